From an optimization exercise on the open Yosys and OpenROAD flow, aimed at small area; shortcuts taken in it are not production practice.
At most, simulation tests tie the RTL to the original design; equivalence was not proved.
Runs are listed by start time; runs that overlapped did not see each other's results, and the first one shown may already differ from the original design.
Some runs may be left out. An edit can pass the tests and still lose a function that they never use.
Only the layout flow was run in runs 3, 12 and 13; the RTL was not checked for function there.
The clock cells of runs 9 to 18 come from the design's own scripts or RTL, not from TritonCTS.
The flow treats the clock pin as an ideal source. Dropping or thinning the clock tree relies on that and would not hold on a real chip.
Power is estimated from default activity; no workload was simulated.

**design/flow/run.sh**
```bash
#!/bin/bash
# synth_recipe.tcl (not shown) runs the flow's synth.tcl, then flattens the netlist and writes it again
# the make line also repeats each setting of config.mk as NAME=value (left out here)
make -C /OpenROAD-flow-scripts/flow DESIGN_CONFIG=/design/flow/config.mk WORK_HOME=/design/flow/orfs CLKGATE_MAP_FILE= SYNTH_SCRIPT=/design/flow/synth_recipe.tcl finish
```
**design/flow/config.mk**
```make
export PLATFORM = sky130hd
export DESIGN_NAME = pong
export DESIGN_NICKNAME = pong
export VERILOG_FILES = /design/flow/design.v
export SDC_FILE = /design/flow/constraint.sdc
export NUM_CORES = 4
export LEC_CHECK = 0
export CAP_MARGIN = 20
export CORE_MARGIN = 2
export CORE_UTILIZATION = 40
export SLEW_MARGIN = 20
```
**design/flow/constraint.sdc**
```tcl
create_clock -name core_clock -period 12.0 [get_ports {pclk}]
set_input_delay 2.4000 -clock core_clock [delete_from_list [all_inputs] [get_ports {pclk}]]
set_output_delay 2.4000 -clock core_clock [all_outputs]
set_load 0.01 [all_outputs]
```
**design/flow/design.v**
```verilog
`timescale 1ns / 1ps
module pong(btns, auto, background, pclk, rst, hsync, vsync, red, green, blue);
    input wire pclk;  
    input wire rst;   
    input wire auto, background;
    input wire[3:0] btns;
    output wire hsync, vsync;
    output reg[4:0] red, blue;
    output reg[5:0] green;
    parameter WINDOW_HEIGHT = 480;
    parameter WINDOW_WIDTH = 640;
    parameter H_PIXELS = 800;
    parameter V_LINES = 521;
    parameter H_PULSE = 96;
    parameter V_PULSE = 2;
    parameter HBP = 144;
    parameter HFP = 784;
    parameter VBP = 31;
    parameter VFP = 511;
    parameter PADDLE_WIDTH = 10;
    parameter PADDLE_HEIGHT = 60;
    parameter PADDLE_LEFT = 40;
    parameter PADDLE_RIGHT = 640-PADDLE_LEFT-PADDLE_WIDTH;
    parameter PADDLE_START = 200;
    reg[8:0] paddle1_pos;
    reg[8:0] paddle2_pos;
    parameter BALL_WIDTH = 6;
    parameter BALL_START_X = 316;
    parameter BALL_START_Y = 210;
    parameter VEL_START_X = 1;
    parameter VEL_START_Y = 3;
    reg[9:0] ball_y;
    reg[10:0] ball_x;
    reg[1:0] vel_x;
    reg[1:0] vel_y;
    reg[12:0] counter;
    reg[9:0] hcount;
    reg[9:0] vcount;    
    wire vga_en;
    wire[10:0] pixel_x;
    wire[9:0] pixel_y;
    reg reset;
    always @(posedge pclk)  begin
        if (rst) begin
            paddle1_pos = PADDLE_START;
            paddle2_pos = PADDLE_START;
            ball_x = BALL_START_X;
            ball_y = BALL_START_Y;
            vel_x = VEL_START_X;
            vel_y = VEL_START_Y;
            reset = 0;
            counter <= 0;
        end else begin
        if (reset) begin
            paddle1_pos = PADDLE_START;
            paddle2_pos = PADDLE_START;
            ball_x = BALL_START_X;
            ball_y = BALL_START_Y;
            vel_x = VEL_START_X;
            vel_y = VEL_START_Y;
            reset = 0;
        end
        if (ball_x < PADDLE_LEFT + PADDLE_WIDTH && vel_x < 2) begin  
            if (ball_x > PADDLE_LEFT && ball_y > paddle1_pos && ball_y < paddle1_pos + PADDLE_HEIGHT) begin
                vel_x = 3 - vel_x;
            end else reset = 1;
        end else if (ball_x > PADDLE_RIGHT && vel_x > 1) begin
            if (ball_x < PADDLE_RIGHT + PADDLE_WIDTH && ball_y > paddle2_pos && ball_y < paddle2_pos + PADDLE_HEIGHT) begin
                vel_x = 3 - vel_x;
            end else reset = 1;
        end else if ((ball_y < 2 && vel_y < 2) || (ball_y > WINDOW_HEIGHT-BALL_WIDTH && vel_y > 1)) begin
            vel_y = 3 - vel_y;   
        end
        if (counter == 0) begin
            if (btns[0] && paddle1_pos+PADDLE_HEIGHT<WINDOW_HEIGHT-1) paddle1_pos = paddle1_pos + 1;
            else if (btns[1] && paddle1_pos>0) paddle1_pos = paddle1_pos - 1;
            if (!auto) begin
                if (btns[2] && paddle2_pos+PADDLE_HEIGHT<WINDOW_HEIGHT-1) paddle2_pos = paddle2_pos + 1;
                else if (btns[3] && paddle2_pos>0) paddle2_pos = paddle2_pos - 1;
            end else paddle2_pos = (ball_y > WINDOW_HEIGHT - PADDLE_HEIGHT/2) ? 
                                        WINDOW_HEIGHT-PADDLE_HEIGHT : 
                                        ((ball_y < PADDLE_HEIGHT/2 + 2) ? 2 : ball_y - PADDLE_HEIGHT/2);
            if (vel_x >= 2) ball_x = ball_x + (vel_x-1);
            else if (vel_x < 2) ball_x = ball_x - (2-vel_x);
            if (vel_y >= 2) ball_y = ball_y + (vel_y-1);
            else if (vel_y < 2) ball_y = ball_y - (2-vel_y);
        end 
        counter <= counter + 1;
        end
    end
    assign vga_en = (counter % 5 == 0) ? 1'b1 : 1'b0;
    always @(posedge pclk) begin
        if (rst) begin
            hcount <= 0;
            vcount <= 0;
        end else if (vga_en) begin
        if (hcount < H_PIXELS-1) hcount <= hcount + 1;
        else begin
            hcount <= 0;
            vcount <= (vcount < V_LINES-1) ? vcount+1 : 0;
        end
        end
    end
    assign hsync = hcount >= H_PULSE;
    assign vsync = vcount >= V_PULSE;
    assign pixel_x = hcount - HBP;
    assign pixel_y = vcount - VBP;
    always @* begin
        if (vcount >= VBP && vcount < VFP && hcount >= HBP && hcount < HFP) begin            
            if (pixel_x > PADDLE_LEFT && pixel_x < PADDLE_LEFT+PADDLE_WIDTH &&
                pixel_y > paddle1_pos && pixel_y < paddle1_pos+PADDLE_HEIGHT) begin
                red = 31;
                blue = 0;
                green = 0;
            end
            else if (pixel_x > PADDLE_RIGHT && pixel_x < PADDLE_RIGHT+PADDLE_WIDTH && 
                     pixel_y > paddle2_pos && pixel_y < paddle2_pos+PADDLE_HEIGHT) begin
                red = 31;
                blue = 0;
                green = 0;
            end
            else if (pixel_x > ball_x && pixel_x < ball_x + BALL_WIDTH &&
                     pixel_y > ball_y && pixel_y < ball_y + BALL_WIDTH) begin
                red = 0;
                blue = 0;
                green = 63;
            end
            else begin
               red = 0;
               blue = 31;
               green = 0;
            end
        end else begin
            red = 0;
            blue = 0;
            green = 0;
        end
    end
endmodule
```
==> results of run 1 <==
sequential cells by signal, indices dropped and copies added (netlist names):
name	cells
ball_x	11
ball_y	10
counter	13
hcount	10
paddle1_pos	9
paddle2_pos	9
reset	1
vcount	10
vel_x	2
vel_y	2
layer usage:
metal / vias up / share of wire / track usage
li1: 6395 / - / -
met1: 5897 / 0.46 / 0.272
met2: 256 / 0.49 / 0.386
met3: 56 / 0.030 / 0.0153
met4: 0 / 0.022 / 0.0605
met5: - / 0 / 0
cells in the final DEF (no fill, tap or decap), types with 8 or more instances in the layout:
cell type / count
ha_1: 179
nor2_1: 168
nand2_1: 123
a21oi_1: 123
inv_1: 111
o21ai_0: 106
xnor2_1: 88
dfxtp_1: 77
nand3_1: 62
nor3_1: 57
nor2b_1: 39
nand2b_1: 39
nand4_1: 34
xor2_1: 32
and3_1: 26
a31oi_1: 26
a211oi_1: 26
o21bai_1: 23
clkdlybuf4s50_1: 23
a21o_1: 21
or3_1: 20
nor4_1: 20
o21a_1: 19
o31ai_1: 17
buf_4: 16
o211ai_1: 15
and2_1: 15
mux2i_1: 15
or2_2: 11
o21ai_1: 11
nand3b_1: 10
a211o_1: 10
clkbuf_16: 9
or4_1: 8
worst paths after layout:
| check | slack (ns) | cells past startpoint | endpoint |
|---|---|---|---|
| max | 1.60 | 31 | hcount[2] |
| min reg2reg | 0.55 | 2 | vcount[8] |
| max reg2reg | 1.60 | 31 | hcount[2] |
| min | 0.55 | 2 | vcount[8] |
power by group:
| group | internal [mW] | leakage (nW) | switching, mW |
|---|---|---|---|
| Combinational | 0.605 | 4.95 | 0.795 |
| Clock | 0.173 | 0.148 | 0.120 |
| Sequential | 0.298 | 0.629 | 0.0536 |
per-stage QoR:
step | utilization | cells
2_1_floorplan | - | 1777
3_3_place_gp | 0.421 | 2130
3_5_place_dp | 0.421 | 2130
4_1_cts | 0.430 | 2146
5_1_grt | 0.430 | 2146
6_report | 0.430 | 2146
cell type report:
| type | count | area share |
|---|---|---|
| Clock buffer | 11 | 0.0186 |
| Clock inverter | 5 | 0.00432 |
| Timing Repair Buffer | 40 | 0.0261 |
| Sequential cell | 77 | 0.113 |
| Inverter | 113 | 0.0311 |
| Multi-Input combinational cell | 1498 | 0.770 |
| Tap cell | 402 | 0.0369 |
logic make-up (layout without fill, tap and decap cells):
logic type	Yosys count	count (layout)	share of synthesized area
muxes	26	26	0.0229
DFF	77	77	0.120
adders and majority gates	184	184	0.181
xor gates and xnor gates	121	121	0.0828
AOI/OAI and AO/OA	491	491	0.253
buffers and inverters	202	169	0.0680
and+or+nand+nor	676	676	0.273
worst register-to-register path, delay by kind of cell (launching register included):
family	cells	cell delay, ns
simple gates	14	4.53
compound gates	11	3.42
flops	1	0.88
fa+ha+maj	2	0.53
mux	2	0.50
buf+inv	2	0.43
==> flow_metrics.env, run 1 <==
export IMPL_outcome="finished clean"
export IMPL_clk_latency_ns=0.35
export IMPL_core_um2=31600
export IMPL_slew_headroom=0.412
export IMPL_routed_wirelength_mm=36.0
export IMPL_portBuffers=24
export IMPL_syn_cell_area_um2=12900
export IMPL_wl_per_cell_um=16.8
export IMPL_syn_inst=1777
export IMPL_grt_pass1_vias=12200
export IMPL_seqCellArea_um2=1540
export IMPL_nFillCells=3158
export IMPL_clk_pin_slew_ns=0.06
export IMPL_grt_total_usage=0.214
export IMPL_fin_nets=1930
export IMPL_tns_ns=0
export IMPL_rsz0062_at_grt="no"
export IMPL_viasPerCell=5.87
export IMPL_synth_edf_count=0
export IMPL_synth_cell_types=111
export IMPL_synth_top_cell_by_area="ha_1"
export IMPL_start_util=0.407
export IMPL_timing_final_ws_setup_ns=1.60
export IMPL_drtIter0Drc=828
export IMPL_synth_area_per_cell_um2=7.25
export IMPL_gp_congestion=0.891
export IMPL_critPathBufInv=2
export IMPL_cp_max_fo=29
export IMPL_cts_hold_buf=0
export IMPL_cts_tree="yes"
export IMPL_power_mw=2.04
export IMPL_design_die_area_um2=33700
export IMPL_synth_flop_cell="dfxtp_1"
export IMPL_drtAntennaViolNets=0
export IMPL_route_detailed_drc=0
export IMPL_fin_crit_sh=0.867
export IMPL_synth_seq_cells=77
export IMPL_antenna_found_initial=0
export IMPL_synthTopCellsByCount="179 x ha_1, 168 x nor2_1, 123 x a21oi_1, 123 x nand2_1, 111 x inv_1"
export IMPL_worstPathRequired_ns=12.25
export IMPL_post_cts_buffers=0
export IMPL_slowest_stage="dfxtp_1"
export IMPL_yosysWarnings=1
export IMPL_num_rows=65
export IMPL_final_max_slew_viol_count=0
export IMPL_ys_seq_area_frac=0.120
export IMPL_fin_skew_ns=0.00847
export IMPL_worst_pin_slew_ns=0.875
export IMPL_clock_root_buffer="clkbuf_16"
export IMPL_grt_ovfl_total=0
export IMPL_diodes=0
export IMPL_die_w_um=184
export IMPL_dpl_cell_area_um2=13300
export IMPL_multi_input_area_um2=10500
export IMPL_min_period_ns=10.40
export IMPL_endpoint_kind="register"
export IMPL_drive_above_1_share=0.0516
export IMPL_cts_num_sinks=77
export IMPL_grt_pass1_wl_mm=60.0
export IMPL_post_synth_top_area_fraction=0.174
export IMPL_max_cap_viol_count=0
export IMPL_yosysMostFrequentCell="ha_1"
export IMPL_setup_viol=0
export IMPL_numCtsBuffers=9
export IMPL_htree_levels=3
export IMPL_ir_drop_mv=0.153
export IMPL_timing_fmax_mhz=96.1
export IMPL_dr_pass1_iters=5
export IMPL_start_kind="register"
export IMPL_cts_resized=0
export IMPL_startpoint="counter[10]"
export IMPL_worstHoldStart="vcount[8]"
export IMPL_hold_slack_ns=0.553
export IMPL_synth_area_leaders="ha_1 17%, dfxtp_1 12%, xnor2_1 6.0%"
export IMPL_hpwl_mm=28.0
export IMPL_cts_buffer_depth=2
export IMPL_cp_top_family="simple AND/OR/NAND/NOR gates"
export IMPL_die_y_um=184
export IMPL_pre_cts_ws_ns=1.74
export IMPL_slowest_delay_ns=0.88
export IMPL_min_path_type="reg2reg"
export IMPL_design_area_um2=13600
export IMPL_path_class="reg2reg"
export IMPL_io_pins=26
export IMPL_finalHoldViolCount=0
export IMPL_worstReg2RegStart="counter[10]"
export IMPL_cp_arrival_ns=10.65
export IMPL_grt_max_degree=50
export IMPL_syn2layout_area_growth_pct=5.65
export IMPL_vias=12600
export IMPL_power_density_nw_per_um2=150
export IMPL_leakage_nw=5.73
export IMPL_synth_async_reset_ratio=0
==> inputs of run 2 (changes only) <==
==> design/flow/design.v (replaced) <==
`timescale 1ns / 1ps
module pong(btns, auto, background, pclk, rst, hsync, vsync, red, green, blue);
    input wire pclk;
    input wire rst;
    input wire auto, background;
    input wire[3:0] btns;
    output wire hsync, vsync;
    output wire[4:0] red, blue;
    output wire[5:0] green;
    reg [10:0] q;
    reg [2:0]  m;
    reg [9:0]  hcount, vcount;
    reg [8:0]  paddle1_pos, paddle2_pos;
    reg [9:0]  ball_x;           
    reg [7:0]  ball_yh;          
    reg        vel_x, vel_y;     
    wire m0   = ~|m;
    wire qz   = ~|q;
    wire step = qz & m0;                               
    wire wrap = q[10] & q[9] & q[6] & q[5] & q[2] & q[1] & m[0];  
    always @(posedge pclk) begin
        if (rst | wrap) begin
            q <= 0;
            m <= 0;
        end else begin
            m <= m[2] ? 3'd0 : m + 3'd1;
            q <= q + {10'd0, m[2]};
        end
    end
    wire hend = hcount[9] & hcount[8] & (&hcount[4:0]);    
    wire vend = vcount[9] & vcount[3];                     
    always @(posedge pclk) begin
        if (rst) begin
            hcount <= 0;
            vcount <= 0;
        end else if (m0) begin
            if (hend) begin
                hcount <= 0;
                vcount <= vend ? 10'd0 : vcount + 10'd1;
            end else
                hcount <= hcount + 10'd1;
        end
    end
    wire zone1 = ~vel_x & ~ball_x[9] & ~ball_x[8] & ~ball_x[7] & ~ball_x[6] &
                 ~ball_x[3] & ~ball_x[2] & ~ball_x[1] & ball_x[0];        
    wire zone2 = vel_x & ball_x[9] & ball_x[6] & (&ball_x[3:0]);          
    wire [8:0] pg = vel_x ? paddle2_pos : paddle1_pos;
    wire [9:0] dyp = {1'b0, ball_yh, 1'b0} - {1'b0, pg};
    wire hit  = (dyp >= 10'd1) && (dyp <= 10'd59);
    wire zone = zone1 | zone2;
    wire restore = zone & ~hit & qz & m[1] & ~m[0];    
    wire wall = (~vel_y & ~|ball_yh) | (vel_y & (&ball_yh[7:5]) & (&ball_yh[3:1]));
    wire p1_top = paddle1_pos[8] & paddle1_pos[7] & paddle1_pos[5] & paddle1_pos[1] & paddle1_pos[0];
    wire p1_bot = ~|paddle1_pos;
    wire p2_top = paddle2_pos[8] & paddle2_pos[7] & paddle2_pos[5] &
                  (paddle2_pos[2] | (paddle2_pos[1] & paddle2_pos[0]));
    wire p2_bot = ~|paddle2_pos;
    wire [7:0] yoff = ball_yh - 8'd15;
    wire [8:0] p2_auto = (ball_yh > 8'd225) ? 9'd420 :
                         (ball_yh < 8'd16)  ? 9'd2 : {yoff, 1'b0};
    always @(posedge pclk) begin
        if (rst | restore) begin
            paddle1_pos <= 9'd200;
            paddle2_pos <= 9'd200;
            ball_x      <= 10'd316;
            ball_yh     <= 8'd105;
            vel_x       <= 1'b0;
            vel_y       <= 1'b1;
        end else begin
            if (zone & hit) vel_x <= ~vel_x;
            if (wall) vel_y <= ~vel_y;
            if (step) begin
                if (btns[0] & ~p1_top) paddle1_pos <= paddle1_pos + 9'd1;
                else if (btns[1] & ~p1_bot) paddle1_pos <= paddle1_pos - 9'd1;
                if (auto) paddle2_pos <= p2_auto;
                else if (btns[2] & ~p2_top) paddle2_pos <= paddle2_pos + 9'd1;
                else if (btns[3] & ~p2_bot) paddle2_pos <= paddle2_pos - 9'd1;
                ball_x  <= vel_x ? ball_x + 10'd1 : ball_x - 10'd1;
                ball_yh <= vel_y ? ball_yh + 8'd1 : ball_yh - 8'd1;
            end
        end
    end
    assign hsync = hcount >= 10'd96;
    assign vsync = vcount >= 10'd2;
    wire vis  = (vcount >= 10'd31) && (vcount < 10'd511) && (hcount >= 10'd144) && (hcount < 10'd784);
    wire pcol = ((hcount >= 10'd185) && (hcount <= 10'd193)) || ((hcount >= 10'd735) && (hcount <= 10'd743));
    wire [8:0] pd = hcount[9] ? paddle2_pos : paddle1_pos;
    wire [9:0] dvp = vcount - {1'b0, pd};
    wire pad = pcol && (dvp >= 10'd32) && (dvp <= 10'd90);
    wire [9:0] dbx = hcount - ball_x;
    wire [9:0] dby = vcount - {1'b0, ball_yh, 1'b0};
    wire ball = (dbx >= 10'd145) && (dbx <= 10'd149) && (dby >= 10'd32) && (dby <= 10'd36);
    assign red   = {5{pad}};
    assign green = {6{vis & ball & ~pad}};
    assign blue  = {5{vis & ~ball & ~pad}};
endmodule
==> run 2 against run 1 <==
  * Still clean on timing, DRC and antenna
  * Die area decreased by 48%
  * Clock skew down 0.0019 ns
  * Design area fell by 47%
  * Critical endpoint is now green[4]
==> flow_metrics.env, run 2 <==
export IMPL_synth_edf_count=0
export IMPL_syn2layout_area_growth_pct=9.87
export IMPL_wl_per_cell_um=14.9
export IMPL_startpoint="hcount[9]"
export IMPL_place_inst=1023
export IMPL_viasPerCell=5.50
export IMPL_route_detailed_drc=0
export IMPL_clock_root_buffer="clkbuf_16"
export IMPL_endpoint_kind="primary output"
export IMPL_min_period_ns=6.72
export IMPL_post_cts_buffers=0
export IMPL_largest_reg_flops=11
export IMPL_p_clk_frac=0.263
export IMPL_syn_cell_area_um2=6590
export IMPL_outcome="finished clean"
export IMPL_leakage_nw=2.98
export IMPL_worstPathRequired_ns=9.60
export IMPL_slowest_delay_ns=0.64
export IMPL_cts_buffer_depth=2
export IMPL_power_density_nw_per_um2=143
export IMPL_grt_pass1_wl_mm=26.1
export IMPL_slew_headroom=0.287
export IMPL_synth_cell_types=67
export IMPL_routed_wirelength_mm=15.5
export IMPL_top_register="q"
export IMPL_rrSetupSlack_ns=8.51
export IMPL_cp_max_fo=10
export IMPL_cts_resized=0
export IMPL_fin_nets=911
export IMPL_tns_ns=0
export IMPL_dpl_cell_area_um2=6950
export IMPL_vias=5712
export IMPL_cp_arrival_ns=4.32
export IMPL_internal_power_mw=0.629
export IMPL_synth_seq_cells=72
export IMPL_path_class="reg2out"
export IMPL_start_kind="register"
export IMPL_start_util=0.412
export IMPL_final_max_slew_viol_count=0
export IMPL_hpwl_mm=11.6
export IMPL_diodes=0
export IMPL_drtIter0Drc=301
export IMPL_drtAntennaViolNets=0
export IMPL_final_cells=1039
export IMPL_worstReg2RegStart="vel_x"
export IMPL_ys_seq_area_frac=0.219
export IMPL_setup_viol=0
export IMPL_timing_final_ws_setup_ns=5.28
export IMPL_mostFrequentLayoutCell="nor2_1"
export IMPL_worstHoldStart="ball_x[6]"
export IMPL_cts_num_sinks=72
export IMPL_cp_top_family="compound AO/OA/AOI/OAI gates"
export IMPL_synth_async_reset_ratio=0
export IMPL_critical_path_cell_count=13
export IMPL_drive_above_1_share=0.0595
export IMPL_switching_power_mw=0.410
export IMPL_max_cap_viol_count=0
export IMPL_clk_latency_ns=0.35
export IMPL_die_w_um=132
export IMPL_antenna_found_initial=0
export IMPL_fin_skew_ns=0.00659
export IMPL_combPwrFrac=0.426
export IMPL_rsz0062_at_grt="no"
export IMPL_design_die_area_um2=17500
export IMPL_dr_pass1_iters=5
export IMPL_p_seq_frac=0.310
export IMPL_design_area_um2=7240
export IMPL_min_to="ball_x[6]"
export IMPL_r2r_end="paddle2_pos[7]"
export IMPL_slowest_stage="clkdlybuf4s50_1"
export IMPL_fin_crit_sh=0.560
export IMPL_cts_tree="yes"
export IMPL_synth_area_per_cell_um2=8.12
export IMPL_critPathBufInv=3
export IMPL_timing_fmax_mhz=149
export IMPL_clk_pin_slew_ns=0.06
export IMPL_grt_total_usage=0.181
export IMPL_crit_top_cell="o21ai_0"
export IMPL_gp_congestion=0.892
export IMPL_mostFrequentLayoutCells="100 x nor2_1, 78 x ha_1, 72 x dfxtp_1, 60 x nand2_1, 43 x a21oi_1"
export IMPL_htree_levels=3
export IMPL_power_mw=1.04
export IMPL_synth_flop_cell="dfxtp_1"
export IMPL_yosysWarnings=1
export IMPL_synthTopCellsByCount="100 x nor2_1, 78 x ha_1, 72 x dfxtp_1"
export IMPL_min_path_cells=2
export IMPL_yosysMostFrequentCell="nor2_1"
export IMPL_grt_ovfl_total=0
export IMPL_post_synth_top_area_fraction=0.219
export IMPL_synth_top_cell_by_area="dfxtp_1"
export IMPL_min_path_type="reg2reg"
export IMPL_grt_max_degree=22
export IMPL_ir_drop_mv=0.0629
export IMPL_synth_area_leaders="dfxtp_1 22%, ha_1 15%, nor2_1 5.7%"
export IMPL_numCtsBuffers=9
export IMPL_syn_inst=812
export IMPL_core_um2=16000
export IMPL_r2r_cells=9
export IMPL_grt_pass1_vias=5242
export IMPL_finalHoldViolCount=0
export IMPL_io_pins=26
export IMPL_worstPathCellList="buf_4, mux2_2, ha_1, inv_1, fa_1, a21o_1, a221oi_1, xnor2_1, o21ai_0, o21ai_0, o31ai_1, nor3_1, clkdlybuf4s50_1"
export IMPL_die_y_um=132
export IMPL_swShare=0.394
export IMPL_num_rows=46
export IMPL_worst_pin_slew_ns=1.06
export IMPL_pre_cts_ws_ns=5.60
export IMPL_cts_hold_buf=0
export IMPL_portBuffers=24
## run 2: cells by family (layout without fill, tap and decap cells)
group	Yosys count	in the layout	synth area share
AO/OA/AOI/OAI	189	189	0.207
adder cells (fa/ha/maj)	85	85	0.169
XOR/XNOR	69	69	0.0939
buffers and inverters	77	88	0.0546
flip-flops	72	72	0.219
multiplexers	30	30	0.0469
AND/OR/NAND/NOR	290	290	0.210
## run 2: final cells by class
cell class / count / area, um2
fill: 1641 / 8760
multi-input combinational: 663 / 4790
sequential: 72 / 1440
timing repair buffer: 30 / 285
tap: 216 / 270
clock buffer: 9 / 225
inverter: 42 / 158
clock inverter: 7 / 72.6
## run 2: through the flow
step | utilization | hold slack (ns)
after global routing | 0.453 | 0.560
after global placement | 0.434 | 0.500
after floorplan | - | 0.462
after CTS | 0.453 | 0.515
after detailed placement | 0.434 | 0.504
final | 0.453 | 0.514
## run 2: worst register-to-register path: stages, from the launching register on
cell and delay, ns:
dfxtp_1 0.77, mux2i_1 0.27, ha_1 0.30, a211o_1 0.31, a311oi_1 0.31, o21bai_1 0.13
mux2i_1 0.21, o211ai_2 0.20, a31oi_4 0.61, o21ai_0 0.22
## run 2: how the worst max path moves through the flow
stage                    end  slack (ns)
floorplan           green[1]        5.98
global placement    green[3]        5.66
detailed placement  green[4]        5.60
CTS                 green[4]        5.21
global route        green[3]        4.86
finish              green[4]        5.28
## run 2: per-layer routing
layer,GRT usage,up-vias,share of wire
met4,0.0532,0,0.014
met3,0.0311,17,0.037
met5,0,-,0
met2,0.276,94,0.43
met1,0.261,2656,0.52
li1,-,2945,-
## run 2: power by group through the flow
stage	Clock (mW)	Combinational, mW	Sequential (mW)
2_1_floorplan	0	0.365	0.305
3_3_place_gp	0	0.435	0.326
3_5_place_dp	0	0.440	0.327
4_1_cts	0.279	0.443	0.321
5_1_grt	0.289	0.505	0.327
6_report	0.274	0.443	0.322
==> inputs of run 3 (changes only) <==
==> design/flow/design.v (replaced) <==
`timescale 1ns / 1ps
module pong(btns, auto, background, pclk, rst, hsync, vsync, red, green, blue);
    input wire pclk;
    input wire rst;
    input wire auto, background;
    input wire[3:0] btns;
    output wire hsync, vsync;
    output wire[4:0] red, blue;
    output wire[5:0] green;
    reg [10:0] q;
    reg [2:0]  m;
    reg [9:0]  hcount, vcount;
    reg [8:0]  paddle1_pos, paddle2_pos;
    reg [9:0]  ball_x;           
    reg [7:0]  ball_yh;          
    reg        vel_x, vel_y;     
    reg        miss;             
    genvar i;
    wire m0   = ~|m;
    wire step = ~|q & m0;                                           
    wire wrap = q[10] & q[9] & q[6] & q[5] & q[2] & q[1] & m[0];    
    wire [11:0] qc;
    wire [10:0] qn;
    assign qc[0] = m[2];
    generate for (i = 0; i < 11; i = i + 1) begin : g_q
        assign qn[i] = q[i] ^ qc[i];
        assign qc[i+1] = q[i] & qc[i];
    end endgenerate
    always @(posedge pclk) begin
        if (rst | wrap) begin
            q <= 0;
            m <= 0;
        end else begin
            m <= {m[1] & m[0], m[1] ^ m[0], ~m[0] & ~m[2]};
            q <= qn;
        end
    end
    wire hend = hcount[9] & hcount[8] & (&hcount[4:0]);    
    wire vend = vcount[9] & vcount[3];                     
    wire [10:0] hc, vc;
    wire [9:0] hn, vn;
    assign hc[0] = m0;
    assign vc[0] = m0 & hend;
    generate for (i = 0; i < 10; i = i + 1) begin : g_hv
        assign hn[i] = hcount[i] ^ hc[i];
        assign hc[i+1] = hcount[i] & hc[i];
        assign vn[i] = vcount[i] ^ vc[i];
        assign vc[i+1] = vcount[i] & vc[i];
    end endgenerate
    always @(posedge pclk) begin
        if (rst | (m0 & hend))
            hcount <= 0;
        else
            hcount <= hn;
        if (rst | (m0 & hend & vend))
            vcount <= 0;
        else
            vcount <= vn;
    end
    wire zone1 = ~vel_x & ~ball_x[9] & ~ball_x[8] & ~ball_x[7] & ~ball_x[6] &
                 ~ball_x[3] & ~ball_x[2] & ~ball_x[1] & ball_x[0];        
    wire zone2 = vel_x & ball_x[9] & ball_x[6] & (&ball_x[3:0]);          
    wire [8:0] pg = vel_x ? paddle2_pos : paddle1_pos;
    wire [8:0] ca, cb;       
    wire [7:0] ph = pg[8:1];
    assign ca[0] = 1'b0;
    generate for (i = 0; i < 8; i = i + 1) begin : g_lo
        assign ca[i+1] = (~ph[i] & ball_yh[i]) | (~(ph[i] ^ ball_yh[i]) & ca[i]);
    end endgenerate
    wire gt_lo = ca[8];
    wire [7:0] d;
    wire [8:0] bw;
    assign bw[0] = 1'b0;
    generate for (i = 0; i < 8; i = i + 1) begin : g_d
        assign d[i] = ball_yh[i] ^ ph[i] ^ bw[i];
        assign bw[i+1] = (~ball_yh[i] & ph[i]) | (~(ball_yh[i] ^ ph[i]) & bw[i]);
    end endgenerate
    wire hit = gt_lo & (d[7:5] == 3'b000) & ((d[4:0] < 5'd30) | ((d[4:0] == 5'd30) & pg[0]));
    wire zone = zone1 | zone2;
    wire wall = (~vel_y & ~|ball_yh) | (vel_y & (&ball_yh[7:5]) & (&ball_yh[3:1]));
    wire init = rst | miss;
    wire p1_top = paddle1_pos[8] & paddle1_pos[7] & paddle1_pos[5] & paddle1_pos[1] & paddle1_pos[0];
    wire p1_bot = ~|paddle1_pos;
    wire p2_top = paddle2_pos[8] & paddle2_pos[7] & paddle2_pos[5] &
                  (paddle2_pos[2] | (paddle2_pos[1] & paddle2_pos[0]));
    wire p2_bot = ~|paddle2_pos;
    wire p1_up = btns[0] & ~p1_top;
    wire p1_dn = btns[1] & ~p1_bot;
    wire p2_up = btns[2] & ~p2_top;
    wire p2_dn = btns[3] & ~p2_bot;
    wire [9:0] p1t, p2t;
    wire [8:0] p1n, p2n;
    assign p1t[0] = step & (p1_up | p1_dn);
    assign p2t[0] = step & (p2_up | p2_dn);
    generate for (i = 0; i < 9; i = i + 1) begin : g_p
        assign p1n[i] = paddle1_pos[i] ^ p1t[i];
        assign p1t[i+1] = p1t[i] & ~(paddle1_pos[i] ^ p1_up);
        assign p2n[i] = paddle2_pos[i] ^ p2t[i];
        assign p2t[i+1] = p2t[i] & ~(paddle2_pos[i] ^ p2_up);
    end endgenerate
    wire [10:0] bxt;
    wire [9:0] bxn;
    assign bxt[0] = step;
    generate for (i = 0; i < 10; i = i + 1) begin : g_bx
        assign bxn[i] = ball_x[i] ^ bxt[i];
        assign bxt[i+1] = bxt[i] & ~(ball_x[i] ^ vel_x);
    end endgenerate
    wire [8:0] byt;
    wire [7:0] byn;
    assign byt[0] = step;
    generate for (i = 0; i < 8; i = i + 1) begin : g_by
        assign byn[i] = ball_yh[i] ^ byt[i];
        assign byt[i+1] = byt[i] & ~(ball_yh[i] ^ vel_y);
    end endgenerate
    wire [7:0] yoff;
    wire [8:0] yb;
    assign yb[0] = 1'b0;
    generate for (i = 0; i < 8; i = i + 1) begin : g_yo
        localparam K = (8'd15 >> i) & 1;
        assign yoff[i] = ball_yh[i] ^ K[0] ^ yb[i];
        assign yb[i+1] = (~ball_yh[i] & (K[0] | yb[i])) | (K[0] & yb[i]);
    end endgenerate
    wire y_hi = (&ball_yh[7:5]) & (|ball_yh[4:1]);    
    wire y_lo = ~|ball_yh[7:4];                                                                                      
    wire [7:0] p2_auto = y_hi ? 8'd210 : y_lo ? 8'd1 : yoff;
    always @(posedge pclk) begin
        miss <= zone & ~hit;
        if (init) begin
            paddle1_pos <= 9'd200;
            paddle2_pos <= 9'd200;
            ball_x      <= 10'd316;
            ball_yh     <= 8'd105;
            vel_x       <= 1'b0;
            vel_y       <= 1'b1;
        end else begin
            if (zone & hit) vel_x <= ~vel_x;
            if (wall) vel_y <= ~vel_y;
            paddle1_pos <= p1n;
            paddle2_pos <= (step & auto) ? {p2_auto, 1'b0} : p2n;
            ball_x  <= bxn;
            ball_yh <= byn;
        end
    end
    assign hsync = hcount[9] | hcount[8] | hcount[7] | (hcount[6] & hcount[5]);    
    assign vsync = |vcount[9:1];                                                      
    wire v_in = (|vcount[9:5] | (&vcount[4:0])) & ~(&vcount[8:0]) & ~vcount[9];     
    wire h_in = (hcount >= 10'd144) && (hcount < 10'd784);
    wire vis  = v_in & h_in;
    wire pcol = ((hcount >= 10'd185) && (hcount <= 10'd193)) || ((hcount >= 10'd735) && (hcount <= 10'd743));
    wire [8:0] pd = hcount[9] ? paddle2_pos : paddle1_pos;
    wire [9:0] e;
    wire [10:0] eb;
    wire [9:0] pd32 = {1'b0, pd} + 10'd32;
    assign eb[0] = 1'b0;
    generate for (i = 0; i < 10; i = i + 1) begin : g_e
        assign e[i] = vcount[i] ^ pd32[i] ^ eb[i];
        assign eb[i+1] = (~vcount[i] & pd32[i]) | (~(vcount[i] ^ pd32[i]) & eb[i]);
    end endgenerate
    wire pad = pcol & ~eb[10] & ~|e[9:6] & ~(&e[5:3] & (e[2] | (e[1] & e[0])));
    wire [9:0] f;
    wire [10:0] fb;
    wire [9:0] bx145 = ball_x + 10'd145;
    assign fb[0] = 1'b0;
    generate for (i = 0; i < 10; i = i + 1) begin : g_f
        assign f[i] = hcount[i] ^ bx145[i] ^ fb[i];
        assign fb[i+1] = (~hcount[i] & bx145[i]) | (~(hcount[i] ^ bx145[i]) & fb[i]);
    end endgenerate
    wire bxon = ~fb[10] & ~|f[9:3] & ~(f[2] & (f[1] | f[0]));
    wire [8:0] g;
    wire [9:0] gb;
    wire [8:0] by16 = {1'b0, ball_yh} + 9'd16;
    assign gb[0] = 1'b0;
    generate for (i = 0; i < 9; i = i + 1) begin : g_g
        assign g[i] = vcount[i+1] ^ by16[i] ^ gb[i];
        assign gb[i+1] = (~vcount[i+1] & by16[i]) | (~(vcount[i+1] ^ by16[i]) & gb[i]);
    end endgenerate
    wire byon = ~gb[9] & ~|g[8:2] & (~g[1] | (~g[0] & ~vcount[0]));
    wire ball = bxon & byon;
    assign red   = {5{pad}};
    assign green = {6{vis & ball & ~pad}};
    assign blue  = {5{vis & ~ball & ~pad}};
endmodule
==> design/flow/flow/run.sh (new file) <==
#!/bin/bash
# Own layout flow: ORFS with an area-oriented synthesis (see synth.tcl), small
# port buffers and a clock tree of small buffers without dummy loads.
set -euo pipefail
cd "$(dirname "$0")/.."
W=$(pwd)
export MY_ABC_SCRIPT=$W/flow/abc.scr
make -C "$FLOW_HOME" DESIGN_CONFIG=$W/config.mk WORK_HOME=$W/orfs CLKGATE_MAP_FILE= \
  SYNTH_SCRIPT=$W/flow/synth.tcl ADDER_MAP_FILE= \
  "CTS_ARGS=-sink_clustering_enable -repair_clock_nets -dont_use_dummy_load -buf_list {sky130_fd_sc_hd__clkbuf_4 sky130_fd_sc_hd__clkbuf_8} -root_buf sky130_fd_sc_hd__clkbuf_8" \
  "BUFFER_PORTS_ARGS=-buffer_cell sky130_fd_sc_hd__buf_1" \
  finish > $W/make.log 2>&1
R=$W/orfs/results/sky130hd/pong/base
: # left out here: write the final layout as DEF
==> design/flow/flow/abc.scr (new file) <==
strash
&get -n
&deepsyn -T 30
&put
dch -f
amap
==> design/flow/flow/synth.tcl (new file) <==
# The standard flow's synthesis (synth_recipe.tcl) with two changes: no full/half-adder
# extraction (ADDER_MAP_FILE is cleared by run.sh) and an area-oriented ABC
# script in place of ORFS's. Registers are untouched by both.
proc synth {args} { yosys synth -nofsm -noshare {*}$args }
proc abc {args} {
  set i [lsearch -exact $args "-script"]
  if {$i >= 0 && [info exists ::env(MY_ABC_SCRIPT)]} { lset args [expr {$i+1}] $::env(MY_ABC_SCRIPT) }
  yosys abc {*}$args
}
source $::env(SCRIPTS_DIR)/synth.tcl
# left out here: clear keep_hierarchy, flatten, clean up, hide names made inside functions, write 1_2_yosys.v
==> design/flow/standard.sh (new file) <==
#!/bin/bash
# synth_recipe.tcl (not shown) runs the flow's synth.tcl, then flattens the netlist and writes it again
# the make line also repeats each setting of config.mk as NAME=value (left out here)
make -C /OpenROAD-flow-scripts/flow DESIGN_CONFIG=/design/flow/config.mk WORK_HOME=/design/flow/orfs CLKGATE_MAP_FILE= SYNTH_SCRIPT=/design/flow/synth_recipe.tcl "${@:-finish}"
removed: design/flow/run.sh
==> run 3 against run 2 <==
  * Register-to-register slack lost 0.21 ns
  * Highest routed layer unchanged
  * Power shrank 51%
  * Largest power group is now registers
  * Critical endpoint is now green[3]
  * Synthesized cell count shrank 21%
==> flow_metrics.env, run 3 <==
export IMPL_start_util=0.407
export IMPL_cts_hold_buf=0
export IMPL_worstPathRequired_ns=9.60
export IMPL_numCtsBuffers=9
export IMPL_cp_max_fo=15
export IMPL_yosysMostFrequentCell="nor2_1"
export IMPL_ir_drop_mv=0.0564
export IMPL_grt_pass1_wl_mm=20.0
export IMPL_crit_top_cell="nor2_1"
export IMPL_max_cap_viol_count=0
export IMPL_die_y_um=109
export IMPL_mostFrequentLayoutCells="136 x nor2_1, 88 x clkinv_1, 73 x dfxtp_1, 55 x o21ai_0, 44 x nand2_1"
export IMPL_ys_seq_area_frac=0.334
export IMPL_post_synth_top_area_fraction=0.334
export IMPL_rsz0062_at_grt="no"
export IMPL_synthTopCellsByCount="136 x nor2_1, 88 x clkinv_1, 73 x dfxtp_1"
export IMPL_min_path_type="reg2reg"
export IMPL_htree_levels=3
export IMPL_power_mw=0.509
export IMPL_largest_reg_flops=11
export IMPL_drtIter0Drc=312
export IMPL_path_class="reg2out"
export IMPL_num_rows=38
export IMPL_synth_flop_cell="dfxtp_1"
export IMPL_endpoint_kind="primary output"
export IMPL_cp_top_family="simple AND/OR/NAND/NOR gates"
export IMPL_core_um2=10700
export IMPL_power_density_nw_per_um2=109
export IMPL_design_die_area_um2=11800
export IMPL_portBuffers=24
export IMPL_grt_max_degree=30
export IMPL_clk_pin_slew_ns=0.08
export IMPL_drive_above_1_share=0.0151
export IMPL_gp_congestion=0.916
export IMPL_cts_resized=0
export IMPL_finalHoldViolCount=0
export IMPL_grt_total_usage=0.217
export IMPL_setup_viol=0
export IMPL_fin_crit_sh=0.543
export IMPL_synth_area_per_cell_um2=6.79
export IMPL_synth_cell_types=41
export IMPL_worst_pin_slew_ns=0.909
export IMPL_syn2layout_area_growth_pct=6.66
export IMPL_clock_root_buffer="clkbuf_8"
export IMPL_clk_latency_ns=0.36
export IMPL_swShare=0.313
export IMPL_vias=4593
export IMPL_viasPerCell=5.71
export IMPL_routed_wirelength_mm=12.0
export IMPL_cts_num_sinks=73
export IMPL_mostFrequentLayoutCell="nor2_1"
export IMPL_fin_nets=674
export IMPL_grt_ovfl_total=0
export IMPL_cp_arrival_ns=4.11
export IMPL_route_detailed_drc=0
export IMPL_final_max_slew_viol_count=0
export IMPL_timing_fmax_mhz=154
export IMPL_antenna_found_initial=0
export IMPL_outcome="finished clean"
export IMPL_synth_area_leaders="dfxtp_1 33%, nor2_1 12%, clkinv_1 7.5%"
export IMPL_drtAntennaViolNets=0
export IMPL_leakage_nw=1.50
export IMPL_die_w_um=109
export IMPL_internal_power_mw=0.350
export IMPL_top_register="q"
export IMPL_slowest_stage="dfxtp_1"
export IMPL_dr_pass1_iters=5
export IMPL_critPathBufInv=2
export IMPL_post_cts_buffers=0
export IMPL_grt_pass1_vias=4253
export IMPL_worstPathCellList="clkinv_1, o22ai_1, nor2_1, or2_0, a2111oi_0, nor2_1, nor2_1, nor3_1, or4_1, nor2b_1, buf_1"
export IMPL_synth_seq_cells=73
export IMPL_cts_buffer_depth=2
export IMPL_p_seq_frac=0.534
export IMPL_slew_headroom=0.390
export IMPL_min_period_ns=6.51
export IMPL_tns_ns=0
export IMPL_diodes=0
export IMPL_io_pins=26
export IMPL_syn_cell_area_um2=4380
export IMPL_syn_inst=644
export IMPL_slowest_delay_ns=0.71
export IMPL_yosysWarnings=1
export IMPL_p_clk_frac=0.301
export IMPL_combPwrFrac=0.166
export IMPL_synth_top_cell_by_area="dfxtp_1"
export IMPL_switching_power_mw=0.159
export IMPL_fin_skew_ns=0.0161
export IMPL_wl_per_cell_um=15.0
export IMPL_start_kind="register"
export IMPL_synth_edf_count=0
export IMPL_cts_tree="yes"
export IMPL_synth_async_reset_ratio=0
export IMPL_hpwl_mm=9.14
[run 3: changes by cell type in the layout (fill, tap and decap cells not counted), sizes merged, moves of 16 or more]
cell | before | now
clkinv | 4 | 88
ha | 78 | 0
inv | 42 | 0
xnor2 | 41 | 0
nor2 | 100 | 136
xor2 | 27 | 0
mux2i | 26 | 0
clkdlybuf4s50 | 24 | 0
o21ai | 31 | 55
o22ai | 3 | 26
buf | 6 | 25
a211oi | 6 | 24
a21o | 17 | 0
nand2 | 60 | 44
[run 3: power by group through the flow]
stage | combinational (mW) | sequential [mW] | clock, mW
after floorplan | 0.0637 | 0.271 | 0
after global placement | 0.0814 | 0.276 | 0
after detailed placement | 0.0830 | 0.277 | 0
after CTS | 0.0836 | 0.271 | 0.157
after global routing | 0.0963 | 0.273 | 0.168
final | 0.0843 | 0.272 | 0.153
[run 3: logic make-up (layout without fill, tap and decap cells)]
family / count (synthesis) / in the layout / share of synthesized area
compound gates: 209 / 209 / 0.310
buf+inv: 102 / 122 / 0.0995
simple gates: 260 / 260 / 0.256
flops: 73 / 73 / 0.334
[run 3: final cells by class]
cell class,instances,area (um2)
clock buffer,9,124
fill,1169,6080
inverter,88,330
multi-input combinational,469,2480
sequential,73,1460
tap,140,175
timing repair buffer,25,97.6
[run 3: path summary, 6_finish.rpt]
path	startpoint	endpoint	slack [ns]	depth (start not counted)
hold / removal	m[1]	m[2]	0.47	2
hold reg to reg	m[1]	m[2]	0.47	2
setup reg to reg	q[1]	paddle2_pos[7]	8.30	13
setup / recovery	hcount[9]	green[3]	5.49	11
[run 3: through the flow]
stage	utilization	instances	worst slack (ns)	instance area, um2	hold WS [ns]
final	0.434	804	5.49	4670	0.469
after global routing	0.434	804	5.04	4670	0.500
after CTS	0.434	804	5.51	4670	0.471
after detailed placement	0.423	795	5.89	4540	0.460
after global placement	0.423	795	5.85	4540	0.446
after floorplan	-	644	6.64	4380	0.432
[run 3: layer usage]
| metal | GRT usage | part of all wire | up-vias |
|---|---|---|---|
| met1 | 0.284 | 0.47 | 2094 |
| li1 | - | - | 2358 |
| met5 | 0 | 0 | - |
| met4 | 0.124 | 0.041 | 0 |
| met3 | 0.0307 | 0.050 | 29 |
| met2 | 0.340 | 0.44 | 112 |
[run 3: worst min-delay path: stages, from the launching register on]
cell     delay [ns]
dfxtp_1        0.32
nand2_1        0.07
nor2_1         0.04
==> inputs of run 4 (changes only) <==
==> design/flow/design.v (replaced) <==
`timescale 1ns / 1ps
module pong(btns, auto, background, pclk, rst, hsync, vsync, red, green, blue);
    input wire pclk;
    input wire rst;
    input wire auto, background;
    input wire[3:0] btns;
    output wire hsync, vsync;
    output wire[4:0] red, blue;
    output wire[5:0] green;
    reg [10:0] q;
    reg [2:0]  m;
    reg [9:0]  hcount, vcount;
    reg [8:0]  pad1, pad2;       
    reg [9:0]  ball_x;           
    reg [7:0]  ball_yh;          
    reg        vel_x, vel_y;     
    genvar i;
    wire m0   = ~|m;
    wire qz   = ~|q;
    wire step = qz & m0;                                            
    wire cnt2 = qz & m[1] & ~m[0];                                  
    wire wrap = q[10] & q[9] & q[6] & q[5] & q[2] & q[1] & m[0];    
    wire [11:0] qc;
    wire [10:0] qn;
    assign qc[0] = m[2];
    generate for (i = 0; i < 11; i = i + 1) begin : g_q
        assign qn[i] = q[i] ^ qc[i];
        assign qc[i+1] = q[i] & qc[i];
    end endgenerate
    always @(posedge pclk) begin
        if (rst | wrap) begin
            q <= 0;
            m <= 0;
        end else begin
            m <= {m[1] & m[0], m[1] ^ m[0], ~m[0] & ~m[2]};
            q <= qn;
        end
    end
    wire hend = hcount[9] & hcount[8] & (&hcount[4:0]);    
    wire vend = vcount[9] & vcount[3];                     
    wire [10:0] hc, vc;
    wire [9:0] hn, vn;
    assign hc[0] = m0;
    assign vc[0] = m0 & hend;
    generate for (i = 0; i < 10; i = i + 1) begin : g_hv
        assign hn[i] = hcount[i] ^ hc[i];
        assign hc[i+1] = hcount[i] & hc[i];
        assign vn[i] = vcount[i] ^ vc[i];
        assign vc[i+1] = vcount[i] & vc[i];
    end endgenerate
    always @(posedge pclk) begin
        if (rst | (m0 & hend))
            hcount <= 0;
        else
            hcount <= hn;
        if (rst | (m0 & hend & vend))
            vcount <= 0;
        else
            vcount <= vn;
    end
    wire zone1 = ~vel_x & ~ball_x[9] & ~ball_x[8] & ~ball_x[7] & ~ball_x[6] &
                 ~ball_x[3] & ~ball_x[2] & ~ball_x[1] & ball_x[0];        
    wire zone2 = vel_x & ball_x[9] & ball_x[6] & (&ball_x[3:0]);          
    wire zone  = zone1 | zone2;
    wire [8:0] pg = vel_x ? pad2 : pad1;
    wire [7:0] e;
    wire [8:0] eb;
    assign eb[0] = 1'b0;
    generate for (i = 0; i < 8; i = i + 1) begin : g_e
        assign e[i] = ball_yh[i] ^ pg[i+1] ^ eb[i];
        assign eb[i+1] = (~ball_yh[i] & pg[i+1]) | (~(ball_yh[i] ^ pg[i+1]) & eb[i]);
    end endgenerate
    wire hit = ((&e[7:4]) & (|e[3:1])) |                                
               (~|e[7:4] & (~(&e[3:0]) | pg[0]));                       
    wire restore = zone & ~hit & cnt2;
    wire wall = (~vel_y & ~|ball_yh) | (vel_y & (&ball_yh[7:5]) & (&ball_yh[3:1]));
    wire init = rst | restore;
    wire p1_top = pad1[8] & pad1[7] & pad1[6] & pad1[0];                
    wire p1_bot = ~pad1[8] & ~pad1[7] & ~pad1[6] & ~pad1[5] & ~pad1[0];  
    wire p2_top = pad2[8] & pad2[7] & pad2[6] & (pad2[1] | pad2[0]);    
    wire p2_bot = ~pad2[8] & ~pad2[7] & ~pad2[6] & ~pad2[5] & ~pad2[0];  
    wire p1_up = btns[0] & ~p1_top;
    wire p1_dn = btns[1] & ~p1_bot;
    wire p2_up = btns[2] & ~p2_top;
    wire p2_dn = btns[3] & ~p2_bot;
    wire [9:0] p1t, p2t;
    wire [8:0] p1n, p2n;
    assign p1t[0] = step & (p1_up | p1_dn);
    assign p2t[0] = step & (p2_up | p2_dn);
    generate for (i = 0; i < 9; i = i + 1) begin : g_p
        assign p1n[i] = pad1[i] ^ p1t[i];
        assign p1t[i+1] = p1t[i] & ~(pad1[i] ^ p1_up);
        assign p2n[i] = pad2[i] ^ p2t[i];
        assign p2t[i+1] = p2t[i] & ~(pad2[i] ^ p2_up);
    end endgenerate
    wire [10:0] bxt;
    wire [9:0] bxn;
    assign bxt[0] = step;
    generate for (i = 0; i < 10; i = i + 1) begin : g_bx
        assign bxn[i] = ball_x[i] ^ bxt[i];
        assign bxt[i+1] = bxt[i] & ~(ball_x[i] ^ vel_x);
    end endgenerate
    wire [8:0] byt;
    wire [7:0] byn;
    assign byt[0] = step;
    generate for (i = 0; i < 8; i = i + 1) begin : g_by
        assign byn[i] = ball_yh[i] ^ byt[i];
        assign byt[i+1] = byt[i] & ~(ball_yh[i] ^ vel_y);
    end endgenerate
    wire y_lo = ~|ball_yh[7:4];                          
    wire y_hi = (&ball_yh[7:5]) & (|ball_yh[4:1]);       
    wire [7:0] p2_auto = y_lo ? 8'd16 : y_hi ? 8'd225 : ball_yh;
    always @(posedge pclk) begin
        if (init) begin
            pad1    <= 9'd230;
            pad2    <= 9'd230;
            ball_x  <= 10'd316;
            ball_yh <= 8'd105;
            vel_x   <= 1'b0;
            vel_y   <= 1'b1;
        end else begin
            if (zone & hit) vel_x <= ~vel_x;
            if (wall) vel_y <= ~vel_y;
            pad1    <= p1n;
            pad2    <= (step & auto) ? {p2_auto, 1'b0} : p2n;
            ball_x  <= bxn;
            ball_yh <= byn;
        end
    end
    assign hsync = hcount[9] | hcount[8] | hcount[7] | (hcount[6] & hcount[5]);    
    assign vsync = |vcount[9:1];                                                      
    wire v_in = (|vcount[9:5] | (&vcount[4:0])) & ~(&vcount[8:0]) & ~vcount[9];     
    wire h_in = (hcount >= 10'd144) && (hcount < 10'd784);
    wire vis  = v_in & h_in;
    wire pcol = ((hcount >= 10'd185) && (hcount <= 10'd193)) || ((hcount >= 10'd735) && (hcount <= 10'd743));
    wire [8:0] pd = hcount[9] ? pad2 : pad1;
    wire [9:0] d, pdx;
    wire [10:0] db;
    assign pdx = {1'b0, pd};
    assign db[0] = 1'b0;
    generate for (i = 0; i < 10; i = i + 1) begin : g_d
        assign d[i] = vcount[i] ^ pdx[i] ^ db[i];
        assign db[i+1] = (~vcount[i] & pdx[i]) | (~(vcount[i] ^ pdx[i]) & db[i]);
    end endgenerate
    wire pad = pcol & ~|d[9:6] & (|d[5:1]) & ~(&d[5:2] & (d[1] | d[0]));
    wire [9:0] f;
    wire [10:0] fb;
    assign fb[0] = 1'b0;
    generate for (i = 0; i < 10; i = i + 1) begin : g_f
        assign f[i] = hcount[i] ^ ball_x[i] ^ fb[i];
        assign fb[i+1] = (~hcount[i] & ball_x[i]) | (~(hcount[i] ^ ball_x[i]) & fb[i]);
    end endgenerate
    wire bxon = (f[9:3] == 7'b0010010) & (|f[2:0]) & ~(f[2] & f[1]);
    wire [8:0] g, yx;
    wire [9:0] gb;
    assign yx = {1'b0, ball_yh};
    assign gb[0] = 1'b0;
    generate for (i = 0; i < 9; i = i + 1) begin : g_g
        assign g[i] = vcount[i+1] ^ yx[i] ^ gb[i];
        assign gb[i+1] = (~vcount[i+1] & yx[i]) | (~(vcount[i+1] ^ yx[i]) & gb[i]);
    end endgenerate
    wire byon = (g[8:2] == 7'b0000100) & (~g[1] | (~g[0] & ~vcount[0]));
    wire ball = bxon & byon;
    assign red   = {5{pad}};
    assign green = {6{vis & ball & ~pad}};
    assign blue  = {5{vis & ~ball & ~pad}};
endmodule
==> run 4 against run 3 <==
  * Power is 5.8% higher
  * Sequential share of layout area is 0.43 points lower
  * Design area stayed put
  * Non-clock buffer count is 2 higher
  * Count of clock-buffer cells in the layout stayed put
  * Clock power hardly changed
  * Critical endpoint is now blue[4]
  * Largest cell class unchanged
==> flow_metrics.env, run 4 <==
export IMPL_worstPathRequired_ns=9.60
export IMPL_rsz0062_at_grt="no"
export IMPL_portBuffers=24
export IMPL_route_detailed_drc=0
export IMPL_antenna_found_initial=0
export IMPL_place_inst=800
export IMPL_leakage_nw=1.55
export IMPL_switching_power_mw=0.177
export IMPL_synth_top_cell_by_area="dfxtp_1"
export IMPL_min_period_ns=6.75
export IMPL_path_class="reg2out"
export IMPL_synth_area_leaders="dfxtp_1 33%, nor2_1 12%, clkinv_1 8.1%"
export IMPL_design_die_area_um2=11800
export IMPL_syn2layout_area_growth_pct=7.03
export IMPL_synth_top_family_by_area="compound AO/OA/AOI/OAI gates"
export IMPL_dr_pass1_iters=6
export IMPL_yosys_area_share_adder=0
export IMPL_cts_resized=0
export IMPL_fin_crit_sh=0.563
export IMPL_synth_async_reset_ratio=0
export IMPL_timing_fmax_mhz=148
export IMPL_swShare=0.329
export IMPL_core_um2=10700
export IMPL_power_density_nw_per_um2=115
export IMPL_synthTopCellsByCount="142 x nor2_1, 94 x clkinv_1, 72 x dfxtp_1"
export IMPL_synth_flop_cell="dfxtp_1"
export IMPL_fin_skew_ns=0.0180
export IMPL_grt_max_degree=17
export IMPL_combPwrFrac=0.215
export IMPL_grt_total_usage=0.209
export IMPL_top_register="q"
export IMPL_cts_buffer_depth=2
export IMPL_yosys_area_share_simple=0.258
export IMPL_finalHoldViolCount=0
export IMPL_worst_pin_slew_ns=0.887
export IMPL_synthXorXnorAreaFrac=0.00201
export IMPL_dpl_cell_area_um2=4540
export IMPL_viasPerCell=5.63
export IMPL_design_area_um2=4670
export IMPL_clk_latency_ns=0.36
export IMPL_outcome="finished clean"
export IMPL_clk_pin_slew_ns=0.08
export IMPL_endpoint_kind="primary output"
export IMPL_clock_root_buffer="clkbuf_8"
export IMPL_mostFrequentLayoutCell="nor2_1"
export IMPL_start_kind="register"
export IMPL_drtAntennaViolNets=0
export IMPL_power_mw=0.539
export IMPL_drtIter0Drc=224
export IMPL_tns_ns=0
export IMPL_synth_edf_count=0
export IMPL_ys_seq_area_frac=0.331
export IMPL_p_clk_frac=0.279
export IMPL_fin_nets=679
export IMPL_max_cap_viol_count=0
export IMPL_grt_pass1_wl_mm=19.3
export IMPL_die_y_um=108
export IMPL_cts_num_sinks=72
export IMPL_cp_arrival_ns=4.35
export IMPL_hpwl_mm=9.01
export IMPL_cts_hold_buf=0
export IMPL_final_max_slew_viol_count=0
export IMPL_die_w_um=108
export IMPL_grt_pass1_vias=4066
export IMPL_synth_mux_area_frac=0
export IMPL_num_rows=38
export IMPL_yosysWarnings=1
export IMPL_r2r_cells=27
export IMPL_htree_levels=3
export IMPL_synth_seq_cells=72
export IMPL_start_util=0.406
export IMPL_setup_viol=0
export IMPL_slew_headroom=0.401
export IMPL_syn_inst=647
export IMPL_synth_compound_area_frac=0.305
export IMPL_gp_congestion=0.847
export IMPL_cp_max_fo=14
export IMPL_synth_area_per_cell_um2=6.74
export IMPL_min_path_type="reg2reg"
export IMPL_mostFrequentLayoutCells="142 x nor2_1, 94 x clkinv_1, 72 x dfxtp_1, 46 x nand2_1, 45 x o21ai_0"
export IMPL_min_path_cells=1
export IMPL_routed_wirelength_mm=11.6
export IMPL_diodes=0
export IMPL_vias=4552
export IMPL_yosysMostFrequentCell="nor2_1"
export IMPL_p_seq_frac=0.506
export IMPL_synth_cell_types=40
export IMPL_post_synth_top_area_fraction=0.331
export IMPL_wl_per_cell_um=14.4
export IMPL_post_cts_buffers=0
export IMPL_grt_ovfl_total=0
export IMPL_ir_drop_mv=0.0843
export IMPL_final_cells=809
export IMPL_internal_power_mw=0.361
export IMPL_io_pins=26
export IMPL_cts_tree="yes"
export IMPL_syn_cell_area_um2=4360
export IMPL_numCtsBuffers=9
export IMPL_drive_above_1_share=0.0179
export IMPL_largest_reg_flops=11
-- run 4: power by group through the flow --
stage / Clock, mW / Combinational, mW / Sequential [mW]
2_1_floorplan: 0 / 0.0873 / 0.272
3_5_place_dp: 0 / 0.113 / 0.278
3_3_place_gp: 0 / 0.112 / 0.278
6_report: 0.150 / 0.116 / 0.273
4_1_cts: 0.155 / 0.114 / 0.272
5_1_grt: 0.166 / 0.133 / 0.275
-- run 4: metal layers --
layer | share of wire | vias to the layer above | wire, um | track usage
li1 | - | 2366 | - | -
met1 | 0.48 | 2061 | 5540 | 0.279
met2 | 0.46 | 112 | 5390 | 0.338
met3 | 0.044 | 13 | 514 | 0.0374
met4 | 0.015 | 0 | 174 | 0.0733
met5 | 0 | - | 0 | 0
-- run 4: logic make-up after synthesis --
| logic type | after synthesis |
|---|---|
| xor gates and xnor gates | 1 |
| AOI/OAI and AO/OA | 205 |
| buffers and inverters | 108 |
| and+or+nand+nor | 261 |
| DFF | 72 |
-- run 4: area by class of cell --
| class | count | area, um2 |
|---|---|---|
| repair buffers | 27 | 113 |
| inverters | 94 | 353 |
| well taps | 140 | 175 |
| multi-input cells | 467 | 2460 |
| clock buffers | 9 | 124 |
| flip-flops and latches | 72 | 1440 |
| fillers | 1148 | 6080 |
-- run 4: final timing paths --
kind         startpoint  endpoint  slack, ns
max           hcount[9]   blue[4]       5.25
min                m[2]      m[0]       0.47
max reg2reg       vel_x   pad2[4]       5.80
min reg2reg        m[2]      m[0]       0.47
-- run 4: per-stage QoR --
stage,hold slack (ns),setup slack (ns),utilization
2_1_floorplan,0.418,6.53,-
3_3_place_gp,0.441,5.74,0.423
3_5_place_dp,0.459,5.66,0.423
4_1_cts,0.471,5.25,0.434
5_1_grt,0.501,4.90,0.434
6_report,0.474,5.25,0.434
-- run 4: worst max-delay path: stages, from the launching register on --
cell      delay (ns)
dfxtp_1         0.69
clkinv_1        0.55
o22ai_1         0.48
nand2_1         0.13
a2111o_1        0.41
or4_1           0.49
nor4_1          0.73
or4b_1          0.26
nor2_1          0.09
buf_1           0.16
==> inputs of run 5 (changes only) <==
--- a/design/flow/flow/run.sh
+++ b/design/flow/flow/run.sh
@@ -9,3 +9,3 @@
   SYNTH_SCRIPT=$W/flow/synth.tcl ADDER_MAP_FILE= \
-  "CTS_ARGS=-sink_clustering_enable -repair_clock_nets -dont_use_dummy_load -buf_list {sky130_fd_sc_hd__clkbuf_4 sky130_fd_sc_hd__clkbuf_8} -root_buf sky130_fd_sc_hd__clkbuf_8" \
+  "CTS_ARGS=-sink_clustering_enable -repair_clock_nets -dont_use_dummy_load -sink_clustering_size 30 -sink_clustering_max_diameter 200 -buf_list {sky130_fd_sc_hd__clkbuf_4} -root_buf sky130_fd_sc_hd__clkbuf_4" \
   "BUFFER_PORTS_ARGS=-buffer_cell sky130_fd_sc_hd__buf_1" \
==> run 5 against run 4 <==
  * Critical endpoint unchanged
  * Core utilization fell by 0.52 points
  * Highest routed layer unchanged
  * Final cell count unchanged
  * Critical path type unchanged
  * Combinational power about the same
==> flow_metrics.env, run 5 <==
export IMPL_outcome="finished clean"
export IMPL_worst_pin_slew_ns=0.891
export IMPL_start_util=0.406
export IMPL_vias=4524
export IMPL_design_die_area_um2=11800
export IMPL_cts_buffer_depth=2
export IMPL_endpoint_kind="primary output"
export IMPL_critPathBufInv=2
export IMPL_setup_viol=0
export IMPL_multi_input_area_um2=2460
export IMPL_synth_cell_types=40
export IMPL_hold_slack_ns=0.480
export IMPL_fin_crit_sh=0.570
export IMPL_cp_arrival_ns=4.44
export IMPL_slowest_delay_ns=0.73
export IMPL_tns_ns=0
export IMPL_gp_congestion=0.847
export IMPL_synth_top_cell_by_area="dfxtp_1"
export IMPL_cts_tree="yes"
export IMPL_largest_reg_flops=11
export IMPL_cts_hold_buf=0
export IMPL_post_cts_buffers=0
export IMPL_mostFrequentLayoutCell="nor2_1"
export IMPL_portBuffers=24
export IMPL_fin_skew_ns=0.0292
export IMPL_cts_resized=0
export IMPL_start_kind="register"
export IMPL_grt_ovfl_total=0
export IMPL_grt_total_usage=0.209
export IMPL_antenna_found_initial=0
export IMPL_syn2layout_area_growth_pct=5.74
export IMPL_syn_cell_area_um2=4360
export IMPL_routed_wirelength_mm=11.6
export IMPL_core_um2=10700
export IMPL_power_density_nw_per_um2=109
export IMPL_pre_cts_ws_ns=5.66
export IMPL_clk_pin_slew_ns=0.12
export IMPL_timing_fmax_mhz=146
export IMPL_timing_final_ws_setup_ns=5.16
export IMPL_design_area_um2=4610
export IMPL_grt_pass1_wl_mm=19.3
export IMPL_grt_pass1_vias=4062
export IMPL_num_rows=38
export IMPL_rsz0062_at_grt="no"
export IMPL_path_class="reg2out"
export IMPL_numCtsBuffers=9
export IMPL_mostFrequentLayoutCells="142 x nor2_1, 94 x clkinv_1, 72 x dfxtp_1, 46 x nand2_1, 45 x o21ai_0"
export IMPL_slowest_stage="nor4_1"
export IMPL_synth_area_leaders="dfxtp_1 33%, nor2_1 12%, clkinv_1 8.1%"
export IMPL_drtIter0Drc=216
export IMPL_viasPerCell=5.59
export IMPL_synth_edf_count=0
export IMPL_power_mw=0.502
export IMPL_cp_max_fo=14
export IMPL_worstPathRequired_ns=9.60
export IMPL_max_cap_viol_count=0
export IMPL_min_period_ns=6.84
export IMPL_die_w_um=108
export IMPL_top_register="q"
export IMPL_synth_async_reset_ratio=0
export IMPL_diodes=0
export IMPL_dpl_cell_area_um2=4540
export IMPL_syn_inst=647
export IMPL_yosysMostFrequentCell="nor2_1"
export IMPL_finalHoldViolCount=0
export IMPL_wl_per_cell_um=14.4
export IMPL_min_path_type="reg2reg"
export IMPL_nFillCells=1154
export IMPL_die_y_um=108
export IMPL_clk_latency_ns=0.43
export IMPL_clock_root_buffer="clkbuf_4"
export IMPL_drive_above_1_share=0.0179
export IMPL_ir_drop_mv=0.0790
export IMPL_grt_max_degree=17
export IMPL_final_max_slew_viol_count=0
export IMPL_drtAntennaViolNets=0
export IMPL_cts_num_sinks=72
export IMPL_route_detailed_drc=0
export IMPL_yosysWarnings=1
export IMPL_synthTopCellsByCount="142 x nor2_1, 94 x clkinv_1, 72 x dfxtp_1"
export IMPL_ys_seq_area_frac=0.331
export IMPL_seqCellArea_um2=1440
export IMPL_leakage_nw=1.52
export IMPL_worstPathCellList="clkinv_1, o22ai_1, nand2_1, a2111o_1, or4_1, nor4_1, or4b_1, nor2_1, buf_1"
export IMPL_cp_top_family="simple AND/OR/NAND/NOR gates"
export IMPL_synth_area_per_cell_um2=6.74
export IMPL_slew_headroom=0.398
export IMPL_dr_pass1_iters=5
export IMPL_synth_seq_cells=72
export IMPL_synth_flop_cell="dfxtp_1"
export IMPL_io_pins=26
export IMPL_htree_levels=3
export IMPL_fin_nets=679
export IMPL_post_synth_top_area_fraction=0.331
export IMPL_hpwl_mm=9.01
## run 5: cell counts after synthesis
No cell type changed its count.
## run 5: worst paths after layout
kind	slack (ns)	endpoint	start	depth (start not counted)
setup reg to reg	5.78	pad2[3]	vel_x	27
hold reg to reg	0.48	m[0]	m[2]	1
hold / removal	0.48	m[0]	m[2]	1
setup / recovery	5.16	blue[4]	hcount[9]	9
## run 5: worst register-to-register path: cells and delay by family, from the launching register on
| family | cells | cell delay, ns |
|---|---|---|
| AO/OA/AOI/OAI | 12 | 2.32 |
| AND/OR/NAND/NOR | 10 | 1.47 |
| flip-flops | 1 | 0.74 |
| buffers and inverters | 4 | 1.42 |
| XOR/XNOR | 1 | 0.19 |
## run 5: through the flow
stage,utilization,std cells
floorplan,-,647
global placement,0.423,800
detailed placement,0.423,800
CTS,0.429,809
global route,0.429,809
finish,0.429,809
## run 5: report_power, final
group | total [mW] | internal [mW] | switching, mW
combinational | 0.116 | 0.0412 | 0.0747
sequential | 0.273 | 0.253 | 0.0194
clock | 0.113 | 0.0349 | 0.0783
total | 0.502 | 0.329 | 0.172
## run 5: cells by family (layout without fill, tap and decap cells)
family	after synthesis	count (layout)	share of synthesized area
and+or+nand+nor	261	261	0.258
xor gates and xnor gates	1	1	0.00201
DFF	72	72	0.331
AOI/OAI and AO/OA	205	205	0.305
buffers and inverters	108	130	0.105
## run 5: cell type report
class / count / area share
clock buffer: 9 / 0.0147
tap: 140 / 0.0380
timing repair buffer: 27 / 0.0244
inverter: 94 / 0.0765
multi-input combinational: 467 / 0.534
sequential: 72 / 0.313
## run 5: routing by layer
metal  GRT usage  vias up  share of wire  wire (um)
met2       0.337      109           0.46       5380
li1            -     2362              -          -
met5           0        -              0          0
met3      0.0265       18          0.042        492
met4      0.0842        0          0.018        205
met1       0.281     2035           0.48       5560
==> inputs of run 6 (changes only) <==
--- a/design/flow/flow/run.sh
+++ b/design/flow/flow/run.sh
@@ -9,3 +9,3 @@
   SYNTH_SCRIPT=$W/flow/synth.tcl ADDER_MAP_FILE= \
-  "CTS_ARGS=-sink_clustering_enable -repair_clock_nets -dont_use_dummy_load -sink_clustering_size 30 -sink_clustering_max_diameter 200 -buf_list {sky130_fd_sc_hd__clkbuf_4} -root_buf sky130_fd_sc_hd__clkbuf_4" \
+  "CTS_ARGS=-sink_clustering_enable -repair_clock_nets -dont_use_dummy_load -sink_clustering_size 80 -sink_clustering_max_diameter 500 -buf_list {sky130_fd_sc_hd__clkbuf_16} -root_buf sky130_fd_sc_hd__clkbuf_16" \
   "BUFFER_PORTS_ARGS=-buffer_cell sky130_fd_sc_hd__buf_1" \
==> run 6 against run 5 <==
  * Final cell count is the same
  * Combinational power is essentially flat
  * Clock power grew 96%
  * Largest cell class unchanged
==> flow_metrics.env, run 6 <==
export IMPL_fin_nets=679
export IMPL_fin_skew_ns=0.0123
export IMPL_num_rows=38
export IMPL_min_period_ns=6.73
export IMPL_cts_buffer_depth=2
export IMPL_cp_arrival_ns=4.33
export IMPL_rsz0062_at_grt="no"
export IMPL_mostFrequentLayoutCell="nor2_1"
export IMPL_grt_total_usage=0.209
export IMPL_p_seq_frac=0.447
export IMPL_internal_power_mw=0.426
export IMPL_yosysMostFrequentCell="nor2_1"
export IMPL_synth_async_reset_ratio=0
export IMPL_post_cts_buffers=0
export IMPL_critPathBufInv=2
export IMPL_switching_power_mw=0.185
export IMPL_cts_hold_buf=0
export IMPL_start_util=0.406
export IMPL_leakage_nw=1.59
export IMPL_grt_pass1_wl_mm=19.3
export IMPL_cp_top_family="simple AND/OR/NAND/NOR gates"
export IMPL_syn_cell_area_um2=4360
export IMPL_timing_final_ws_setup_ns=5.27
export IMPL_slowest_delay_ns=0.73
export IMPL_wl_per_cell_um=14.4
export IMPL_viasPerCell=5.61
export IMPL_grt_pass1_vias=4076
export IMPL_numCtsBuffers=9
export IMPL_gp_congestion=0.847
export IMPL_clock_root_buffer="clkbuf_16"
export IMPL_cts_tree="yes"
export IMPL_io_pins=26
export IMPL_synth_area_leaders="dfxtp_1 33%, nor2_1 12%, clkinv_1 8.1%"
export IMPL_top_register="q"
export IMPL_ys_seq_area_frac=0.331
export IMPL_worst_pin_slew_ns=0.882
export IMPL_diodes=0
export IMPL_slowest_stage="nor4_1"
export IMPL_min_path_type="reg2reg"
export IMPL_combPwrFrac=0.191
export IMPL_clk_latency_ns=0.34
export IMPL_route_detailed_drc=0
export IMPL_tns_ns=0
export IMPL_synth_top_cell_by_area="dfxtp_1"
export IMPL_clk_pin_slew_ns=0.06
export IMPL_die_w_um=108
export IMPL_grt_max_degree=17
export IMPL_worstPathRequired_ns=9.60
export IMPL_startpoint="hcount[9]"
export IMPL_drtAntennaViolNets=0
export IMPL_pre_cts_ws_ns=5.66
export IMPL_power_density_nw_per_um2=128
export IMPL_postLayoutCoreUtil=0.444
export IMPL_syn2layout_area_growth_pct=9.35
export IMPL_drtIter0Drc=231
export IMPL_synth_edf_count=0
export IMPL_worstPathCellList="clkinv_1, o22ai_1, nand2_1, a2111o_1, or4_1, nor4_1, or4b_1, nor2_1, buf_1"
export IMPL_synth_seq_cells=72
export IMPL_cts_num_sinks=72
export IMPL_worstHoldStart="m[2]"
export IMPL_cp_max_fo=14
export IMPL_core_um2=10700
export IMPL_finalHoldViolCount=0
export IMPL_swShare=0.303
export IMPL_die_y_um=108
export IMPL_htree_levels=3
export IMPL_design_die_area_um2=11800
export IMPL_grt_ovfl_total=0
export IMPL_cts_resized=0
export IMPL_antenna_found_initial=0
export IMPL_dr_pass1_iters=5
export IMPL_mostFrequentLayoutCells="142 x nor2_1, 94 x clkinv_1, 72 x dfxtp_1, 46 x nand2_1, 45 x o21ai_0"
export IMPL_rrSetupSlack_ns=5.78
export IMPL_portBuffers=24
export IMPL_fin_crit_sh=0.561
export IMPL_setup_viol=0
export IMPL_max_cap_viol_count=0
export IMPL_final_max_slew_viol_count=0
export IMPL_drive_above_1_share=0.0179
export IMPL_p_clk_frac=0.362
export IMPL_hpwl_mm=9.01
export IMPL_ir_drop_mv=0.0691
export IMPL_post_synth_top_area_fraction=0.331
export IMPL_routed_wirelength_mm=11.6
export IMPL_endpoint_kind="primary output"
export IMPL_vias=4538
export IMPL_path_class="reg2out"
export IMPL_syn_inst=647
export IMPL_nFillCells=1136
export IMPL_yosysWarnings=1
export IMPL_synth_area_per_cell_um2=6.74
export IMPL_synthTopCellsByCount="142 x nor2_1, 94 x clkinv_1, 72 x dfxtp_1"
export IMPL_timing_fmax_mhz=149
export IMPL_synth_cell_types=40
export IMPL_worstReg2RegStart="vel_x"
export IMPL_outcome="finished clean"
export IMPL_slew_headroom=0.404
export IMPL_synth_flop_cell="dfxtp_1"
export IMPL_start_kind="register"
export IMPL_largest_reg_flops=11
run 6: path summary, 6_finish.rpt:
| path | to | cells after the start |
|---|---|---|
| worst min-delay path | m[0] | 1 |
| worst min register to register | m[0] | 1 |
| worst max-delay path | blue[4] | 9 |
| worst max register to register | pad2[4] | 27 |
run 6: power by group through the flow:
stage               sequential, mW  combinational [mW]  clock (mW)
detailed placement           0.278               0.113           0
CTS                          0.273               0.115       0.227
floorplan                    0.272              0.0873           0
global placement             0.278               0.112           0
global route                 0.275               0.134       0.239
finish                       0.273               0.117       0.221
run 6: cell type report:
type / count / area, um2 / area share
inverter: 94 / 353 / 0.0740
multi-input combinational: 467 / 2460 / 0.516
sequential: 72 / 1440 / 0.302
tap: 140 / 175 / 0.0367
timing repair buffer: 27 / 113 / 0.0236
clock buffer: 9 / 225 / 0.0472
run 6: worst reg2reg max path: stages (launching register included):
cell      delay (ns)
dfxtp_1         0.72
clkinv_1        0.59
o22ai_1         0.36
nor2_1          0.08
a21oi_1         0.28
o211ai_1        0.18
nand2_1         0.13
nor2_1          0.06
nand2_1         0.07
o21a_1          0.15
nand2_1         0.07
o21ai_0         0.11
nand2_1         0.10
o21ai_0         0.10
o21ai_0         0.16
o21ai_0         0.25
nor2_1          0.07
a21oi_1         0.14
xor2_1          0.20
o21ai_0         0.19
a31oi_1         0.23
clkinv_1        0.48
nor2_1          0.31
clkinv_1        0.11
nor2_1          0.21
clkinv_1        0.24
or3_1           0.39
o22ai_1         0.16
run 6: cells by family (layout without fill, tap and decap cells):
| family | after synthesis | count (layout) | synth area share |
|---|---|---|---|
| buf+inv | 108 | 130 | 0.105 |
| simple gates | 261 | 261 | 0.258 |
| xor+xnor | 1 | 1 | 0.00201 |
| compound gates | 205 | 205 | 0.305 |
| flops | 72 | 72 | 0.331 |
run 6: stage by stage:
step                instances  cell area (um2)  hold WS (ns)  power, mW
finish                    809             4770         0.470      0.611
global route              809             4770         0.498      0.648
CTS                       809             4770         0.468      0.615
detailed placement        800             4540         0.459      0.391
global placement          800             4540         0.441      0.389
floorplan                 647             4360         0.418      0.360
run 6: routing by layer:
layer / part of all wire / GRT usage / wire length [um]
met5: 0 / 0 / 0
met4: 0.020 / 0.0797 / 235
met3: 0.036 / 0.0368 / 421
met2: 0.46 / 0.340 / 5360
met1: 0.48 / 0.276 / 5620
==> inputs of run 7 (changes only) <==
--- a/design/flow/flow/run.sh
+++ b/design/flow/flow/run.sh
@@ -9,3 +9,3 @@
   SYNTH_SCRIPT=$W/flow/synth.tcl ADDER_MAP_FILE= \
-  "CTS_ARGS=-sink_clustering_enable -repair_clock_nets -dont_use_dummy_load -sink_clustering_size 80 -sink_clustering_max_diameter 500 -buf_list {sky130_fd_sc_hd__clkbuf_16} -root_buf sky130_fd_sc_hd__clkbuf_16" \
+  "CTS_ARGS=-sink_clustering_enable -repair_clock_nets -dont_use_dummy_load -buf_list {sky130_fd_sc_hd__clkbuf_2} -root_buf sky130_fd_sc_hd__clkbuf_8" \
   "BUFFER_PORTS_ARGS=-buffer_cell sky130_fd_sc_hd__buf_1" \
--- a/design/flow/config.mk
+++ b/design/flow/config.mk
@@ -9,3 +9,4 @@
 export CORE_MARGIN = 2
-export CORE_UTILIZATION = 40
+export CORE_UTILIZATION = 65
+export PLACE_DENSITY = 0.8
 export SLEW_MARGIN = 20
==> run 7 against run 6 <==
  * Fmax is 1.4% lower
  * Combinational power hardly changed
  * Sequential power hardly changed
  * Register-to-register slack worse by 0.03 ns
  * Clock skew is 0.014 ns higher
==> flow_metrics.env, run 7 <==
export IMPL_synth_area_per_cell_um2=6.74
export IMPL_endpoint_kind="primary output"
export IMPL_cts_buffer_depth=2
export IMPL_synthTopCellsByCount="142 x nor2_1, 94 x clkinv_1, 72 x dfxtp_1"
export IMPL_synth_seq_cells=72
export IMPL_ir_drop_mv=0.0859
export IMPL_numCtsBuffers=9
export IMPL_r2r_end="pad2[3]"
export IMPL_nFillCells=567
export IMPL_fin_crit_sh=0.569
export IMPL_drtIter0Drc=381
export IMPL_cts_hold_buf=0
export IMPL_cp_max_fo=14
export IMPL_slew_headroom=0.400
export IMPL_seqCellArea_um2=1440
export IMPL_drtAntennaViolNets=0
export IMPL_die_w_um=85.9
export IMPL_startpoint="hcount[9]"
export IMPL_start_util=0.679
export IMPL_syn2layout_area_growth_pct=5.22
export IMPL_cts_num_sinks=72
export IMPL_wl_per_cell_um=15.2
export IMPL_synth_edf_count=0
export IMPL_multi_input_area_um2=2460
export IMPL_synth_cell_types=40
export IMPL_fin_skew_ns=0.0258
export IMPL_antenna_found_initial=0
export IMPL_post_cts_buffers=0
export IMPL_worst_pin_slew_ns=0.888
export IMPL_min_period_ns=6.83
export IMPL_r2r_cells=28
export IMPL_clk_latency_ns=0.35
export IMPL_setup_viol=0
export IMPL_viasPerCell=6.32
export IMPL_hpwl_mm=8.78
export IMPL_num_rows=29
export IMPL_synth_area_leaders="dfxtp_1 33%, nor2_1 12%, clkinv_1 8.1%"
export IMPL_syn_cell_area_um2=4360
export IMPL_met3_usage=0.0674
export IMPL_grt_total_usage=0.323
export IMPL_grtUsageMet2=0.516
export IMPL_yosysMostFrequentCell="nor2_1"
export IMPL_grt_busiest_layer="met2"
export IMPL_min_path_type="reg2reg"
export IMPL_drive_above_1_share=0.0179
export IMPL_grt_ovfl_total=0
export IMPL_core_um2=6420
export IMPL_cts_tree="yes"
export IMPL_rsz0062_at_grt="no"
export IMPL_timing_fmax_mhz=146
export IMPL_top_register="q"
export IMPL_power_mw=0.537
export IMPL_final_max_slew_viol_count=0
export IMPL_worstHoldStart="m[2]"
export IMPL_ys_seq_area_frac=0.331
export IMPL_fin_nets=679
export IMPL_design_die_area_um2=7380
export IMPL_io_pins=26
export IMPL_leakage_nw=1.55
export IMPL_outcome="finished clean"
export IMPL_finalHoldViolCount=0
export IMPL_path_class="reg2out"
export IMPL_syn_inst=647
export IMPL_dr_pass1_iters=7
export IMPL_grtUsageMet1=0.444
export IMPL_synth_async_reset_ratio=0
export IMPL_vias=4713
export IMPL_diodes=0
export IMPL_grt_pass1_wl_mm=19.1
export IMPL_start_kind="register"
export IMPL_grt_pass1_vias=4076
export IMPL_tns_ns=0
export IMPL_worstReg2RegStart="vel_x"
export IMPL_power_density_nw_per_um2=117
export IMPL_mostFrequentLayoutCell="nor2_1"
export IMPL_routed_wirelength_mm=11.4
export IMPL_portBuffers=24
export IMPL_clock_root_buffer="clkbuf_8"
export IMPL_min_to="m[0]"
export IMPL_cts_resized=0
export IMPL_yosysWarnings=1
export IMPL_synth_flop_cell="dfxtp_1"
export IMPL_post_synth_top_area_fraction=0.331
export IMPL_max_cap_viol_count=0
export IMPL_synth_top_cell_by_area="dfxtp_1"
export IMPL_die_y_um=85.9
export IMPL_grt_max_degree=17
export IMPL_rrSetupSlack_ns=5.75
export IMPL_route_detailed_drc=0
export IMPL_worstPathRequired_ns=9.60
export IMPL_mostFrequentLayoutCells="142 x nor2_1, 94 x clkinv_1, 72 x dfxtp_1, 46 x nand2_1, 45 x o21ai_0"
export IMPL_htree_levels=3
export IMPL_min_path_cells=1
export IMPL_largest_reg_flops=11
export IMPL_clk_pin_slew_ns=0.07
export IMPL_gp_congestion=0.917
export IMPL_cp_arrival_ns=4.43
-- run 7: cell counts after synthesis --
No cell type changed its count.
-- run 7: area by class of cell --
class | instances | share of cell area
clock buffers | 9 | 0.0270
inverters | 94 | 0.0769
multi-input cells | 467 | 0.536
flip-flops and latches | 72 | 0.314
well taps | 77 | 0.0210
repair buffers | 27 | 0.0245
-- run 7: per-layer routing --
metal  share of wire  vias up
li1                -     2359
met1            0.45     2143
met2            0.46      185
met3           0.073       26
met4           0.020        0
met5               0        -
-- run 7: power by group --
| part | internal (mW) | total, mW | switching, mW | leakage [nW] |
|---|---|---|---|---|
| clock | 0.0669 | 0.148 | 0.0807 | 0.0647 |
| sequential | 0.253 | 0.273 | 0.0193 | 0.585 |
| combinational | 0.0411 | 0.117 | 0.0759 | 0.895 |
-- run 7: cell families (layout without fill, tap and decap cells) --
group,count (synthesis),count (layout),share of synthesized area
flops,72,72,0.331
compound gates,205,205,0.305
xor+xnor,1,1,0.00201
simple gates,261,261,0.258
buf+inv,108,130,0.105
-- run 7: critical path: stages, from the launching register on --
cell      delay (ns)
dfxtp_1         0.73
clkinv_1        0.62
o22ai_1         0.46
clkinv_1        0.14
a22oi_1         0.34
nor2_1          0.09
nor4_1          0.23
o21ai_0         0.15
a21oi_1         0.13
nor4_1          0.11
or4b_1          0.56
nor2b_1         0.29
buf_1           0.20
-- run 7: stage by stage --
step                worst slack, ns  utilization  hold WS [ns]  instance area (um2)  instances
finish                         5.17        0.714         0.452                 4590        746
detailed placement             5.61        0.695         0.442                 4460        737
floorplan                      6.53            -         0.418                 4360        647
global route                   4.76        0.714         0.494                 4590        746
global placement               5.69        0.695         0.437                 4460        737
CTS                            5.25        0.714         0.453                 4590        746
-- run 7: worst max path at each step --
| stage | endpoint | cells after the start | slack, ns |
|---|---|---|---|
| after floorplan | green[1] | 12 | 6.53 |
| final | green[2] | 12 | 5.17 |
| after global placement | blue[0] | 9 | 5.69 |
| after global routing | green[2] | 12 | 4.76 |
| after CTS | blue[1] | 9 | 5.25 |
| after detailed placement | blue[1] | 9 | 5.61 |
==> inputs of run 8 (changes only) <==
==> design/flow/flow/run.sh (replaced) <==
#!/bin/bash
# Own layout flow: ORFS with an area-oriented synthesis (see synth.tcl), small
# port buffers, no timing-driven buffering in placement, and a small
# hand-built two-level clock tree (cts_hook.tcl) in place of TritonCTS.
set -euo pipefail
cd "$(dirname "$0")/.."
W=$(pwd)
export MY_ABC_SCRIPT=$W/flow/abc.scr
make -C "$FLOW_HOME" DESIGN_CONFIG=$W/config.mk WORK_HOME=$W/orfs CLKGATE_MAP_FILE= \
  SYNTH_SCRIPT=$W/flow/synth.tcl ADDER_MAP_FILE= \
  REMOVE_ABC_BUFFERS=1 GPL_TIMING_DRIVEN=0 \
  PRE_CTS_TCL=$W/flow/cts_hook.tcl \
  "BUFFER_PORTS_ARGS=-buffer_cell sky130_fd_sc_hd__buf_1" \
  finish > $W/make.log 2>&1
R=$W/orfs/results/sky130hd/pong/base
: # left out here: write the final layout as DEF
==> design/flow/flow/clock_tree.tcl (new file) <==
# Clock tree built by hand: the flip-flops are split into CLK_K groups by
# position (k-means); each group gets one leaf buffer at its centre, and one
# root buffer drives the leaf buffers. 
proc build_clock_tree {K leaf_cell root_cell} {
  set block [ord::get_db_block]
  set dbu [$block getDefUnits]
  set net [$block findNet pclk]
  set pins {}
  set xs {}
  set ys {}
  foreach it [$net getITerms] {
    set inst [$it getInst]
    set loc [$inst getLocation]
    lappend pins "[$inst getName]/[[$it getMTerm] getName]"
    lappend xs [expr {[lindex $loc 0] / double($dbu)}]
    lappend ys [expr {[lindex $loc 1] / double($dbu)}]
  }
  set n [llength $pins]
  # initial centres: spread along sorted x
  set order [lsort -real -indices $xs]
  set cx {}; set cy {}
  for {set k 0} {$k < $K} {incr k} {
    set i [lindex $order [expr {int(($k + 0.5) * $n / $K)}]]
    lappend cx [lindex $xs $i]; lappend cy [lindex $ys $i]
  }
  for {set iter 0} {$iter < 50} {incr iter} {
    # capacity-limited assignment: nearest centre with room left, pins taken
    # in order of how much they prefer their best centre
    set cap [expr {int(ceil(double($n) / $K))}]
    set cnt {}
    for {set k 0} {$k < $K} {incr k} { lappend cnt 0 }
    set asg {}
    set pref {}
    for {set i 0} {$i < $n} {incr i} {
      lappend asg -1
      set ds {}
      for {set k 0} {$k < $K} {incr k} {
        lappend ds [expr {abs([lindex $xs $i] - [lindex $cx $k]) + abs([lindex $ys $i] - [lindex $cy $k])}]
      }
      set srt [lsort -real $ds]
      lappend pref [list $i [expr {[lindex $srt end] - [lindex $srt 0]}] $ds]
    }
    foreach e [lsort -real -decreasing -index 1 $pref] {
      set i [lindex $e 0]; set ds [lindex $e 2]
      foreach k [lsort -real -indices $ds] {
        if {[lindex $cnt $k] < $cap} { lset asg $i $k; lset cnt $k [expr {[lindex $cnt $k] + 1}]; break }
      }
    }
    for {set k 0} {$k < $K} {incr k} {
      set sx 0; set sy 0; set c 0
      for {set i 0} {$i < $n} {incr i} {
        if {[lindex $asg $i] == $k} { set sx [expr {$sx + [lindex $xs $i]}]; set sy [expr {$sy + [lindex $ys $i]}]; incr c }
      }
      if {$c > 0} { lset cx $k [expr {$sx / $c}]; lset cy $k [expr {$sy / $c}] }
    }
  }
  set rx 0; set ry 0
  for {set k 0} {$k < $K} {incr k} {
    set pl {}
    for {set i 0} {$i < $n} {incr i} {
      if {[lindex $asg $i] == $k} { lappend pl [get_pins [lindex $pins $i]] }
    }
    puts "clock leaf $k: [llength $pl] sinks at [lindex $cx $k] [lindex $cy $k]"
    insert_buffer -buffer_cell $leaf_cell -net pclk -load_pins $pl -location [list [lindex $cx $k] [lindex $cy $k]] -buffer_name clkleaf_$k -net_name clknet_leaf_$k
    set rx [expr {$rx + [lindex $cx $k] / $K}]; set ry [expr {$ry + [lindex $cy $k] / $K}]
  }
  insert_buffer -buffer_cell $root_cell -net pclk -location [list $rx $ry] -buffer_name clkroot -net_name clknet_root
  foreach nn [$block getNets] {
    if {[string match "clknet_*" [$nn getName]] || [$nn getName] == "pclk"} { $nn setSigType CLOCK }
  }
  set_propagated_clock [all_clocks]
}
==> design/flow/flow/cts_eval.tcl (new file) <==
# Run by cts_hook.tcl in a separate OpenROAD: builds one candidate clock tree
# on the placed design and prints the worst flip-flop clock-pin slew.
read_lef $::env(TECH_LEF)
read_lef $::env(SC_LEF)
foreach lib $::env(LIB_FILES) { read_liberty $lib }
read_db $::env(RESULTS_DIR)/3_place.odb
read_sdc $::env(RESULTS_DIR)/3_place.sdc
source $::env(PLATFORM_DIR)/setRC.tcl
source $::env(CLK_TREE_TCL)
build_clock_tree $::env(CLK_K) $::env(CLK_LEAF) $::env(CLK_ROOT)
detailed_placement
estimate_parasitics -placement
set worst 0
foreach p [get_pins -of_objects [get_cells -filter "is_sequential"] -filter "name == CLK"] {
  set s [get_property $p slew_max]
  if {$s > $worst} { set worst $s }
}
puts "CTS_EVAL_SLEW $worst"
==> design/flow/flow/cts_hook.tcl (new file) <==
# PRE_CTS_TCL hook: replaces TritonCTS with a small two-level clock tree
# (clock_tree.tcl). Candidates are tried in order of buffer area, each in a
# separate OpenROAD on the placed design; the first whose worst estimated
# flip-flop clock-pin slew is at most 105 ps is built here.
set dir [file dirname [info script]]
source $dir/clock_tree.tcl
set ::env(CLK_TREE_TCL) $dir/clock_tree.tcl
set cands {
  {4 sky130_fd_sc_hd__clkbuf_8 sky130_fd_sc_hd__clkbuf_8}
  {8 sky130_fd_sc_hd__clkbuf_4 sky130_fd_sc_hd__clkbuf_8}
  {9 sky130_fd_sc_hd__clkbuf_4 sky130_fd_sc_hd__clkbuf_8}
  {5 sky130_fd_sc_hd__clkbuf_8 sky130_fd_sc_hd__clkbuf_8}
  {10 sky130_fd_sc_hd__clkbuf_4 sky130_fd_sc_hd__clkbuf_8}
  {6 sky130_fd_sc_hd__clkbuf_8 sky130_fd_sc_hd__clkbuf_8}
  {12 sky130_fd_sc_hd__clkbuf_4 sky130_fd_sc_hd__clkbuf_8}
  {8 sky130_fd_sc_hd__clkbuf_8 sky130_fd_sc_hd__clkbuf_8}
}
set chosen [lindex $cands end]
foreach c $cands {
  set ::env(CLK_K) [lindex $c 0]
  set ::env(CLK_LEAF) [lindex $c 1]
  set ::env(CLK_ROOT) [lindex $c 2]
  set out [exec openroad -no_init -exit $dir/cts_eval.tcl 2>@1]
  set slew 1
  regexp {CTS_EVAL_SLEW ([0-9.eE+-]+)} $out -> slew
  puts "clock tree candidate $c: worst slew $slew"
  if {$slew <= 0.105e-9 || ($slew < 1e-3 && $slew <= 0.105)} { set chosen $c; break }
}
puts "clock tree chosen: $chosen"
build_clock_tree {*}$chosen
proc clock_tree_synthesis {args} { puts "clock_tree_synthesis skipped: clock tree built by cts_hook.tcl" }
--- a/design/flow/config.mk
+++ b/design/flow/config.mk
@@ -9,4 +9,3 @@
 export CORE_MARGIN = 2
-export CORE_UTILIZATION = 65
-export PLACE_DENSITY = 0.8
+export CORE_UTILIZATION = 40
 export SLEW_MARGIN = 20
==> run 8 against run 7 <==
  * Area after synthesis stayed put
  * Synthesized cell count did not move
  * The flow now stops in clock tree synthesis (4_1_cts)
==> flow_metrics.env, run 8 <==
export IMPL_outcome="stopped before the end"
export IMPL_synth_cell_types=40
export IMPL_io_pins=26
export IMPL_synthTopCellsByCount="142 x nor2_1, 94 x clkinv_1, 72 x dfxtp_1"
export IMPL_place_inst=798
export IMPL_synthXorXnorAreaFrac=0.00201
export IMPL_pre_cts_ws_ns=5.66
export IMPL_synth_mux_area_frac=0
export IMPL_stop_stage="clock tree synthesis (4_1_cts)"
export IMPL_synth_compound_area_frac=0.305
export IMPL_gp_congestion=0.893
export IMPL_num_rows=38
export IMPL_syn_cell_area_um2=4360
export IMPL_yosys_area_share_adder=0
export IMPL_hpwl_mm=9.11
export IMPL_die_w_um=108
export IMPL_synth_area_leaders="dfxtp_1 33%, nor2_1 12%, clkinv_1 8.1%"
export IMPL_stop_error="Error: cts.tcl, 6 OpenROAD e136b9c9734c"
export IMPL_yosysWarnings=1
export IMPL_synth_async_reset_ratio=0
export IMPL_synth_top_cell_by_area="dfxtp_1"
export IMPL_die_y_um=108
export IMPL_post_synth_top_area_fraction=0.331
export IMPL_yosys_area_share_simple=0.258
export IMPL_start_util=0.406
export IMPL_syn_inst=647
export IMPL_ys_seq_area_frac=0.331
export IMPL_synth_flop_cell="dfxtp_1"
export IMPL_synth_area_per_cell_um2=6.74
export IMPL_yosysMostFrequentCell="nor2_1"
export IMPL_synth_seq_cells=72
export IMPL_synth_edf_count=0
export IMPL_synth_top_family_by_area="compound AO/OA/AOI/OAI gates"
export IMPL_portBuffers=24
[run 8: kinds of logic after synthesis]
logic type                Yosys count
AOI/OAI and AO/OA                 205
buffers and inverters             108
xor gates and xnor gates            1
and+or+nand+nor                   261
DFF                                72
[run 8: power groups by stage]
stage               clock network, mW  logic [mW]  registers [mW]
floorplan                           0      0.0873           0.272
global placement                    0       0.111           0.278
detailed placement                  0       0.115           0.278
[run 8: how the worst min path moves through the flow]
stage                       to  depth (start not counted)
after floorplan           m[0]                          1
after global placement    m[0]                          1
after detailed placement  m[0]                          1
[run 8: per-stage QoR]
stage                util  instance area (um2)
floorplan               -                 4260
global placement    0.421                 4520
detailed placement  0.422                 4540
==> inputs of run 9 (changes only) <==
--- a/design/flow/flow/cts_eval.tcl
+++ b/design/flow/flow/cts_eval.tcl
@@ -13,3 +13,3 @@
 set worst 0
-foreach p [get_pins -of_objects [get_cells -filter "is_sequential"] -filter "name == CLK"] {
+foreach p [get_pins -of_objects [get_cells -filter "ref_name =~ sky130_fd_sc_hd__df*"] -filter "name == CLK"] {
   set s [get_property $p slew_max]
--- a/design/flow/flow/cts_hook.tcl
+++ b/design/flow/flow/cts_hook.tcl
@@ -22,3 +22,3 @@
   set ::env(CLK_ROOT) [lindex $c 2]
-  set out [exec openroad -no_init -exit $dir/cts_eval.tcl 2>@1]
+  if {[catch {exec openroad -no_init -exit $dir/cts_eval.tcl 2>@1} out]} { puts "clock tree candidate $c failed: $out" }
   set slew 1
==> run 9 against run 8 <==
  * Now clean on timing, DRC and antenna
  * Synthesized cell count stayed put
  * Area after synthesis stayed put
==> flow_metrics.env, run 9 <==
export IMPL_outcome="finished clean"
export IMPL_design_die_area_um2=11800
export IMPL_routed_wirelength_mm=11.7
export IMPL_synthTopCellsByCount="142 x nor2_1, 94 x clkinv_1, 72 x dfxtp_1"
export IMPL_pre_cts_ws_ns=5.66
export IMPL_gp_congestion=0.893
export IMPL_fin_nets=677
export IMPL_num_rows=38
export IMPL_syn2layout_area_growth_pct=6.92
export IMPL_post_synth_top_area_fraction=0.331
export IMPL_power_mw=0.543
export IMPL_drtAntennaViolNets=0
export IMPL_min_period_ns=6.73
export IMPL_grt_total_usage=0.199
export IMPL_p_seq_frac=0.503
export IMPL_fin_crit_sh=0.561
export IMPL_die_y_um=108
export IMPL_timing_fmax_mhz=149
export IMPL_mostFrequentLayoutCells="142 x nor2_1, 94 x clkinv_1, 72 x dfxtp_1, 46 x nand2_1, 45 x o21ai_0"
export IMPL_synth_area_leaders="dfxtp_1 33%, nor2_1 12%, clkinv_1 8.1%"
export IMPL_finalHoldViolCount=0
export IMPL_wl_per_cell_um=14.5
export IMPL_synth_top_cell_by_area="dfxtp_1"
export IMPL_synth_edf_count=0
export IMPL_synth_cell_types=40
export IMPL_die_w_um=108
export IMPL_setup_viol=0
export IMPL_drive_above_1_share=0.0165
export IMPL_cts_resized=0
export IMPL_endpoint_kind="primary output"
export IMPL_path_class="reg2out"
export IMPL_synth_seq_cells=72
export IMPL_mostFrequentLayoutCell="nor2_1"
export IMPL_cp_arrival_ns=4.33
export IMPL_synth_flop_cell="dfxtp_1"
export IMPL_power_density_nw_per_um2=117
export IMPL_largest_reg_flops=11
export IMPL_slowest_stage="nor4_1"
export IMPL_switching_power_mw=0.182
export IMPL_clk_pin_slew_ns=0.07
export IMPL_min_path_type="reg2reg"
export IMPL_post_cts_buffers=0
export IMPL_p_clk_frac=0.282
export IMPL_hpwl_mm=9.11
export IMPL_slowest_delay_ns=0.70
export IMPL_ys_seq_area_frac=0.331
export IMPL_swShare=0.336
export IMPL_drtIter0Drc=232
export IMPL_worstPathCellList="clkinv_1, o22ai_1, nand2_1, a2111o_1, or4_1, nor4_1, or4b_1, nor2_1, buf_1"
export IMPL_final_max_slew_viol_count=0
export IMPL_syn_cell_area_um2=4360
export IMPL_ir_drop_mv=0.0685
export IMPL_grt_pass1_vias=3936
export IMPL_syn_inst=647
export IMPL_slew_headroom=0.301
export IMPL_tns_ns=0
export IMPL_clk_latency_ns=0.37
export IMPL_start_kind="register"
export IMPL_start_util=0.406
export IMPL_viasPerCell=5.54
export IMPL_combPwrFrac=0.215
export IMPL_internal_power_mw=0.361
export IMPL_grt_pass1_wl_mm=19.2
export IMPL_hold_slack_ns=0.439
export IMPL_diodes=0
export IMPL_yosysMostFrequentCell="nor2_1"
export IMPL_timing_final_ws_setup_ns=5.27
export IMPL_fin_skew_ns=0.0120
export IMPL_core_um2=10700
export IMPL_dr_pass1_iters=7
export IMPL_worstPathRequired_ns=9.60
export IMPL_io_pins=26
export IMPL_leakage_nw=1.54
export IMPL_route_detailed_drc=0
export IMPL_cp_max_fo=14
export IMPL_max_cap_viol_count=0
export IMPL_cts_hold_buf=0
export IMPL_grt_max_degree=17
export IMPL_synth_async_reset_ratio=0
export IMPL_worst_pin_slew_ns=1.04
export IMPL_antenna_found_initial=0
export IMPL_yosysWarnings=1
export IMPL_vias=4472
export IMPL_top_register="q"
export IMPL_portBuffers=24
export IMPL_synth_area_per_cell_um2=6.74
export IMPL_grt_ovfl_total=0
export IMPL_rsz0062_at_grt="no"
## run 9: cell counts after synthesis
Identical to the previous run, type by type.
## run 9: critical path: cells and delay by family, from the launching register on
family          cells  cell delay, ns
flops               1            0.68
compound gates      2            0.88
simple gates        5            1.64
buf+inv             2            0.76
## run 9: power by group through the flow
stage	Combinational (mW)	Clock [mW]	Sequential, mW
detailed placement	0.115	0	0.278
global route	0.132	0.168	0.276
finish	0.117	0.153	0.273
global placement	0.111	0	0.278
floorplan	0.0873	0	0.272
CTS	0.115	0.160	0.273
## run 9: through the flow
stage / cells / instance area [um2] / utilization
global route: 807 / 4660 / 0.434
floorplan: 633 / 4260 / -
global placement: 797 / 4520 / 0.421
CTS: 807 / 4660 / 0.434
finish: 807 / 4660 / 0.434
detailed placement: 798 / 4540 / 0.422
## run 9: cells by family after synthesis
kind of cell / count (synthesis) / share of synthesized area
AND/OR/NAND/NOR: 261 / 0.258
AO/OA/AOI/OAI: 205 / 0.305
XOR/XNOR: 1 / 0.00201
buffers and inverters: 108 / 0.105
flip-flops: 72 / 0.331
## run 9: metal layers
| metal | vias up | share of wire | routed length [um] | track usage |
|---|---|---|---|---|
| li1 | 2361 | - | - | - |
| met1 | 2009 | 0.48 | 5620 | 0.281 |
| met2 | 88 | 0.46 | 5350 | 0.329 |
| met3 | 14 | 0.043 | 498 | 0.0151 |
| met4 | 0 | 0.021 | 246 | 0.0467 |
| met5 | - | 0 | 0 | 0 |
## run 9: cell type report, without the clock buffers
cell class | instances | area [um2]
Multi-Input combinational cell | 467 | 2470
Inverter | 94 | 353
Fill cell | 1131 | 6080
Sequential cell | 72 | 1440
Tap cell | 140 | 175
Timing Repair Buffer | 25 | 101
## run 9: worst paths after layout
check / start / endpoint / slack, ns / depth (start not counted)
max: hcount[9] / blue[4] / 5.27 / 9
min: m[2] / m[0] / 0.44 / 1
max reg2reg: vel_x / pad2[3] / 5.50 / 28
min reg2reg: m[2] / m[0] / 0.44 / 1
==> inputs of run 10 (changes only) <==
--- a/design/flow/design.v
+++ b/design/flow/design.v
@@ -122,3 +122,3 @@
             if (zone & hit) vel_x <= ~vel_x;
-            if (wall) vel_y <= ~vel_y;
+            if (wall & ~zone) vel_y <= ~vel_y;
             pad1    <= p1n;
--- a/design/flow/flow/cts_hook.tcl
+++ b/design/flow/flow/cts_hook.tcl
@@ -26,3 +26,3 @@
   puts "clock tree candidate $c: worst slew $slew"
-  if {$slew <= 0.105e-9 || ($slew < 1e-3 && $slew <= 0.105)} { set chosen $c; break }
+  if {$slew <= 0.105} { set chosen $c; break }
 }
--- a/design/flow/config.mk
+++ b/design/flow/config.mk
@@ -9,3 +9,4 @@
 export CORE_MARGIN = 2
-export CORE_UTILIZATION = 40
+export CORE_UTILIZATION = 70
+export PLACE_DENSITY = 0.8
 export SLEW_MARGIN = 20
==> run 10 against run 9 <==
  * Register-to-register slack worse by 0.05 ns
  * Core utilization is 33 points higher
  * Power is 5.3% lower
  * Critical path depth is 3 higher
==> flow_metrics.env, run 10 <==
export IMPL_outcome="finished clean"
export IMPL_synth_flop_cell="dfxtp_1"
export IMPL_drtIter0Drc=383
export IMPL_hpwl_mm=8.87
export IMPL_tns_ns=0
export IMPL_syn_inst=647
export IMPL_antenna_found_initial=0
export IMPL_fin_nets=677
export IMPL_num_rows=28
export IMPL_vias=4937
export IMPL_drive_above_1_share=0.0165
export IMPL_grt_max_degree=17
export IMPL_routed_wirelength_mm=11.9
export IMPL_startpoint="hcount[9]"
export IMPL_swShare=0.345
export IMPL_start_util=0.732
export IMPL_combPwrFrac=0.233
export IMPL_ys_seq_area_frac=0.329
export IMPL_seqCellArea_um2=1440
export IMPL_wl_per_cell_um=16.0
export IMPL_synthTopCellsByCount="134 x nor2_1, 95 x clkinv_1, 72 x dfxtp_1"
export IMPL_grt_ovfl_total=0
export IMPL_die_w_um=83.1
export IMPL_mostFrequentLayoutCell="nor2_1"
export IMPL_synth_seq_cells=72
export IMPL_internal_power_mw=0.337
export IMPL_r2r_cells=26
export IMPL_worstReg2RegStart="vel_x"
export IMPL_portBuffers=24
export IMPL_min_to="m[2]"
export IMPL_core_um2=5990
export IMPL_p_clk_frac=0.234
export IMPL_nFillCells=496
export IMPL_fin_crit_sh=0.596
export IMPL_post_cts_buffers=0
export IMPL_rrSetupSlack_ns=5.45
export IMPL_max_cap_viol_count=0
export IMPL_timing_fmax_mhz=140
export IMPL_path_class="reg2out"
export IMPL_drtAntennaViolNets=0
export IMPL_slew_headroom=0.271
export IMPL_syn_cell_area_um2=4380
export IMPL_top_register="q"
export IMPL_mostFrequentLayoutCells="134 x nor2_1, 95 x clkinv_1, 72 x dfxtp_1, 51 x o21ai_0, 44 x nor3_1"
export IMPL_clk_latency_ns=0.38
export IMPL_clk_pin_slew_ns=0.08
export IMPL_worst_pin_slew_ns=1.08
export IMPL_synth_cell_types=39
export IMPL_gp_congestion=0.928
export IMPL_endpoint_kind="primary output"
export IMPL_multi_input_area_um2=2480
export IMPL_start_kind="register"
export IMPL_pre_cts_ws_ns=5.41
export IMPL_syn2layout_area_growth_pct=3.74
export IMPL_leakage_nw=1.49
export IMPL_grt_pass1_vias=4518
export IMPL_worstPathRequired_ns=9.60
export IMPL_fin_skew_ns=0.0269
export IMPL_yosysWarnings=1
export IMPL_ir_drop_mv=0.0981
export IMPL_design_die_area_um2=6910
export IMPL_synth_edf_count=0
export IMPL_r2r_end="pad2[4]"
export IMPL_diodes=0
export IMPL_io_pins=26
export IMPL_dr_pass1_iters=5
export IMPL_cts_hold_buf=0
export IMPL_cts_resized=0
export IMPL_switching_power_mw=0.178
export IMPL_timing_final_ws_setup_ns=4.85
export IMPL_synth_async_reset_ratio=0
export IMPL_final_max_slew_viol_count=0
export IMPL_yosysMostFrequentCell="nor2_1"
export IMPL_finalHoldViolCount=0
export IMPL_worstHoldStart="m[1]"
export IMPL_synth_area_leaders="dfxtp_1 33%, nor2_1 11%, clkinv_1 8.1%"
export IMPL_power_density_nw_per_um2=113
export IMPL_post_synth_top_area_fraction=0.329
export IMPL_min_path_cells=2
export IMPL_die_y_um=83.1
export IMPL_setup_viol=0
export IMPL_synth_top_cell_by_area="dfxtp_1"
export IMPL_viasPerCell=6.65
export IMPL_largest_reg_flops=11
export IMPL_min_period_ns=7.15
export IMPL_rsz0062_at_grt="no"
export IMPL_synth_area_per_cell_um2=6.78
export IMPL_p_seq_frac=0.533
export IMPL_cp_arrival_ns=4.75
export IMPL_grt_total_usage=0.330
export IMPL_route_detailed_drc=0
export IMPL_min_path_type="reg2reg"
export IMPL_grt_pass1_wl_mm=19.7
export IMPL_cp_max_fo=16
## run 10: cell count changes after synthesis, sizes merged, moves of 4 or more
cell	change
o21ai	+5
a21oi	-10
nor3	+5
a211oi	+4
nand3	+4
nor2	-8
or4	-4
## run 10: cell type report, without the clock buffers
cell class	instances	share of cell area
Sequential cell	72	0.317
Tap cell	75	0.0206
Inverter	95	0.0784
Multi-Input combinational cell	466	0.546
Timing Repair Buffer	24	0.0198
## run 10: metal layers
metal,share of wire,vias up,GRT usage
li1,-,2381,-
met5,0,-,0
met3,0.085,42,0.0328
met4,0.024,0,0.104
met1,0.42,2235,0.440
met2,0.48,279,0.565
## run 10: power by group through the flow
| stage | Clock (mW) | Sequential (mW) | Combinational (mW) |
|---|---|---|---|
| 3_3_place_gp | 0 | 0.277 | 0.109 |
| 2_1_floorplan | 0 | 0.273 | 0.0894 |
| 6_report | 0.120 | 0.274 | 0.120 |
| 5_1_grt | 0.130 | 0.276 | 0.134 |
| 4_1_cts | 0.121 | 0.273 | 0.116 |
| 3_5_place_dp | 0 | 0.278 | 0.115 |
## run 10: how the worst max path moves through the flow
stage                     to  slack (ns)  cells past startpoint
floorplan           green[0]        5.21                      9
global placement     pad2[4]        5.36                     26
detailed placement  green[1]        5.41                     12
CTS                 green[1]        5.00                     12
global route        green[4]        4.60                     12
finish              green[4]        4.85                     12
## run 10: cells by family (layout without fill, tap and decap cells)
logic type,Yosys count,in the layout,synth area share
flip-flops,72,72,0.329
AND/OR/NAND/NOR,256,256,0.251
AO/OA/AOI/OAI,210,210,0.314
buffers and inverters,109,129,0.105
## run 10: stage by stage
step / std cells / area (um2) / utilization / hold WS [ns] / total power [mW]
5_1_grt: 742 / 4550 / 0.759 / 0.495 / 0.540
6_report: 742 / 4550 / 0.759 / 0.484 / 0.514
2_1_floorplan: 633 / 4280 / - / 0.425 / 0.362
4_1_cts: 742 / 4550 / 0.759 / 0.481 / 0.510
3_5_place_dp: 732 / 4470 / 0.746 / 0.468 / 0.394
3_3_place_gp: 732 / 4460 / 0.745 / 0.461 / 0.386
## run 10: worst max-delay path, stage by stage, from the launching register on
cell      delay (ns)
dfxtp_1         0.77
clkinv_1        0.58
o22ai_1         0.45
nor2_1          0.12
a21oi_1         0.31
clkinv_1        0.17
o32ai_1         0.45
nor2_1          0.10
nor4_1          0.75
clkinv_1        0.16
o311ai_0        0.16
nor2_1          0.19
buf_1           0.16
==> inputs of run 11 (changes only) <==
--- a/design/flow/flow/run.sh
+++ b/design/flow/flow/run.sh
@@ -1,3 +1,4 @@
 #!/bin/bash
-# Own layout flow: ORFS with an area-oriented synthesis (see synth.tcl), small
+# Own layout flow: ORFS with an area-oriented synthesis that keeps the best of
+# several ABC scripts (see synth.tcl), small
 # port buffers, no timing-driven buffering in placement, and a small
@@ -7,3 +8,3 @@
 W=$(pwd)
-export MY_ABC_SCRIPT=$W/flow/abc.scr
+export MY_ABC_SCRIPTS="$(ls $W/flow/abc_*.scr | tr '\n' ' ')"
 make -C "$FLOW_HOME" DESIGN_CONFIG=$W/config.mk WORK_HOME=$W/orfs CLKGATE_MAP_FILE= \
==> design/flow/flow/abc_dch.scr (new file) <==
strash
dch -f
amap
==> design/flow/flow/abc_ds1.scr (new file) <==
strash
&get -n
&deepsyn -T 20 -S 1
&put
dch -f
amap
==> design/flow/flow/abc_ds2.scr (new file) <==
strash
&get -n
&deepsyn -T 20 -S 2
&put
dch -f
amap
==> design/flow/flow/abc_ds3.scr (new file) <==
strash
&get -n
&deepsyn -T 20 -S 3
&put
dch -f
amap
==> design/flow/flow/abc_ds4.scr (new file) <==
strash
&get -n
&deepsyn -T 20 -S 4
&put
dch -f
amap
==> design/flow/flow/abc_ds5.scr (new file) <==
strash
&get -n
&deepsyn -T 20 -S 5
&put
dch -f
amap
==> design/flow/flow/abc_ds6.scr (new file) <==
strash
&get -n
&deepsyn -T 20 -S 6
&put
dch -f
amap
==> design/flow/flow/abc_ds7.scr (new file) <==
strash
&get -n
&deepsyn -T 20 -S 7
&put
dch -f
amap
==> design/flow/flow/abc_ds8.scr (new file) <==
strash
&get -n
&deepsyn -T 20 -S 8
&put
dch -f
amap
--- a/design/flow/flow/cts_hook.tcl
+++ b/design/flow/flow/cts_hook.tcl
@@ -3,3 +3,3 @@
 # separate OpenROAD on the placed design; the first whose worst estimated
-# flip-flop clock-pin slew is at most 105 ps is built here.
+# flip-flop clock-pin slew is at most 100 ps is built here.
 set dir [file dirname [info script]]
@@ -26,3 +26,3 @@
   puts "clock tree candidate $c: worst slew $slew"
-  if {$slew <= 0.105} { set chosen $c; break }
+  if {$slew <= 0.100} { set chosen $c; break }
 }
==> design/flow/flow/synth.tcl (replaced) <==
# The standard flow's synthesis (synth_recipe.tcl) with two changes: no full/half-adder
# extraction (ADDER_MAP_FILE is cleared by run.sh) and, in place of ORFS's
# single ABC run, several area-oriented ABC scripts tried on the same logic,
# keeping the smallest mapped result. Registers are untouched by both.
proc synth {args} { yosys synth -nofsm -noshare {*}$args }
proc abc {args} {
  set i [lsearch -exact $args "-script"]
  if {$i < 0 || ![info exists ::env(MY_ABC_SCRIPTS)]} { yosys abc {*}$args; return }
  set lib [lindex $::env(LIB_FILES) 0]
  yosys design -save pre_abc
  set best ""
  set best_area 1e30
  foreach s $::env(MY_ABC_SCRIPTS) {
    yosys design -load pre_abc
    lset args [expr {$i+1}] $s
    yosys abc {*}$args
    yosys opt_clean
    set out [tee -q -s result.string stat -liberty $lib]
    set area 1e30
    regexp {Chip area for module[^:]*:\s*([0-9.]+)} $out -> area
    puts "ABC script [file tail $s]: area $area"
    if {$area < $best_area} { set best_area $area; set best $s; yosys design -save best_abc }
  }
  puts "ABC script chosen: [file tail $best] ($best_area)"
  yosys design -load best_abc
}
source $::env(SCRIPTS_DIR)/synth.tcl
# left out here: clear keep_hierarchy, flatten, clean up, hide names made inside functions, write 1_2_yosys.v
removed: design/flow/flow/abc.scr
==> run 11 against run 10 <==
  * Still clean on timing, DRC and antenna
  * Clock skew shrank 0.0089 ns
  * Synthesized cell count decreased by 2.2%
  * Sequential power is 4% lower
==> flow_metrics.env, run 11 <==
export IMPL_outcome="finished clean"
export IMPL_yosysWarnings=1
export IMPL_cts_hold_buf=0
export IMPL_leakage_nw=1.48
export IMPL_fin_nets=659
export IMPL_synth_cell_types=41
export IMPL_synth_top_cell_by_area="dfxtp_1"
export IMPL_cp_top_family="compound AO/OA/AOI/OAI gates"
export IMPL_synthXorXnorAreaFrac=0
export IMPL_yosysMostFrequentCell="nor2_1"
export IMPL_fin_crit_sh=0.594
export IMPL_grt_ovfl_total=0
export IMPL_worstPathCellList="clkinv_1, o22ai_1, nor2_1, a21oi_1, nand2_1, o21ai_0, a21oi_1, nand2_1, o21a_1, nand2_1, o21a_1, and4_1, or3_1, a211oi_1, or4_1, nor2_1, buf_1"
export IMPL_start_kind="register"
export IMPL_crit_top_cell="nand2_1"
export IMPL_hpwl_mm=8.52
export IMPL_seqCellArea_um2=1440
export IMPL_ir_drop_mv=0.129
export IMPL_rsz0062_at_grt="no"
export IMPL_slowest_stage="dfxtp_1"
export IMPL_routed_wirelength_mm=11.2
export IMPL_synthTopCellsByCount="121 x nor2_1, 100 x clkinv_1, 72 x dfxtp_1"
export IMPL_antenna_found_initial=0
export IMPL_path_class="reg2out"
export IMPL_min_period_ns=7.13
export IMPL_endpoint_kind="primary output"
export IMPL_cts_resized=0
export IMPL_power_mw=0.473
export IMPL_viasPerCell=6.50
export IMPL_timing_fmax_mhz=140
export IMPL_synth_area_leaders="dfxtp_1 33%, nor2_1 10%, clkinv_1 8.6%"
export IMPL_worst_pin_slew_ns=0.840
export IMPL_grt_total_usage=0.324
export IMPL_yosys_area_share_adder=0
export IMPL_synth_area_per_cell_um2=6.88
export IMPL_dr_pass1_iters=8
export IMPL_synth_top_family_by_area="compound AO/OA/AOI/OAI gates"
export IMPL_clk_latency_ns=0.35
export IMPL_clk_pin_slew_ns=0.09
export IMPL_nFillCells=487
export IMPL_grt_max_degree=20
export IMPL_final_max_slew_viol_count=0
export IMPL_syn_inst=633
export IMPL_synth_compound_area_frac=0.311
export IMPL_ys_seq_area_frac=0.331
export IMPL_design_die_area_um2=6860
export IMPL_largest_reg_flops=11
export IMPL_die_y_um=82.9
export IMPL_route_detailed_drc=0
export IMPL_num_rows=28
export IMPL_mostFrequentLayoutCells="121 x nor2_1, 100 x clkinv_1, 72 x dfxtp_1, 48 x nand2_1, 45 x o21ai_0"
export IMPL_drtIter0Drc=444
export IMPL_critPathBufInv=2
export IMPL_gp_congestion=0.932
export IMPL_slew_headroom=0.433
export IMPL_drtAntennaViolNets=0
export IMPL_cp_arrival_ns=4.73
export IMPL_start_util=0.731
export IMPL_portBuffers=24
export IMPL_worstPathRequired_ns=9.60
export IMPL_grt_pass1_vias=4338
export IMPL_slowest_delay_ns=0.74
export IMPL_mostFrequentLayoutCell="nor2_1"
export IMPL_tns_ns=0
export IMPL_core_um2=5960
export IMPL_wl_per_cell_um=15.4
export IMPL_synth_async_reset_ratio=0
export IMPL_diodes=0
export IMPL_syn2layout_area_growth_pct=3.85
export IMPL_min_path_type="reg2reg"
export IMPL_synth_edf_count=0
export IMPL_fin_skew_ns=0.0180
export IMPL_drive_above_1_share=0.0108
export IMPL_max_cap_viol_count=0
export IMPL_synth_flop_cell="dfxtp_1"
export IMPL_cp_max_fo=14
export IMPL_power_density_nw_per_um2=105
export IMPL_post_synth_top_area_fraction=0.331
export IMPL_synth_seq_cells=72
export IMPL_yosys_area_share_simple=0.248
export IMPL_syn_cell_area_um2=4350
export IMPL_synth_mux_area_frac=0
export IMPL_post_cts_buffers=0
export IMPL_top_register="q"
export IMPL_multi_input_area_um2=2440
export IMPL_grt_pass1_wl_mm=19.3
export IMPL_vias=4707
export IMPL_io_pins=26
export IMPL_finalHoldViolCount=0
export IMPL_setup_viol=0
export IMPL_die_w_um=82.9
## run 11: cell types whose count changed in the layout (fill, tap and decap cells not counted), moves of 6 or more
cell / before / now
nor2_1: 134 / 121
o21ai_0: 51 / 45
o221ai_1: 10 / 21
nor3_1: 44 / 32
clkbuf_4: 9 / 0
o211ai_1: 9 / 2
## run 11: logic make-up (layout without fill, tap and decap cells)
| logic type | count (synthesis) | after routing |
|---|---|---|
| buf+inv | 114 | 130 |
| simple gates | 246 | 246 |
| flops | 72 | 72 |
| compound gates | 201 | 201 |
## run 11: final cells by class, without the clock buffers
cell class | count | area share
multi-input combinational | 447 | 0.539
timing repair buffer | 24 | 0.0199
sequential | 72 | 0.319
inverter | 100 | 0.0830
tap | 75 | 0.0208
## run 11: path summary, 6_finish.rpt
| kind | startpoint | to | slack [ns] | cells past startpoint |
|---|---|---|---|---|
| hold reg to reg | q[1] | q[1] | 0.48 | 2 |
| setup reg to reg | vel_x | pad2[6] | 5.62 | 24 |
| setup / recovery | hcount[9] | blue[2] | 4.87 | 17 |
| hold / removal | q[1] | q[1] | 0.48 | 2 |
## run 11: worst reg2reg max path: stages (launching register included)
cell,delay [ns]
dfxtp_1,0.79
clkinv_1,0.60
o22ai_1,0.40
clkinv_1,0.13
o22ai_1,0.21
clkinv_1,0.12
nand2_1,0.11
o21a_1,0.14
nand2_1,0.06
o21ai_0,0.09
nand2_1,0.09
o21ai_0,0.14
a21oi_1,0.14
nand2_1,0.09
o21ai_0,0.10
nand2_1,0.09
o21ai_0,0.10
a21oi_1,0.28
nand3_1,0.11
nor2b_1,0.17
a31oi_2,0.63
clkinv_1,0.75
a21oi_1,0.38
clkinv_1,0.28
o22a_1,0.27
## run 11: metrics by stage
stage	util	hold WS, ns	cell area (um2)	setup slack [ns]	cells
2_1_floorplan	-	0.425	4250	5.47	619
3_3_place_gp	0.744	0.456	4430	5.20	718
3_5_place_dp	0.745	0.468	4440	5.37	718
4_1_cts	0.759	0.488	4520	4.98	724
5_1_grt	0.759	0.515	4520	4.46	724
6_report	0.759	0.482	4520	4.87	724
## run 11: power breakdown
| group | internal, mW | total [mW] | switching (mW) |
|---|---|---|---|
| sequential | 0.250 | 0.264 | 0.0149 |
| combinational | 0.0303 | 0.0873 | 0.0571 |
| clock | 0.0454 | 0.121 | 0.0760 |
## run 11: routing by layer
layer / part of all wire / track usage / vias to the layer above
li1: - / - / 2318
met1: 0.44 / 0.445 / 2133
met2: 0.44 / 0.529 / 220
met3: 0.081 / 0.0348 / 36
met4: 0.037 / 0.116 / 0
met5: 0 / 0 / -
==> inputs of run 12 (changes only) <==
--- a/design/flow/design.v
+++ b/design/flow/design.v
@@ -9,3 +9,3 @@
     output wire[5:0] green;
-    reg [10:0] q;
+    reg [12:0] lfsr;
     reg [2:0]  m;
@@ -17,22 +17,14 @@
     genvar i;
+    wire nz   = ~|lfsr[11:2];
+    wire z12  = nz & ~lfsr[1] & ~lfsr[0];
+    wire step = z12 & ~lfsr[12];                                    
+    wire wrap = z12 & lfsr[12];                                     
+    wire cnt2 = nz & ~lfsr[12] & lfsr[1] & lfsr[0];                 
     wire m0   = ~|m;
-    wire qz   = ~|q;
-    wire step = qz & m0;                                            
-    wire cnt2 = qz & m[1] & ~m[0];                                  
-    wire wrap = q[10] & q[9] & q[6] & q[5] & q[2] & q[1] & m[0];    
-    wire [11:0] qc;
-    wire [10:0] qn;
-    assign qc[0] = m[2];
-    generate for (i = 0; i < 11; i = i + 1) begin : g_q
-        assign qn[i] = q[i] ^ qc[i];
-        assign qc[i+1] = q[i] & qc[i];
-    end endgenerate
+    wire lfb  = lfsr[12] ^ lfsr[3] ^ lfsr[2] ^ lfsr[0] ^ z12;
     always @(posedge pclk) begin
-        if (rst | wrap) begin
-            q <= 0;
-            m <= 0;
-        end else begin
-            m <= {m[1] & m[0], m[1] ^ m[0], ~m[0] & ~m[2]};
-            q <= qn;
-        end
+        if (rst) lfsr <= 13'd0;
+        else     lfsr <= {lfsr[11:0], lfb};
+        if (rst | wrap) m <= 3'd0;
+        else            m <= {m[1] & m[0], m[1] ^ m[0], ~m[0] & ~m[2]};
     end
@@ -136,11 +128,10 @@
     wire [8:0] pd = hcount[9] ? pad2 : pad1;
-    wire [9:0] d, pdx;
-    wire [10:0] db;
-    assign pdx = {1'b0, pd};
+    wire [8:0] d;
+    wire [9:0] db;
     assign db[0] = 1'b0;
-    generate for (i = 0; i < 10; i = i + 1) begin : g_d
-        assign d[i] = vcount[i] ^ pdx[i] ^ db[i];
-        assign db[i+1] = (~vcount[i] & pdx[i]) | (~(vcount[i] ^ pdx[i]) & db[i]);
+    generate for (i = 0; i < 9; i = i + 1) begin : g_d
+        assign d[i] = vcount[i] ^ pd[i] ^ db[i];
+        assign db[i+1] = (~vcount[i] & pd[i]) | (~(vcount[i] ^ pd[i]) & db[i]);
     end endgenerate
-    wire pad = pcol & ~|d[9:6] & (|d[5:1]) & ~(&d[5:2] & (d[1] | d[0]));
+    wire pad = pcol & ~|d[8:6] & (|d[5:1]) & ~(&d[5:2] & (d[1] | d[0]));
     wire [9:0] f;
@@ -153,11 +144,10 @@
     wire bxon = (f[9:3] == 7'b0010010) & (|f[2:0]) & ~(f[2] & f[1]);
-    wire [8:0] g, yx;
-    wire [9:0] gb;
-    assign yx = {1'b0, ball_yh};
+    wire [7:0] g;
+    wire [8:0] gb;
     assign gb[0] = 1'b0;
-    generate for (i = 0; i < 9; i = i + 1) begin : g_g
-        assign g[i] = vcount[i+1] ^ yx[i] ^ gb[i];
-        assign gb[i+1] = (~vcount[i+1] & yx[i]) | (~(vcount[i+1] ^ yx[i]) & gb[i]);
+    generate for (i = 0; i < 8; i = i + 1) begin : g_g
+        assign g[i] = vcount[i+1] ^ ball_yh[i] ^ gb[i];
+        assign gb[i+1] = (~vcount[i+1] & ball_yh[i]) | (~(vcount[i+1] ^ ball_yh[i]) & gb[i]);
     end endgenerate
-    wire byon = (g[8:2] == 7'b0000100) & (~g[1] | (~g[0] & ~vcount[0]));
+    wire byon = (g[7:2] == 6'b000100) & (~g[1] | (~g[0] & ~vcount[0]));
     wire ball = bxon & byon;
--- a/design/flow/flow/clock_tree.tcl
+++ b/design/flow/flow/clock_tree.tcl
@@ -1,4 +1 @@
-# Clock tree built by hand: the flip-flops are split into CLK_K groups by
-# position (k-means); each group gets one leaf buffer at its centre, and one
-# root buffer drives the leaf buffers. 
 proc build_clock_tree {K leaf_cell root_cell} {
@@ -66,3 +63,5 @@
   }
-  insert_buffer -buffer_cell $root_cell -net pclk -location [list $rx $ry] -buffer_name clkroot -net_name clknet_root
+  if {$root_cell != "none"} {
+    insert_buffer -buffer_cell $root_cell -net pclk -location [list $rx $ry] -buffer_name clkroot -net_name clknet_root
+  }
   foreach nn [$block getNets] {
--- a/design/flow/flow/cts_hook.tcl
+++ b/design/flow/flow/cts_hook.tcl
@@ -3,3 +3,3 @@
 # separate OpenROAD on the placed design; the first whose worst estimated
-# flip-flop clock-pin slew is at most 100 ps is built here.
+# flip-flop clock-pin slew is at most 105 ps is built here.
 set dir [file dirname [info script]]
@@ -8,9 +8,11 @@
 set cands {
-  {4 sky130_fd_sc_hd__clkbuf_8 sky130_fd_sc_hd__clkbuf_8}
-  {8 sky130_fd_sc_hd__clkbuf_4 sky130_fd_sc_hd__clkbuf_8}
-  {9 sky130_fd_sc_hd__clkbuf_4 sky130_fd_sc_hd__clkbuf_8}
-  {5 sky130_fd_sc_hd__clkbuf_8 sky130_fd_sc_hd__clkbuf_8}
-  {10 sky130_fd_sc_hd__clkbuf_4 sky130_fd_sc_hd__clkbuf_8}
-  {6 sky130_fd_sc_hd__clkbuf_8 sky130_fd_sc_hd__clkbuf_8}
-  {12 sky130_fd_sc_hd__clkbuf_4 sky130_fd_sc_hd__clkbuf_8}
+  {4 sky130_fd_sc_hd__buf_8 none}
+  {5 sky130_fd_sc_hd__buf_8 sky130_fd_sc_hd__buf_4}
+  {8 sky130_fd_sc_hd__buf_4 sky130_fd_sc_hd__buf_4}
+  {6 sky130_fd_sc_hd__buf_8 sky130_fd_sc_hd__buf_4}
+  {9 sky130_fd_sc_hd__buf_4 sky130_fd_sc_hd__buf_4}
+  {4 sky130_fd_sc_hd__buf_12 none}
+  {7 sky130_fd_sc_hd__buf_8 sky130_fd_sc_hd__buf_4}
+  {10 sky130_fd_sc_hd__buf_4 sky130_fd_sc_hd__buf_4}
+  {8 sky130_fd_sc_hd__buf_8 sky130_fd_sc_hd__buf_4}
   {8 sky130_fd_sc_hd__clkbuf_8 sky130_fd_sc_hd__clkbuf_8}
@@ -26,3 +28,3 @@
   puts "clock tree candidate $c: worst slew $slew"
-  if {$slew <= 0.100} { set chosen $c; break }
+  if {$slew <= 0.105} { set chosen $c; break }
 }
==> run 12 against run 11 <==
  * Largest cell class unchanged
  * Still clean
  * Die area is 0.60% lower
  * Core utilization is 0.13 points higher
  * First-iteration DRC count is 0.68% lower
  * Critical path type unchanged
==> flow_metrics.env, run 12 <==
export IMPL_outcome="finished clean"
export IMPL_synth_async_reset_ratio=0
export IMPL_r2r_cells=24
export IMPL_design_area_um2=4530
export IMPL_synth_flop_cell="dfxtp_1"
export IMPL_viasPerCell=6.46
export IMPL_route_detailed_drc=0
export IMPL_worstPathCellList="clkinv_1, o22ai_1, nor2_1, a21oi_1, a21o_1, nand2_1, o21ai_0, nand2_1, o21ai_0, nand2_1, o21ai_0, nand2_1, o21ai_0, nor4_1, a2111oi_1, buf_1, a311o_1, nor2b_1, buf_1"
export IMPL_tns_ns=0
export IMPL_slowest_delay_ns=0.75
export IMPL_design_die_area_um2=6820
export IMPL_vias=4547
export IMPL_rrSetupSlack_ns=5.90
export IMPL_critPathBufInv=3
export IMPL_cp_top_family="compound AO/OA/AOI/OAI gates"
export IMPL_mostFrequentLayoutCells="110 x nor2_1, 101 x clkinv_1, 74 x dfxtp_1, 43 x o21ai_0, 41 x o221ai_1"
export IMPL_ir_drop_mv=0.136
export IMPL_grt_total_usage=0.322
export IMPL_dpl_cell_area_um2=4450
export IMPL_gp_congestion=0.937
export IMPL_cts_hold_buf=0
export IMPL_fin_skew_ns=0.0134
export IMPL_synthTopCellsByCount="110 x nor2_1, 101 x clkinv_1, 74 x dfxtp_1"
export IMPL_portBuffers=24
export IMPL_worstHoldStart="lfsr[8]"
export IMPL_synth_area_per_cell_um2=7.08
export IMPL_clk_pin_slew_ns=0.09
export IMPL_synth_edf_count=0
export IMPL_core_um2=5960
export IMPL_nFillCells=484
export IMPL_rsz0062_at_grt="no"
export IMPL_grt_pass1_wl_mm=17.7
export IMPL_syn_cell_area_um2=4330
export IMPL_antenna_found_initial=0
export IMPL_post_synth_top_area_fraction=0.342
export IMPL_path_class="reg2out"
export IMPL_min_path_type="reg2reg"
export IMPL_yosysMostFrequentCell="nor2_1"
export IMPL_post_cts_buffers=0
export IMPL_io_pins=26
export IMPL_syn_inst=611
export IMPL_grt_pass1_vias=3948
export IMPL_grt_max_degree=21
export IMPL_die_w_um=82.6
export IMPL_diodes=0
export IMPL_slowest_stage="dfxtp_1"
export IMPL_top_register="lfsr"
export IMPL_yosysWarnings=1
export IMPL_worstPathRequired_ns=9.60
export IMPL_worstReg2RegStart="vel_x"
export IMPL_synth_area_leaders="dfxtp_1 34%, nor2_1 9.5%, clkinv_1 8.8%"
export IMPL_endpoint_kind="primary output"
export IMPL_cp_max_fo=15
export IMPL_power_density_nw_per_um2=116
export IMPL_hpwl_mm=8.12
export IMPL_r2r_end="ball_yh[2]"
export IMPL_leakage_nw=1.48
export IMPL_max_cap_viol_count=0
export IMPL_final_max_slew_viol_count=0
export IMPL_mostFrequentLayoutCell="nor2_1"
export IMPL_min_to="lfsr[9]"
export IMPL_place_inst=698
export IMPL_wl_per_cell_um=15.6
export IMPL_finalHoldViolCount=0
export IMPL_num_rows=28
export IMPL_synth_seq_cells=74
export IMPL_postLayoutCoreUtil=0.760
export IMPL_timing_fmax_mhz=138
export IMPL_slew_headroom=0.389
export IMPL_fin_nets=639
export IMPL_dr_pass1_iters=5
export IMPL_synth_cell_types=39
export IMPL_clk_latency_ns=0.36
export IMPL_setup_viol=0
export IMPL_routed_wirelength_mm=11.0
export IMPL_min_period_ns=7.25
export IMPL_drive_above_1_share=0.0175
export IMPL_cts_resized=0
export IMPL_final_cells=704
export IMPL_drtAntennaViolNets=0
export IMPL_grt_ovfl_total=0
export IMPL_die_y_um=82.6
export IMPL_largest_reg_flops=13
export IMPL_drtIter0Drc=441
export IMPL_worst_pin_slew_ns=0.909
export IMPL_start_kind="register"
export IMPL_fin_crit_sh=0.604
export IMPL_min_path_cells=2
export IMPL_start_util=0.726
export IMPL_synth_top_cell_by_area="dfxtp_1"
export IMPL_ys_seq_area_frac=0.342
export IMPL_cp_arrival_ns=4.85
export IMPL_syn2layout_area_growth_pct=4.69
==> run 12: changes by cell type in the layout (fill, tap and decap cells not counted), sizes merged, moves of 9 or more <==
cell,change
o22ai,+9
nor3,-13
nor2,-11
o221ai,+20
nand2,-11
==> run 12: cells by family after synthesis <==
group                  after synthesis  share of synthesized area
and+or+nand+nor                    197                      0.194
DFF                                 74                      0.342
buffers and inverters              115                      0.112
AOI/OAI and AO/OA                  225                      0.351
==> run 12: through the flow <==
step / setup WS, ns / power [mW] / hold WS, ns
floorplan: 4.18 / 0.368 / 0.392
global placement: 4.78 / 0.389 / 0.400
detailed placement: 5.25 / 0.396 / 0.413
CTS: 4.82 / 0.522 / 0.428
global route: 4.29 / 0.550 / 0.438
finish: 4.75 / 0.527 / 0.426
==> run 12: report_power, final <==
group	internal (mW)	total [mW]	switching (mW)
registers	0.259	0.279	0.0192
clock network	0.0496	0.132	0.0823
logic	0.0416	0.116	0.0744
==> run 12: area by class of cell, without the clock buffers <==
class	count	area [um2]	share of cell area
timing repair buffer	26	105	0.0232
tap	75	93.8	0.0207
inverter	101	379	0.0837
multi-input combinational	422	2390	0.527
sequential	74	1480	0.327
==> run 12: worst max path at each step <==
stage / startpoint / endpoint / cells after the start
2_1_floorplan: hcount[9] / green[0] / 17
3_3_place_gp: hcount[9] / green[5] / 18
3_5_place_dp: hcount[9] / green[2] / 19
4_1_cts: hcount[9] / green[2] / 19
5_1_grt: hcount[9] / green[3] / 20
6_report: hcount[9] / green[4] / 19
==> run 12: per-layer routing <==
layer / wire [um] / share of wire / up-vias / global-route usage
li1: - / - / 2299 / -
met1: 4690 / 0.43 / 2050 / 0.426
met2: 5200 / 0.47 / 163 / 0.556
met3: 760 / 0.069 / 35 / 0.0283
met4: 356 / 0.032 / 0 / 0.103
met5: 0 / 0 / - / 0
==> run 12: worst min-delay path, stage by stage (launching register included) <==
cell,delay (ns)
dfxtp_1,0.31
clkinv_1,0.05
nor2_1,0.03
==> inputs of run 13 (changes only) <==
--- a/design/flow/config.mk
+++ b/design/flow/config.mk
@@ -7,3 +7,3 @@
 export LEC_CHECK = 0
-export CAP_MARGIN = 20
+export CAP_MARGIN = 0
 export CORE_MARGIN = 2
@@ -11,2 +11,2 @@
 export PLACE_DENSITY = 0.8
-export SLEW_MARGIN = 20
+export SLEW_MARGIN = 0
==> run 13 against run 12 <==
  * Fmax is 1.3% lower
  * Critical path depth is 1 higher
  * Sequential power hardly changed
  * Critical endpoint unchanged
==> flow_metrics.env, run 13 <==
export IMPL_place_inst=698
export IMPL_seqCellArea_um2=1480
export IMPL_start_kind="register"
export IMPL_start_util=0.726
export IMPL_hold_slack_ns=0.421
export IMPL_slew_headroom=0.396
export IMPL_finalHoldViolCount=0
export IMPL_synth_flop_cell="dfxtp_1"
export IMPL_hpwl_mm=8.02
export IMPL_cts_resized=0
export IMPL_final_max_slew_viol_count=0
export IMPL_setup_viol=0
export IMPL_antenna_found_initial=0
export IMPL_max_cap_viol_count=0
export IMPL_grt_pass1_vias=3837
export IMPL_rsz0062_at_grt="no"
export IMPL_vias=4562
export IMPL_min_path_type="reg2reg"
export IMPL_syn2layout_area_growth_pct=4.92
export IMPL_ys_seq_area_frac=0.342
export IMPL_tns_ns=0
export IMPL_power_mw=0.527
export IMPL_cp_max_fo=15
export IMPL_drtIter0Drc=370
export IMPL_io_pins=26
export IMPL_grt_max_degree=21
export IMPL_final_cells=704
export IMPL_yosysMostFrequentCell="nor2_1"
export IMPL_route_detailed_drc=0
export IMPL_combPwrFrac=0.220
export IMPL_mostFrequentLayoutCells="110 x nor2_1, 101 x clkinv_1, 74 x dfxtp_1, 43 x o21ai_0, 41 x o221ai_1"
export IMPL_portBuffers=24
export IMPL_grt_ovfl_total=0
export IMPL_mostFrequentLayoutCell="nor2_1"
export IMPL_drtAntennaViolNets=0
export IMPL_gp_congestion=0.937
export IMPL_die_y_um=82.6
export IMPL_path_class="reg2out"
export IMPL_fin_crit_sh=0.612
export IMPL_synth_area_leaders="dfxtp_1 34%, nor2_1 9.5%, clkinv_1 8.8%"
export IMPL_cp_arrival_ns=4.94
export IMPL_endpoint_kind="primary output"
export IMPL_viasPerCell=6.48
export IMPL_min_period_ns=7.34
export IMPL_fin_nets=639
export IMPL_syn_cell_area_um2=4330
export IMPL_timing_fmax_mhz=136
export IMPL_grt_pass1_wl_mm=17.1
export IMPL_design_die_area_um2=6820
export IMPL_multi_input_area_um2=2390
export IMPL_p_seq_frac=0.528
export IMPL_worst_pin_slew_ns=0.906
export IMPL_num_rows=28
export IMPL_wl_per_cell_um=15.3
export IMPL_diodes=0
export IMPL_post_synth_top_area_fraction=0.342
export IMPL_core_um2=5960
export IMPL_cts_hold_buf=0
export IMPL_die_w_um=82.6
export IMPL_dr_pass1_iters=5
export IMPL_grt_total_usage=0.313
export IMPL_swShare=0.335
export IMPL_synth_seq_cells=74
export IMPL_switching_power_mw=0.176
export IMPL_largest_reg_flops=13
export IMPL_post_cts_buffers=0
export IMPL_fin_skew_ns=0.0207
export IMPL_synth_top_cell_by_area="dfxtp_1"
export IMPL_routed_wirelength_mm=10.8
export IMPL_synth_edf_count=0
export IMPL_clk_latency_ns=0.39
export IMPL_synth_area_per_cell_um2=7.08
export IMPL_power_density_nw_per_um2=116
export IMPL_synthTopCellsByCount="110 x nor2_1, 101 x clkinv_1, 74 x dfxtp_1"
export IMPL_ir_drop_mv=0.116
export IMPL_p_clk_frac=0.252
export IMPL_drive_above_1_share=0.0191
export IMPL_top_register="lfsr"
export IMPL_yosysWarnings=1
export IMPL_nFillCells=465
export IMPL_clk_pin_slew_ns=0.09
export IMPL_worstPathRequired_ns=9.60
export IMPL_synth_cell_types=39
export IMPL_syn_inst=611
export IMPL_internal_power_mw=0.351
export IMPL_outcome="finished clean"
export IMPL_leakage_nw=1.49
export IMPL_synth_async_reset_ratio=0
-- run 13: kinds of logic (layout without fill, tap and decap cells) --
| kind of cell | Yosys count | after routing | synth area share |
|---|---|---|---|
| buffers and inverters | 115 | 133 | 0.112 |
| flip-flops | 74 | 74 | 0.342 |
| AO/OA/AOI/OAI | 225 | 225 | 0.351 |
| AND/OR/NAND/NOR | 197 | 197 | 0.194 |
-- run 13: power groups by stage --
stage                     Sequential [mW]  Clock (mW)  Combinational [mW]
after floorplan                     0.279           0              0.0894
after global placement              0.282           0               0.107
after detailed placement            0.283           0               0.112
after CTS                           0.278       0.132               0.113
after global routing                0.281       0.139               0.130
final                               0.278       0.133               0.116
-- run 13: layout make-up, without the clock buffers --
class                           count  area share
Sequential cell                    74       0.326
Multi-Input combinational cell    422       0.526
Inverter                          101      0.0835
Timing Repair Buffer               26      0.0254
Tap cell                           75      0.0207
-- run 13: per-stage QoR --
| stage | setup slack (ns) | cell area (um2) | util |
|---|---|---|---|
| after floorplan | 4.18 | 4220 | - |
| after global placement | 4.78 | 4400 | 0.739 |
| after detailed placement | 5.19 | 4430 | 0.745 |
| after CTS | 4.75 | 4520 | 0.758 |
| after global routing | 4.19 | 4540 | 0.762 |
| final | 4.66 | 4540 | 0.762 |
-- run 13: critical path: stages, from the launching register on --
cell             delay [ns]
dfxtp_1                0.76
clkinv_1               0.64
o22ai_1                0.43
nor2_1                 0.10
a21oi_1                0.28
a21o_1                 0.19
nand2_1                0.06
o21ai_0                0.09
nand2_1                0.09
o21ai_0                0.10
nand2_1                0.09
o21ai_0                0.10
nand2_1                0.08
o21ai_0                0.11
nand4_1                0.12
o221ai_1               0.18
a2111oi_1              0.08
clkdlybuf4s18_2        0.29
a311o_1                0.30
nor2b_1                0.27
buf_1                  0.19
-- run 13: worst paths after layout --
kind / start / to / slack [ns] / cells after the start
setup / recovery: hcount[9] / green[4] / 4.66 / 20
hold / removal: m[2] / m[0] / 0.42 / 1
hold reg to reg: m[2] / m[0] / 0.42 / 1
setup reg to reg: vel_x / ball_yh[2] / 6.37 / 24
-- run 13: routing by layer --
layer / GRT usage / wire length (um)
met5: 0 / 0
met4: 0.0885 / 320
met3: 0.0283 / 672
met2: 0.552 / 5040
met1: 0.409 / 4760
==> inputs of run 14 (changes only) <==
--- a/design/flow/design.v
+++ b/design/flow/design.v
@@ -22,3 +22,3 @@
     wire cnt2 = nz & ~lfsr[12] & lfsr[1] & lfsr[0];                 
-    wire m0   = ~|m;
+    wire m0   = ~m[1] & ~m[0];                                      
     wire lfb  = lfsr[12] ^ lfsr[3] ^ lfsr[2] ^ lfsr[0] ^ z12;
@@ -28,3 +28,3 @@
         if (rst | wrap) m <= 3'd0;
-        else            m <= {m[1] & m[0], m[1] ^ m[0], ~m[0] & ~m[2]};
+        else            m <= {m[1] & m[0], m[0], ~m[2]};
     end
--- a/design/flow/config.mk
+++ b/design/flow/config.mk
@@ -7,3 +7,3 @@
 export LEC_CHECK = 0
-export CAP_MARGIN = 0
+export CAP_MARGIN = 20
 export CORE_MARGIN = 2
@@ -11,2 +11,2 @@
 export PLACE_DENSITY = 0.8
-export SLEW_MARGIN = 0
+export SLEW_MARGIN = 20
==> run 14 against run 13 <==
  * Register-to-register slack got worse by 0.38 ns
  * Area after synthesis decreased by 0.40%
  * Critical endpoint is now blue[4]
  * Sequential share of layout area increased by 0.47 points
==> flow_metrics.env, run 14 <==
export IMPL_largest_reg_flops=13
export IMPL_hpwl_mm=8.14
export IMPL_drtAntennaViolNets=0
export IMPL_grt_ovfl_total=0
export IMPL_clk_latency_ns=0.37
export IMPL_timing_final_ws_setup_ns=5.18
export IMPL_cp_arrival_ns=4.42
export IMPL_synth_compound_area_frac=0.306
export IMPL_grt_total_usage=0.325
export IMPL_power_density_nw_per_um2=115
export IMPL_cts_hold_buf=0
export IMPL_critPathBufInv=3
export IMPL_viasPerCell=6.38
export IMPL_slowest_delay_ns=0.69
export IMPL_pre_cts_ws_ns=5.62
export IMPL_syn_inst=619
export IMPL_yosys_area_share_simple=0.243
export IMPL_die_y_um=82.5
export IMPL_leakage_nw=1.48
export IMPL_min_path_type="reg2reg"
export IMPL_synth_top_cell_by_area="dfxtp_1"
export IMPL_mostFrequentLayoutCells="129 x nor2_1, 94 x clkinv_1, 74 x dfxtp_1, 42 x o21ai_0, 40 x a21oi_1"
export IMPL_design_die_area_um2=6800
export IMPL_synth_edf_count=0
export IMPL_endpoint_kind="primary output"
export IMPL_worstPathRequired_ns=9.60
export IMPL_vias=4529
export IMPL_syn_cell_area_um2=4310
export IMPL_synthTopCellsByCount="129 x nor2_1, 94 x clkinv_1, 74 x dfxtp_1"
export IMPL_grt_pass1_vias=4073
export IMPL_top_register="lfsr"
export IMPL_start_kind="register"
export IMPL_synth_area_per_cell_um2=6.96
export IMPL_worst_pin_slew_ns=0.949
export IMPL_post_synth_top_area_fraction=0.344
export IMPL_wl_per_cell_um=15.2
export IMPL_synth_async_reset_ratio=0
export IMPL_start_util=0.728
export IMPL_ir_drop_mv=0.122
export IMPL_rsz0062_at_grt="no"
export IMPL_diodes=0
export IMPL_synth_cell_types=40
export IMPL_cp_max_fo=15
export IMPL_drive_above_1_share=0.0110
export IMPL_worstPathCellList="clkinv_1, o22ai_1, clkinv_1, a22oi_1, nand2_1, o21a_1, a21oi_1, nand2_1, o21ai_0, nor4b_1, or4_1, a311oi_1, or4_1, nor2_1, buf_1"
export IMPL_hold_slack_ns=0.404
export IMPL_drtIter0Drc=323
export IMPL_setup_viol=0
export IMPL_fin_nets=645
export IMPL_r2r_cells=20
export IMPL_post_cts_buffers=0
export IMPL_worstReg2RegStart="vel_x"
export IMPL_startpoint="hcount[9]"
export IMPL_clk_pin_slew_ns=0.09
export IMPL_dr_pass1_iters=5
export IMPL_io_pins=26
export IMPL_finalHoldViolCount=0
export IMPL_timing_fmax_mhz=147
export IMPL_slowest_stage="dfxtp_1"
export IMPL_mostFrequentLayoutCell="nor2_1"
export IMPL_path_class="reg2out"
export IMPL_die_w_um=82.5
export IMPL_synth_mux_area_frac=0
export IMPL_yosys_area_share_adder=0
export IMPL_route_detailed_drc=0
export IMPL_r2r_end="pad2[3]"
export IMPL_synth_area_leaders="dfxtp_1 34%, nor2_1 11%, clkinv_1 8.2%"
export IMPL_rrSetupSlack_ns=5.99
export IMPL_design_area_um2=4470
export IMPL_cts_resized=0
export IMPL_syn2layout_area_growth_pct=3.83
export IMPL_min_period_ns=6.82
export IMPL_tns_ns=0
export IMPL_fin_skew_ns=0.0142
export IMPL_grt_max_degree=23
export IMPL_portBuffers=24
export IMPL_worstHoldStart="m[2]"
export IMPL_num_rows=28
export IMPL_ys_seq_area_frac=0.344
export IMPL_synthXorXnorAreaFrac=0
export IMPL_grt_pass1_wl_mm=17.7
export IMPL_slew_headroom=0.368
export IMPL_outcome="finished clean"
export IMPL_synth_seq_cells=74
export IMPL_power_mw=0.514
export IMPL_final_max_slew_viol_count=0
export IMPL_critical_path_cell_count=15
export IMPL_core_um2=5920
export IMPL_cp_top_family="compound AO/OA/AOI/OAI gates"
export IMPL_synth_flop_cell="dfxtp_1"
export IMPL_synth_top_family_by_area="compound AO/OA/AOI/OAI gates"
export IMPL_dpl_cell_area_um2=4390
export IMPL_yosysMostFrequentCell="nor2_1"
export IMPL_crit_end="blue[4]"
export IMPL_fin_crit_sh=0.569
export IMPL_antenna_found_initial=0
export IMPL_yosysWarnings=1
export IMPL_max_cap_viol_count=0
export IMPL_routed_wirelength_mm=10.8
export IMPL_gp_congestion=0.984
==> run 14: cell types whose count changed after synthesis, moves of 4 or more <==
cell / before / now
nor2_1: 110 / 129
o221ai_1: 41 / 23
o22ai_1: 35 / 27
clkinv_1: 101 / 94
or2_0: 2 / 9
a211oi_1: 17 / 12
a221oi_1: 6 / 11
nor2b_1: 3 / 8
o21a_1: 4 / 9
a22oi_1: 8 / 4
nand4_1: 6 / 2
or4_1: 1 / 5
==> run 14: cell type report, without the clock buffers <==
type,count,area [um2]
inverter,94,353
fill,476,1450
timing repair buffer,24,90.1
sequential,74,1480
multi-input combinational,437,2370
tap,75,93.8
==> run 14: per-layer routing <==
layer | track usage | up-vias | share of wire
met5 | 0 | - | 0
li1 | - | 2255 | -
met4 | 0.110 | 0 | 0.031
met2 | 0.583 | 170 | 0.48
met1 | 0.409 | 2077 | 0.43
met3 | 0.0239 | 27 | 0.061
==> run 14: cells by family (layout without fill, tap and decap cells) <==
group                  count (synthesis)  in the layout
and+or+nand+nor                      237            237
DFF                                   74             74
AOI/OAI and AO/OA                    200            200
buffers and inverters                108            124
==> run 14: how the worst min path moves through the flow <==
stage / depth (start not counted) / slack, ns / endpoint
5_1_grt: 1 / 0.41 / m[0]
2_1_floorplan: 1 / 0.37 / m[0]
4_1_cts: 1 / 0.40 / m[0]
3_5_place_dp: 1 / 0.38 / m[0]
6_report: 1 / 0.40 / m[0]
3_3_place_gp: 1 / 0.37 / m[0]
==> run 14: power by group <==
part	internal, mW	switching [mW]
Combinational	0.0375	0.0682
Sequential	0.258	0.0188
Clock	0.0495	0.0816
==> run 14: through the flow <==
stage | utilization | std cells
after floorplan | - | 605
after global placement | 0.741 | 704
after detailed placement | 0.742 | 704
after CTS | 0.755 | 710
after global routing | 0.755 | 710
final | 0.755 | 710
==> inputs of run 15 (changes only) <==
--- a/design/flow/flow/run.sh
+++ b/design/flow/flow/run.sh
@@ -4,3 +4,4 @@
 # port buffers, no timing-driven buffering in placement, and a small
-# hand-built two-level clock tree (cts_hook.tcl) in place of TritonCTS.
+# hand-built two-level clock tree (cts_hook.tcl) in place of TritonCTS, and
+# only small buffers for repair_design (repair_hook.tcl).
 set -euo pipefail
@@ -13,2 +14,3 @@
   PRE_CTS_TCL=$W/flow/cts_hook.tcl \
+  PRE_RESIZE_TCL=$W/flow/repair_hook.tcl PRE_GLOBAL_ROUTE_TCL=$W/flow/repair_hook.tcl \
   "BUFFER_PORTS_ARGS=-buffer_cell sky130_fd_sc_hd__buf_1" \
==> design/flow/flow/repair_hook.tcl (new file) <==
# PRE_RESIZE_TCL / PRE_GLOBAL_ROUTE_TCL hook: keep the large buffers and the
# delay cells out of repair_design's reach, so that nets with many loads are
# repaired with small buffers.
set_dont_use [get_lib_cells {sky130_fd_sc_hd__buf_6 sky130_fd_sc_hd__buf_8 sky130_fd_sc_hd__buf_12 sky130_fd_sc_hd__buf_16 sky130_fd_sc_hd__bufbuf_* sky130_fd_sc_hd__clkbuf_8 sky130_fd_sc_hd__clkbuf_16 sky130_fd_sc_hd__clkdlybuf4s* sky130_fd_sc_hd__dlygate4sd* sky130_fd_sc_hd__dlymetal6s*}]
==> run 15 against run 14 <==
  * Still clean on timing, DRC and antenna
  * Hold slack unchanged
  * Fmax did not move
  * Design area did not move
  * Final cell count unchanged
  * Global-route usage unchanged
  * Clock skew did not move
  * Combinational power barely moved
  * Power unchanged
  * Critical path type unchanged
  * Critical endpoint unchanged
  * Largest power group unchanged
==> flow_metrics.env, run 15 <==
export IMPL_slowest_delay_ns=0.69
export IMPL_final_cells=710
export IMPL_min_path_type="reg2reg"
export IMPL_finalHoldViolCount=0
export IMPL_cts_resized=0
export IMPL_nFillCells=476
export IMPL_r2r_cells=20
export IMPL_synth_flop_cell="dfxtp_1"
export IMPL_route_detailed_drc=0
export IMPL_endpoint_kind="primary output"
export IMPL_mostFrequentLayoutCells="129 x nor2_1, 94 x clkinv_1, 74 x dfxtp_1, 42 x o21ai_0, 40 x a21oi_1"
export IMPL_yosys_area_share_simple=0.243
export IMPL_drtIter0Drc=323
export IMPL_start_util=0.728
export IMPL_hold_slack_ns=0.404
export IMPL_rrSetupSlack_ns=5.99
export IMPL_fin_crit_sh=0.569
export IMPL_max_cap_viol_count=0
export IMPL_die_w_um=82.5
export IMPL_min_to="m[0]"
export IMPL_place_inst=704
export IMPL_worstHoldStart="m[2]"
export IMPL_yosys_area_share_adder=0
export IMPL_portBuffers=24
export IMPL_postLayoutCoreUtil=0.755
export IMPL_syn_inst=619
export IMPL_synth_cell_types=40
export IMPL_vias=4529
export IMPL_setup_viol=0
export IMPL_clk_latency_ns=0.37
export IMPL_synth_area_per_cell_um2=6.96
export IMPL_grt_pass1_vias=4073
export IMPL_synth_compound_area_frac=0.306
export IMPL_start_kind="register"
export IMPL_core_um2=5920
export IMPL_tns_ns=0
export IMPL_num_rows=28
export IMPL_fin_skew_ns=0.0142
export IMPL_yosysWarnings=1
export IMPL_die_y_um=82.5
export IMPL_drive_above_1_share=0.0110
export IMPL_final_max_slew_viol_count=0
export IMPL_worst_pin_slew_ns=0.949
export IMPL_clk_pin_slew_ns=0.09
export IMPL_min_period_ns=6.82
export IMPL_r2r_end="pad2[3]"
export IMPL_cp_arrival_ns=4.42
export IMPL_dr_pass1_iters=5
export IMPL_dpl_cell_area_um2=4390
export IMPL_cp_max_fo=15
export IMPL_rsz0062_at_grt="no"
export IMPL_syn_cell_area_um2=4310
export IMPL_routed_wirelength_mm=10.8
export IMPL_diodes=0
export IMPL_ir_drop_mv=0.122
export IMPL_cts_hold_buf=0
export IMPL_synth_async_reset_ratio=0
export IMPL_ys_seq_area_frac=0.344
export IMPL_worstPathCellList="clkinv_1, o22ai_1, clkinv_1, a22oi_1, nand2_1, o21a_1, a21oi_1, nand2_1, o21ai_0, nor4b_1, or4_1, a311oi_1, or4_1, nor2_1, buf_1"
export IMPL_min_path_cells=1
export IMPL_top_register="lfsr"
export IMPL_synth_mux_area_frac=0
export IMPL_path_class="reg2out"
export IMPL_synth_seq_cells=74
export IMPL_antenna_found_initial=0
export IMPL_power_density_nw_per_um2=115
export IMPL_timing_fmax_mhz=147
export IMPL_worstPathRequired_ns=9.60
export IMPL_slowest_stage="dfxtp_1"
export IMPL_grt_ovfl_total=0
export IMPL_design_die_area_um2=6800
export IMPL_io_pins=26
export IMPL_wl_per_cell_um=15.2
export IMPL_synthXorXnorAreaFrac=0
export IMPL_outcome="finished clean"
export IMPL_synthTopCellsByCount="129 x nor2_1, 94 x clkinv_1, 74 x dfxtp_1"
export IMPL_drtAntennaViolNets=0
export IMPL_largest_reg_flops=13
export IMPL_synth_area_leaders="dfxtp_1 34%, nor2_1 11%, clkinv_1 8.2%"
export IMPL_synth_top_cell_by_area="dfxtp_1"
export IMPL_post_synth_top_area_fraction=0.344
export IMPL_synth_top_family_by_area="compound AO/OA/AOI/OAI gates"
export IMPL_syn2layout_area_growth_pct=3.83
export IMPL_leakage_nw=1.48
export IMPL_grt_pass1_wl_mm=17.7
export IMPL_grt_total_usage=0.325
export IMPL_worstReg2RegStart="vel_x"
export IMPL_post_cts_buffers=0
export IMPL_gp_congestion=0.984
export IMPL_fin_nets=645
export IMPL_grt_max_degree=23
export IMPL_slew_headroom=0.368
export IMPL_startpoint="hcount[9]"
export IMPL_design_area_um2=4470
export IMPL_mostFrequentLayoutCell="nor2_1"
export IMPL_hpwl_mm=8.14
export IMPL_viasPerCell=6.38
export IMPL_yosysMostFrequentCell="nor2_1"
export IMPL_synth_edf_count=0
## run 15: logic make-up after synthesis
group / after synthesis
flops: 74
simple gates: 237
buf+inv: 108
compound gates: 200
## run 15: power breakdown
group	switching [mW]	internal (mW)
clock network	0.0816	0.0495
logic	0.0682	0.0375
registers	0.0188	0.258
## run 15: worst max path at each step
stage | to | slack [ns] | cells past startpoint
finish | blue[4] | 5.18 | 15
global route | blue[1] | 4.53 | 15
global placement | blue[0] | 5.69 | 15
CTS | blue[4] | 5.17 | 15
floorplan | green[0] | 5.48 | 14
detailed placement | blue[4] | 5.62 | 15
## run 15: metal layers
metal  global-route usage  routed length, um  part of all wire
met1                0.409               4580              0.43
met2                0.583               5200              0.48
met3               0.0239                655             0.061
met4                0.110                338             0.031
met5                    0                  0                 0
## run 15: worst max-delay path: cells and delay by family (launching register included)
family | cells | cell delay, ns
flops | 1 | 0.69
simple gates | 6 | 0.95
compound gates | 6 | 1.56
buf+inv | 3 | 0.86
## run 15: layout make-up, without the clock buffers
class                      count  area (um2)  share of cell area
sequential                    74        1480               0.331
tap                           75        93.8              0.0210
timing repair buffer          24        90.1              0.0201
inverter                      94         353              0.0789
multi-input combinational    437        2370               0.530
## run 15: metrics by stage
stage / setup slack (ns) / power, mW
final: 5.18 / 0.514
after global routing: 4.53 / 0.538
after CTS: 5.17 / 0.512
after detailed placement: 5.62 / 0.384
after global placement: 5.69 / 0.379
after floorplan: 5.48 / 0.357
==> inputs of run 16 (changes only) <==
==> design/flow/flow/abc_ds10.scr (new file) <==
strash
&get -n
&deepsyn -T 20 -S 10
&put
dch -f
amap
==> design/flow/flow/abc_ds11.scr (new file) <==
strash
&get -n
&deepsyn -T 20 -S 11
&put
dch -f
amap
==> design/flow/flow/abc_ds12.scr (new file) <==
strash
&get -n
&deepsyn -T 20 -S 12
&put
dch -f
amap
==> design/flow/flow/abc_ds13.scr (new file) <==
strash
&get -n
&deepsyn -T 20 -S 13
&put
dch -f
amap
==> design/flow/flow/abc_ds14.scr (new file) <==
strash
&get -n
&deepsyn -T 20 -S 14
&put
dch -f
amap
==> design/flow/flow/abc_ds15.scr (new file) <==
strash
&get -n
&deepsyn -T 20 -S 15
&put
dch -f
amap
==> design/flow/flow/abc_ds16.scr (new file) <==
strash
&get -n
&deepsyn -T 20 -S 16
&put
dch -f
amap
==> design/flow/flow/abc_ds9.scr (new file) <==
strash
&get -n
&deepsyn -T 20 -S 9
&put
dch -f
amap
--- a/design/flow/flow/cts_hook.tcl
+++ b/design/flow/flow/cts_hook.tcl
@@ -3,3 +3,3 @@
 # separate OpenROAD on the placed design; the first whose worst estimated
-# flip-flop clock-pin slew is at most 105 ps is built here.
+# flip-flop clock-pin slew is at most 110 ps is built here.
 set dir [file dirname [info script]]
@@ -28,3 +28,3 @@
   puts "clock tree candidate $c: worst slew $slew"
-  if {$slew <= 0.105} { set chosen $c; break }
+  if {$slew <= 0.110} { set chosen $c; break }
 }
==> run 16 against run 15 <==
  * Die area grew 0.13%
  * Clock skew is essentially flat
  * Critical path depth grew 1
  * Clock power shrank 21%
  * Final cell count grew 1.7%
  * Area after synthesis grew 0.15%
  * Power grew 30%
  * Largest power group unchanged
  * Critical path type unchanged
  * Highest routed layer unchanged
  * Via count grew 1.3%
  * Combinational power grew 130%
  * Wire length grew 5.3%
  * Critical endpoint is now green[3]
  * Still clean
  * Largest cell class unchanged
  * Sequential cell count is the same
==> flow_metrics.env, run 16 <==
export IMPL_synthXorXnorAreaFrac=0
export IMPL_vias=4587
export IMPL_diodes=0
export IMPL_hold_slack_ns=0.397
export IMPL_ir_drop_mv=0.197
export IMPL_synth_cell_types=40
export IMPL_synth_async_reset_ratio=0
export IMPL_synth_flop_cell="dfxtp_1"
export IMPL_fin_skew_ns=0.0141
export IMPL_met3_usage=0.0272
export IMPL_min_path_type="reg2reg"
export IMPL_final_cells=722
export IMPL_grt_ovfl_total=0
export IMPL_io_pins=26
export IMPL_grt_pass1_wl_mm=17.9
export IMPL_postLayoutCoreUtil=0.749
export IMPL_finalHoldViolCount=0
export IMPL_outcome="finished clean"
export IMPL_synthTopCellsByCount="133 x nor2_1, 104 x clkinv_1, 74 x dfxtp_1"
export IMPL_grt_total_usage=0.330
export IMPL_dr_pass1_iters=6
export IMPL_synth_top_cell_by_area="dfxtp_1"
export IMPL_nFillCells=501
export IMPL_syn2layout_area_growth_pct=3.45
export IMPL_yosysWarnings=1
export IMPL_p_clk_frac=0.155
export IMPL_synth_compound_area_frac=0.295
export IMPL_yosysMostFrequentCell="nor2_1"
export IMPL_slew_headroom=0.356
export IMPL_largest_reg_flops=13
export IMPL_cp_arrival_ns=4.21
export IMPL_grt_max_degree=20
export IMPL_grtUsageMet1=0.444
export IMPL_internal_power_mw=0.398
export IMPL_final_max_slew_viol_count=0
export IMPL_synth_mux_area_frac=0
export IMPL_die_w_um=82.5
export IMPL_dpl_cell_area_um2=4400
export IMPL_post_synth_top_area_fraction=0.343
export IMPL_wl_per_cell_um=15.7
export IMPL_rsz0062_at_grt="no"
export IMPL_power_density_nw_per_um2=150
export IMPL_tns_ns=0
export IMPL_timing_fmax_mhz=151
export IMPL_power_mw=0.668
export IMPL_hpwl_mm=8.62
export IMPL_p_seq_frac=0.474
export IMPL_place_inst=718
export IMPL_synth_top_family_by_area="compound AO/OA/AOI/OAI gates"
export IMPL_synth_seq_cells=74
export IMPL_top_register="lfsr"
export IMPL_mostFrequentLayoutCells="133 x nor2_1, 104 x clkinv_1, 74 x dfxtp_1, 54 x o21ai_0, 38 x nand2_1"
export IMPL_grt_busiest_layer="met2"
export IMPL_gp_congestion=0.944
export IMPL_routed_wirelength_mm=11.4
export IMPL_drive_above_1_share=0.00927
export IMPL_ys_seq_area_frac=0.343
export IMPL_multi_input_area_um2=2350
export IMPL_die_y_um=82.5
export IMPL_max_cap_viol_count=0
export IMPL_drtIter0Drc=411
export IMPL_antenna_found_initial=0
export IMPL_start_util=0.724
export IMPL_synth_area_per_cell_um2=6.82
export IMPL_route_detailed_drc=0
export IMPL_min_period_ns=6.61
export IMPL_synth_area_leaders="dfxtp_1 34%, nor2_1 12%, clkinv_1 9.0%"
export IMPL_clk_pin_slew_ns=0.10
export IMPL_post_cts_buffers=0
export IMPL_synth_edf_count=0
export IMPL_design_area_um2=4460
export IMPL_clk_latency_ns=0.14
export IMPL_seqCellArea_um2=1480
export IMPL_core_um2=5960
export IMPL_syn_cell_area_um2=4310
export IMPL_design_die_area_um2=6810
export IMPL_fin_nets=657
export IMPL_yosys_area_share_simple=0.247
export IMPL_fin_crit_sh=0.551
export IMPL_start_kind="register"
export IMPL_num_rows=28
export IMPL_swShare=0.403
export IMPL_grt_pass1_vias=4031
export IMPL_leakage_nw=1.49
export IMPL_switching_power_mw=0.269
export IMPL_endpoint_kind="primary output"
export IMPL_mostFrequentLayoutCell="nor2_1"
export IMPL_timing_final_ws_setup_ns=5.39
export IMPL_path_class="reg2out"
export IMPL_syn_inst=633
export IMPL_cts_resized=0
export IMPL_cts_hold_buf=0
export IMPL_drtAntennaViolNets=0
export IMPL_pre_cts_ws_ns=5.44
export IMPL_combPwrFrac=0.371
export IMPL_yosys_area_share_adder=0
export IMPL_portBuffers=24
export IMPL_worst_pin_slew_ns=0.953
export IMPL_grtUsageMet2=0.573
export IMPL_cp_max_fo=16
export IMPL_viasPerCell=6.35
export IMPL_worstPathRequired_ns=9.60
export IMPL_setup_viol=0
[run 16: path summary, 6_finish.rpt]
path | from | end | slack (ns) | depth (start not counted)
max | hcount[9] | green[3] | 5.39 | 16
min reg2reg | m[2] | m[0] | 0.40 | 1
min | m[2] | m[0] | 0.40 | 1
max reg2reg | vel_x | pad2[1] | 6.23 | 20
[run 16: area by class of cell, without the clock buffers]
| type | count | area share |
|---|---|---|
| Sequential cell | 74 | 0.332 |
| Timing Repair Buffer | 24 | 0.0202 |
| Tap cell | 75 | 0.0210 |
| Inverter | 104 | 0.0875 |
| Multi-Input combinational cell | 441 | 0.526 |
[run 16: layer usage]
layer / vias up / wire (um)
li1: 2277 / -
met1: 2106 / 5030
met2: 172 / 5290
met3: 32 / 743
met4: 0 / 291
met5: - / 0
[run 16: critical path, cell delays in order (launching register included)]
cell and delay, ns:
dfxtp_1 0.77, clkinv_1 0.58, o22ai_1 0.42, nor2_1 0.09, a21oi_1 0.21, o21ai_0 0.13
a21oi_1 0.21, or2_0 0.17, nand2_1 0.07, o21ai_0 0.13, nor2_1 0.08, nor2_1 0.11
nor2_1 0.06, a2111oi_2 0.59, or3_1 0.22, nor2_1 0.09, buf_1 0.15
[run 16: cells by family after synthesis]
group,after synthesis
compound gates,196
buf+inv,118
flops,74
simple gates,245
[run 16: power groups by stage]
stage	registers [mW]	clock network, mW	logic, mW
3_5_place_dp	0.319	0	0.241
4_1_cts	0.314	0.103	0.242
6_report	0.316	0.104	0.248
2_1_floorplan	0.308	0	0.186
5_1_grt	0.320	0.111	0.277
3_3_place_gp	0.318	0	0.228
==> inputs of run 17 (changes only) <==
==> design/flow/flow/abc_ds1.scr (replaced) <==
strash
&get -n
&deepsyn -J 50 -T 300 -S 1
&put
dch -f
amap
==> design/flow/flow/abc_ds10.scr (replaced) <==
strash
&get -n
&deepsyn -J 50 -T 300 -S 10
&put
dch -f
amap
==> design/flow/flow/abc_ds11.scr (replaced) <==
strash
&get -n
&deepsyn -J 50 -T 300 -S 11
&put
dch -f
amap
==> design/flow/flow/abc_ds12.scr (replaced) <==
strash
&get -n
&deepsyn -J 50 -T 300 -S 12
&put
dch -f
amap
==> design/flow/flow/abc_ds13.scr (replaced) <==
strash
&get -n
&deepsyn -J 50 -T 300 -S 13
&put
dch -f
amap
==> design/flow/flow/abc_ds14.scr (replaced) <==
strash
&get -n
&deepsyn -J 50 -T 300 -S 14
&put
dch -f
amap
==> design/flow/flow/abc_ds15.scr (replaced) <==
strash
&get -n
&deepsyn -J 50 -T 300 -S 15
&put
dch -f
amap
==> design/flow/flow/abc_ds16.scr (replaced) <==
strash
&get -n
&deepsyn -J 50 -T 300 -S 16
&put
dch -f
amap
==> design/flow/flow/abc_ds2.scr (replaced) <==
strash
&get -n
&deepsyn -J 50 -T 300 -S 2
&put
dch -f
amap
==> design/flow/flow/abc_ds3.scr (replaced) <==
strash
&get -n
&deepsyn -J 50 -T 300 -S 3
&put
dch -f
amap
==> design/flow/flow/abc_ds4.scr (replaced) <==
strash
&get -n
&deepsyn -J 50 -T 300 -S 4
&put
dch -f
amap
==> design/flow/flow/abc_ds5.scr (replaced) <==
strash
&get -n
&deepsyn -J 50 -T 300 -S 5
&put
dch -f
amap
==> design/flow/flow/abc_ds6.scr (replaced) <==
strash
&get -n
&deepsyn -J 50 -T 300 -S 6
&put
dch -f
amap
==> design/flow/flow/abc_ds7.scr (replaced) <==
strash
&get -n
&deepsyn -J 50 -T 300 -S 7
&put
dch -f
amap
==> design/flow/flow/abc_ds8.scr (replaced) <==
strash
&get -n
&deepsyn -J 50 -T 300 -S 8
&put
dch -f
amap
==> design/flow/flow/abc_ds9.scr (replaced) <==
strash
&get -n
&deepsyn -J 50 -T 300 -S 9
&put
dch -f
amap
==> run 17 against run 16 <==
  * First-iteration DRC count decreased by 7.5%
  * Wire length decreased by 5.4%
  * Core utilization increased by 0.23 points
  * Critical path depth decreased by 1
  * Register-to-register slack got worse by 0.29 ns
  * Clock skew about the same
  * Clock power about the same
==> flow_metrics.env, run 17 <==
export IMPL_antenna_found_initial=0
export IMPL_synth_async_reset_ratio=0
export IMPL_timing_final_ws_setup_ns=5.36
export IMPL_mostFrequentLayoutCell="nor2_1"
export IMPL_min_period_ns=6.64
export IMPL_clk_pin_slew_ns=0.10
export IMPL_core_um2=5920
export IMPL_fin_crit_sh=0.554
export IMPL_fin_skew_ns=0.0137
export IMPL_nFillCells=480
export IMPL_clk_latency_ns=0.13
export IMPL_grt_max_degree=23
export IMPL_num_rows=28
export IMPL_start_kind="register"
export IMPL_syn_cell_area_um2=4310
export IMPL_power_mw=0.484
export IMPL_leakage_nw=1.47
export IMPL_syn_inst=619
export IMPL_yosys_area_share_simple=0.243
export IMPL_slowest_delay_ns=0.68
export IMPL_grtUsageMet1=0.411
export IMPL_yosysMostFrequentCell="nor2_1"
export IMPL_pre_cts_ws_ns=5.62
export IMPL_drive_above_1_share=0.00790
export IMPL_slowest_stage="dfxtp_1"
export IMPL_synth_compound_area_frac=0.306
export IMPL_synth_seq_cells=74
export IMPL_design_area_um2=4450
export IMPL_syn2layout_area_growth_pct=3.31
export IMPL_post_synth_top_area_fraction=0.344
export IMPL_io_pins=26
export IMPL_synth_area_per_cell_um2=6.96
export IMPL_yosys_area_share_adder=0
export IMPL_met3_usage=0.0130
export IMPL_dpl_cell_area_um2=4390
export IMPL_slew_headroom=0.361
export IMPL_worstPathRequired_ns=9.60
export IMPL_wl_per_cell_um=15.2
export IMPL_ir_drop_mv=0.133
export IMPL_grt_total_usage=0.324
export IMPL_route_detailed_drc=0
export IMPL_largest_reg_flops=13
export IMPL_dr_pass1_iters=5
export IMPL_synthXorXnorAreaFrac=0
export IMPL_gp_congestion=0.984
export IMPL_hpwl_mm=8.14
export IMPL_endpoint_kind="primary output"
export IMPL_routed_wirelength_mm=10.7
export IMPL_final_max_slew_viol_count=0
export IMPL_finalHoldViolCount=0
export IMPL_synth_top_family_by_area="compound AO/OA/AOI/OAI gates"
export IMPL_grt_ovfl_total=0
export IMPL_synth_flop_cell="dfxtp_1"
export IMPL_synth_mux_area_frac=0
export IMPL_min_path_type="reg2reg"
export IMPL_outcome="finished clean"
export IMPL_post_cts_buffers=0
export IMPL_rrSetupSlack_ns=5.94
export IMPL_synth_cell_types=40
export IMPL_die_w_um=82.5
export IMPL_final_cells=708
export IMPL_tns_ns=0
export IMPL_drtIter0Drc=380
export IMPL_yosysWarnings=1
export IMPL_viasPerCell=6.42
export IMPL_place_inst=704
export IMPL_timing_fmax_mhz=151
export IMPL_power_density_nw_per_um2=109
export IMPL_grt_pass1_wl_mm=17.6
export IMPL_path_class="reg2out"
export IMPL_r2r_end="pad2[3]"
export IMPL_synth_area_leaders="dfxtp_1 34%, nor2_1 11%, clkinv_1 8.2%"
export IMPL_die_y_um=82.5
export IMPL_r2r_cells=22
export IMPL_ys_seq_area_frac=0.344
export IMPL_worstReg2RegStart="vel_x"
export IMPL_cp_arrival_ns=4.24
export IMPL_cp_max_fo=15
export IMPL_rsz0062_at_grt="no"
export IMPL_fin_nets=643
export IMPL_grtUsageMet2=0.583
export IMPL_cts_resized=0
export IMPL_synthTopCellsByCount="129 x nor2_1, 94 x clkinv_1, 74 x dfxtp_1"
export IMPL_worst_pin_slew_ns=0.958
export IMPL_grt_pass1_vias=4080
export IMPL_diodes=0
export IMPL_drtAntennaViolNets=0
export IMPL_setup_viol=0
export IMPL_worstPathCellList="clkinv_1, o22ai_1, clkinv_1, a22oi_1, nand2_1, o21a_1, a21oi_1, nand2_1, o21ai_0, nor4b_1, or4_1, a311oi_1, or4_1, nor2_1, buf_1"
export IMPL_max_cap_viol_count=0
export IMPL_cts_hold_buf=0
export IMPL_design_die_area_um2=6800
export IMPL_grt_busiest_layer="met2"
export IMPL_start_util=0.728
export IMPL_top_register="lfsr"
export IMPL_crit_end="blue[4]"
export IMPL_startpoint="hcount[9]"
export IMPL_mostFrequentLayoutCells="129 x nor2_1, 94 x clkinv_1, 74 x dfxtp_1, 42 x o21ai_0, 40 x a21oi_1"
export IMPL_vias=4548
export IMPL_synth_edf_count=0
export IMPL_worstHoldStart="m[2]"
export IMPL_synth_top_cell_by_area="dfxtp_1"
export IMPL_portBuffers=24
run 17: changes by cell type in the layout (fill, tap and decap cells not counted), sizes merged, moves of 4 or more:
cell    before  now
o211ai       9    5
o221ai      17   23
or2          3    9
nor2       133  129
a21oi       30   41
o21ai       55   42
clkinv     104   94
o21a         4    9
a221oi       4   11
nor3        31   22
nand4        6    2
run 17: worst max-delay path, delay by kind of cell (launching register included):
kind | cells | cell delay [ns]
AO/OA/AOI/OAI | 6 | 1.61
buffers and inverters | 3 | 0.85
flip-flops | 1 | 0.68
AND/OR/NAND/NOR | 6 | 0.96
run 17: metrics by stage:
stage | hold WS [ns] | utilization
finish | 0.393 | 0.752
global route | 0.404 | 0.752
CTS | 0.394 | 0.752
detailed placement | 0.376 | 0.742
global placement | 0.375 | 0.741
floorplan | 0.368 | -
run 17: report_power, final:
group          internal (mW)  leakage (nW)  total [mW]  switching [mW]
Clock                 0.0383        0.0297       0.101          0.0627
Combinational         0.0375         0.837       0.106          0.0687
Sequential             0.258         0.602       0.277          0.0189
Total                  0.334          1.47       0.484           0.150
run 17: cells by family after synthesis:
family | Yosys count
AND/OR/NAND/NOR | 237
flip-flops | 74
AO/OA/AOI/OAI | 200
buffers and inverters | 108
run 17: area by class of cell, without the clock buffers:
type / count / area, um2 / area share
multi-input combinational: 437 / 2370 / 0.533
timing repair buffer: 24 / 90.1 / 0.0202
sequential: 74 / 1480 / 0.333
tap: 75 / 93.8 / 0.0211
inverter: 94 / 353 / 0.0793
run 17: worst min-delay path by stage:
stage	cells after the start	slack, ns	end
3_5_place_dp	1	0.38	m[0]
3_3_place_gp	1	0.37	m[0]
2_1_floorplan	1	0.37	m[0]
4_1_cts	1	0.39	m[0]
5_1_grt	1	0.40	m[0]
6_report	1	0.39	m[0]
run 17: routing by layer:
metal / share of wire / vias to the layer above / wire length [um]
li1: - / 2260 / -
met1: 0.43 / 2068 / 4660
met2: 0.47 / 184 / 5090
met3: 0.054 / 36 / 576
met4: 0.039 / 0 / 418
met5: 0 / - / 0
==> inputs of run 18 (changes only) <==
--- a/design/flow/flow/cts_hook.tcl
+++ b/design/flow/flow/cts_hook.tcl
@@ -8,11 +8,11 @@
 set cands {
+  {4 sky130_fd_sc_hd__clkbuf_8 none}
   {4 sky130_fd_sc_hd__buf_8 none}
-  {5 sky130_fd_sc_hd__buf_8 sky130_fd_sc_hd__buf_4}
+  {5 sky130_fd_sc_hd__buf_6 sky130_fd_sc_hd__buf_4}
   {8 sky130_fd_sc_hd__buf_4 sky130_fd_sc_hd__buf_4}
-  {6 sky130_fd_sc_hd__buf_8 sky130_fd_sc_hd__buf_4}
+  {6 sky130_fd_sc_hd__buf_6 sky130_fd_sc_hd__buf_4}
   {9 sky130_fd_sc_hd__buf_4 sky130_fd_sc_hd__buf_4}
+  {5 sky130_fd_sc_hd__clkbuf_8 sky130_fd_sc_hd__buf_4}
   {4 sky130_fd_sc_hd__buf_12 none}
-  {7 sky130_fd_sc_hd__buf_8 sky130_fd_sc_hd__buf_4}
   {10 sky130_fd_sc_hd__buf_4 sky130_fd_sc_hd__buf_4}
-  {8 sky130_fd_sc_hd__buf_8 sky130_fd_sc_hd__buf_4}
   {8 sky130_fd_sc_hd__clkbuf_8 sky130_fd_sc_hd__clkbuf_8}
==> run 18 against run 17 <==
  * Sequential power barely moved
  * Largest power group unchanged
  * Power did not move
  * Die area did not move
  * Still clean
  * Via count did not move
  * Setup slack did not move
==> flow_metrics.env, run 18 <==
export IMPL_yosysMostFrequentCell="nor2_1"
export IMPL_min_to="m[0]"
export IMPL_mostFrequentLayoutCells="129 x nor2_1, 94 x clkinv_1, 74 x dfxtp_1, 42 x o21ai_0, 40 x a21oi_1"
export IMPL_die_y_um=82.5
export IMPL_die_w_um=82.5
export IMPL_endpoint_kind="primary output"
export IMPL_synth_flop_cell="dfxtp_1"
export IMPL_setup_viol=0
export IMPL_synth_top_cell_by_area="dfxtp_1"
export IMPL_swShare=0.311
export IMPL_diodes=0
export IMPL_post_cts_buffers=0
export IMPL_yosysWarnings=1
export IMPL_synth_area_leaders="dfxtp_1 34%, nor2_1 11%, clkinv_1 8.2%"
export IMPL_worstHoldStart="m[2]"
export IMPL_grt_pass1_vias=4080
export IMPL_syn2layout_area_growth_pct=3.31
export IMPL_synth_area_per_cell_um2=6.96
export IMPL_ir_drop_mv=0.133
export IMPL_dpl_cell_area_um2=4390
export IMPL_critPathBufInv=3
export IMPL_clk_latency_ns=0.13
export IMPL_largest_reg_flops=13
export IMPL_cp_arrival_ns=4.24
export IMPL_routed_wirelength_mm=10.7
export IMPL_clk_pin_slew_ns=0.10
export IMPL_viasPerCell=6.42
export IMPL_startpoint="hcount[9]"
export IMPL_min_period_ns=6.64
export IMPL_p_seq_frac=0.572
export IMPL_num_rows=28
export IMPL_synth_cell_types=40
export IMPL_timing_fmax_mhz=151
export IMPL_grt_max_degree=23
export IMPL_grt_pass1_wl_mm=17.6
export IMPL_slowest_stage="dfxtp_1"
export IMPL_cts_hold_buf=0
export IMPL_gp_congestion=0.984
export IMPL_wl_per_cell_um=15.2
export IMPL_design_area_um2=4450
export IMPL_synth_seq_cells=74
export IMPL_power_density_nw_per_um2=109
export IMPL_worstReg2RegStart="vel_x"
export IMPL_hpwl_mm=8.14
export IMPL_min_path_cells=1
export IMPL_rsz0062_at_grt="no"
export IMPL_fin_nets=643
export IMPL_drtAntennaViolNets=0
export IMPL_vias=4548
export IMPL_grt_ovfl_total=0
export IMPL_antenna_found_initial=0
export IMPL_switching_power_mw=0.150
export IMPL_rrSetupSlack_ns=5.94
export IMPL_internal_power_mw=0.334
export IMPL_route_detailed_drc=0
export IMPL_grt_total_usage=0.324
export IMPL_fin_crit_sh=0.554
export IMPL_syn_cell_area_um2=4310
export IMPL_slowest_delay_ns=0.68
export IMPL_synth_edf_count=0
export IMPL_finalHoldViolCount=0
export IMPL_path_class="reg2out"
export IMPL_post_synth_top_area_fraction=0.344
export IMPL_start_kind="register"
export IMPL_p_clk_frac=0.209
export IMPL_syn_inst=619
export IMPL_ys_seq_area_frac=0.344
export IMPL_worstPathRequired_ns=9.60
export IMPL_combPwrFrac=0.219
export IMPL_cts_resized=0
export IMPL_cp_top_family="compound AO/OA/AOI/OAI gates"
export IMPL_fin_skew_ns=0.0137
export IMPL_min_path_type="reg2reg"
export IMPL_worstPathCellList="clkinv_1, o22ai_1, clkinv_1, a22oi_1, nand2_1, o21a_1, a21oi_1, nand2_1, o21ai_0, nor4b_1, or4_1, a311oi_1, or4_1, nor2_1, buf_1"
export IMPL_top_register="lfsr"
export IMPL_synthTopCellsByCount="129 x nor2_1, 94 x clkinv_1, 74 x dfxtp_1"
export IMPL_max_cap_viol_count=0
export IMPL_r2r_end="pad2[3]"
export IMPL_outcome="finished clean"
export IMPL_core_um2=5920
export IMPL_synth_async_reset_ratio=0
export IMPL_worst_pin_slew_ns=0.958
export IMPL_leakage_nw=1.47
export IMPL_tns_ns=0
export IMPL_r2r_cells=22
export IMPL_drive_above_1_share=0.00790
export IMPL_io_pins=26
export IMPL_start_util=0.728
export IMPL_portBuffers=24
export IMPL_dr_pass1_iters=5
export IMPL_mostFrequentLayoutCell="nor2_1"
export IMPL_slew_headroom=0.361
export IMPL_final_max_slew_viol_count=0
export IMPL_drtIter0Drc=380
export IMPL_design_die_area_um2=6800
export IMPL_cp_max_fo=15
run 18: stage by stage:
step / utilization / setup slack (ns) / total power [mW] / hold slack (ns) / std cells
after floorplan: - / 5.48 / 0.357 / 0.368 / 605
after global placement: 0.741 / 5.69 / 0.379 / 0.375 / 704
after detailed placement: 0.742 / 5.62 / 0.384 / 0.376 / 704
after CTS: 0.752 / 5.41 / 0.482 / 0.394 / 708
after global routing: 0.752 / 4.77 / 0.506 / 0.404 / 708
final: 0.752 / 5.36 / 0.484 / 0.393 / 708
run 18: final cells by class, without the clock buffers:
cell class	instances	area [um2]
Sequential cell	74	1480
Inverter	94	353
Fill cell	480	1470
Timing Repair Buffer	24	90.1
Multi-Input combinational cell	437	2370
Tap cell	75	93.8
run 18: cells by family after synthesis:
kind of cell / count (synthesis) / share of synthesized area
AOI/OAI and AO/OA: 200 / 0.306
DFF: 74 / 0.344
and+or+nand+nor: 237 / 0.243
buffers and inverters: 108 / 0.106
run 18: worst max path at each step:
stage | endpoint | depth (start not counted)
6_report | blue[4] | 15
3_5_place_dp | blue[4] | 15
4_1_cts | blue[4] | 15
2_1_floorplan | green[0] | 14
3_3_place_gp | blue[0] | 15
5_1_grt | blue[1] | 15
run 18: power groups by stage:
stage	registers (mW)	logic, mW	clock network (mW)
after floorplan	0.276	0.0810	0
after global placement	0.281	0.0977	0
after detailed placement	0.282	0.103	0
after CTS	0.276	0.104	0.103
after global routing	0.278	0.119	0.109
final	0.277	0.106	0.101
run 18: routing by layer:
metal	vias to the layer above	track usage	wire length (um)
met1	2068	0.411	4660
met2	184	0.583	5090
li1	2260	-	-
met4	0	0.117	418
met5	-	0	0
met3	36	0.0130	576

==> static timing again, ports no longer ideal <==
No port has a modelled driver above. Below, the same layouts with a new extraction and two added sets of constraints. Step 1, drivers: a clkbuf_16 drives pclk and a buf_2 each remaining input, both assumed. Step 2 also shifts input and output timing later by t, the mid clock arrival at the registers, as if the neighbouring blocks saw the same clock. a / b / c = no drivers / after step 1 / after step 2; a / b = the first two.
run	shift t [ns]	setup WS [ns]	worst hold slack (ns)	worst slew at a driven data input, ns
run 1	0.400	1.598 / 1.598 / 1.598	0.553 / 0.553 / 0.553	0.03
run 2	0.384	5.285 / 5.243 / 5.627	0.514 / 0.514 / 0.514	0.03
run 3	0.380	5.488 / 5.457 / 5.836	0.469 / 0.469 / 0.469	0.03
run 4	0.389	5.245 / 5.212 / 5.601	0.474 / 0.474 / 0.474	0.03
run 5	0.451	5.158 / 5.128 / 5.578	0.480 / 0.480 / 0.480	0.03
run 6	0.368	5.270 / 5.233 / 5.601	0.470 / 0.470 / 0.470	0.03
run 7	0.367	5.174 / 5.145 / 5.512	0.452 / 0.452 / 0.452	0.04
run 9	0.395	5.270 / 5.240 / 5.501	0.439 / 0.439 / 0.439	0.03
run 10	0.392	4.849 / 4.820 / 5.212	0.484 / 0.484 / 0.484	0.03
run 11	0.363	4.867 / 4.841 / 5.204	0.482 / 0.482 / 0.482	0.03
run 12	0.386	4.752 / 4.723 / 5.109	0.426 / 0.426 / 0.426	0.03
run 13	0.403	4.657 / 4.631 / 5.034	0.421 / 0.421 / 0.421	0.03
run 14	0.392	5.175 / 5.149 / 5.541	0.404 / 0.404 / 0.404	0.03
run 15	0.392	5.175 / 5.149 / 5.541	0.404 / 0.404 / 0.404	0.03
run 16	0.210	5.389 / 5.311 / 5.520	0.397 / 0.397 / 0.397	0.03
run 17	0.203	5.357 / 5.281 / 5.484	0.393 / 0.393 / 0.393	0.03
run 18	0.203	5.357 / 5.281 / 5.484	0.393 / 0.393 / 0.393	0.03
After both steps every run listed still meets setup and hold.
